Source: an optimization exercise on an open RTL-to-GDS flow (aim: small area, a short achievable clock period and few clock cycles). Production flows keep margins and buffers that such runs may drop. RTL that was checked went through simulation tests only; none was proved equivalent to the original. Order is by start time. A run may have started before the one above it ended, and the first run may already hold edits. The series may have gaps, and a smaller design here may also do less where the tests do not look. Only the layout flow was run in run 3; the RTL was not checked for function there.

[run.sh]
#!/bin/bash
# synth_recipe.tcl (not shown) runs the flow's synth.tcl, then flattens the netlist and writes it again
# the make line also repeats each setting of config.mk as NAME=value (left out here)
make -C /OpenROAD-flow-scripts/flow DESIGN_CONFIG=/design/flow/config.mk WORK_HOME=/design/flow/orfs CLKGATE_MAP_FILE= SYNTH_SCRIPT=/design/flow/synth_recipe.tcl finish
[config.mk]
export PLATFORM = sky130hd
export DESIGN_NAME = math24_async
export DESIGN_NICKNAME = math24_async
export VERILOG_FILES = /design/flow/design.v
export SDC_FILE = /design/flow/constraint.sdc
export NUM_CORES = 4
export LEC_CHECK = 0
export CAP_MARGIN = 40
export CORE_MARGIN = 2
export CORE_UTILIZATION = 45
export SLEW_MARGIN = 40
[constraint.sdc]
create_clock -name core_clock -period 75.0 [get_ports {iw_clk}]
set_input_delay 15.0000 -clock core_clock [delete_from_list [all_inputs] [get_ports {iw_clk}]]
set_output_delay 15.0000 -clock core_clock [all_outputs]
set_load 0.01 [all_outputs]
[design.v]
module math24_async(
    input  wire                iw_clk,
    input  wire                iw_rst,
    input  wire [23:0] iw_math_ctrl,
    input  wire [23:0] iw_math_opa,
    input  wire [23:0] iw_math_opb,
    input  wire [23:0] iw_math_opc,
    output reg                 ow_csr_wen,
    output reg  [11:0] ow_csr_waddr,
    output reg  [23:0] ow_csr_wdata
);
    wire start = iw_math_ctrl[0];
    wire [4:0] op = iw_math_ctrl[5:1];
    reg  busy;
    reg  ready;
    reg  div0;
    reg  [2:0] wstep;  
    reg  [47:0] prod;
    reg  [23:0] quot;
    reg  [23:0] rem;
    reg  [23:0] root;
    reg  [4:0]  latched_op;
    reg  [23:0] opa_l;
    reg  [23:0] opb_l;
    function automatic [23:0] isqrt24;
        input [23:0] x;
        reg [11:0] r;
        reg [11:0] t;
        integer k;
        begin
            r = 12'd0;
            for (k = 11; k >= 0; k = k - 1) begin
                t = r | (12'd1 << k);
                if ((t * t) <= x)
                    r = t;
            end
            isqrt24 = {12'd0, r};
        end
    endfunction
    function automatic [23:0] add12_diad;
        input [23:0] a;
        input [23:0] b;
        reg [11:0] al, ah, bl, bh;
        reg [11:0] sl, sh;
        begin
            al = a[11:0];  ah = a[23:12];
            bl = b[11:0];  bh = b[23:12];
            sl = (al + bl) & 12'hFFF;
            sh = (ah + bh) & 12'hFFF;
            add12_diad = {sh, sl};
        end
    endfunction
    function automatic [23:0] sub12_diad;
        input [23:0] a;
        input [23:0] b;
        reg [11:0] al, ah, bl, bh;
        reg [11:0] rl, rh;
        begin
            al = a[11:0];  ah = a[23:12];
            bl = b[11:0];  bh = b[23:12];
            rl = (al - bl) & 12'hFFF;
            rh = (ah - bh) & 12'hFFF;
            sub12_diad = {rh, rl};
        end
    endfunction
    function automatic [23:0] neg12_diad;
        input [23:0] a;
        reg [11:0] al, ah;
        reg [11:0] nl, nh;
        begin
            al = a[11:0];  ah = a[23:12];
            nl = (~al + 12'd1) & 12'hFFF;
            nh = (~ah + 12'd1) & 12'hFFF;
            neg12_diad = {nh, nl};
        end
    endfunction
    function automatic [23:0] mul12_diad;
        input [23:0] a;
        input [23:0] b;
        reg [11:0] al, ah, bl, bh;
        reg [11:0] pl, ph;
        begin
            al = a[11:0];  ah = a[23:12];
            bl = b[11:0];  bh = b[23:12];
            pl = (al * bl) & 12'hFFF;
            ph = (ah * bh) & 12'hFFF;
            mul12_diad = {ph, pl};
        end
    endfunction
    function automatic [11:0] isqrt12;
        input [11:0] x;
        reg [5:0] r;
        reg [5:0] t;
        integer k;
        begin
            r = 6'd0;
            for (k = 5; k >= 0; k = k - 1) begin
                t = r | (6'd1 << k);
                if ((t * t) <= x)
                    r = t;
            end
            isqrt12 = {6'd0, r};
        end
    endfunction
    always @* begin
        ow_csr_wen   = 1'b0;
        ow_csr_waddr = {(11+1){1'b0}};
        ow_csr_wdata = {(23+1){1'b0}};
        if (wstep != 3'd0) begin
            ow_csr_wen = 1'b1;
            case (wstep)
                3'd1: begin
                    ow_csr_waddr = 12'h010;
                    ow_csr_wdata = {iw_math_ctrl[23:1], 1'b0};
                end
                3'd2: begin
                    ow_csr_waddr = 12'h011;
                    ow_csr_wdata = div0 ? {21'd0, 1'b1, 1'b0, 1'b1}
                                         : {21'd0, 1'b0, 1'b1, 1'b0};
                end
                3'd3: begin
                    ow_csr_waddr = 12'h014;
                    case (latched_op)
                        5'h00: ow_csr_wdata = prod[23:0];         
                        5'h01: ow_csr_wdata = quot;                
                        5'h02: ow_csr_wdata = rem;                 
                        5'h03: ow_csr_wdata = root;                
                        5'h04: ow_csr_wdata = prod[23:0];         
                        5'h05: ow_csr_wdata = quot;                
                        5'h06: ow_csr_wdata = rem;                 
                        5'h07: ow_csr_wdata = root;                
                        5'h08: ow_csr_wdata = quot;                
                        5'h09: ow_csr_wdata = quot;                
                        5'h0A: ow_csr_wdata = quot;                
                        5'h0B: ow_csr_wdata = quot;                
                        5'h0C: ow_csr_wdata = rem;                 
                        5'h0D: ow_csr_wdata = rem;                 
                        5'h0E: ow_csr_wdata = quot;                
                        5'h0F: ow_csr_wdata = quot;                
                        5'h10: ow_csr_wdata = quot;                
                        5'h11: ow_csr_wdata = quot;                
                        5'h12: ow_csr_wdata = quot;                
                        5'h13: ow_csr_wdata = quot;                
                        5'h14: ow_csr_wdata = quot;                
                        5'h15: ow_csr_wdata = quot;                
                        5'h16: ow_csr_wdata = rem;                 
                        5'h17: ow_csr_wdata = root;                
                        5'h18: ow_csr_wdata = root;                
                        5'h19: ow_csr_wdata = quot;                
                        5'h1A: ow_csr_wdata = quot;                
                        5'h1B: ow_csr_wdata = quot;                
                        5'h1C: ow_csr_wdata = quot;                
                        5'h1D: ow_csr_wdata = rem;                 
                        5'h1E: ow_csr_wdata = rem;                 
                        default: ow_csr_wdata = {(23+1){1'b0}};
                    endcase
                end
                3'd4: begin
                    ow_csr_waddr = 12'h015;
                    case (latched_op)
                        5'h00: ow_csr_wdata = prod[47:24];        
                        5'h01: ow_csr_wdata = rem;                
                        5'h04: ow_csr_wdata = prod[47:24];        
                        5'h05: ow_csr_wdata = rem;                
                        5'h15: ow_csr_wdata = rem;                
                        default: ow_csr_wdata = {(23+1){1'b0}};
                    endcase
                end
                3'd5: begin
                    ow_csr_waddr = 12'h011;
                    ow_csr_wdata = {21'd0, div0, 1'b0, 1'b1};
                end
                default: begin
                    ow_csr_wen   = 1'b0;
                end
            endcase
        end
    end
    always @(posedge iw_clk or posedge iw_rst) begin
        if (iw_rst) begin
            busy       <= 1'b0;
            ready      <= 1'b0;
            div0       <= 1'b0;
            wstep      <= 3'd0;
            prod       <= 48'd0;
            quot       <= 24'd0;
            rem        <= 24'd0;
            root       <= 24'd0;
            latched_op <= 5'd0;
            opa_l      <= 24'd0;
            opb_l      <= 24'd0;
        end else begin
            if (wstep != 3'd0) begin
                if (wstep == 3'd5) begin
                    wstep <= 3'd0;  
                    busy  <= 1'b0;
                    ready <= 1'b1;
                end else begin
                    wstep <= wstep + 3'd1;
                end
            end else if (start && !busy) begin
                busy       <= 1'b1;
                ready      <= 1'b0;
                div0       <= 1'b0;
            latched_op <= op;
            opa_l      <= iw_math_opa;
            opb_l      <= iw_math_opb;
                case (op)
                    5'h00: begin  
                        prod <= iw_math_opa * iw_math_opb;
                        quot <= 24'd0; rem  <= 24'd0; root <= 24'd0;
                    end
                    5'h01: begin  
                        if (iw_math_opb == 24'd0) begin
                            div0 <= 1'b1; quot <= 24'd0; rem  <= 24'd0;
                        end else begin
                            quot <= iw_math_opa / iw_math_opb;
                            rem  <= iw_math_opa % iw_math_opb;
                        end
                        prod <= 48'd0; root <= 24'd0;
                    end
                    5'h02: begin  
                        if (iw_math_opb == 24'd0) begin
                            div0 <= 1'b1; rem  <= 24'd0;
                        end else begin
                            rem  <= iw_math_opa % iw_math_opb;
                        end
                        prod <= 48'd0; quot <= 24'd0; root <= 24'd0;
                    end
                    5'h03: begin  
                        root <= isqrt24(iw_math_opa);
                        prod <= 48'd0; quot <= 24'd0; rem  <= 24'd0;
                    end
                    5'h04: begin  
                        prod <= $signed(iw_math_opa) * $signed(iw_math_opb);
                        quot <= 24'd0; rem  <= 24'd0; root <= 24'd0;
                    end
                    5'h05: begin  
                        if (iw_math_opb == 24'd0) begin
                            div0 <= 1'b1; quot <= 24'd0; rem <= 24'd0;
                        end else begin
                            quot <= $signed(iw_math_opa) / $signed(iw_math_opb);
                            rem  <= $signed(iw_math_opa) % $signed(iw_math_opb);
                        end
                        prod <= 48'd0; root <= 24'd0;
                    end
                    5'h06: begin  
                        if (iw_math_opb == 24'd0) begin
                            div0 <= 1'b1; rem <= 24'd0;
                        end else begin
                            rem  <= $signed(iw_math_opa) % $signed(iw_math_opb);
                        end
                        prod <= 48'd0; quot <= 24'd0; root <= 24'd0;
                    end
                    5'h07: begin  
                        root <= ($signed(iw_math_opa) < 0) ? -$signed(iw_math_opa) : iw_math_opa;
                        prod <= 48'd0; quot <= 24'd0; rem  <= 24'd0;
                    end
                    5'h08: begin  
                        quot <= (iw_math_opa < iw_math_opb) ? iw_math_opa : iw_math_opb;
                        prod <= 48'd0; rem  <= 24'd0; root <= 24'd0;
                    end
                    5'h09: begin  
                        quot <= (iw_math_opa > iw_math_opb) ? iw_math_opa : iw_math_opb;
                        prod <= 48'd0; rem  <= 24'd0; root <= 24'd0;
                    end
                    5'h0A: begin  
                        quot <= ($signed(iw_math_opa) < $signed(iw_math_opb)) ? iw_math_opa : iw_math_opb;
                        prod <= 48'd0; rem  <= 24'd0; root <= 24'd0;
                    end
                    5'h0B: begin  
                        quot <= ($signed(iw_math_opa) > $signed(iw_math_opb)) ? iw_math_opa : iw_math_opb;
                        prod <= 48'd0; rem  <= 24'd0; root <= 24'd0;
                    end
                    5'h0C: begin  
                        if (iw_math_opa < iw_math_opc)      rem <= iw_math_opc;
                        else if (iw_math_opa > iw_math_opb) rem <= iw_math_opb;
                        else                                rem <= iw_math_opa;
                        prod <= 48'd0; quot <= 24'd0; root <= 24'd0;
                    end
                    5'h0D: begin  
                        if ($signed(iw_math_opa) < $signed(iw_math_opc))      rem <= iw_math_opc;
                        else if ($signed(iw_math_opa) > $signed(iw_math_opb)) rem <= iw_math_opb;
                        else                                                  rem <= iw_math_opa;
                        prod <= 48'd0; quot <= 24'd0; root <= 24'd0;
                    end
                    5'h0E: begin  
                        quot <= (iw_math_opa + iw_math_opb) & 24'hFFFFFF;
                        prod <= 48'd0; rem <= 24'd0; root <= 24'd0; div0 <= 1'b0;
                    end
                    5'h0F: begin  
                        quot <= (iw_math_opa - iw_math_opb) & 24'hFFFFFF;
                        prod <= 48'd0; rem <= 24'd0; root <= 24'd0; div0 <= 1'b0;
                    end
                    5'h10: begin  
                        quot <= ((~iw_math_opa) + 24'd1) & 24'hFFFFFF;
                        prod <= 48'd0; rem <= 24'd0; root <= 24'd0; div0 <= 1'b0;
                    end
                    5'h11: begin  
                        quot <= add12_diad(iw_math_opa, iw_math_opb);
                        prod <= 48'd0; rem <= 24'd0; root <= 24'd0; div0 <= 1'b0;
                    end
                    5'h12: begin  
                        quot <= sub12_diad(iw_math_opa, iw_math_opb);
                        prod <= 48'd0; rem <= 24'd0; root <= 24'd0; div0 <= 1'b0;
                    end
                    5'h13: begin  
                        quot <= neg12_diad(iw_math_opa);
                        prod <= 48'd0; rem <= 24'd0; root <= 24'd0; div0 <= 1'b0;
                    end
                    5'h14: begin  
                        quot <= mul12_diad(iw_math_opa, iw_math_opb);
                        prod <= 48'd0; rem <= 24'd0; root <= 24'd0; div0 <= 1'b0;
                    end
                    5'h15: begin  
                        reg [11:0] al, ah, bl, bh;
                        reg [11:0] ql, qh, rl, rh;
                        reg any_div0;
                        al = iw_math_opa[11:0];  ah = iw_math_opa[23:12];
                        bl = iw_math_opb[11:0];  bh = iw_math_opb[23:12];
                        any_div0 = 1'b0;
                        if (bl == 12'd0) begin ql = 12'd0; rl = 12'd0; any_div0 = 1'b1; end
                        else begin ql = (al / bl) & 12'hFFF; rl = (al % bl) & 12'hFFF; end
                        if (bh == 12'd0) begin qh = 12'd0; rh = 12'd0; any_div0 = 1'b1; end
                        else begin qh = (ah / bh) & 12'hFFF; rh = (ah % bh) & 12'hFFF; end
                        quot <= {qh, ql};
                        rem  <= {rh, rl};
                        div0 <= any_div0;
                        prod <= 48'd0; root <= 24'd0;
                    end
                    5'h16: begin  
                        reg [11:0] al, ah, bl, bh;
                        reg [11:0] rl, rh;
                        reg any_div0;
                        al = iw_math_opa[11:0];  ah = iw_math_opa[23:12];
                        bl = iw_math_opb[11:0];  bh = iw_math_opb[23:12];
                        any_div0 = 1'b0;
                        if (bl == 12'd0) begin rl = 12'd0; any_div0 = 1'b1; end
                        else begin rl = (al % bl) & 12'hFFF; end
                        if (bh == 12'd0) begin rh = 12'd0; any_div0 = 1'b1; end
                        else begin rh = (ah % bh) & 12'hFFF; end
                        quot <= 24'd0; rem <= {rh, rl}; prod <= 48'd0; root <= 24'd0; div0 <= any_div0;
                    end
                    5'h17: begin  
                        reg [11:0] al, ah;
                        al = iw_math_opa[11:0];  ah = iw_math_opa[23:12];
                        root <= {isqrt12(ah), isqrt12(al)};
                        prod <= 48'd0; quot <= 24'd0; rem  <= 24'd0; div0 <= 1'b0;
                    end
                    5'h18: begin  
                        reg [11:0] al, ah;
                        reg [11:0] nl, nh;
                        al = iw_math_opa[11:0];  ah = iw_math_opa[23:12];
                        nl = al[11] ? ((~al + 12'd1) & 12'hFFF) : al;
                        nh = ah[11] ? ((~ah + 12'd1) & 12'hFFF) : ah;
                        root <= {nh, nl};
                        prod <= 48'd0; quot <= 24'd0; rem  <= 24'd0; div0 <= 1'b0;
                    end
                    5'h19: begin  
                        reg [11:0] al, ah, bl, bh;
                        reg [11:0] rl, rh;
                        al = iw_math_opa[11:0];  ah = iw_math_opa[23:12];
                        bl = iw_math_opb[11:0];  bh = iw_math_opb[23:12];
                        rl = (al < bl) ? al : bl;
                        rh = (ah < bh) ? ah : bh;
                        quot <= {rh, rl};
                        prod <= 48'd0; rem  <= 24'd0; root <= 24'd0; div0 <= 1'b0;
                    end
                    5'h1A: begin  
                        reg [11:0] al, ah, bl, bh;
                        reg [11:0] rl, rh;
                        al = iw_math_opa[11:0];  ah = iw_math_opa[23:12];
                        bl = iw_math_opb[11:0];  bh = iw_math_opb[23:12];
                        rl = (al > bl) ? al : bl;
                        rh = (ah > bh) ? ah : bh;
                        quot <= {rh, rl};
                        prod <= 48'd0; rem  <= 24'd0; root <= 24'd0; div0 <= 1'b0;
                    end
                    5'h1B: begin  
                        reg  signed [11:0] al, ah, bl, bh;
                        reg  signed [11:0] rl, rh;
                        al = iw_math_opa[11:0];  ah = iw_math_opa[23:12];
                        bl = iw_math_opb[11:0];  bh = iw_math_opb[23:12];
                        rl = (al < bl) ? al : bl;
                        rh = (ah < bh) ? ah : bh;
                        quot <= {rh, rl};
                        prod <= 48'd0; rem  <= 24'd0; root <= 24'd0; div0 <= 1'b0;
                    end
                    5'h1C: begin  
                        reg  signed [11:0] al, ah, bl, bh;
                        reg  signed [11:0] rl, rh;
                        al = iw_math_opa[11:0];  ah = iw_math_opa[23:12];
                        bl = iw_math_opb[11:0];  bh = iw_math_opb[23:12];
                        rl = (al > bl) ? al : bl;
                        rh = (ah > bh) ? ah : bh;
                        quot <= {rh, rl};
                        prod <= 48'd0; rem  <= 24'd0; root <= 24'd0; div0 <= 1'b0;
                    end
                    5'h1D: begin  
                        reg [11:0] al, ah, bl, bh, cl, ch;
                        reg [11:0] rl, rh;
                        al = iw_math_opa[11:0];  ah = iw_math_opa[23:12];
                        bl = iw_math_opb[11:0];  bh = iw_math_opb[23:12];  
                        cl = iw_math_opc[11:0];  ch = iw_math_opc[23:12];  
                        rl = (al < cl) ? cl : ((al > bl) ? bl : al);
                        rh = (ah < ch) ? ch : ((ah > bh) ? bh : ah);
                        rem <= {rh, rl};
                        prod <= 48'd0; quot <= 24'd0; root <= 24'd0; div0 <= 1'b0;
                    end
                    5'h1E: begin  
                        reg  signed [11:0] al, ah, bl, bh, cl, ch;
                        reg  signed [11:0] rl, rh;
                        al = iw_math_opa[11:0];  ah = iw_math_opa[23:12];
                        bl = iw_math_opb[11:0];  bh = iw_math_opb[23:12];  
                        cl = iw_math_opc[11:0];  ch = iw_math_opc[23:12];  
                        rl = (al < cl) ? cl : ((al > bl) ? bl : al);
                        rh = (ah < ch) ? ch : ((ah > bh) ? bh : ah);
                        rem <= {rh, rl};
                        prod <= 48'd0; quot <= 24'd0; root <= 24'd0; div0 <= 1'b0;
                    end
                    default: begin
                        prod <= 48'd0; quot <= 24'd0; rem  <= 24'd0; root <= 24'd0;
                    end
                endcase
                wstep <= 3'd1;
            end else begin
                ready <= ready;  
            end
        end
    end
endmodule
==> results.tsv, run 1 <==
stage	metric	value	unit
setup_path	R2R cell count	9	
global_route	largest net degree at the start of global routing	93	
synthesis	synth unique cells	105	
routing	average routed wire per standard cell	29.8	µm
synthesis	Synth top area share	20.4	%
setup_path	slowest stage delay, CP	0.71	ns
synthesis	synth warn	1	
cells_and_area	most common cell after layout, fill and taps aside	ha_1	
global_route	Total GRT Usage	41.2	%
cts	Hold-fix buffers, CTS	0	
cts	latest clock arrival within the worst-skew pair	0.52	ns
global_route	vias in the first global route	104000	
placed_design	IO buf count	125	
global_route	initial antenna violation count	53	
die	chip height	491	µm
sta	Final setup viols	0	
cells_and_area	most frequent cells in the layout	ha_1 (1673), inv_1 (1542), nor2_1 (1354)	
cells_and_area	share of cells above drive strength 1	8.11	%
sta	max-slew violations	0	
sta	hold_ws	0.492	ns
die	Initial Util	45.3	%
sta	Final Hold Viols	0	
routing	vias post-DR	110000	
placed_design	DP Wirelength	411000	µm
setup_path	critical path class	input pin to flop	
cts	clk slew on worst S/H paths	0.08	ns
cells_and_area	filler cell count	23800	
routing	DRT Pass-1 Iters	17	
sta	min cycle time layout	72.42	ns
synthesis	leading area contributor after synthesis	fa_1	
cells_and_area	Final Instance Area	0.115	mm²
synthesis	Post-synth EDFFs	0	
cts	worst-case clock buffer depth	2	
setup_path	worst-path maximum fanout	37	
global_route	total grt overflow	0	
outcome	status	complete, no violations	
setup_path	crit start category	input pin	
worst_hold_path	Hold Crit Class	flop to flop	
sta	Worst slew margin	26.3	%
routing	vias per inst	6.39	
cts	clock root buffer	clkbuf_16	
synthesis	most area-consuming cells after synthesis	fa_1 (20%), ha_1 (20%), inv_1 (5.5%)	
routing	total wire length	512000	µm
cells_and_area	Layout Cells excl Fill	17200	
synthesis	sequential area share after synthesis	3.04	%
synthesis	Post-Syn Area	0.107	mm²
placed_design	Inst Count DP	17100	
setup_path	Critical Path Slowest Stage Cell	or4b_2	
cells_and_area	Area growth, synth to finish	7.82	%
die	Die Wd	491	µm
setup_path	Setup crit end kind	flop	
synthesis	Synth Area per Inst	7.70	µm²
cts	H-tree Lvls	4	
cells_and_area	Nets	16800	
synthesis	Syn Inst Count	13900	
worst_hold_path	hold depth	2	
die	IO Pins	135	
die	num rows	178	
routing	DR iter-0 viols	13300	
synthesis	Async SR Flop Fraction	100	%
die	die footprint	0.242	mm²
routing	DR DRC count	0	
placed_design	Routability Congestion	1.10	
sta	Final Cycle Share	96.6	%
synthesis	Top FF cell, synth	dfrtp_1	
sta	fmax	13.8	MHz
placed_design	Placed Area	0.114	mm²
sta	Clock Skew	0.0253	ns
setup_path	R2R Setup Slk	71.29	ns
synthesis	register bit total from synthesis	130	
die	Core ar.	0.236	mm²
job	MaxCap Viol Count	0	
setup_path	critical path's most frequent cell	ha_1	
cts	TritonCTS clock tree	built	
sta	Worst-Margin Slew	1.09	ns
setup_path	Critical Path AT	72.83	ns
cts	Sink Count	130	
global_route	global-route wire length before repair	732000	µm
routing	Routed Antenna Nets	0	
setup_path	Required @ worst endpoint	75.41	ns
cells_and_area	final core utilization	48.9	%
cts	CTS buffer count	17	
[stage by stage]
stage | setup slack [ns] | TNS, ns
2_1_floorplan | 2.35 | 0
3_3_place_gp | 0.473 | 0
3_5_place_dp | 0.274 | 0
4_1_cts | 0.560 | 0
5_1_grt | -0.145 | -0.560
6_report | 2.58 | 0
[final timing paths]
kind                                 startpoint                   end
max                              iw_math_opb[2]   rem[16]$_DFFE_PP0P_
min                        root[20]$_DFFE_PP0P_  root[20]$_DFFE_PP0P_
max reg2reg                wstep[0]$_DFFE_PP0P_   rem[23]$_DFFE_PP0P_
min reg2reg                root[20]$_DFFE_PP0P_  root[20]$_DFFE_PP0P_
max in group asynchronous                iw_rst  root[23]$_DFFE_PP0P_
min in group asynchronous                iw_rst  quot[23]$_DFFE_PP0P_
[flip-flops by register name (all words and copies together) (netlist names)]
name        cells
prod           48
quot           24
rem            24
root           24
latched_op      5
wstep           3
busy            1
div0            1
[kinds of logic after synthesis]
group	share of synthesized area, %
adder cells (fa/ha/maj)	39.9
flip-flops	3.04
XOR/XNOR	6.32
multiplexers	2.06
AND/OR/NAND/NOR	18.1
buffers and inverters	7.70
other	0.00351
AO/OA/AOI/OAI	22.9
[Yosys cell counts, types with 223 or more instances]
cell type and n:
ha_1 1675, xnor2_1 549, o21a_1 305, fa_1 1087, o211ai_1 236, nand2_1 1289
nor2_1 1368, a21o_1 291, o21ai_0 662, inv_1 1566, clkbuf_1 452, a21oi_1 861
xor2_1 223, nor3_1 394
[per-layer routing]
layer | vias up | global-route usage, % | wire, µm
li1 | 49000 | - | -
met1 | 52900 | 52.2 | 199000
met2 | 6237 | 60.2 | 209000
met3 | 1591 | 13.3 | 62900
met4 | 36 | 25.9 | 40400
met5 | - | 0.0397 | 311
[repair_timing]
| action | in CTS | in global routing |
|---|---|---|
| gates resized for setup | 0 | 105 |
| buffers inserted | 0 | 11 |
| endpoints found under the setup margin | 0 | 48 |
[worst max-delay path: cells and delay by family]
| family | cells | cell delay (ns) |
|---|---|---|
| AO/OA/AOI/OAI | 105 | 26.20 |
| AND/OR/NAND/NOR | 77 | 18.38 |
| adder cells (fa/ha/maj) | 23 | 7.19 |
| buffers and inverters | 18 | 3.96 |
| multiplexers | 4 | 1.48 |
| XOR/XNOR | 1 | 0.46 |
[layout make-up]
type,count,area [µm²],area share [%]
multi-input cells,11600,96500,83.7
well taps,3150,3940,3.42
clock buffers,18,439,0.381
clock inverters,13,126,0.110
flip-flops and latches,130,3250,2.82
repair buffers,635,4950,4.29
diodes,34,85.1,0.0738
inverters,1594,6010,5.21
Testbench counts, summed over its fixed seeds: cycles 144,000.
Power of run 1 is left out: the tool's default activity adds up to more than one toggle a clock period on the data nets, which glitch-free logic cannot reach.
==> run 2, diff against run 1 <==
==> design.v (replaced) <==
module math24_async(
    input  wire                iw_clk,
    input  wire                iw_rst,
    input  wire [23:0] iw_math_ctrl,
    input  wire [23:0] iw_math_opa,
    input  wire [23:0] iw_math_opb,
    input  wire [23:0] iw_math_opc,
    output wire                ow_csr_wen,
    output wire [11:0] ow_csr_waddr,
    output wire [23:0] ow_csr_wdata
);
    localparam integer K = 2;            
    localparam integer M_DIV    = 0;
    localparam integer M_DIV12  = 1;
    localparam integer M_MUL    = 2;
    localparam integer M_MUL12  = 3;
    localparam integer M_SQRT   = 4;
    localparam integer M_SQRT12 = 5;
    localparam integer M_NEGQ   = 6;
    localparam integer M_NEGR   = 7;
    localparam integer M_ADD    = 8;
    localparam integer M_CMP    = 9;
    localparam integer M_CLAMP  = 10;
    localparam [2:0] P_IDLE = 3'd0;
    localparam [2:0] P_CTRL = 3'd1;
    localparam [2:0] P_ST1  = 3'd2;
    localparam [2:0] P_WAIT = 3'd3;
    localparam [2:0] P_RES0 = 3'd4;
    localparam [2:0] P_RES1 = 3'd5;
    localparam [2:0] P_ST2  = 3'd6;
    reg  [2:0]  ph;
    reg         wen_r;
    reg         a0_r, a2_r;
    reg  [23:0] W;
    reg  [23:0] R, Q, D;
    reg  [4:0]  op;
    reg         sa;
    reg  [5:0]  cnt;
    assign ow_csr_wen   = wen_r;
    assign ow_csr_waddr = {7'd0, 1'b1, 1'b0, a2_r, 1'b0, a0_r};
    assign ow_csr_wdata = W;
    wire lane = (op >= 5'h11) && (op != 5'h1F);
    wire sgn  = (op == 5'h04) || (op == 5'h05) || (op == 5'h06) || (op == 5'h0A) ||
                (op == 5'h0B) || (op == 5'h0D) || (op == 5'h1B) || (op == 5'h1C) ||
                (op == 5'h1E);
    wire sub  = (op == 5'h0F) || (op == 5'h12);
    wire mx   = (op == 5'h09) || (op == 5'h0B) || (op == 5'h1A) || (op == 5'h1C);
    reg [5:0] nsteps;
    always @* begin
        case (op)
            5'h00, 5'h01, 5'h02, 5'h04: nsteps = 6'd24;
            5'h05:                      nsteps = 6'd27;
            5'h06:                      nsteps = 6'd26;
            5'h03, 5'h14, 5'h15, 5'h16: nsteps = 6'd12;
            5'h17:                      nsteps = 6'd6;
            5'h0C, 5'h0D, 5'h1D, 5'h1E: nsteps = 6'd2;
            5'h1F:                      nsteps = 6'd0;
            default:                    nsteps = 6'd1;
        endcase
    end
    function automatic [13:0] modef(input [4:0] o, input [5:0] idx);
        reg [10:0] m;
        reg        mneg;
        reg [1:0]  nsel;   
        begin
            m = 11'd0; mneg = 1'b0; nsel = 2'd0;
            case (o)
                5'h00: m[M_MUL] = 1'b1;
                5'h04: begin m[M_MUL] = 1'b1; mneg = (idx == 6'd23); end
                5'h01, 5'h02: m[M_DIV] = 1'b1;
                5'h03: m[M_SQRT] = 1'b1;
                5'h05: begin
                    if (idx == 6'd0)       begin m[M_NEGQ] = 1'b1; nsel = 2'd1; end
                    else if (idx <= 6'd24) m[M_DIV] = 1'b1;
                    else if (idx == 6'd25) begin m[M_NEGQ] = 1'b1; nsel = 2'd2; end
                    else                   m[M_NEGR] = 1'b1;
                end
                5'h06: begin
                    if (idx == 6'd0)       begin m[M_NEGQ] = 1'b1; nsel = 2'd1; end
                    else if (idx <= 6'd24) m[M_DIV] = 1'b1;
                    else                   m[M_NEGR] = 1'b1;
                end
                5'h07, 5'h18: begin m[M_NEGQ] = 1'b1; nsel = 2'd1; end
                5'h10, 5'h13: m[M_NEGQ] = 1'b1;
                5'h08, 5'h09, 5'h0A, 5'h0B,
                5'h19, 5'h1A, 5'h1B, 5'h1C: m[M_CMP] = 1'b1;
                5'h0C, 5'h0D, 5'h1D, 5'h1E: begin
                    if (idx == 6'd0) m[M_CMP] = 1'b1;
                    else             m[M_CLAMP] = 1'b1;
                end
                5'h0E, 5'h0F, 5'h11, 5'h12: m[M_ADD] = 1'b1;
                5'h14: m[M_MUL12] = 1'b1;
                5'h15, 5'h16: m[M_DIV12] = 1'b1;
                5'h17: m[M_SQRT12] = 1'b1;
                default: ;
            endcase
            modef = {mneg, nsel, m};
        end
    endfunction
    function automatic [25:0] p24x(input [24:0] v);
        p24x = {v[24:12], 1'b1, v[11:0]};
    endfunction
    function automatic [25:0] p24y(input [24:0] v);
        p24y = {v[24:12], 1'b0, v[11:0]};
    endfunction
    function automatic [71:0] step(input [23:0] r, input [23:0] q, input [23:0] d,
                                   input [10:0] m, input ln, input sg, input sbt, input mxx,
                                   input mng, input [1:0] nsl, input sa_);
        reg [25:0] X, Y;
        reg        cin, cinh, ch;
        reg [13:0] sl, sh;
        reg [24:0] yv;
        reg        sb, lt24, ltl, lth, cl, chh, fl, fh, sel_l, sel_h;
        reg [23:0] rn, qn, dn;
        begin
            X = 26'd0; Y = 26'd0; cin = 1'b0; cinh = 1'b0;
            sb = sg & d[23];
            yv = {sg & d[23], d};
            if (m[M_DIV]) begin
                X = p24x({r, q[23]});
                Y = p24y({1'b1, d ^ {24{~sb}}});
                cin = ~sb;
            end
            if (m[M_DIV12]) begin
                X = {r[23:12], q[23], r[11:0], q[11]};
                Y = {1'b1, ~d[23:12], 1'b1, ~d[11:0]};
                cin = 1'b1; cinh = 1'b1;
            end
            if (m[M_MUL]) begin
                X = p24x({sg & r[23], r});
                Y = p24y(q[0] ? (mng ? ~yv : yv) : 25'd0);
                cin = q[0] & mng;
            end
            if (m[M_MUL12]) begin
                X = {1'b0, r[23:12], 1'b0, r[11:0]};
                Y = {1'b0, q[12] ? d[23:12] : 12'd0, 1'b0, q[0] ? d[11:0] : 12'd0};
            end
            if (m[M_SQRT]) begin
                X = p24x({r[22:0], q[23:22]});
                Y = p24y({11'h7FF, ~d[11:0], 2'b10});
                cin = 1'b1;
            end
            if (m[M_SQRT12]) begin
                X = {r[22:12], q[23:22], r[10:0], q[11:10]};
                Y = {5'h1F, ~d[17:12], 2'b10, 5'h1F, ~d[5:0], 2'b10};
                cin = 1'b1; cinh = 1'b1;
            end
            if (m[M_NEGQ]) begin
                X = ln ? {1'b0, ~q[23:12], 1'b0, ~q[11:0]} : p24x({1'b0, ~q});
                cin = 1'b1; cinh = 1'b1;
            end
            if (m[M_NEGR]) begin
                X = p24x({1'b0, ~r});
                cin = 1'b1;
            end
            if (m[M_ADD]) begin
                X = ln ? {1'b0, q[23:12], 1'b0, q[11:0]} : p24x({1'b0, q});
                Y = ln ? {sbt, d[23:12] ^ {12{sbt}}, sbt, d[11:0] ^ {12{sbt}}}
                       : p24y({sbt, d ^ {24{sbt}}});
                cin = sbt; cinh = sbt;
            end
            if (m[M_CMP]) begin
                X = ln ? {sg & q[23], q[23:12], sg & q[11], q[11:0]} : p24x({sg & q[23], q});
                Y = ln ? ~{sg & d[23], d[23:12], sg & d[11], d[11:0]} : p24y(~{sg & d[23], d});
                cin = 1'b1; cinh = 1'b1;
            end
            if (m[M_CLAMP]) begin
                X = ln ? {sg & r[23], r[23:12], sg & r[11], r[11:0]} : p24x({sg & r[23], r});
                Y = ln ? ~{sg & q[23], q[23:12], sg & q[11], q[11:0]} : p24y(~{sg & q[23], q});
            end
            sl = {1'b0, X[12:0]} + {1'b0, Y[12:0]} + {13'd0, cin};
            ch = ln ? cinh : sl[13];
            sh = {1'b0, X[25:13]} + {1'b0, Y[25:13]} + {13'd0, ch};
            rn = r; qn = q; dn = d;
            if (m[M_DIV]) begin
                rn = sh[13] ? {sh[11:0], sl[11:0]} : {r[22:0], q[23]};
                qn = {q[22:0], sh[13]};
            end
            if (m[M_DIV12]) begin
                rn = {sh[13] ? sh[11:0] : {r[22:12], q[23]}, sl[13] ? sl[11:0] : {r[10:0], q[11]}};
                qn = {q[22:12], sh[13], q[10:0], sl[13]};
            end
            if (m[M_MUL]) begin
                rn = {sh[12:0], sl[11:1]};
                qn = {sl[0], q[23:1]};
            end
            if (m[M_MUL12]) begin
                rn = {sh[12:1], sl[12:1]};
                qn = {sh[0], q[23:13], sl[0], q[11:1]};
            end
            if (m[M_SQRT]) begin
                rn = sh[13] ? {sh[11:0], sl[11:0]} : {r[21:0], q[23:22]};
                dn = {d[22:0], sh[13]};
                qn = {q[21:0], 2'b00};
            end
            if (m[M_SQRT12]) begin
                rn = {sh[13] ? sh[11:0] : {r[21:12], q[23:22]}, sl[13] ? sl[11:0] : {r[9:0], q[11:10]}};
                dn = {d[22:12], sh[13], d[10:0], sl[13]};
                qn = {q[21:12], 2'b00, q[9:0], 2'b00};
            end
            if (m[M_NEGQ]) begin
                cl  = (nsl == 2'd0) ? 1'b1 : (nsl == 2'd1) ? (ln ? q[11] : q[23]) : (sa_ ^ d[23]);
                chh = (nsl == 2'd0) ? 1'b1 : (nsl == 2'd1) ? q[23] : (sa_ ^ d[23]);
                qn = {chh ? sh[11:0] : q[23:12], cl ? sl[11:0] : q[11:0]};
            end
            if (m[M_NEGR]) begin
                rn = sa_ ? {sh[11:0], sl[11:0]} : r;
            end
            if (m[M_ADD]) begin
                qn = {sh[11:0], sl[11:0]};
            end
            if (m[M_CMP]) begin
                lth = sh[12];
                ltl = ln ? sl[12] : sh[12];
                dn = {(lth ^ mxx) ? q[23:12] : d[23:12], (ltl ^ mxx) ? q[11:0] : d[11:0]};
            end
            if (m[M_CLAMP]) begin
                fh = ~sh[12];
                fl = ln ? ~sl[12] : ~sh[12];
                dn = {fh ? r[23:12] : d[23:12], fl ? r[11:0] : d[11:0]};
            end
            step = {rn, qn, dn};
        end
    endfunction
    reg  [23:0] cr [0:K];
    reg  [23:0] cq [0:K];
    reg  [23:0] cd [0:K];
    reg  [13:0] md;
    reg  [71:0] so;
    integer j;
    always @* begin
        cr[0] = R; cq[0] = Q; cd[0] = D;
        for (j = 0; j < K; j = j + 1) begin
            md = ((cnt + j) < nsteps) ? modef(op, cnt + j) : 14'd0;
            so = step(cr[j], cq[j], cd[j], md[10:0], lane, sgn, sub, mx, md[13], md[12:11], sa);
            cr[j+1] = so[71:48]; cq[j+1] = so[47:24]; cd[j+1] = so[23:0];
        end
    end
    wire [23:0] Rn = cr[K];
    wire [23:0] Qn = cq[K];
    wire [23:0] Dn = cd[K];
    wire dzl  = (D[11:0] == 12'd0);
    wire dzh  = (D[23:12] == 12'd0);
    wire div24 = (op == 5'h01) || (op == 5'h02) || (op == 5'h05) || (op == 5'h06);
    wire div12 = (op == 5'h15) || (op == 5'h16);
    wire div0  = (div24 & dzl & dzh) | (div12 & (dzl | dzh));
    wire mzl   = (div24 & dzl & dzh) | (div12 & dzl);
    wire mzh   = (div24 & dzl & dzh) | (div12 & dzh);
    wire src0_q = (op == 5'h00) || (op == 5'h01) || (op == 5'h04) || (op == 5'h05) ||
                  (op == 5'h07) || (op == 5'h0E) || (op == 5'h0F) || (op == 5'h10) ||
                  (op == 5'h11) || (op == 5'h12) || (op == 5'h13) || (op == 5'h14) ||
                  (op == 5'h15) || (op == 5'h18);
    wire src0_r = (op == 5'h02) || (op == 5'h06) || (op == 5'h16);
    wire src0_d = (op == 5'h03) || ((op >= 5'h08) && (op <= 5'h0D)) || (op == 5'h17) ||
                  ((op >= 5'h19) && (op <= 5'h1E));
    wire src1_r = (op == 5'h00) || (op == 5'h04) || (op == 5'h01) || (op == 5'h05) ||
                  (op == 5'h15);
    wire [23:0] res0_raw = ({24{src0_q}} & Qn) | ({24{src0_r}} & Rn) | ({24{src0_d}} & Dn);
    wire [23:0] res0 = {mzh ? 12'd0 : res0_raw[23:12], mzl ? 12'd0 : res0_raw[11:0]};
    wire [23:0] res1_raw = {24{src1_r}} & R;
    wire [23:0] res1 = {mzh ? 12'd0 : res1_raw[23:12], mzl ? 12'd0 : res1_raw[11:0]};
    wire running = (ph == P_CTRL) || (ph == P_ST1) || (ph == P_WAIT);
    wire done    = (cnt + K) >= nsteps;
    wire start   = (ph == P_IDLE) && iw_math_ctrl[0];
    always @(posedge iw_clk or posedge iw_rst) begin
        if (iw_rst) begin
            ph    <= P_IDLE;
            wen_r <= 1'b0;
        end else begin
            case (ph)
                P_IDLE: if (iw_math_ctrl[0]) begin ph <= P_CTRL; wen_r <= 1'b1; end
                P_CTRL: ph <= P_ST1;
                P_ST1, P_WAIT: begin
                    if (done) begin ph <= P_RES0; wen_r <= 1'b1; end
                    else      begin ph <= P_WAIT; wen_r <= 1'b0; end
                end
                P_RES0: ph <= P_RES1;
                P_RES1: ph <= P_ST2;
                default: begin ph <= P_IDLE; wen_r <= 1'b0; end
            endcase
        end
    end
    always @(posedge iw_clk) begin
        if (start) begin
            Q   <= iw_math_opa;
            D   <= (iw_math_ctrl[5:1] == 5'h03 || iw_math_ctrl[5:1] == 5'h17) ? 24'd0 : iw_math_opb;
            R   <= (iw_math_ctrl[5:1] == 5'h0C || iw_math_ctrl[5:1] == 5'h0D ||
                    iw_math_ctrl[5:1] == 5'h1D || iw_math_ctrl[5:1] == 5'h1E) ? iw_math_opc : 24'd0;
            op  <= iw_math_ctrl[5:1];
            sa  <= iw_math_opa[23];
            cnt <= 6'd0;
            W   <= {iw_math_ctrl[23:1], 1'b0};
            a0_r <= 1'b0; a2_r <= 1'b0;
        end else begin
            if (running) begin
                R <= Rn; Q <= Qn; D <= Dn;
                if (!done) cnt <= cnt + K;
                else       cnt <= nsteps;
            end
            case (ph)
                P_CTRL: begin W <= div0 ? 24'h5 : 24'h2; a0_r <= 1'b1; a2_r <= 1'b0; end
                P_ST1, P_WAIT: if (done) begin W <= res0; a0_r <= 1'b0; a2_r <= 1'b1; end
                P_RES0: begin W <= res1; a0_r <= 1'b1; a2_r <= 1'b1; end
                P_RES1: begin W <= div0 ? 24'h5 : 24'h1; a0_r <= 1'b1; a2_r <= 1'b0; end
                default: ;
            endcase
        end
    end
endmodule
==> run 2 against run 1 <==
Net effect:
- utilization is 2.3 points higher
- register-to-register slack got worse by 17 ns
- critical path depth down 164
- worst hold slack got worse by 0.0086 ns
- maximum frequency rose to 3.6 times the previous value
- global-route usage rose by 12 points
- flip-flop and latch count is 11 lower
- area after synthesis shrank 78%
- die area decreased by 78%
- via count down 70%
- cell count is 76% lower
==> results.tsv, run 2 <==
stage	metric	value	unit	change
cells_and_area	most frequent cells in the layout	nand2_1 (402), o21ai_0 (332), a21oi_1 (313)		
cells_and_area	filler cell count	5159		-78%
cts	worst-case clock buffer depth	2		unchanged
sta	min cycle time layout	20.40	ns	-52.02 ns
synthesis	Post-synth EDFFs	101		+101
setup_path	R2R cell count	64		+55
placed_design	IO buf count	124		-0.80%
worst_hold_path	Hold Crit Class	flop to flop		
die	Initial Util	45.7	%	+0.38 points
die	IO Pins	135		unchanged
cts	Hold-fix buffers, CTS	0		unchanged
setup_path	critical path class	flop to flop		
sta	fmax	49.0	MHz	+260%
setup_path	Critical Path AT	20.61	ns	-52.22 ns
die	Core ar.	0.0515	mm²	-78%
global_route	largest net degree at the start of global routing	62		-33%
cells_and_area	Nets	3574		-79%
sta	setup slack after layout	54.60	ns	+52.02 ns
setup_path	Required @ worst endpoint	75.21	ns	-0.20 ns
cts	clk slew on worst S/H paths	0.07	ns	about the same
synthesis	Syn Inst Count	3423		-75%
placed_design	pre-CTS setup slack	55.63	ns	+55.36 ns
routing	DR iter-0 viols	6999		-48%
sta	Final Cycle Share	27.2	%	-69 points
synthesis	synth warn	4		+3
setup_path	Critical Path Slowest Stage Cell	nor2_1		
global_route	initial antenna violation count	7		-87%
synthesis	register bit total from synthesis	119		-8.5%
synthesis	Synth Area per Inst	6.88	µm²	-11%
sta	max-slew violations	0		unchanged
synthesis	Synth top area share	12.9	%	-7.5 points
sta	Worst-Margin Slew	0.998	ns	-0.0960 ns
sta	TNS Setup	0	ns	unchanged
cts	H-tree Lvls	4		unchanged
outcome	status	complete, no violations		
die	num rows	83		-53%
cts	clock root buffer	clkbuf_16		
cts	Sink Count	119		-8.5%
die	chip height	233	µm	-53%
setup_path	Setup crit end kind	flop		
setup_path	critical path's most frequent cell	o21ai_0		
synthesis	top post-synthesis cells by count	nand2_1 (405), o21ai_0 (337), nor2_1 (321)		
die	die footprint	0.0542	mm²	-78%
global_route	Total GRT Usage	53.3	%	+12 points
sta	RSZ-0062 raised after global routing	no		
global_route	global-route wire length before repair	210000	µm	-71%
cts	latest clock arrival within the worst-skew pair	0.50	ns	-0.02 ns
job	MaxCap Viol Count	0		unchanged
cts	post-CTS resize count	0		unchanged
cts	TritonCTS clock tree	built		
synthesis	sequential area share after synthesis	14.5	%	+11 points
placed_design	Routability Congestion	1.14		+3.0%
synthesis	most area-consuming cells after synthesis	edfxtp_1 (13%), o21ai_0 (7.2%), a21oi_1 (6.8%)		
synthesis	Top FF cell, synth	edfxtp_1		
setup_path	crit start category	flop		
synthesis	leading area contributor after synthesis	edfxtp_1		
routing	total wire length	149000	µm	-71%
routing	vias per inst	8.00		+25%
cells_and_area	most common cell after layout, fill and taps aside	nand2_1		
routing	average routed wire per standard cell	36.5	µm	+23%
routing	Routed Antenna Nets	0		unchanged
routing	DR DRC count	0		unchanged
cells_and_area	FF+latch area	0.00341	mm²	+4.9%
sta	Final setup viols	0		unchanged
global_route	total grt overflow	0		unchanged
routing	vias post-DR	32700		-70%
routing	DRT Pass-1 Iters	10		-7
setup_path	slowest stage delay, CP	0.72	ns	about the same
cells_and_area	Area growth, synth to finish	12.0	%	
synthesis	most frequent cell after synthesis	nand2_1		
placed_design	DP Wirelength	108000	µm	-74%
sta	Worst slew margin	33.2	%	+6.9 points
worst_hold_path	hold depth	1		-1
cells_and_area	share of cells above drive strength 1	10.6	%	+2.5 points
cts	post-CTS setup buffer count	0		unchanged
die	Die Wd	233	µm	-53%
synthesis	synth unique cells	122		+16%
global_route	vias in the first global route	29100		-72%
cells_and_area	multi-input logic area	0.0189	mm²	-80%
setup_path	worst-path maximum fanout	24		-35%
synthesis	Async SR Flop Fraction	3.36	%	-97 points
sta	Clock Skew	0.0205	ns	-0.00479 ns
sta	Final Hold Viols	0		unchanged
synthesis	Post-Syn Area	0.0235	mm²	-78%
cts	CTS buffer count	17		unchanged
run 2: changes by cell type in the layout (fill, tap and decap cells not counted), sizes merged, moves of 201 or more:
cell,delta
xor2,-201
a21oi,-536
nor2,-1044
o21ai,-314
nor3,-319
buf,-399
ha,-1604
fa,-1079
a21o,-239
xnor2,-516
nand2,-885
inv,-1514
o21a,-277
run 2: cell families after synthesis:
| logic type | synth area share [%] |
|---|---|
| AOI/OAI and AO/OA | 45.8 |
| and+or+nand+nor | 21.5 |
| buffers and inverters | 6.94 |
| DFF | 14.5 |
| muxes | 4.67 |
| adders and majority gates | 4.50 |
| xor gates and xnor gates | 2.08 |
| other | 0.0319 |
run 2: per-stage QoR:
step / std cells / util, % / cell area (µm²) / hold WS (ns)
2_1_floorplan: 3442 / - / 23600 / 0.441
3_3_place_gp: 4050 / 49.5 / 25500 / 0.457
3_5_place_dp: 4051 / 49.7 / 25600 / 0.471
4_1_cts: 4083 / 50.9 / 26200 / 0.488
5_1_grt: 4090 / 51.2 / 26400 / 0.532
6_report: 4091 / 51.2 / 26400 / 0.484
run 2: metal layers:
layer / vias to the layer above / track usage (%) / share of wire, %
met2: 3351 / 71.9 / 38
met5: - / 1.47 / 0.14
met3: 888 / 26.3 / 18
li1: 13200 / - / -
met4: 14 / 32.5 / 8.5
met1: 15300 / 67.0 / 36
run 2: worst paths after layout:
check,startpoint,to,slack [ns]
setup / recovery,cnt[4]$_SDFFE_PP0P_,W[7]$_DFFE_PP_,54.60
hold / removal,wen_r$_DFFE_PP0P_,wen_r$_DFFE_PP0P_,0.48
max in group asynchronous,iw_rst,ph[2]$_DFFE_PP0P_,60.19
setup reg to reg,cnt[4]$_SDFFE_PP0P_,W[7]$_DFFE_PP_,54.60
min in group asynchronous,iw_rst,wen_r$_DFFE_PP0P_,14.67
hold reg to reg,wen_r$_DFFE_PP0P_,wen_r$_DFFE_PP0P_,0.48
run 2: worst max-delay path, delay by kind of cell (launching register included):
kind,cells,cell delay [ns]
multiplexers,2,0.47
adder cells (fa/ha/maj),7,2.68
AO/OA/AOI/OAI,35,10.83
AND/OR/NAND/NOR,14,3.73
buffers and inverters,6,1.62
flip-flops,1,0.71
run 2: area by class of cell:
cell class | instances | share of cell area (%)
Multi-Input combinational cell | 2927 | 71.7
Sequential cell | 119 | 12.9
Timing Repair Buffer | 273 | 9.02
Tap cell | 680 | 3.23
Clock buffer | 17 | 1.61
Inverter | 59 | 0.839
Clock inverter | 15 | 0.650
Antenna cell | 1 | 0.00949
Testbench counts for the RTL of run 2, summed over its fixed seeds: cycles 207,435.
Power of run 2 is left out for the same reason.
==> run 3, diff against run 2 <==
==> design.v (replaced) <==
module math24_async(
    input  wire                iw_clk,
    input  wire                iw_rst,
    input  wire [23:0] iw_math_ctrl,
    input  wire [23:0] iw_math_opa,
    input  wire [23:0] iw_math_opb,
    input  wire [23:0] iw_math_opc,
    output wire                ow_csr_wen,
    output wire [11:0] ow_csr_waddr,
    output wire [23:0] ow_csr_wdata
);
    localparam integer K = 1;            
    localparam integer M_DIV   = 0;      
    localparam integer M_SQRT  = 1;      
    localparam integer M_MUL   = 2;      
    localparam integer M_NEGQ  = 3;      
    localparam integer M_NEGR  = 4;      
    localparam integer M_ADD   = 5;      
    localparam integer M_CMP   = 6;      
    localparam integer M_CLAMP = 7;      
    localparam integer NM      = 8;
    localparam [2:0] P_IDLE = 3'b100;
    localparam [2:0] P_CTRL = 3'b000;
    localparam [2:0] P_ST1  = 3'b001;
    localparam [2:0] P_WAIT = 3'b110;
    localparam [2:0] P_RES0 = 3'b010;
    localparam [2:0] P_RES1 = 3'b011;
    localparam [2:0] P_ST2  = 3'b101;
    reg  [2:0]  ph;
    reg         wen_r;
    reg  [23:0] W;
    reg  [23:0] R, Q, D;
    reg  [4:0]  op;
    reg         sa;
    reg  [5:0]  cnt;
    assign ow_csr_wen   = wen_r;
    assign ow_csr_waddr = {7'd0, 1'b1, 1'b0, ph[1], 1'b0, ph[0]};
    assign ow_csr_wdata = W;
    wire idle = (ph == P_IDLE);
    wire lane = (op >= 5'h11) && (op != 5'h1F);
    wire sgn  = (op == 5'h04) || (op == 5'h05) || (op == 5'h06) || (op == 5'h0A) ||
                (op == 5'h0B) || (op == 5'h0D) || (op == 5'h1B) || (op == 5'h1C) ||
                (op == 5'h1E);
    wire sub  = (op == 5'h0F) || (op == 5'h12);
    wire mx   = (op == 5'h09) || (op == 5'h0B) || (op == 5'h1A) || (op == 5'h1C);
    wire clampop = (op == 5'h0C) || (op == 5'h0D) || (op == 5'h1D) || (op == 5'h1E);
    wire sqrtop  = (op == 5'h03) || (op == 5'h17);
    reg [5:0] nsteps;
    always @* begin
        case (op)
            5'h00, 5'h01, 5'h02, 5'h04: nsteps = 6'd24;
            5'h05:                      nsteps = 6'd27;
            5'h06:                      nsteps = 6'd26;
            5'h03, 5'h14, 5'h15, 5'h16: nsteps = 6'd12;
            5'h17:                      nsteps = 6'd6;
            5'h0C, 5'h0D, 5'h1D, 5'h1E: nsteps = 6'd2;
            5'h1F:                      nsteps = 6'd0;
            default:                    nsteps = 6'd1;
        endcase
    end
    function automatic [NM+2:0] modef(input [4:0] o, input [5:0] idx);
        reg [NM-1:0] m;
        reg        mneg;
        reg [1:0]  nsel;   
        begin
            m = {NM{1'b0}}; mneg = 1'b0; nsel = 2'd0;
            case (o)
                5'h00, 5'h14: m[M_MUL] = 1'b1;
                5'h04: begin m[M_MUL] = 1'b1; mneg = (idx == 6'd23); end
                5'h01, 5'h02, 5'h15, 5'h16: m[M_DIV] = 1'b1;
                5'h03, 5'h17: m[M_SQRT] = 1'b1;
                5'h05: begin
                    if (idx == 6'd0)       begin m[M_NEGQ] = 1'b1; nsel = 2'd1; end
                    else if (idx <= 6'd24) m[M_DIV] = 1'b1;
                    else if (idx == 6'd25) begin m[M_NEGQ] = 1'b1; nsel = 2'd2; end
                    else                   m[M_NEGR] = 1'b1;
                end
                5'h06: begin
                    if (idx == 6'd0)       begin m[M_NEGQ] = 1'b1; nsel = 2'd1; end
                    else if (idx <= 6'd24) m[M_DIV] = 1'b1;
                    else                   m[M_NEGR] = 1'b1;
                end
                5'h07, 5'h18: begin m[M_NEGQ] = 1'b1; nsel = 2'd1; end
                5'h10, 5'h13: m[M_NEGQ] = 1'b1;
                5'h08, 5'h09, 5'h0A, 5'h0B,
                5'h19, 5'h1A, 5'h1B, 5'h1C: m[M_CMP] = 1'b1;
                5'h0C, 5'h0D, 5'h1D, 5'h1E: begin
                    if (idx == 6'd0) m[M_CMP] = 1'b1;
                    else             m[M_CLAMP] = 1'b1;
                end
                5'h0E, 5'h0F, 5'h11, 5'h12: m[M_ADD] = 1'b1;
                default: ;
            endcase
            modef = {mneg, nsel, m};
        end
    endfunction
    function automatic [25:0] rep26(input b);
        rep26 = {26{b}};
    endfunction
    function automatic [23:0] rep24(input b);
        rep24 = {24{b}};
    endfunction
    function automatic [13:0] radd13(input [12:0] a, input [12:0] b, input c0);
        reg [13:0] c;
        reg [12:0] s;
        integer i;
        begin
            c[0] = c0;
            for (i = 0; i < 13; i = i + 1) begin
                s[i]   = a[i] ^ b[i] ^ c[i];
                c[i+1] = (a[i] & b[i]) | (c[i] & (a[i] ^ b[i]));
            end
            radd13 = {c[13], s};
        end
    endfunction
    function automatic [71:0] step(input [23:0] r, input [23:0] q, input [23:0] d,
                                   input [NM-1:0] m, input ln, input sg, input sbt,
                                   input mxx, input mng, input [1:0] nsl, input sa_);
        reg [25:0] X, Y, XA, XB, XC, XD, YA, YB, YC;
        reg        cin, cinh, ch, dum;
        reg [13:0] sl, sh;
        reg [23:0] S, XV;
        reg        yinv, ga, gh, yel, yeh, ql, qh, ltl, lth, cl, chh, nq, xcinv;
        reg        k_hold_r, k_hold_q, k_hold_d;
        reg [23:0] rn, qn, dn;
        begin
            dum = ~ln & (m[M_DIV] | m[M_SQRT] | m[M_MUL] | m[M_NEGQ] | m[M_NEGR] |
                         m[M_ADD] | m[M_CMP] | m[M_CLAMP]);
            XA = {r[23:12], ln ? q[23] : r[11], ln ? r[11] : 1'b0, r[10:0], ln ? q[11] : q[23]};
            XB = {r[22:12], ln ? q[23:22] : r[11:10], ln ? r[10] : 1'b0,
                  r[9:0], ln ? q[11:10] : q[23:22]};
            xcinv = m[M_NEGR];
            XC = {sg & r[23], r[23:12], ln & sg & r[11], r[11:0]} ^ {{13{xcinv}}, 1'b0, {12{xcinv}}};
            XD = {sg & q[23], q[23:12], ln & sg & q[11], q[11:0]};
            X = (rep26(m[M_DIV]) & XA) | (rep26(m[M_SQRT]) & XB) |
                (rep26(m[M_MUL] | m[M_NEGR] | m[M_CLAMP]) & XC) |
                (rep26(m[M_ADD] | m[M_CMP]) & XD) | {13'd0, dum, 12'd0};
            yinv = (m[M_DIV] & ~(sg & d[23])) | (m[M_MUL] & mng) | (m[M_ADD] & sbt) | m[M_CMP];
            yeh  = m[M_DIV] | (m[M_MUL] & ((sg & d[23]) ^ mng)) | (m[M_ADD] & sbt) |
                   (m[M_CMP] & ~(sg & d[23]));
            yel  = ln & (m[M_DIV] | (m[M_ADD] & sbt) | (m[M_CMP] & ~(sg & d[11])));
            ga   = m[M_DIV] | m[M_ADD] | m[M_CMP] | (m[M_MUL] & q[0]);
            gh   = m[M_DIV] | m[M_ADD] | m[M_CMP] | (m[M_MUL] & (ln ? q[12] : q[0]));
            YA = {gh & yeh, {12{gh}} & (d[23:12] ^ {12{yinv}}),
                  ga & yel, {12{ga}} & (d[11:0] ^ {12{yinv}})};
            YB = ln ? {5'h1F, ~d[17:12], 2'b10, 5'h1F, ~d[5:0], 2'b10}
                    : {11'h7FF, ~d[11:10], 1'b0, ~d[9:0], 2'b10};
            YC = {~(sg & q[23]), ~q[23:12], ln & ~(sg & q[11]), ~q[11:0]};
            Y = (rep26(m[M_DIV] | m[M_MUL] | m[M_ADD] | m[M_CMP]) & YA) |
                (rep26(m[M_SQRT]) & YB) | (rep26(m[M_NEGQ] | m[M_CLAMP]) & YC);
            cin  = (m[M_DIV] & ~(sg & d[23])) | (m[M_MUL] & q[0] & mng) | m[M_SQRT] |
                   m[M_NEGQ] | m[M_NEGR] | (m[M_ADD] & sbt) | m[M_CMP];
            cinh = m[M_DIV] | m[M_SQRT] | m[M_NEGQ] | (m[M_ADD] & sbt) | m[M_CMP];
            sl = radd13(X[12:0], Y[12:0], cin);
            ch = ln ? cinh : sl[13];
            sh = radd13(X[25:13], Y[25:13], ch);
            S  = {sh[11:0], sl[11:0]};
            qh = sh[13];
            ql = ln ? sl[13] : sh[13];
            XV = {X[24:13], X[11:0]};
            k_hold_r = ~(m[M_DIV] | m[M_SQRT] | m[M_MUL] | m[M_NEGR]);
            rn = ({24{m[M_DIV] | m[M_SQRT]}} &
                     {qh ? S[23:12] : XV[23:12], ql ? S[11:0] : XV[11:0]}) |
                 ({24{m[M_MUL]}} & {sh[12:1], ln ? sl[12] : sh[0], sl[11:1]}) |
                 ({24{m[M_NEGR]}} & (sa_ ? S : r)) |
                 ({24{k_hold_r}} & r);
            nq  = m[M_NEGQ];
            cl  = (nsl == 2'd0) | ((nsl == 2'd1) & (ln ? q[11] : q[23])) | ((nsl == 2'd2) & (sa_ ^ d[23]));
            chh = (nsl == 2'd0) | ((nsl == 2'd1) & q[23]) | ((nsl == 2'd2) & (sa_ ^ d[23]));
            k_hold_q = ~(m[M_DIV] | m[M_SQRT] | m[M_MUL] | m[M_NEGQ] | m[M_ADD]);
            qn = ({24{m[M_DIV]}} & {q[22:12], ln ? qh : q[11], q[10:0], ql}) |
                 ({24{m[M_SQRT]}} & {q[21:12], ln ? 2'b00 : q[11:10], q[9:0], 2'b00}) |
                 ({24{m[M_MUL]}} & {ln ? sh[0] : sl[0], q[23:13], ln ? sl[0] : q[12], q[11:1]}) |
                 ({24{nq}} & {chh ? S[23:12] : q[23:12], cl ? S[11:0] : q[11:0]}) |
                 ({24{m[M_ADD]}} & S) |
                 ({24{k_hold_q}} & q);
            ltl = ln ? sl[12] : sh[12];
            lth = sh[12];
            k_hold_d = ~(m[M_SQRT] | m[M_CMP] | m[M_CLAMP]);
            dn = ({24{m[M_SQRT]}} & {d[22:12], ln ? qh : d[11], d[10:0], ql}) |
                 ({24{m[M_CMP]}} & {((lth ^ mxx) ? q[23:12] : d[23:12]),
                                    ((ltl ^ mxx) ? q[11:0] : d[11:0])}) |
                 ({24{m[M_CLAMP]}} & {(~lth ? r[23:12] : d[23:12]), (~ltl ? r[11:0] : d[11:0])}) |
                 ({24{k_hold_d}} & d);
            step = {rn, qn, dn};
        end
    endfunction
    wire first = (cnt == 6'd0);
    wire [23:0] R0 = R & {24{~(first & ~clampop)}};
    wire [23:0] D0 = D & {24{~(first & sqrtop)}};
    reg  [23:0] cr [0:K];
    reg  [23:0] cq [0:K];
    reg  [23:0] cd [0:K];
    reg  [NM+2:0] md;
    reg  [71:0] so;
    integer j;
    always @* begin
        cr[0] = R0; cq[0] = Q; cd[0] = D0;
        for (j = 0; j < K; j = j + 1) begin
            md = ((cnt + j) < nsteps) ? modef(op, cnt + j) : {(NM+3){1'b0}};
            so = step(cr[j], cq[j], cd[j], md[NM-1:0], lane, sgn, sub, mx, md[NM+2],
                      md[NM+1:NM], sa);
            cr[j+1] = so[71:48]; cq[j+1] = so[47:24]; cd[j+1] = so[23:0];
        end
    end
    wire [23:0] Rn = cr[K];
    wire [23:0] Qn = cq[K];
    wire [23:0] Dn = cd[K];
    wire dzl  = (D[11:0] == 12'd0);
    wire dzh  = (D[23:12] == 12'd0);
    wire div24 = (op == 5'h01) || (op == 5'h02) || (op == 5'h05) || (op == 5'h06);
    wire div12 = (op == 5'h15) || (op == 5'h16);
    wire div0  = (div24 & dzl & dzh) | (div12 & (dzl | dzh));
    wire mzl   = (div24 & dzl & dzh) | (div12 & dzl);
    wire mzh   = (div24 & dzl & dzh) | (div12 & dzh);
    wire src0_q = (op == 5'h00) || (op == 5'h01) || (op == 5'h04) || (op == 5'h05) ||
                  (op == 5'h07) || (op == 5'h0E) || (op == 5'h0F) || (op == 5'h10) ||
                  (op == 5'h11) || (op == 5'h12) || (op == 5'h13) || (op == 5'h14) ||
                  (op == 5'h15) || (op == 5'h18);
    wire src0_r = (op == 5'h02) || (op == 5'h06) || (op == 5'h16);
    wire src0_d = (op == 5'h03) || ((op >= 5'h08) && (op <= 5'h0D)) || (op == 5'h17) ||
                  ((op >= 5'h19) && (op <= 5'h1E));
    wire src1_r = (op == 5'h00) || (op == 5'h04) || (op == 5'h01) || (op == 5'h05) ||
                  (op == 5'h15);
    wire s0ql = src0_q & ~mzl, s0qh = src0_q & ~mzh;
    wire s0rl = src0_r & ~mzl, s0rh = src0_r & ~mzh;
    wire s1l  = src1_r & ~mzl, s1h  = src1_r & ~mzh;
    wire [23:0] res0 = ({{12{s0qh}}, {12{s0ql}}} & Qn) | ({{12{s0rh}}, {12{s0rl}}} & Rn) |
                       ({24{src0_d}} & Dn);
    wire [23:0] res1 = {{12{s1h}}, {12{s1l}}} & R;
    wire done = (cnt + K) >= nsteps;
    always @(posedge iw_clk or posedge iw_rst) begin
        if (iw_rst) begin
            ph    <= P_IDLE;
            wen_r <= 1'b0;
        end else begin
            case (ph)
                P_IDLE: if (iw_math_ctrl[0]) begin ph <= P_CTRL; wen_r <= 1'b1; end
                P_CTRL: ph <= P_ST1;
                P_ST1, P_WAIT: begin
                    if (done) begin ph <= P_RES0; wen_r <= 1'b1; end
                    else      begin ph <= P_WAIT; wen_r <= 1'b0; end
                end
                P_RES0: ph <= P_RES1;
                P_RES1: ph <= P_ST2;
                default: begin ph <= P_IDLE; wen_r <= 1'b0; end
            endcase
        end
    end
    always @(posedge iw_clk) begin
        if (idle) begin
            Q   <= iw_math_opa;
            D   <= iw_math_opb;
            R   <= iw_math_opc;
            op  <= iw_math_ctrl[5:1];
            sa  <= iw_math_opa[23];
            cnt <= 6'd0;
            W   <= {iw_math_ctrl[23:1], 1'b0};
        end else begin
            R <= Rn; Q <= Qn; D <= Dn;
            cnt <= cnt + K;
            case (ph)
                P_CTRL:        W <= div0 ? 24'h5 : 24'h2;
                P_ST1, P_WAIT: W <= res0;
                P_RES0:        W <= res1;
                default:       W <= div0 ? 24'h5 : 24'h1;
            endcase
        end
    end
endmodule
==> run 3 against run 2 <==
Net effect:
- still clean on timing, DRC and antenna
- cell area decreased by 52%
- area after synthesis decreased by 54%
- global-route usage decreased by 15 points
- worst setup slack improved by 3.1 ns
- critical path depth decreased by 19
- clock-buffer cell count increased by 3
- register-to-register slack improved by 3.1 ns
- flip-flop and latch count decreased by 2
- critical path type unchanged
- largest cell class unchanged
==> results.tsv, run 3 <==
stage	metric	value	unit	change
setup_path	critical path class	flop to flop		
sta	Worst-Margin Slew	0.902	ns	-0.0964 ns
setup_path	Required @ worst endpoint	75.32	ns	+0.11 ns
synthesis	leading area contributor after synthesis	dfxtp_1		
cts	post-CTS setup buffer count	0		unchanged
setup_path	worst-path maximum fanout	25		+4.2%
synthesis	Synth Area per Inst	7.79	µm²	+13%
routing	vias post-DR	12300		-62%
synthesis	sequential area share after synthesis	22.6	%	+8.1 points
outcome	status	complete, no violations		
cts	clk slew on worst S/H paths	0.06	ns	about the same
synthesis	synth warn	4		unchanged
cts	latest clock arrival within the worst-skew pair	0.44	ns	-0.06 ns
cts	Hold-fix buffers, CTS	0		unchanged
placed_design	DP Wirelength	33800	µm	-69%
synthesis	most area-consuming cells after synthesis	dfxtp_1 (20%), nor2_1 (4.9%), a21oi_1 (4.9%)		
cells_and_area	number of diodes	0		-1
sta	Final Hold Viols	0		unchanged
routing	average routed wire per standard cell	27.2	µm	-25%
cts	clock root buffer	clkbuf_16		
sta	TNS Setup	0	ns	unchanged
cts	post-CTS resize count	0		unchanged
cells_and_area	share of cells above drive strength 1	9.42	%	-1.2 points
setup_path	slowest stage delay, CP	0.52	ns	-0.20 ns
sta	Clock Skew	0.0154	ns	-0.00513 ns
die	chip height	158	µm	-32%
synthesis	top post-synthesis cells by count	nor2_1 (140), dfxtp_1 (107), nand2_1 (105)		
cts	TritonCTS clock tree	built		
cells_and_area	most frequent cells in the layout	nor2_1 (137), clkdlybuf4s50_1 (124), dfxtp_1 (107)		
synthesis	Synth Area in Simple Gates	19.8	%	-1.7 points
synthesis	Post-Synth XOR/XNOR Area	3.01	%	+0.93 points
placed_design	IO buf count	124		unchanged
global_route	global-route wire length before repair	71100	µm	-66%
sta	min cycle time layout	17.33	ns	-3.07 ns
synthesis	largest family of logic cells by synthesized area	compound AO/OA/AOI/OAI gates		
cells_and_area	filler cell count	2282		-56%
setup_path	Setup crit end kind	flop		
synthesis	Post-synth EDFFs	6		-94%
synthesis	most frequent cell after synthesis	nor2_1		
die	Die Wd	158	µm	-32%
global_route	largest net degree at the start of global routing	88		+42%
cts	worst-case clock buffer depth	2		unchanged
sta	max-slew violations	0		unchanged
sta	Worst slew margin	39.2	%	+6.0 points
routing	DR iter-0 viols	1897		-73%
routing	DRT Pass-1 Iters	13		+3
global_route	total grt overflow	0		unchanged
cts	Sink Count	117		-1.7%
synthesis	post-synthesis mux area share	3.92	%	-0.74 points
die	Initial Util	45.8	%	+0.083 points
cells_and_area	Area growth, synth to finish	18.4	%	
global_route	vias in the first global route	11500		-61%
job	MaxCap Viol Count	0		unchanged
synthesis	register bit total from synthesis	117		-1.7%
synthesis	synthesized-area fraction occupied by adder cells	6.72	%	+2.2 points
routing	Routed Antenna Nets	0		unchanged
cts	CTS buffer count	17		unchanged
setup_path	crit start category	flop		
die	IO Pins	135		unchanged
sta	Final Cycle Share	23.1	%	-4.1 points
global_route	initial antenna violation count	0		-7
cts	H-tree Lvls	4		unchanged
die	num rows	56		-33%
routing	total wire length	48000	µm	-68%
synthesis	Async SR Flop Fraction	3.42	%	+0.057 points
synthesis	Post-Syn Area	0.0107	mm²	-54%
synthesis	synth unique cells	102		-16%
routing	DR DRC count	0		unchanged
synthesis	Synth top area share	20.0	%	+7.1 points
sta	Final setup viols	0		unchanged
die	Core ar.	0.0234	mm²	-55%
synthesis	Syn Inst Count	1376		-60%
cells_and_area	Nets	1570		-56%
sta	fmax	57.7	MHz	+18%
worst_hold_path	Hold Crit Class	flop to flop		
sta	RSZ-0062 raised after global routing	no		
setup_path	Critical Path AT	17.65	ns	-2.96 ns
synthesis	Top FF cell, synth	dfxtp_1		
die	die footprint	0.0251	mm²	-54%
synthesis	compound-cell area share of the yosys netlist	36.4	%	-9.4 points
cells_and_area	most common cell after layout, fill and taps aside	nor2_1		
setup_path	Critical Path Slowest Stage Cell	dfxtp_1		
setup_path	critical path's most frequent cell	fa_1		
placed_design	Routability Congestion	0.995		-12%
routing	vias per inst	6.98		-13%
global_route	Total GRT Usage	38.0	%	-15 points
[run 3: cells by family (layout without fill, tap and decap cells)]
| family | Yosys count | after routing |
|---|---|---|
| other | 2 | 10 |
| buffers and inverters | 172 | 231 |
| DFF | 117 | 117 |
| xor gates and xnor gates | 36 | 36 |
| and+or+nand+nor | 438 | 438 |
| muxes | 40 | 40 |
| AOI/OAI and AO/OA | 529 | 529 |
| adders and majority gates | 42 | 42 |
[run 3: final cells by class]
type	count	area [µm²]	share of cell area [%]
clock buffer	20	468	3.69
inverter	39	146	1.15
tap	319	399	3.14
timing repair buffer	160	1530	12.0
multi-input combinational	1095	7590	59.8
clock inverter	12	141	1.11
sequential	117	2420	19.1
[run 3: metrics by stage]
stage          hold slack (ns)  setup slack, ns  std cells  utilization, %  cell area [µm²]
6_report                 0.498            57.67       1762            54.2            12700
5_1_grt                  0.536            56.97       1762            54.2            12700
4_1_cts                  0.503            57.79       1759            54.0            12600
3_5_place_dp             0.489            57.82       1727            51.4            12000
3_3_place_gp             0.482            57.86       1725            51.2            12000
2_1_floorplan            0.460            59.20       1384               -            10700
[run 3: worst max-delay path, delay by kind of cell, from the launching register on]
family | cells | cell delay, ns
AO/OA/AOI/OAI | 9 | 2.01
buffers and inverters | 4 | 0.84
flip-flops | 1 | 0.52
adder cells (fa/ha/maj) | 27 | 12.10
multiplexers | 1 | 0.41
AND/OR/NAND/NOR | 4 | 1.29
[run 3: metal layers]
| metal | wire length [µm] | track usage (%) | up-vias |
|---|---|---|---|
| li1 | - | - | 5352 |
| met2 | 19600 | 54.3 | 979 |
| met4 | 2620 | 19.6 | 0 |
| met3 | 6180 | 11.5 | 177 |
| met5 | 0 | 0 | - |
| met1 | 19500 | 51.5 | 5792 |
[run 3: path summary, 6_finish.rpt]
check,start,to,slack (ns),depth (start not counted)
min,wen_r$_DFFE_PP0P_,wen_r$_DFFE_PP0P_,0.50,2
max,cnt[3]$_SDFF_PP0_,W[2]$_DFF_P_,57.67,45
min in group asynchronous,iw_rst,ph[1]$_DFFE_PP0P_,14.75,2
min reg2reg,wen_r$_DFFE_PP0P_,wen_r$_DFFE_PP0P_,0.50,2
max reg2reg,cnt[3]$_SDFF_PP0_,W[2]$_DFF_P_,57.67,45
max in group asynchronous,iw_rst,ph[2]$_DFFE_PP1P_,60.03,2
Power of run 3 is left out for the same reason.
==> run 4, diff against run 3 <==
--- a/design.v
+++ b/design.v
@@ -11,3 +11,2 @@
 );
-    localparam integer K = 1;            
     localparam integer M_DIV   = 0;      
@@ -29,2 +28,3 @@
     reg  [2:0]  ph;
+    reg  [1:0]  wa;
     reg         wen_r;
@@ -36,3 +36,3 @@
     assign ow_csr_wen   = wen_r;
-    assign ow_csr_waddr = {7'd0, 1'b1, 1'b0, ph[1], 1'b0, ph[0]};
+    assign ow_csr_waddr = {7'd0, 1'b1, 1'b0, wa[1], 1'b0, wa[0]};
     assign ow_csr_wdata = W;
@@ -117,3 +117,4 @@
                                    input [NM-1:0] m, input ln, input sg, input sbt,
-                                   input mxx, input mng, input [1:0] nsl, input sa_);
+                                   input mxx, input mng, input [1:0] nsl, input sa_,
+                                   input [23:0] dx);
         reg [25:0] X, Y, XA, XB, XC, XD, YA, YB, YC;
@@ -143,4 +144,3 @@
             gh   = m[M_DIV] | m[M_ADD] | m[M_CMP] | (m[M_MUL] & (ln ? q[12] : q[0]));
-            YA = {gh & yeh, {12{gh}} & (d[23:12] ^ {12{yinv}}),
-                  ga & yel, {12{ga}} & (d[11:0] ^ {12{yinv}})};
+            YA = {gh & yeh, {12{gh}} & dx[23:12], ga & yel, {12{ga}} & dx[11:0]};
             YB = ln ? {5'h1F, ~d[17:12], 2'b10, 5'h1F, ~d[5:0], 2'b10}
@@ -187,23 +187,40 @@
     endfunction
-    wire first = (cnt == 6'd0);
+    reg  [NM+2:0] md_r;                  
+    wire first = (ph == P_CTRL);
     wire [23:0] R0 = R & {24{~(first & ~clampop)}};
     wire [23:0] D0 = D & {24{~(first & sqrtop)}};
-    reg  [23:0] cr [0:K];
-    reg  [23:0] cq [0:K];
-    reg  [23:0] cd [0:K];
-    reg  [NM+2:0] md;
-    reg  [71:0] so;
-    integer j;
+    wire        yinv = (md_r[M_DIV] & ~(sgn & D0[23])) | (md_r[M_MUL] & md_r[NM+2]) |
+                       (md_r[M_ADD] & sub) | md_r[M_CMP];
+    wire [23:0] dx = D0 ^ {24{yinv}};
+    wire [71:0] so = step(R0, Q, D0, md_r[NM-1:0], lane, sgn, sub, mx, md_r[NM+2],
+                          md_r[NM+1:NM], sa, dx);
+    function automatic rcarry24(input [23:0] a, input [23:0] b, input c0);
+        reg c;
+        integer i;
+        begin
+            c = c0;
+            for (i = 0; i < 24; i = i + 1)
+                c = (a[i] & b[i]) | (c & (a[i] ^ b[i]));
+            rcarry24 = c;
+        end
+    endfunction
+    wire [23:0] t8  = {R0[15:0], Q[23:16]};
+    wire        ge8 = rcarry24(t8, dx, yinv);
+    wire        skok = (cnt <= (sgn ? 6'd17 : 6'd16));
+    wire        skip = md_r[M_DIV] & ~lane & skok & (R0[23:16] == 8'd0) & ~ge8;
+    wire [23:0] Rn = skip ? t8 : so[71:48];
+    wire [23:0] Qn = skip ? {Q[15:0], 8'd0} : so[47:24];
+    wire [23:0] Dn = so[23:0];
+    wire [5:0]  cnt_1 = cnt + 6'd1;
+    wire [NM+2:0] md_1 = (cnt_1 < nsteps) ? modef(op, cnt_1) : {(NM+3){1'b0}};
+    wire        skend = sgn ? (cnt == 6'd17) : (cnt == 6'd16);
+    reg  [NM+2:0] md_s;
     always @* begin
-        cr[0] = R0; cq[0] = Q; cd[0] = D0;
-        for (j = 0; j < K; j = j + 1) begin
-            md = ((cnt + j) < nsteps) ? modef(op, cnt + j) : {(NM+3){1'b0}};
-            so = step(cr[j], cq[j], cd[j], md[NM-1:0], lane, sgn, sub, mx, md[NM+2],
-                      md[NM+1:NM], sa);
-            cr[j+1] = so[71:48]; cq[j+1] = so[47:24]; cd[j+1] = so[23:0];
-        end
-    end
-    wire [23:0] Rn = cr[K];
-    wire [23:0] Qn = cq[K];
-    wire [23:0] Dn = cd[K];
+        md_s = {(NM+3){1'b0}};
+        if (!skend)              md_s[M_DIV] = 1'b1;
+        else if (op == 5'h05)    begin md_s[M_NEGQ] = 1'b1; md_s[NM+1:NM] = 2'd2; end
+        else if (op == 5'h06)    md_s[M_NEGR] = 1'b1;
+    end
+    wire [5:0]  cnt_n = skip ? cnt + 6'd8 : cnt_1;
+    wire [NM+2:0] md_n = skip ? md_s : md_1;
     wire dzl  = (D[11:0] == 12'd0);
@@ -230,3 +247,19 @@
     wire [23:0] res1 = {{12{s1h}}, {12{s1l}}} & R;
-    wire done = (cnt + K) >= nsteps;
+    wire done = skip ? (skend & ~sgn) : (cnt_1 >= nsteps);
+    reg  [2:0] ph_n;
+    reg        wen_n;
+    always @* begin
+        ph_n = ph; wen_n = wen_r;
+        case (ph)
+            P_IDLE: if (iw_math_ctrl[0]) begin ph_n = P_CTRL; wen_n = 1'b1; end
+            P_CTRL: ph_n = P_ST1;
+            P_ST1, P_WAIT: begin
+                if (done) begin ph_n = P_RES0; wen_n = 1'b1; end
+                else      begin ph_n = P_WAIT; wen_n = 1'b0; end
+            end
+            P_RES0: ph_n = P_RES1;
+            P_RES1: ph_n = P_ST2;
+            default: begin ph_n = P_IDLE; wen_n = 1'b0; end
+        endcase
+    end
     always @(posedge iw_clk or posedge iw_rst) begin
@@ -236,15 +269,7 @@
         end else begin
-            case (ph)
-                P_IDLE: if (iw_math_ctrl[0]) begin ph <= P_CTRL; wen_r <= 1'b1; end
-                P_CTRL: ph <= P_ST1;
-                P_ST1, P_WAIT: begin
-                    if (done) begin ph <= P_RES0; wen_r <= 1'b1; end
-                    else      begin ph <= P_WAIT; wen_r <= 1'b0; end
-                end
-                P_RES0: ph <= P_RES1;
-                P_RES1: ph <= P_ST2;
-                default: begin ph <= P_IDLE; wen_r <= 1'b0; end
-            endcase
-        end
-    end
+            ph    <= ph_n;
+            wen_r <= wen_n;
+        end
+    end
+    always @(posedge iw_clk) wa <= ph_n[1:0];
     always @(posedge iw_clk) begin
@@ -257,2 +282,3 @@
             cnt <= 6'd0;
+            md_r <= modef(iw_math_ctrl[5:1], 6'd0);
             W   <= {iw_math_ctrl[23:1], 1'b0};
@@ -260,3 +286,4 @@
             R <= Rn; Q <= Qn; D <= Dn;
-            cnt <= cnt + K;
+            cnt <= cnt_n;
+            md_r <= md_n;
             case (ph)
==> run 4 against run 3 <==
Net effect:
- still clean on timing, DRC and antenna
- clock skew is 0.0034 ns lower
- maximum frequency is 2.0% higher
- synthesized cell count grew 22%
- utilization shrank 1.2 points
- flip-flop and latch count increased by 13
- wire length increased by 28%
- worst setup slack better by 0.33 ns
- worst hold slack better by 0.055 ns
- critical path depth decreased by 2
==> results.tsv, run 4 <==
stage	metric	value	unit	change
routing	vias per inst	7.19		+2.9%
synthesis	synth warn	1		-3
die	num rows	60		+7.1%
cts	Sink Count	130		+11%
setup_path	critical path's most frequent cell	fa_1		
cts	clock root buffer	clkbuf_16		
synthesis	top post-synthesis cells by count	nand2_1 (214), o21ai_0 (150), clkbuf_1 (144)		
cts	post-CTS setup buffer count	0		unchanged
synthesis	Async SR Flop Fraction	3.08	%	-0.34 points
routing	Routed Antenna Nets	0		unchanged
cells_and_area	filler cell count	2678		+17%
setup_path	Crit path depth	43		-4.4%
routing	DR iter-0 viols	2724		+44%
sta	Worst slew margin	34.0	%	-5.2 points
die	chip height	170	µm	+7.1%
routing	total wire length	61300	µm	+28%
cts	worst-case clock buffer depth	2		unchanged
cells_and_area	most frequent cells in the layout	nand2_1 (212), o21ai_0 (149), nor2_1 (135)		
setup_path	crit start category	flop		
sta	max-slew violations	0		unchanged
routing	vias post-DR	14700		+20%
cts	TritonCTS clock tree	built		
die	Initial Util	45.8	%	about the same
setup_path	R2R cell count	43		-4.4%
cts	post-CTS resize count	0		unchanged
global_route	largest net degree at the start of global routing	80		-9.1%
setup_path	Critical Path Slowest Stage Cell	or4b_2		
cts	CTS buffer count	17		unchanged
setup_path	Worst Path Buf+Inv	4		unchanged
sta	TNS Setup	0	ns	unchanged
synthesis	Post-Syn Area	0.0123	mm²	+15%
sta	Final setup viols	0		unchanged
setup_path	Setup crit end kind	flop		
cells_and_area	most common cell after layout, fill and taps aside	nand2_1		
setup_path	worst-path maximum fanout	26		+4.0%
sta	Worst-Margin Slew	0.981	ns	+0.0788 ns
sta	fmax	58.8	MHz	+2.0%
cts	clk slew on worst S/H paths	0.07	ns	about the same
die	Die Wd	170	µm	+7.1%
die	IO Pins	135		unchanged
global_route	total grt overflow	0		unchanged
cells_and_area	share of cells above drive strength 1	7.72	%	-1.7 points
job	MaxCap Viol Count	0		unchanged
synthesis	synth unique cells	76		-25%
sta	RSZ-0062 raised after global routing	no		
routing	DRT Pass-1 Iters	9		-4
placed_design	IO buf count	124		unchanged
routing	DR DRC count	0		unchanged
placed_design	DP Wirelength	44200	µm	+31%
sta	Final Hold Viols	0		unchanged
setup_path	Critical Path AT	17.36	ns	-0.29 ns
cells_and_area	multi-input logic area	0.00874	mm²	+15%
setup_path	critical path class	flop to flop		
synthesis	Top FF cell, synth	dfxtp_1		
die	die footprint	0.0288	mm²	+15%
synthesis	sequential area share after synthesis	21.8	%	-0.86 points
synthesis	most area-consuming cells after synthesis	dfxtp_1 (19%), nand2_1 (6.5%), o21ai_0 (6.1%)		
synthesis	Post-synth EDFFs	6		unchanged
synthesis	Syn Inst Count	1681		+22%
setup_path	delay-heaviest family, CP	adder cells		
setup_path	Required @ worst endpoint	75.36	ns	+0.04 ns
global_route	Total GRT Usage	41.9	%	+3.9 points
die	Core ar.	0.0270	mm²	+15%
sta	Final Cycle Share	22.7	%	-0.44 points
cts	Hold-fix buffers, CTS	0		unchanged
synthesis	Synth Area per Inst	7.34	µm²	-5.8%
cells_and_area	Area growth, synth to finish	15.8	%	
synthesis	Synth top area share	19.5	%	-0.52 points
cells_and_area	FF+latch area	0.00269	mm²	+11%
global_route	global-route wire length before repair	89100	µm	+25%
global_route	initial antenna violation count	3		+3
cells_and_area	Nets	1857		+18%
outcome	status	complete, no violations		
synthesis	register bit total from synthesis	130		+11%
global_route	vias in the first global route	13700		+20%
worst_hold_path	Hold Crit Class	flop to flop		
cts	latest clock arrival within the worst-skew pair	0.45	ns	about the same
routing	average routed wire per standard cell	29.9	µm	+9.7%
sta	Clock Skew	0.0120	ns	-0.00337 ns
cts	H-tree Lvls	4		unchanged
placed_design	Routability Congestion	1.04		+4.2%
setup_path	slowest stage delay, CP	0.74	ns	+0.22 ns
worst_hold_path	hold depth	2		unchanged
sta	min cycle time layout	17.00	ns	-0.334 ns
synthesis	most frequent cell after synthesis	nand2_1		
synthesis	leading area contributor after synthesis	dfxtp_1		
run 4: metal layers:
metal	GRT usage (%)	share of wire [%]	wire, µm
met1	54.5	38	23200
met2	60.8	42	25400
met3	16.0	16	9560
met4	20.2	5.1	3100
met5	0	0.015	9
run 4: final timing paths:
| kind | start | endpoint | slack, ns |
|---|---|---|---|
| max in group asynchronous | iw_rst | ph[2]$_DFFE_PP1P_ | 60.05 |
| hold reg to reg | cnt[1]$_SDFFE_PP0N_ | cnt[1]$_SDFFE_PP0N_ | 0.55 |
| hold / removal | cnt[1]$_SDFFE_PP0N_ | cnt[1]$_SDFFE_PP0N_ | 0.55 |
| setup / recovery | op[3]$_DFFE_PP_ | W[1]$_DFF_P_ | 58.00 |
| min in group asynchronous | iw_rst | wen_r$_DFFE_PP0P_ | 14.73 |
| setup reg to reg | op[3]$_DFFE_PP_ | W[1]$_DFF_P_ | 58.00 |
run 4: cell families (layout without fill, tap and decap cells):
logic type / after synthesis / after routing / synth area share [%]
AO/OA/AOI/OAI: 602 / 602 / 34.4
XOR/XNOR: 42 / 42 / 2.98
adder cells (fa/ha/maj): 63 / 63 / 7.95
buffers and inverters: 247 / 268 / 7.99
flip-flops: 130 / 130 / 21.8
multiplexers: 62 / 62 / 5.26
other: 2 / 11 / 0.0609
AND/OR/NAND/NOR: 533 / 533 / 19.6
run 4: layout make-up:
type	instances	share of cell area, %
Antenna cell	1	0.0175
Inverter	62	1.65
Multi-Input combinational cell	1312	61.1
Sequential cell	130	18.8
Tap cell	341	2.99
Timing Repair Buffer	174	11.3
Clock inverter	13	0.972
Clock buffer	19	3.18
run 4: tightest hold or removal path, cell delays in order, from the launching register on:
cell     delay, ns
dfxtp_1       0.37
nand2_1       0.08
a21oi_1       0.05
run 4: through the flow:
stage	setup WS (ns)	hold slack (ns)	utilization, %	instances	instance area [µm²]
after CTS	58.17	0.551	53.0	2048	14300
after global routing	57.47	0.592	53.0	2051	14300
after global placement	58.20	0.537	50.7	2015	13700
final	58.00	0.553	53.0	2052	14300
after floorplan	58.88	0.482	-	1689	12400
after detailed placement	58.16	0.542	50.8	2016	13700
Testbench counts for the RTL of run 4, summed over its fixed seeds: cycles 237,492.
Power of run 4 is not shown: the default activity estimate is doubtful for this run.
==> run 5, diff against run 4 <==
==> flow/run.sh (new file) <==
#!/bin/bash
# Standard layout, with plain buf_1 cells as the port buffers instead of the
# delay buffers buffer_ports picks by default.
set -e
export BUFFER_PORTS_ARGS="-buffer_cell sky130_fd_sc_hd__buf_1"
cp standard.sh standard.sh.txt 2>/dev/null || true
bash standard.sh > standard.log 2>&1
==> standard.sh (new file) <==
#!/bin/bash
# synth_recipe.tcl (not shown) runs the flow's synth.tcl, then flattens the netlist and writes it again
# the make line also repeats each setting of config.mk as NAME=value (left out here)
make -C /OpenROAD-flow-scripts/flow DESIGN_CONFIG=/design/flow/config.mk WORK_HOME=/design/flow/orfs CLKGATE_MAP_FILE= SYNTH_SCRIPT=/design/flow/synth_recipe.tcl "${@:-finish}"
removed: run.sh
==> run 5 against run 4 <==
Net effect:
- cell area decreased by 5.7%
- global-route usage increased by 0.067 points
- die area unchanged
- synthesized cell count unchanged
- critical path type unchanged
- highest routed layer unchanged
==> results.tsv, run 5 <==
stage	metric	value	unit	change
outcome	status	complete, no violations		
setup_path	Critical Path Slowest Stage Cell	or4b_2		
sta	min cycle time layout	17.05	ns	+0.0529 ns
worst_hold_path	Min-Delay Endpoint	cnt[1]$_SDFFE_PP0N_		
die	Core ar.	0.0270	mm²	unchanged
routing	vias per inst	7.17		-0.15%
die	num rows	60		unchanged
placed_design	Routability Congestion	1.07		+2.7%
setup_path	critical path's most frequent cell	fa_1		
setup_path	worst-path maximum fanout	26		unchanged
sta	Final setup viols	0		unchanged
cts	CTS buffer count	17		unchanged
synthesis	most frequent cell after synthesis	nand2_1		
cts	H-tree Lvls	4		unchanged
synthesis	most area-consuming cells after synthesis	dfxtp_1 (19%), nand2_1 (6.5%), o21ai_0 (6.1%)		
routing	vias post-DR	14700		-0.39%
cells_and_area	Nets	1853		-0.22%
die	Die Wd	170	µm	unchanged
synthesis	synth warn	1		unchanged
synthesis	Post-synth EDFFs	6		unchanged
setup_path	Setup crit end kind	flop		
cts	clk slew on worst S/H paths	0.06	ns	about the same
synthesis	register bit total from synthesis	130		unchanged
synthesis	Synth Area per Inst	7.34	µm²	unchanged
cells_and_area	number of diodes	0		-1
setup_path	Required @ worst endpoint	75.37	ns	about the same
routing	DRT Pass-1 Iters	9		unchanged
cts	latest clock arrival within the worst-skew pair	0.46	ns	about the same
global_route	initial antenna violation count	1		-2
global_route	global-route wire length before repair	88900	µm	-0.16%
cells_and_area	share of cells above drive strength 1	7.56	%	-0.16 points
cells_and_area	final core utilization	50.0	%	-3.0 points
synthesis	Top FF cell, synth	dfxtp_1		
synthesis	sequential area share after synthesis	21.8	%	unchanged
setup_path	R2R cell count	43		unchanged
cts	worst-case clock buffer depth	2		unchanged
sta	TNS Setup	0	ns	unchanged
job	MaxCap Viol Count	0		unchanged
sta	fmax	58.7	MHz	-0.31%
cts	Sink Count	130		unchanged
global_route	Total GRT Usage	42.0	%	+0.067 points
setup_path	R2R Setup Slk	57.95	ns	-0.05 ns
cells_and_area	most common cell after layout, fill and taps aside	nand2_1		
setup_path	crit start category	flop		
sta	max-slew violations	0		unchanged
cells_and_area	most frequent cells in the layout	nand2_1 (212), o21ai_0 (149), nor2_1 (134)		
setup_path	critical path class	flop to flop		
global_route	largest net degree at the start of global routing	70		-13%
cts	TritonCTS clock tree	built		
sta	RSZ-0062 raised after global routing	no		
placed_design	DP Wirelength	44700	µm	+1.2%
routing	total wire length	61800	µm	+0.84%
die	IO Pins	135		unchanged
placed_design	IO buf count	124		unchanged
setup_path	RR Endpoint	W[2]$_DFF_P_		
sta	Worst slew margin	41.6	%	+7.6 points
sta	Worst-Margin Slew	0.876	ns	-0.105 ns
routing	DR DRC count	0		unchanged
cts	post-CTS setup buffer count	0		unchanged
routing	average routed wire per standard cell	30.2	µm	+1.1%
worst_hold_path	Hold Crit Class	flop to flop		
synthesis	Async SR Flop Fraction	3.08	%	unchanged
cells_and_area	Area growth, synth to finish	9.25	%	
die	chip height	170	µm	unchanged
cts	Hold-fix buffers, CTS	0		unchanged
synthesis	top post-synthesis cells by count	nand2_1 (214), o21ai_0 (150), clkbuf_1 (144)		
sta	Final Hold Viols	0		unchanged
synthesis	leading area contributor after synthesis	dfxtp_1		
routing	DR iter-0 viols	2545		-6.6%
cts	post-CTS resize count	0		unchanged
worst_hold_path	hold depth	2		unchanged
global_route	total grt overflow	0		unchanged
sta	Final Cycle Share	22.7	%	+0.071 points
cts	clock root buffer	clkbuf_16		
setup_path	slowest stage delay, CP	0.73	ns	about the same
die	Initial Util	45.8	%	unchanged
setup_path	reg2reg start	op[3]$_DFFE_PP_		
synthesis	Synth top area share	19.5	%	unchanged
sta	Clock Skew	0.0177	ns	+0.00566 ns
routing	Routed Antenna Nets	0		unchanged
global_route	vias in the first global route	13400		-1.8%
synthesis	Syn Inst Count	1681		unchanged
synthesis	synth unique cells	76		unchanged
worst_hold_path	hold_sp	cnt[1]$_SDFFE_PP0N_		
die	die footprint	0.0288	mm²	unchanged
setup_path	Critical Path AT	17.42	ns	+0.06 ns
synthesis	Post-Syn Area	0.0123	mm²	unchanged
==> run 5: cell counts after synthesis <==
Identical to the previous run, type by type.
==> run 5: worst max-delay path by stage <==
stage | startpoint | endpoint | slack (ns) | cells past startpoint
2_1_floorplan | iw_math_ctrl[2] | nsteps[2]$_DFF_P_ | 58.88 | 7
3_3_place_gp | op[3]$_DFFE_PP_ | W[3]$_DFF_P_ | 58.45 | 44
3_5_place_dp | op[3]$_DFFE_PP_ | W[2]$_DFF_P_ | 58.28 | 43
4_1_cts | op[3]$_DFFE_PP_ | W[2]$_DFF_P_ | 58.20 | 43
5_1_grt | op[3]$_DFFE_PP_ | R[2]$_DFF_P_ | 57.34 | 43
6_report | op[3]$_DFFE_PP_ | W[2]$_DFF_P_ | 57.95 | 43
==> run 5: metrics by stage <==
stage | cell area (µm²) | hold slack, ns | std cells | worst slack [ns]
finish | 13500 | 0.568 | 2047 | 57.95
floorplan | 12400 | 0.482 | 1689 | 58.88
CTS | 13500 | 0.562 | 2044 | 58.20
global route | 13500 | 0.619 | 2047 | 57.34
detailed placement | 12900 | 0.553 | 2012 | 58.28
global placement | 12900 | 0.545 | 2012 | 58.45
==> run 5: kinds of logic (layout without fill, tap and decap cells) <==
family          Yosys count  in the layout  synth area share, %
xor+xnor                 42             42                 2.98
fa+ha+maj                63             63                 7.95
flops                   130            130                 21.8
other cells               2             10               0.0609
mux                      62             62                 5.26
buf+inv                 247            264                 7.99
simple gates            533            533                 19.6
compound gates          602            602                 34.4
==> run 5: layer usage <==
metal  routed length, µm  part of all wire [%]  global-route usage (%)  vias to the layer above
met5                  27                 0.044                       0                        -
met4                2900                   4.7                    17.6                        4
met3                8430                    14                    13.5                      221
met2               25900                    42                    62.3                     1146
met1               24500                    40                    56.1                     7028
li1                    -                     -                       -                     6288
==> run 5: cell type report <==
class / count / area, µm²
fillers: 2739 / 13500
multi-input cells: 1312 / 8750
well taps: 341 / 427
inverters: 62 / 235
flip-flops and latches: 130 / 2690
clock inverters: 12 / 119
repair buffers: 170 / 803
clock buffers: 20 / 458
==> run 5: worst max-delay path, delay by kind of cell (launching register included) <==
family / cells / cell delay, ns
and+or+nand+nor: 2 / 0.92
buffers and inverters: 4 / 0.63
AOI/OAI and AO/OA: 10 / 2.54
xor gates and xnor gates: 1 / 0.20
adders and majority gates: 26 / 11.96
DFF: 1 / 0.70
Power of run 5 is not shown: the default activity estimate is doubtful for this run.
==> run 6, diff against run 5 <==
--- a/design.v
+++ b/design.v
@@ -39,10 +39,19 @@
     wire idle = (ph == P_IDLE);
-    wire lane = (op >= 5'h11) && (op != 5'h1F);
-    wire sgn  = (op == 5'h04) || (op == 5'h05) || (op == 5'h06) || (op == 5'h0A) ||
-                (op == 5'h0B) || (op == 5'h0D) || (op == 5'h1B) || (op == 5'h1C) ||
-                (op == 5'h1E);
-    wire sub  = (op == 5'h0F) || (op == 5'h12);
-    wire mx   = (op == 5'h09) || (op == 5'h0B) || (op == 5'h1A) || (op == 5'h1C);
-    wire clampop = (op == 5'h0C) || (op == 5'h0D) || (op == 5'h1D) || (op == 5'h1E);
-    wire sqrtop  = (op == 5'h03) || (op == 5'h17);
+    function automatic [5:0] opflags(input [4:0] o);
+        opflags = {(o >= 5'h11) && (o != 5'h1F),
+                   (o == 5'h04) || (o == 5'h05) || (o == 5'h06) || (o == 5'h0A) ||
+                   (o == 5'h0B) || (o == 5'h0D) || (o == 5'h1B) || (o == 5'h1C) ||
+                   (o == 5'h1E),
+                   (o == 5'h0F) || (o == 5'h12),
+                   (o == 5'h09) || (o == 5'h0B) || (o == 5'h1A) || (o == 5'h1C),
+                   (o == 5'h0C) || (o == 5'h0D) || (o == 5'h1D) || (o == 5'h1E),
+                   (o == 5'h03) || (o == 5'h17)};
+    endfunction
+    reg  [5:0] fl;
+    wire lane    = fl[5];
+    wire sgn     = fl[4];
+    wire sub     = fl[3];
+    wire mx      = fl[2];
+    wire clampop = fl[1];
+    wire sqrtop  = fl[0];
     reg [5:0] nsteps;
@@ -280,2 +289,3 @@
             op  <= iw_math_ctrl[5:1];
+            fl  <= opflags(iw_math_ctrl[5:1]);
             sa  <= iw_math_opa[23];
--- a/flow/run.sh
+++ b/flow/run.sh
@@ -5,3 +5,2 @@
 export BUFFER_PORTS_ARGS="-buffer_cell sky130_fd_sc_hd__buf_1"
-cp standard.sh standard.sh.txt 2>/dev/null || true
 bash standard.sh > standard.log 2>&1
--- a/config.mk
+++ b/config.mk
@@ -9,3 +9,3 @@
 export CORE_MARGIN = 2
-export CORE_UTILIZATION = 45
+export CORE_UTILIZATION = 65
 export SLEW_MARGIN = 40
==> run 6 against run 5 <==
Net effect:
- still clean on timing, DRC and antenna
- global-route usage grew 8.4 points
- non-clock buffer count is 10 lower
- utilization rose by 21 points
- register-to-register slack better by 0.64 ns
- maximum frequency rose by 3.9%
- flip-flop and latch count increased by 6
- clock skew hardly changed
- wire length shrank 14%
- cell area is 1.9% higher
- worst setup slack improved by 0.64 ns
- synthesized cell count grew 2.2%
- cell count down 1.9%
==> results.tsv, run 6 <==
stage	metric	value	unit	change
outcome	status	complete, no violations		
cts	TritonCTS clock tree	built		
synthesis	Syn Inst Count	1718		+2.2%
synthesis	most area-consuming cells after synthesis	dfxtp_1 (19%), nand2_1 (7.5%), o21ai_0 (6.2%)		
synthesis	synth unique cells	90		+18%
cts	Sink Count	136		+4.6%
cells_and_area	filler cell count	1642		-40%
cts	latest clock arrival within the worst-skew pair	0.46	ns	about the same
synthesis	leading area contributor after synthesis	dfxtp_1		
die	Die Wd	144	µm	-15%
setup_path	critical path class	flop to flop		
worst_hold_path	Hold Crit Class	flop to flop		
sta	Final Hold Viols	0		unchanged
cts	H-tree Lvls	4		unchanged
cells_and_area	Nets	1890		+2.0%
synthesis	most frequent cell after synthesis	nand2_1		
cts	post-CTS setup buffer count	0		unchanged
cts	clock root buffer	clkbuf_16		
sta	Clock Skew	0.0179	ns	+0.000276 ns
setup_path	Critical Path Slowest Stage Cell	fa_2		
setup_path	critical path's most frequent cell	fa_1		
sta	RSZ-0062 raised after global routing	no		
cells_and_area	most frequent cells in the layout	nand2_1 (253), o21ai_0 (158), nor2_1 (150)		
sta	Worst slew margin	42.1	%	+0.51 points
setup_path	reg2reg start	ph[1]$_DFF_PP0_		
routing	DR DRC count	0		unchanged
synthesis	Post-synth EDFFs	12		+6
sta	fmax	60.9	MHz	+3.9%
synthesis	Post-Syn Area	0.0127	mm²	+2.9%
routing	Routed Antenna Nets	0		unchanged
global_route	global-route wire length before repair	78400	µm	-12%
synthesis	top post-synthesis cells by count	nand2_1 (254), o21ai_0 (158), nor2_1 (151)		
cells_and_area	Area growth, synth to finish	8.18	%	
global_route	initial antenna violation count	2		+1
sta	Worst-Margin Slew	0.868	ns	-0.00767 ns
cells_and_area	number of diodes	0		unchanged
die	IO Pins	135		unchanged
synthesis	sequential area share after synthesis	22.6	%	+0.81 points
cells_and_area	most common cell after layout, fill and taps aside	nand2_1		
die	die footprint	0.0207	mm²	-28%
synthesis	Async SR Flop Fraction	2.94	%	-0.14 points
sta	max-slew violations	0		unchanged
synthesis	Synth Area per Inst	7.39	µm²	+0.65%
synthesis	register bit total from synthesis	136		+4.6%
sta	TNS Setup	0	ns	unchanged
sta	Final Cycle Share	21.9	%	-0.85 points
setup_path	Setup crit end kind	flop		
setup_path	worst-path maximum fanout	27		+3.8%
sta	min cycle time layout	16.41	ns	-0.637 ns
setup_path	slowest stage delay, CP	0.65	ns	-0.08 ns
global_route	vias in the first global route	13400		-0.72%
placed_design	IO buf count	124		unchanged
cells_and_area	share of cells above drive strength 1	7.11	%	-0.45 points
die	chip height	144	µm	-15%
global_route	largest net degree at the start of global routing	83		+19%
synthesis	synth warn	1		unchanged
placed_design	Routability Congestion	1.04		-2.0%
sta	Final setup viols	0		unchanged
setup_path	Setup crit start	ph[1]$_DFF_PP0_		
cts	CTS buffer count	17		unchanged
job	MaxCap Viol Count	0		unchanged
global_route	Total GRT Usage	50.4	%	+8.4 points
routing	DR iter-0 viols	3178		+25%
setup_path	R2R Setup Slk	58.59	ns	+0.64 ns
routing	total wire length	53100	µm	-14%
synthesis	Synth top area share	18.9	%	-0.54 points
setup_path	Required @ worst endpoint	75.31	ns	-0.06 ns
setup_path	RR Endpoint	W[10]$_DFF_P_		
setup_path	crit start category	flop		
synthesis	Top FF cell, synth	dfxtp_1		
setup_path	R2R cell count	45		+4.7%
routing	average routed wire per standard cell	26.4	µm	-12%
routing	vias per inst	7.36		+2.6%
routing	DRT Pass-1 Iters	17		+8
die	num rows	51		-15%
die	Core ar.	0.0193	mm²	-28%
placed_design	DP Wirelength	37200	µm	-17%
cts	post-CTS resize count	0		unchanged
cts	Hold-fix buffers, CTS	0		unchanged
global_route	total grt overflow	0		unchanged
setup_path	Critical Path AT	16.72	ns	-0.70 ns
setup_path	CP endpoint	W[10]$_DFF_P_		
cts	worst-case clock buffer depth	2		unchanged
die	Initial Util	65.6	%	+20 points
cts	clk slew on worst S/H paths	0.07	ns	about the same
routing	vias post-DR	14800		+0.64%
==> run 6: kinds of logic (layout without fill, tap and decap cells) <==
family / Yosys count / after routing / share of synthesized area (%)
AO/OA/AOI/OAI: 570 / 570 / 31.6
buffers and inverters: 234 / 251 / 7.80
flip-flops: 136 / 136 / 22.6
AND/OR/NAND/NOR: 593 / 593 / 21.1
adder cells (fa/ha/maj): 64 / 64 / 7.81
other: 2 / 10 / 0.0592
XOR/XNOR: 61 / 61 / 4.21
multiplexers: 58 / 58 / 4.80
==> run 6: worst min path at each step <==
stage	startpoint	to	slack, ns	depth (start not counted)
4_1_cts	R[14]$_DFF_P_	W[14]$_DFF_P_	0.52	2
2_1_floorplan	R[14]$_DFF_P_	W[14]$_DFF_P_	0.45	2
3_5_place_dp	R[14]$_DFF_P_	W[14]$_DFF_P_	0.50	2
3_3_place_gp	R[14]$_DFF_P_	W[14]$_DFF_P_	0.49	2
5_1_grt	R[14]$_DFF_P_	W[14]$_DFF_P_	0.56	2
6_report	R[14]$_DFF_P_	W[14]$_DFF_P_	0.52	2
==> run 6: routing by layer <==
layer	vias to the layer above	GRT usage [%]	part of all wire (%)	wire [µm]
li1	6349	-	-	-
met1	6718	65.0	36	19200
met2	1404	69.2	39	20800
met3	310	22.0	18	9320
met4	0	29.7	7.0	3710
met5	-	0.752	0	0
==> run 6: final cells by class <==
class	instances	area, µm²	area share (%)
sequential	136	2870	20.9
tap	265	332	2.41
clock inverter	15	194	1.41
multi-input combinational	1356	8940	65.1
inverter	59	224	1.63
timing repair buffer	160	744	5.42
clock buffer	17	425	3.10
==> run 6: critical path: cells and delay by family, from the launching register on <==
kind / cells / cell delay, ns
buffers and inverters: 4 / 0.66
muxes: 1 / 0.62
AOI/OAI and AO/OA: 7 / 1.45
and+or+nand+nor: 5 / 1.20
adders and majority gates: 26 / 11.39
DFF: 1 / 0.57
xor gates and xnor gates: 2 / 0.37
==> run 6: metrics by stage <==
step	instances	cell area (µm²)	hold WS [ns]	setup WS (ns)	util, %
2_1_floorplan	1726	12700	0.454	58.86	-
3_3_place_gp	1970	13000	0.490	58.59	67.3
3_5_place_dp	1973	13100	0.499	58.57	67.7
4_1_cts	2005	13700	0.525	58.82	70.9
5_1_grt	2008	13700	0.557	58.08	71.0
6_report	2008	13700	0.520	58.59	71.0
Testbench counts for the RTL of run 6, summed over its fixed seeds: cycles 237,492.
Power of run 6 is left out: the tool's default activity adds up to more than one toggle a clock period on the data nets, which glitch-free logic cannot reach.
==> run 7, diff against run 6 <==
--- a/design.v
+++ b/design.v
@@ -69,3 +69,3 @@
     end
-    function automatic [NM+2:0] modef(input [4:0] o, input [5:0] idx);
+    function automatic [NM+2:0] modef(input [4:0] o, input f0, input e23, input e25, input g24);
         reg [NM-1:0] m;
@@ -77,3 +77,3 @@
                 5'h00, 5'h14: m[M_MUL] = 1'b1;
-                5'h04: begin m[M_MUL] = 1'b1; mneg = (idx == 6'd23); end
+                5'h04: begin m[M_MUL] = 1'b1; mneg = e23; end
                 5'h01, 5'h02, 5'h15, 5'h16: m[M_DIV] = 1'b1;
@@ -81,11 +81,11 @@
                 5'h05: begin
-                    if (idx == 6'd0)       begin m[M_NEGQ] = 1'b1; nsel = 2'd1; end
-                    else if (idx <= 6'd24) m[M_DIV] = 1'b1;
-                    else if (idx == 6'd25) begin m[M_NEGQ] = 1'b1; nsel = 2'd2; end
-                    else                   m[M_NEGR] = 1'b1;
+                    if (f0)       begin m[M_NEGQ] = 1'b1; nsel = 2'd1; end
+                    else if (!g24) m[M_DIV] = 1'b1;
+                    else if (e25) begin m[M_NEGQ] = 1'b1; nsel = 2'd2; end
+                    else          m[M_NEGR] = 1'b1;
                 end
                 5'h06: begin
-                    if (idx == 6'd0)       begin m[M_NEGQ] = 1'b1; nsel = 2'd1; end
-                    else if (idx <= 6'd24) m[M_DIV] = 1'b1;
-                    else                   m[M_NEGR] = 1'b1;
+                    if (f0)       begin m[M_NEGQ] = 1'b1; nsel = 2'd1; end
+                    else if (!g24) m[M_DIV] = 1'b1;
+                    else          m[M_NEGR] = 1'b1;
                 end
@@ -96,4 +96,4 @@
                 5'h0C, 5'h0D, 5'h1D, 5'h1E: begin
-                    if (idx == 6'd0) m[M_CMP] = 1'b1;
-                    else             m[M_CLAMP] = 1'b1;
+                    if (f0) m[M_CMP] = 1'b1;
+                    else    m[M_CLAMP] = 1'b1;
                 end
@@ -196,3 +196,5 @@
     endfunction
-    reg  [NM+2:0] md_r;                  
+    reg         act;                     
+    reg         e23, e25, g24;           
+    wire [NM+2:0] md_r = act ? modef(op, ph == P_CTRL, e23, e25, g24) : {(NM+3){1'b0}};
     wire first = (ph == P_CTRL);
@@ -223,13 +225,4 @@
     wire [5:0]  cnt_1 = cnt + 6'd1;
-    wire [NM+2:0] md_1 = (cnt_1 < nsteps) ? modef(op, cnt_1) : {(NM+3){1'b0}};
     wire        skend = sgn ? (cnt == 6'd17) : (cnt == 6'd16);
-    reg  [NM+2:0] md_s;
-    always @* begin
-        md_s = {(NM+3){1'b0}};
-        if (!skend)              md_s[M_DIV] = 1'b1;
-        else if (op == 5'h05)    begin md_s[M_NEGQ] = 1'b1; md_s[NM+1:NM] = 2'd2; end
-        else if (op == 5'h06)    md_s[M_NEGR] = 1'b1;
-    end
     wire [5:0]  cnt_n = skip ? cnt + 6'd8 : cnt_1;
-    wire [NM+2:0] md_n = skip ? md_s : md_1;
     wire dzl  = (D[11:0] == 12'd0);
@@ -292,3 +285,4 @@
             cnt <= 6'd0;
-            md_r <= modef(iw_math_ctrl[5:1], 6'd0);
+            act <= (iw_math_ctrl[5:1] != 5'h1F);
+            e23 <= 1'b0; e25 <= 1'b0; g24 <= 1'b0;
             W   <= {iw_math_ctrl[23:1], 1'b0};
@@ -297,3 +291,4 @@
             cnt <= cnt_n;
-            md_r <= md_n;
+            act <= (cnt_n < nsteps);
+            e23 <= (cnt_n == 6'd23); e25 <= (cnt_n == 6'd25); g24 <= (cnt_n > 6'd24);
             case (ph)
==> run 7 against run 6 <==
Net effect:
- largest cell class unchanged
- sequential share of layout area up 0.32 points
- wire length up 1.8%
- via count down 2.1%
- first-iteration DRC count down 7.5%
- worst hold slack worse by 0.0045 ns
- still clean on timing, DRC and antenna
- clock-buffer cell count unchanged
==> results.tsv, run 7 <==
stage	metric	value	unit	change
setup_path	crit start category	flop		
cts	post-CTS resize count	0		unchanged
sta	Final Hold Viols	0		unchanged
sta	Final Cycle Share	23.0	%	+1.1 points
global_route	initial antenna violation count	1		-1
cells_and_area	most common cell after layout, fill and taps aside	nand2_1		
routing	vias per inst	7.86		+6.8%
outcome	status	complete, no violations		
cts	post-CTS setup buffer count	0		unchanged
synthesis	Syn Inst Count	1563		-9.0%
setup_path	Required @ worst endpoint	75.30	ns	about the same
global_route	Total GRT Usage	54.9	%	+4.5 points
sta	Final setup viols	0		unchanged
cts	worst-case clock buffer depth	2		unchanged
placed_design	DP Wirelength	36500	µm	-1.8%
die	chip height	139	µm	-3.4%
cells_and_area	filler cell count	1543		-6.0%
cells_and_area	number of diodes	0		unchanged
setup_path	Critical Path AT	17.54	ns	+0.82 ns
cts	CTS buffer count	17		unchanged
sta	fmax	58.0	MHz	-4.8%
sta	Worst slew margin	30.1	%	-12 points
cts	latest clock arrival within the worst-skew pair	0.46	ns	about the same
setup_path	RR Endpoint	W[6]$_DFF_P_		
routing	DR DRC count	0		unchanged
synthesis	sequential area share after synthesis	23.0	%	+0.46 points
setup_path	worst-path maximum fanout	15		-44%
synthesis	synth warn	1		unchanged
cts	Sink Count	129		-5.1%
global_route	total grt overflow	0		unchanged
setup_path	critical path class	flop to flop		
die	Die Wd	139	µm	-3.4%
sta	min cycle time layout	17.25	ns	+0.834 ns
die	die footprint	0.0193	mm²	-6.6%
cells_and_area	Nets	1761		-6.8%
synthesis	Post-synth EDFFs	12		unchanged
synthesis	top post-synthesis cells by count	nand2_1 (199), nor2_1 (167), o21ai_0 (119)		
setup_path	R2R Setup Slk	57.75	ns	-0.83 ns
cts	clk slew on worst S/H paths	0.07	ns	about the same
cts	H-tree Lvls	4		unchanged
synthesis	most area-consuming cells after synthesis	dfxtp_1 (19%), nand2_1 (6.3%), nor2_1 (5.3%)		
sta	RSZ-0062 raised after global routing	no		
setup_path	reg2reg start	op[4]$_DFFE_PP_		
synthesis	Synth Area per Inst	7.57	µm²	+2.4%
worst_hold_path	hold depth	2		unchanged
die	Core ar.	0.0179	mm²	-7.4%
global_route	vias in the first global route	13500		+0.87%
cells_and_area	most frequent cells in the layout	nand2_1 (198), nor2_1 (164), buf_1 (124)		
die	IO Pins	135		unchanged
placed_design	Routability Congestion	1.04		-0.17%
synthesis	most frequent cell after synthesis	nand2_1		
sta	TNS Setup	0	ns	unchanged
worst_hold_path	Min-Delay Endpoint	W[7]$_DFF_P_		
sta	Worst-Margin Slew	1.04	ns	+0.175 ns
setup_path	critical path's most frequent cell	fa_1		
worst_hold_path	hold_sp	R[7]$_DFF_P_		
global_route	global-route wire length before repair	80900	µm	+3.2%
setup_path	slowest stage delay, CP	0.69	ns	+0.04 ns
setup_path	R2R cell count	46		+2.2%
job	MaxCap Viol Count	0		unchanged
setup_path	Critical Path Slowest Stage Cell	nand3_1		
synthesis	Synth top area share	19.1	%	+0.20 points
routing	average routed wire per standard cell	29.4	µm	+11%
sta	Clock Skew	0.0194	ns	+0.00142 ns
die	Initial Util	66.1	%	+0.43 points
synthesis	leading area contributor after synthesis	dfxtp_1		
routing	DR iter-0 viols	2940		-7.5%
placed_design	IO buf count	124		unchanged
routing	Routed Antenna Nets	0		unchanged
synthesis	register bit total from synthesis	129		-5.1%
cells_and_area	final core utilization	71.8	%	+0.77 points
die	num rows	49		-3.9%
synthesis	Async SR Flop Fraction	3.10	%	+0.16 points
cts	TritonCTS clock tree	built		
synthesis	Top FF cell, synth	dfxtp_1		
routing	total wire length	54100	µm	+1.8%
setup_path	Setup crit end kind	flop		
cells_and_area	Area growth, synth to finish	8.64	%	
synthesis	synth unique cells	92		+2.2%
synthesis	Post-Syn Area	0.0118	mm²	-6.8%
routing	vias post-DR	14500		-2.1%
cells_and_area	share of cells above drive strength 1	7.63	%	+0.52 points
cts	Hold-fix buffers, CTS	0		unchanged
cts	clock root buffer	clkbuf_16		
worst_hold_path	Hold Crit Class	flop to flop		
routing	DRT Pass-1 Iters	14		-3
global_route	largest net degree at the start of global routing	90		+8.4%
sta	max-slew violations	0		unchanged
-- run 7: per-stage QoR --
stage                     worst slack, ns  hold slack, ns  cells  instance area, µm²
after CTS                           58.21           0.506   1837               12800
after global placement              58.48           0.483   1805               12200
after detailed placement            58.33           0.485   1805               12200
after floorplan                     58.91           0.458   1571               11900
after global routing                57.24           0.534   1841               12900
final                               57.75           0.516   1841               12900
-- run 7: logic make-up (layout without fill, tap and decap cells) --
logic type | Yosys count | after routing | synth area share [%]
AOI/OAI and AO/OA | 554 | 554 | 33.9
and+or+nand+nor | 511 | 511 | 19.3
buffers and inverters | 203 | 244 | 7.31
DFF | 129 | 129 | 23.0
adders and majority gates | 64 | 64 | 8.42
xor gates and xnor gates | 60 | 60 | 4.44
muxes | 40 | 40 | 3.53
other | 2 | 10 | 0.0635
-- run 7: worst max path at each step --
stage / from / endpoint / slack, ns / cells past startpoint
2_1_floorplan: iw_math_ctrl[1] / nsteps[2]$_DFF_P_ / 58.91 / 7
3_3_place_gp: ph[2]$_DFFE_PP1P_ / W[3]$_DFF_P_ / 58.48 / 47
3_5_place_dp: op[4]$_DFFE_PP_ / W[3]$_DFF_P_ / 58.33 / 46
4_1_cts: op[4]$_DFFE_PP_ / W[3]$_DFF_P_ / 58.21 / 46
5_1_grt: op[4]$_DFFE_PP_ / D[6]$_DFF_P_ / 57.24 / 46
6_report: op[4]$_DFFE_PP_ / W[6]$_DFF_P_ / 57.75 / 46
-- run 7: worst max-delay path, delay by kind of cell (launching register included) --
kind | cells | cell delay (ns)
adders and majority gates | 26 | 11.06
buffers and inverters | 6 | 0.83
DFF | 1 | 0.62
and+or+nand+nor | 5 | 2.24
xor gates and xnor gates | 2 | 0.40
AOI/OAI and AO/OA | 6 | 1.64
muxes | 1 | 0.29
-- run 7: cell type report --
cell class / instances / area (µm²) / share of cell area [%]
multi-input cells: 1239 / 8340 / 64.9
clock buffers: 17 / 425 / 3.31
repair buffers: 160 / 736 / 5.72
inverters: 52 / 198 / 1.54
flip-flops and latches: 129 / 2720 / 21.2
clock inverters: 15 / 143 / 1.11
well taps: 229 / 287 / 2.23
-- run 7: layer usage --
metal,up-vias,wire length [µm],global-route usage [%]
met4,2,6010,45.4
met5,-,24,3.51
met2,1443,21600,77.2
met3,516,8890,25.5
li1,5970,-,-
met1,6540,17600,63.1
Testbench counts for the RTL of run 7, summed over its fixed seeds: cycles 237,492.
Power of run 7 is not shown: the default activity estimate is doubtful for this run.
==> run 8, diff against run 7 <==
--- a/design.v
+++ b/design.v
@@ -124,2 +124,34 @@
     endfunction
+    function automatic [13:0] radd13s(input [12:0] a, input [12:0] b, input cin);
+        reg [13:0] c, pa;
+        reg [12:0] s, p;
+        integer i;
+        begin
+            p = a ^ b;
+            c[0] = cin;
+            for (i = 0; i < 9; i = i + 1)
+                c[i+1] = (a[i] & b[i]) | (c[i] & p[i]);
+            for (i = 0; i < 9; i = i + 1)
+                s[i] = p[i] ^ c[i];
+            pa[9] = 1'b1;
+            c[9]  = 1'b0;
+            for (i = 9; i < 13; i = i + 1) begin
+                c[i+1]  = (a[i] & b[i]) | (c[i] & p[i]);
+                pa[i+1] = pa[i] & p[i];
+            end
+            for (i = 9; i < 13; i = i + 1)
+                s[i] = p[i] ^ (c[i] | (radd9c(a, b, cin) & pa[i]));
+            radd13s = {c[13] | (radd9c(a, b, cin) & pa[13]), s};
+        end
+    endfunction
+    function automatic radd9c(input [12:0] a, input [12:0] b, input cin);
+        reg c;
+        integer i;
+        begin
+            c = cin;
+            for (i = 0; i < 9; i = i + 1)
+                c = (a[i] & b[i]) | (c & (a[i] ^ b[i]));
+            radd9c = c;
+        end
+    endfunction
     function automatic [71:0] step(input [23:0] r, input [23:0] q, input [23:0] d,
@@ -164,3 +196,3 @@
             ch = ln ? cinh : sl[13];
-            sh = radd13(X[25:13], Y[25:13], ch);
+            sh = radd13s(X[25:13], Y[25:13], ch);
             S  = {sh[11:0], sl[11:0]};
@@ -198,3 +230,34 @@
     reg         e23, e25, g24;           
-    wire [NM+2:0] md_r = act ? modef(op, ph == P_CTRL, e23, e25, g24) : {(NM+3){1'b0}};
+    function automatic [9:0] opclass(input [4:0] o);
+        opclass = {(o == 5'h00) || (o == 5'h04) || (o == 5'h14),
+                   (o == 5'h04),
+                   (o == 5'h01) || (o == 5'h02) || (o == 5'h15) || (o == 5'h16),
+                   (o == 5'h03) || (o == 5'h17),
+                   (o == 5'h05) || (o == 5'h06),
+                   (o == 5'h05),
+                   (o == 5'h07) || (o == 5'h18),
+                   (o == 5'h10) || (o == 5'h13),
+                   ((o >= 5'h08) && (o <= 5'h0B)) || ((o >= 5'h19) && (o <= 5'h1C)),
+                   (o == 5'h0E) || (o == 5'h0F) || (o == 5'h11) || (o == 5'h12)};
+    endfunction
+    reg  [9:0] cf;
+    wire c_mul = cf[9], c_muls = cf[8], c_div = cf[7], c_sqrt = cf[6], c_sdiv = cf[5],
+         c_divs = cf[4], c_negs = cf[3], c_neg = cf[2], c_cmp = cf[1], c_add = cf[0];
+    wire f0 = (ph == P_CTRL);
+    wire negq2 = c_divs & e25;
+    reg  [NM+2:0] md_r;
+    always @* begin
+        md_r = {(NM+3){1'b0}};
+        md_r[M_MUL]   = act & c_mul;
+        md_r[NM+2]    = act & c_muls & e23;
+        md_r[M_DIV]   = act & (c_div | (c_sdiv & ~f0 & ~g24));
+        md_r[M_SQRT]  = act & c_sqrt;
+        md_r[M_NEGQ]  = act & (c_negs | c_neg | (c_sdiv & f0) | negq2);
+        md_r[NM]      = c_negs | (c_sdiv & f0);
+        md_r[NM+1]    = negq2;
+        md_r[M_NEGR]  = act & c_sdiv & g24 & ~negq2;
+        md_r[M_ADD]   = act & c_add;
+        md_r[M_CMP]   = act & (c_cmp | (clampop & f0));
+        md_r[M_CLAMP] = act & clampop & ~f0;
+    end
     wire first = (ph == P_CTRL);
@@ -283,2 +346,3 @@
             fl  <= opflags(iw_math_ctrl[5:1]);
+            cf  <= opclass(iw_math_ctrl[5:1]);
             sa  <= iw_math_opa[23];
==> run 8 against run 7 <==
Net effect:
- clock skew down 0.0058 ns
- global-route usage fell by 3.4 points
- highest routed layer is now met4
- non-clock buffer count fell by 2
- synthesized cell count rose by 2.8%
- critical endpoint is now act$_DFF_P_
- clock-buffer cell count stayed put
- cell count up 2.5%
- maximum frequency grew 7.4%
- largest cell class unchanged
- wire length fell by 3.9%
- flip-flop and latch count rose by 9
- first-iteration DRC count decreased by 2.3%
==> results.tsv, run 8 <==
stage	metric	value	unit	change
cts	post-CTS resize count	0		unchanged
cells_and_area	most frequent cells in the layout	nand2_1 (191), nor2_1 (161), a21oi_1 (125), buf_1 (125), dfxtp_1 (113)		
synthesis	Post-Syn Area	0.0122	mm²	+2.8%
routing	total wire length	51900	µm	-3.9%
die	Core ar.	0.0185	mm²	+3.4%
sta	max-slew violations	0		unchanged
placed_design	Routability Congestion	1.08		+3.9%
setup_path	worst-path maximum fanout	16		+1
die	Die Wd	141	µm	+1.3%
outcome	status	complete, no violations		
cts	clk slew on worst S/H paths	0.07	ns	about the same
sta	RSZ-0062 raised after global routing	no		
sta	Final setup viols	0		unchanged
cells_and_area	Area growth, synth to finish	8.64	%	about the same
global_route	global-route wire length before repair	77700	µm	-3.9%
placed_design	IO buf count	124		unchanged
cts	worst-case clock buffer depth	2		unchanged
die	num rows	50		+2.0%
synthesis	largest family of logic cells by synthesized area	compound AO/OA/AOI/OAI gates		
sta	Final Hold Viols	0		unchanged
sta	Clock Skew	0.0136	ns	-0.00580 ns
placed_design	DP Wirelength	35600	µm	-2.5%
routing	DR DRC count	0		unchanged
routing	DRT Pass-1 Iters	9		-5
sta	Worst slew margin	41.3	%	+11 points
synthesis	Syn Inst Count	1607		+2.8%
synthesis	top post-synthesis cells by count	nand2_1 (192), nor2_1 (165), a21oi_1 (126)		
routing	Routed Antenna Nets	0		unchanged
cells_and_area	Final Instance Area	0.0132	mm²	+2.8%
setup_path	Required @ worst endpoint	75.34	ns	+0.04 ns
setup_path	Critical Path AT	16.40	ns	-1.14 ns
synthesis	Async SR Flop Fraction	2.90	%	-0.20 points
synthesis	Synth Area in Simple Gates	19.1	%	-0.20 points
synthesis	register bit total from synthesis	138		+7.0%
global_route	vias in the first global route	13200		-1.9%
sta	fmax	62.3	MHz	+7.4%
synthesis	sequential area share after synthesis	24.6	%	+1.6 points
cells_and_area	share of cells above drive strength 1	7.63	%	about the same
global_route	met2 GRT Util	74.5	%	-2.8 points
cts	latest clock arrival within the worst-skew pair	0.46	ns	about the same
cts	Hold-fix buffers, CTS	0		unchanged
synthesis	synthesized-area fraction occupied by adder cells	8.11	%	-0.31 points
setup_path	delay-heaviest family, CP	simple AND/OR/NAND/NOR gates		
sta	Final Cycle Share	21.4	%	-1.6 points
setup_path	critical path class	input pin to flop		
setup_path	slowest stage delay, CP	0.48	ns	-0.21 ns
global_route	initial antenna violation count	3		+2
synthesis	Post-Synth XOR/XNOR Area	2.92	%	-1.5 points
die	Initial Util	65.7	%	-0.42 points
cts	H-tree Lvls	4		unchanged
die	die footprint	0.0198	mm²	+2.7%
synthesis	synth unique cells	91		-1.1%
cts	clock root buffer	clkbuf_16		
cells_and_area	Layout Cells excl Fill	1887		+2.5%
sta	Worst-Margin Slew	0.878	ns	-0.165 ns
synthesis	synth warn	1		unchanged
placed_design	Placed Area	0.0126	mm²	+3.1%
synthesis	leading area contributor after synthesis	dfxtp_1		
setup_path	CP cell instances	buf_1 > nand2_1 > nor2_1 > nand2_1 > nand2_1 > o31ai_1 > a21boi_0		
cts	Sink Count	138		+7.0%
routing	DR iter-0 viols	2873		-2.3%
global_route	total grt overflow	0		unchanged
setup_path	Worst Path Buf+Inv	1		-5
synthesis	most area-consuming cells after synthesis	dfxtp_1 (19%), nand2_1 (5.9%), a21oi_1 (5.2%)		
synthesis	post-synthesis mux area share	4.86	%	+1.3 points
die	chip height	141	µm	+1.3%
global_route	Total GRT Usage	51.5	%	-3.4 points
placed_design	Inst Count DP	1853		+2.7%
cts	TritonCTS clock tree	built		
global_route	largest net degree at the start of global routing	103		+14%
cts	post-CTS setup buffer count	0		unchanged
setup_path	critical path's most frequent cell	nand2_1		
sta	min cycle time layout	16.06	ns	-1.19 ns
synthesis	most frequent cell after synthesis	nand2_1		
cells_and_area	most common cell after layout, fill and taps aside	nand2_1		
synthesis	Post-synth EDFFs	21		+9
sta	TNS Setup	0	ns	unchanged
routing	average routed wire per standard cell	27.5	µm	-6.2%
worst_hold_path	Hold Crit Class	flop to flop		
die	IO Pins	135		unchanged
global_route	Top Usage Layer GRT	met2		
cells_and_area	filler cell count	1543		unchanged
job	MaxCap Viol Count	0		unchanged
routing	vias per inst	7.57		-3.8%
cells_and_area	multi-input logic area	0.00836	mm²	+0.30%
setup_path	Setup crit end kind	flop		
synthesis	Top FF cell, synth	dfxtp_1		
synthesis	Synth Area per Inst	7.57	µm²	about the same
cts	CTS buffer count	17		unchanged
routing	vias post-DR	14300		-1.3%
global_route	routing usage on met3	18.5	%	-7.0 points
cells_and_area	FF+latch area	0.00299	mm²	+9.9%
setup_path	Critical Path Slowest Stage Cell	buf_1		
setup_path	crit start category	input pin		
cells_and_area	Nets	1801		+2.3%
global_route	met1 usage	65.1	%	+2.0 points
synthesis	Synth top area share	18.6	%	-0.52 points
synthesis	compound-cell area share of the yosys netlist	32.9	%	-0.99 points
-- run 8: cell count changes after synthesis, sizes merged, moves of 19 or more --
cell,change
o21ai,-19
a222oi,-20
o211ai,-36
xnor2,-23
a21oi,+38
a22oi,+37
-- run 8: through the flow --
step                      hold WS, ns  utilization [%]  worst slack (ns)
after floorplan                 0.484                -             59.01
after global placement          0.507             67.8             58.60
after detailed placement        0.513             68.1             58.54
after CTS                       0.542             71.2             58.97
after global routing            0.563             71.3             58.50
final                           0.535             71.3             58.94
-- run 8: area by class of cell --
cell class	instances	area share, %
antenna	2	0.0379
clock buffer	17	3.22
clock inverter	15	1.14
inverter	67	1.91
multi-input combinational	1256	63.3
sequential	138	22.7
tap	234	2.22
timing repair buffer	158	5.48
-- run 8: path summary, 6_finish.rpt --
kind | end | slack (ns) | startpoint | cells after the start
hold reg to reg | wen_r$_DFFE_PP0P_ | 0.54 | wen_r$_DFFE_PP0P_ | 2
setup / recovery | act$_DFF_P_ | 58.94 | iw_math_ctrl[4] | 7
hold / removal | wen_r$_DFFE_PP0P_ | 0.54 | wen_r$_DFFE_PP0P_ | 2
min in group asynchronous | wen_r$_DFFE_PP0P_ | 14.38 | iw_rst | 2
setup reg to reg | W[2]$_DFF_P_ | 59.06 | ph[1]$_DFF_PP0_ | 44
max in group asynchronous | ph[2]$_DFFE_PP1P_ | 60.39 | iw_rst | 2
-- run 8: layer usage --
layer | vias up | part of all wire, %
met5 | - | 0
met4 | 0 | 8.7
met3 | 393 | 17
met1 | 6401 | 35
met2 | 1461 | 40
li1 | 6021 | -
-- run 8: worst reg2reg max path, delay by kind of cell, from the launching register on --
| family | cells | cell delay (ns) |
|---|---|---|
| AO/OA/AOI/OAI | 10 | 3.16 |
| XOR/XNOR | 1 | 0.20 |
| adder cells (fa/ha/maj) | 22 | 9.45 |
| buffers and inverters | 6 | 1.07 |
| flip-flops | 1 | 0.62 |
| AND/OR/NAND/NOR | 5 | 1.33 |
-- run 8: kinds of logic (layout without fill, tap and decap cells) --
kind of cell,Yosys count,after routing
flops,138,138
xor+xnor,39,39
mux,55,55
simple gates,517,517
buf+inv,221,257
compound gates,570,570
fa+ha+maj,65,65
other cells,2,12
Testbench counts for the RTL of run 8, summed over its fixed seeds: cycles 237,492.
Power of run 8 is left out: the tool's default activity adds up to more than one toggle a clock period on the data nets, which glitch-free logic cannot reach.
==> run 9, diff against run 8 <==
==> flow/run.sh (replaced) <==
#!/bin/bash
# Standard layout with two changes to how cells are chosen:
#  - plain buf_1 cells as the port buffers instead of delay buffers
#  - a clock tree of clkbuf_8 buffers without dummy loads
set -e
export BUFFER_PORTS_ARGS="-buffer_cell sky130_fd_sc_hd__buf_1"
export CTS_ARGS="-sink_clustering_enable -repair_clock_nets -buf_list sky130_fd_sc_hd__clkbuf_8 -dont_use_dummy_load"
bash standard.sh > standard.log 2>&1
--- a/config.mk
+++ b/config.mk
@@ -9,3 +9,3 @@
 export CORE_MARGIN = 2
-export CORE_UTILIZATION = 65
+export CORE_UTILIZATION = 55
 export SLEW_MARGIN = 40
==> run 9 against run 8 <==
Net effect:
- still clean on timing, DRC and antenna
- first-iteration DRC count shrank 19%
- global-route usage shrank 8.0 points
- die area grew 18%
- critical path depth shrank 6
- clock skew grew 0.028 ns
- cell area shrank 2.3%
- flip-flop and latch count is the same
- register-to-register slack gained 0.14 ns
- via count shrank 4.3%
- worst hold slack lost 0.0037 ns
- cell count grew 1.5%
- critical endpoint is now ow_csr_wen
- highest routed layer unchanged
==> results.tsv, run 9 <==
stage	metric	value	unit	change
outcome	status	complete, no violations		
synthesis	most frequent cell after synthesis	nand2_1		
setup_path	Critical Path Slowest Stage Cell	dfrtp_1		
synthesis	synth warn	1		unchanged
routing	Routed Antenna Nets	0		unchanged
routing	vias per inst	7.13		-5.7%
sta	Clock Skew	0.0417	ns	+0.0282 ns
synthesis	largest family of logic cells by synthesized area	compound AO/OA/AOI/OAI gates		
synthesis	Post-Syn Area	0.0122	mm²	unchanged
setup_path	CP cell instances	buf_1		
placed_design	IO buf count	124		unchanged
die	Die Wd	153	µm	+8.5%
setup_path	delay-heaviest family, CP	flip-flops		
cts	CTS buffer count	17		unchanged
worst_hold_path	hold depth	2		unchanged
synthesis	top post-synthesis cells by count	nand2_1 (192), nor2_1 (165), a21oi_1 (126)		
die	IO Pins	135		unchanged
global_route	total grt overflow	0		unchanged
sta	min cycle time layout	16.00	ns	-0.0593 ns
die	Initial Util	55.9	%	-9.8 points
setup_path	Worst Path Buf+Inv	1		unchanged
die	die footprint	0.0233	mm²	+18%
placed_design	DP Wirelength	37300	µm	+4.8%
setup_path	critical path class	flop to primary output		
synthesis	Async SR Flop Fraction	2.90	%	unchanged
worst_hold_path	Min-Delay Endpoint	wen_r$_DFFE_PP0P_		
sta	TNS Setup	0	ns	unchanged
setup_path	worst-path maximum fanout	2		-14
synthesis	synthesized-area fraction occupied by adder cells	8.11	%	unchanged
synthesis	post-synthesis mux area share	4.86	%	unchanged
synthesis	Post-Synth XOR/XNOR Area	2.92	%	unchanged
die	Core ar.	0.0218	mm²	+17%
cts	Sink Count	138		unchanged
global_route	global-route wire length before repair	78400	µm	+0.90%
global_route	largest net degree at the start of global routing	60		-42%
cells_and_area	number of diodes	0		-2
synthesis	synth unique cells	91		unchanged
cts	worst-case clock buffer depth	2		unchanged
worst_hold_path	hold_sp	wen_r$_DFFE_PP0P_		
cts	clk slew on worst S/H paths	0.10	ns	+0.03 ns
cts	H-tree Lvls	4		unchanged
synthesis	most area-consuming cells after synthesis	dfxtp_1 (19%), nand2_1 (5.9%), a21oi_1 (5.2%)		
cts	clock root buffer	clkbuf_8		
synthesis	compound-cell area share of the yosys netlist	32.9	%	unchanged
setup_path	RR Endpoint	W[13]$_DFF_P_		
synthesis	Synth Area in Simple Gates	19.1	%	unchanged
synthesis	Synth Area per Inst	7.57	µm²	unchanged
routing	total wire length	52100	µm	+0.37%
setup_path	Required @ worst endpoint	60.00	ns	-15.34 ns
cells_and_area	Area growth, synth to finish	6.09	%	
routing	DRT Pass-1 Iters	14		+5
setup_path	Crit path depth	1		-6
sta	hold_ws	0.532	ns	-0.00370 ns
cells_and_area	filler cell count	2133		+38%
synthesis	Top FF cell, synth	dfxtp_1		
setup_path	R2R cell count	42		-4.5%
cts	post-CTS setup buffer count	0		unchanged
cts	Hold-fix buffers, CTS	0		unchanged
sta	Final Hold Viols	0		unchanged
setup_path	Critical Path AT	1.00	ns	-15.40 ns
cells_and_area	final core utilization	59.3	%	-12 points
placed_design	Inst Count DP	1898		+2.4%
cells_and_area	most frequent cells in the layout	nand2_1 (190), nor2_1 (162), a21oi_1 (125)		
die	num rows	54		+8.0%
cells_and_area	most common cell after layout, fill and taps aside	nand2_1		
cts	post-CTS resize count	0		unchanged
global_route	Total GRT Usage	43.5	%	-8.0 points
sta	Worst-Margin Slew	0.884	ns	+0.00642 ns
sta	max-slew violations	0		unchanged
setup_path	crit start category	flop		
setup_path	Setup crit end kind	primary output		
synthesis	Syn Inst Count	1607		unchanged
cts	latest clock arrival within the worst-skew pair	0.49	ns	+0.03 ns
routing	DR iter-0 viols	2341		-19%
cells_and_area	share of cells above drive strength 1	6.79	%	-0.84 points
worst_hold_path	Hold Crit Class	flop to flop		
routing	average routed wire per standard cell	27.2	µm	-1.1%
synthesis	leading area contributor after synthesis	dfxtp_1		
synthesis	Post-synth EDFFs	21		unchanged
synthesis	Synth top area share	18.6	%	unchanged
synthesis	sequential area share after synthesis	24.6	%	unchanged
routing	DR DRC count	0		unchanged
cells_and_area	Nets	1800		-0.056%
job	MaxCap Viol Count	0		unchanged
setup_path	slowest stage delay, CP	0.39	ns	-0.09 ns
global_route	initial antenna violation count	1		-2
cells_and_area	Layout Cells excl Fill	1915		+1.5%
synthesis	register bit total from synthesis	138		unchanged
placed_design	Routability Congestion	1.08		+0.11%
sta	Final Cycle Share	21.3	%	-0.079 points
cts	TritonCTS clock tree	built		
sta	fmax	62.5	MHz	+0.37%
sta	RSZ-0062 raised after global routing	no		
die	chip height	153	µm	+8.5%
sta	Worst slew margin	40.7	%	-0.61 points
setup_path	reg2reg start	ph[1]$_DFF_PP0_		
setup_path	R2R Setup Slk	59.20	ns	+0.14 ns
routing	vias post-DR	13700		-4.3%
sta	Final setup viols	0		unchanged
global_route	vias in the first global route	12800		-3.3%
==> run 9: cell counts after synthesis <==
No cell type changed its count.
==> run 9: through the flow <==
stage	setup slack [ns]	instance area (µm²)
after detailed placement	58.54	12600
after global placement	58.59	12600
after global routing	58.81	12900
after CTS	59.00	12900
final	59.00	12900
after floorplan	59.01	12200
==> run 9: final cells by class <==
class | instances | area (µm²) | share of cell area [%]
flip-flops and latches | 138 | 2990 | 23.2
multi-input cells | 1256 | 8360 | 64.8
well taps | 280 | 350 | 2.72
inverters | 67 | 253 | 1.96
clock buffers | 17 | 234 | 1.81
repair buffers | 157 | 711 | 5.51
==> run 9: logic make-up (layout without fill, tap and decap cells) <==
logic type | count (synthesis) | in the layout
adder cells (fa/ha/maj) | 65 | 65
multiplexers | 55 | 55
buffers and inverters | 221 | 241
XOR/XNOR | 39 | 39
AND/OR/NAND/NOR | 517 | 517
AO/OA/AOI/OAI | 570 | 570
flip-flops | 138 | 138
other | 2 | 10
==> run 9: worst min-delay path: stages, from the launching register on <==
cell	delay [ns]
dfrtp_1	0.35
o21ai_0	0.08
o221ai_1	0.07
==> run 9: worst max-delay path by stage <==
stage,from,endpoint,slack [ns]
floorplan,iw_math_ctrl[1],nsteps[1]$_DFF_P_,59.01
global placement,iw_math_ctrl[2],nsteps[3]$_DFF_P_,58.59
detailed placement,iw_math_ctrl[2],nsteps[3]$_DFF_P_,58.54
CTS,wen_r$_DFFE_PP0P_,ow_csr_wen,59.00
global route,iw_math_ctrl[2],nsteps[3]$_DFF_P_,58.81
finish,wen_r$_DFFE_PP0P_,ow_csr_wen,59.00
==> run 9: layer usage <==
layer  vias to the layer above  GRT usage (%)  share of wire (%)
li1                       6007              -                  -
met1                      6228           57.4                 38
met2                      1156           64.0                 41
met3                       266           12.4                 14
met4                         0           24.4                7.0
met5                         -              0                  0
Power of run 9 is left out for the same reason.
==> run 10, diff against run 9 <==
--- a/config.mk
+++ b/config.mk
@@ -7,5 +7,5 @@
 export LEC_CHECK = 0
-export CAP_MARGIN = 40
+export CAP_MARGIN = 15
 export CORE_MARGIN = 2
-export CORE_UTILIZATION = 55
-export SLEW_MARGIN = 40
+export CORE_UTILIZATION = 60
+export SLEW_MARGIN = 15
==> run 10 against run 9 <==
Net effect:
- still clean
- register-to-register slack worse by 0.10 ns
- synthesized cell count unchanged
- flip-flop and latch count did not move
- first-iteration DRC count rose by 0.56%
- via count up 2.0%
- area after synthesis unchanged
- worst hold slack better by 0.016 ns
- non-clock buffer count stayed put
- worst setup slack got worse by 0.023 ns
- maximum frequency fell by 0.14%
- clock skew grew 0.0027 ns
- global-route usage up 3.1 points
- critical endpoint unchanged
- largest cell class unchanged
==> results.tsv, run 10 <==
stage	metric	value	unit	change
outcome	status	complete, no violations		
setup_path	Required @ worst endpoint	60.00	ns	about the same
cts	CTS buffer count	17		unchanged
cts	Hold-fix buffers, CTS	0		unchanged
synthesis	Post-synth EDFFs	21		unchanged
sta	Final Hold Viols	0		unchanged
setup_path	Setup crit end kind	primary output		
routing	DR DRC count	0		unchanged
die	Initial Util	60.7	%	+4.8 points
cells_and_area	Nets	1800		unchanged
routing	DR iter-0 viols	2354		+0.56%
cts	clock root buffer	clkbuf_8		
placed_design	IO buf count	124		unchanged
routing	vias post-DR	13900		+2.0%
setup_path	Worst Path Buf+Inv	1		unchanged
setup_path	CP cell instances	buf_1		
sta	Worst-Margin Slew	1.39	ns	+0.507 ns
cells_and_area	Area growth, synth to finish	5.67	%	
routing	average routed wire per standard cell	26.7	µm	-1.9%
die	Die Wd	146	µm	-4.1%
sta	Final setup viols	0		unchanged
setup_path	Critical Path AT	1.02	ns	+0.02 ns
sta	Worst slew margin	6.40	%	-34 points
sta	min cycle time layout	16.02	ns	+0.0227 ns
cells_and_area	final core utilization	64.1	%	+4.8 points
die	die footprint	0.0214	mm²	-8.1%
synthesis	Async SR Flop Fraction	2.90	%	unchanged
sta	max-slew violations	0		unchanged
cells_and_area	share of cells above drive strength 1	6.24	%	-0.55 points
cts	latest clock arrival within the worst-skew pair	0.50	ns	about the same
die	num rows	52		-3.7%
cells_and_area	multi-input logic area	0.00832	mm²	-0.49%
cells_and_area	filler cell count	1890		-11%
global_route	global-route wire length before repair	76800	µm	-2.0%
die	IO Pins	135		unchanged
cts	TritonCTS clock tree	built		
setup_path	slowest stage delay, CP	0.40	ns	about the same
die	chip height	146	µm	-4.1%
synthesis	most frequent cell after synthesis	nand2_1		
setup_path	delay-heaviest family, CP	flip-flops		
job	MaxCap Viol Count	0		unchanged
cts	post-CTS setup buffer count	0		unchanged
cts	Sink Count	138		unchanged
synthesis	synth warn	1		unchanged
cts	post-CTS resize count	0		unchanged
routing	DRT Pass-1 Iters	8		-6
setup_path	critical path class	flop to primary output		
sta	RSZ-0062 raised after global routing	no		
placed_design	Routability Congestion	1.09		+0.24%
global_route	Total GRT Usage	46.6	%	+3.1 points
global_route	vias in the first global route	12800		-0.13%
synthesis	sequential area share after synthesis	24.6	%	unchanged
setup_path	worst-path maximum fanout	2		unchanged
sta	Clock Skew	0.0445	ns	+0.00272 ns
synthesis	synth unique cells	91		unchanged
cts	worst-case clock buffer depth	2		unchanged
global_route	largest net degree at the start of global routing	83		+38%
synthesis	Syn Inst Count	1607		unchanged
synthesis	Post-Syn Area	0.0122	mm²	unchanged
global_route	initial antenna violation count	0		-1
synthesis	Synth top area share	18.6	%	unchanged
routing	Routed Antenna Nets	0		unchanged
synthesis	top post-synthesis cells by count	nand2_1 (192), nor2_1 (165), a21oi_1 (126)		
worst_hold_path	Hold Crit Class	flop to flop		
setup_path	Critical Path Slowest Stage Cell	dfrtp_1		
global_route	total grt overflow	0		unchanged
synthesis	leading area contributor after synthesis	dfxtp_1		
sta	fmax	62.4	MHz	-0.14%
routing	vias per inst	7.31		+2.5%
cts	clk slew on worst S/H paths	0.11	ns	about the same
cells_and_area	most frequent cells in the layout	nand2_1 (191), nor2_1 (164), a21oi_1 (126)		
setup_path	crit start category	flop		
routing	total wire length	50900	µm	-2.4%
synthesis	register bit total from synthesis	138		unchanged
synthesis	most area-consuming cells after synthesis	dfxtp_1 (19%), nand2_1 (5.9%), a21oi_1 (5.2%)		
synthesis	Top FF cell, synth	dfxtp_1		
sta	TNS Setup	0	ns	unchanged
placed_design	DP Wirelength	36200	µm	-2.8%
sta	Final Cycle Share	21.4	%	+0.030 points
synthesis	Synth Area per Inst	7.57	µm²	unchanged
die	Core ar.	0.0200	mm²	-7.9%
cts	H-tree Lvls	4		unchanged
cells_and_area	FF+latch area	0.00299	mm²	unchanged
cells_and_area	number of diodes	0		unchanged
cells_and_area	most common cell after layout, fill and taps aside	nand2_1		
-- run 10: cell counts after synthesis --
No cell type changed its count.
-- run 10: logic make-up after synthesis --
logic type,Yosys count,synth area share (%)
AOI/OAI and AO/OA,570,32.9
buffers and inverters,221,7.41
DFF,138,24.6
adders and majority gates,65,8.11
xor gates and xnor gates,39,2.92
other,2,0.0618
and+or+nand+nor,517,19.1
muxes,55,4.86
-- run 10: final cells by class --
type / instances / area share (%)
well taps: 270 / 2.63
flip-flops and latches: 138 / 23.3
multi-input cells: 1256 / 64.7
inverters: 67 / 1.97
clock buffers: 17 / 1.82
repair buffers: 157 / 5.55
-- run 10: metrics by stage --
stage                     instance area [µm²]  worst slack [ns]  hold slack (ns)  instances
after detailed placement                12600             58.53            0.508       1888
after global routing                    12800             58.75            0.574       1905
after global placement                  12600             58.58            0.507       1888
final                                   12800             58.98            0.548       1905
after floorplan                         12200             59.01            0.484       1615
after CTS                               12800             58.97            0.548       1905
-- run 10: worst min-delay path: stages (launching register included) --
cell,delay [ns]
dfrtp_1,0.36
o21ai_0,0.08
o221ai_1,0.07
-- run 10: worst paths after layout --
path	slack (ns)	startpoint	cells after the start	endpoint
hold reg to reg	0.55	wen_r$_DFFE_PP0P_	2	wen_r$_DFFE_PP0P_
max in group asynchronous	60.44	iw_rst	2	ph[2]$_DFFE_PP1P_
hold / removal	0.55	wen_r$_DFFE_PP0P_	2	wen_r$_DFFE_PP0P_
min in group asynchronous	14.33	iw_rst	2	ph[1]$_DFF_PP0_
setup / recovery	58.98	wen_r$_DFFE_PP0P_	1	ow_csr_wen
setup reg to reg	59.10	ph[1]$_DFF_PP0_	40	W[1]$_DFF_P_
-- run 10: metal layers --
metal | part of all wire [%] | global-route usage (%)
met1 | 38 | 62.0
met5 | 0 | 0
met4 | 7.5 | 27.9
met3 | 14 | 11.2
met2 | 41 | 68.9
Power of run 10 is left out for the same reason.
==> run 11, diff against run 10 <==
--- a/design.v
+++ b/design.v
@@ -60,4 +60,4 @@
             5'h00, 5'h01, 5'h02, 5'h04: nsteps = 6'd24;
-            5'h05:                      nsteps = 6'd27;
-            5'h06:                      nsteps = 6'd26;
+            5'h05:                      nsteps = sa ? 6'd27 : (D[23] ? 6'd26 : 6'd25);
+            5'h06:                      nsteps = sa ? 6'd26 : 6'd25;
             5'h03, 5'h14, 5'h15, 5'h16: nsteps = 6'd12;
@@ -252,5 +252,5 @@
         md_r[NM+2]    = act & c_muls & e23;
-        md_r[M_DIV]   = act & (c_div | (c_sdiv & ~f0 & ~g24));
+        md_r[M_DIV]   = act & (c_div | (c_sdiv & ~g24 & ~(f0 & Q[23])));
         md_r[M_SQRT]  = act & c_sqrt;
-        md_r[M_NEGQ]  = act & (c_negs | c_neg | (c_sdiv & f0) | negq2);
+        md_r[M_NEGQ]  = act & (c_negs | c_neg | (c_sdiv & f0 & Q[23]) | negq2);
         md_r[NM]      = c_negs | (c_sdiv & f0);
@@ -289,3 +289,4 @@
     wire        skend = sgn ? (cnt == 6'd17) : (cnt == 6'd16);
-    wire [5:0]  cnt_n = skip ? cnt + 6'd8 : cnt_1;
+    wire        adj   = c_sdiv & f0 & ~Q[23];
+    wire [5:0]  cnt_n = (skip ? cnt + 6'd8 : cnt_1) + {5'd0, adj};
     wire dzl  = (D[11:0] == 12'd0);
--- a/config.mk
+++ b/config.mk
@@ -7,5 +7,5 @@
 export LEC_CHECK = 0
-export CAP_MARGIN = 15
+export CAP_MARGIN = 40
 export CORE_MARGIN = 2
-export CORE_UTILIZATION = 60
-export SLEW_MARGIN = 15
+export CORE_UTILIZATION = 55
+export SLEW_MARGIN = 40
==> run 11 against run 10 <==
Net effect:
- synthesized cell count increased by 1.7%
- register-to-register slack about the same
- clock skew decreased by 0.0086 ns
- critical path type unchanged
==> results.tsv, run 11 <==
stage	metric	value	unit	change
outcome	status	complete, no violations		
cells_and_area	number of diodes	0		unchanged
cts	worst-case clock buffer depth	2		unchanged
setup_path	R2R Setup Slk	59.10	ns	about the same
sta	Final setup viols	0		unchanged
global_route	global-route wire length before repair	85700	µm	+12%
cts	H-tree Lvls	4		unchanged
cells_and_area	share of cells above drive strength 1	5.99	%	-0.25 points
cts	post-CTS resize count	0		unchanged
placed_design	Inst Count DP	1932		+2.3%
synthesis	Syn Inst Count	1635		+1.7%
cts	Sink Count	133		-3.6%
global_route	largest net degree at the start of global routing	69		-17%
job	MaxCap Viol Count	0		unchanged
cells_and_area	final core utilization	59.5	%	-4.6 points
sta	Worst-Margin Slew	0.968	ns	-0.423 ns
synthesis	most area-consuming cells after synthesis	dfxtp_1 (18%), nand2_1 (7.0%), o21ai_0 (5.5%)		
setup_path	Setup crit end kind	primary output		
setup_path	Required @ worst endpoint	60.00	ns	about the same
synthesis	top post-synthesis cells by count	nand2_1 (227), nor2_1 (141), o21ai_0 (134)		
cells_and_area	Layout Cells excl Fill	1949		+2.3%
sta	RSZ-0062 raised after global routing	no		
cts	Hold-fix buffers, CTS	0		unchanged
synthesis	synth warn	1		unchanged
die	Core ar.	0.0218	mm²	+8.9%
synthesis	synth unique cells	87		-4.4%
cts	post-CTS setup buffer count	0		unchanged
worst_hold_path	Hold Crit Class	flop to flop		
global_route	total grt overflow	0		unchanged
synthesis	leading area contributor after synthesis	dfxtp_1		
placed_design	DP Wirelength	43300	µm	+19%
setup_path	delay-heaviest family, CP	flip-flops		
synthesis	Synth top area share	17.7	%	-0.89 points
cells_and_area	Nets	1833		+1.8%
sta	Final Cycle Share	21.4	%	about the same
die	Initial Util	55.9	%	-4.8 points
sta	TNS Setup	0	ns	unchanged
cells_and_area	filler cell count	2044		+8.1%
placed_design	Routability Congestion	1.07		-1.3%
routing	average routed wire per standard cell	30.4	µm	+14%
cells_and_area	Area growth, synth to finish	6.50	%	
cts	clk slew on worst S/H paths	0.10	ns	about the same
sta	fmax	62.4	MHz	about the same
global_route	initial antenna violation count	0		unchanged
routing	DR DRC count	0		unchanged
synthesis	Async SR Flop Fraction	3.01	%	+0.11 points
synthesis	most frequent cell after synthesis	nand2_1		
sta	min cycle time layout	16.03	ns	+0.00390 ns
cts	clock root buffer	clkbuf_8		
synthesis	Synth Area per Inst	7.46	µm²	-1.4%
routing	DR iter-0 viols	3366		+43%
die	chip height	153	µm	+4.5%
setup_path	CP cell instances	buf_1		
routing	vias per inst	7.50		+2.6%
placed_design	IO buf count	124		unchanged
synthesis	Top FF cell, synth	dfxtp_1		
die	IO Pins	135		unchanged
sta	Final Hold Viols	0		unchanged
routing	total wire length	59200	µm	+16%
setup_path	worst-path maximum fanout	2		unchanged
sta	Clock Skew	0.0359	ns	-0.00856 ns
setup_path	Critical Path AT	1.03	ns	about the same
synthesis	sequential area share after synthesis	23.7	%	-0.91 points
routing	DRT Pass-1 Iters	17		+9
die	Die Wd	153	µm	+4.5%
cts	TritonCTS clock tree	built		
die	die footprint	0.0234	mm²	+9.2%
setup_path	crit start category	flop		
routing	vias post-DR	14600		+5.0%
die	num rows	54		+3.8%
synthesis	Post-Syn Area	0.0122	mm²	+0.36%
setup_path	critical path class	flop to primary output		
setup_path	Worst Path Buf+Inv	1		unchanged
sta	hold_ws	0.580	ns	+0.0328 ns
synthesis	Post-synth EDFFs	21		unchanged
global_route	Total GRT Usage	48.6	%	+1.9 points
cts	latest clock arrival within the worst-skew pair	0.49	ns	about the same
cells_and_area	most frequent cells in the layout	nand2_1 (226), nor2_1 (141), o21ai_0 (133)		
cells_and_area	most common cell after layout, fill and taps aside	nand2_1		
setup_path	slowest stage delay, CP	0.41	ns	about the same
sta	max-slew violations	0		unchanged
synthesis	register bit total from synthesis	133		-3.6%
cts	CTS buffer count	17		unchanged
sta	Worst slew margin	34.9	%	+28 points
routing	Routed Antenna Nets	0		unchanged
setup_path	Critical Path Slowest Stage Cell	dfrtp_1		
global_route	vias in the first global route	13300		+3.8%
run 11: cell types whose count changed after synthesis, moves of 17 or more:
cell | previous run | this run
a21oi_1 | 126 | 93
a22oi_1 | 47 | 22
o21ai_0 | 106 | 134
nand2_1 | 192 | 227
a221oi_1 | 23 | 40
o221ai_1 | 29 | 46
mux2_2 | 29 | 11
a211oi_1 | 16 | 38
nor2_1 | 165 | 141
run 11: logic make-up (layout without fill, tap and decap cells):
| group | Yosys count | count (layout) | share of synthesized area, % |
|---|---|---|---|
| AO/OA/AOI/OAI | 576 | 576 | 33.4 |
| AND/OR/NAND/NOR | 548 | 548 | 20.5 |
| buffers and inverters | 224 | 250 | 7.33 |
| flip-flops | 133 | 133 | 23.7 |
| adder cells (fa/ha/maj) | 64 | 64 | 7.98 |
| multiplexers | 45 | 45 | 3.80 |
| XOR/XNOR | 43 | 43 | 3.26 |
| other | 2 | 10 | 0.0615 |
run 11: per-layer routing:
layer / vias to the layer above / track usage, % / wire, µm
li1: 6147 / - / -
met1: 6670 / 66.9 / 22400
met2: 1484 / 62.4 / 21400
met3: 316 / 24.1 / 11400
met4: 2 / 22.7 / 3940
met5: - / 0 / 34
run 11: path summary, 6_finish.rpt:
path                                endpoint              start  cells after the start
setup / recovery                  ow_csr_wen  wen_r$_DFFE_PP0P_                      1
hold / removal                  W[6]$_DFF_P_       R[6]$_DFF_P_                      2
setup reg to reg             W[0]$_SDFF_PP0_    ph[0]$_DFF_PP0_                     44
hold reg to reg                 W[6]$_DFF_P_       R[6]$_DFF_P_                      2
max in group asynchronous  ph[2]$_DFFE_PP1P_             iw_rst                      2
min in group asynchronous  wen_r$_DFFE_PP0P_             iw_rst                      2
run 11: area by class of cell:
cell class	count	area [µm²]	share of cell area, %
Sequential cell	133	2890	22.3
Clock buffer	17	234	1.80
Timing Repair Buffer	162	758	5.83
Inverter	71	269	2.07
Tap cell	280	350	2.70
Multi-Input combinational cell	1286	8490	65.3
run 11: metrics by stage:
step                instance area (µm²)  setup WS [ns]
floorplan                         12200          58.86
global placement                  12700          58.63
detailed placement                12800          58.63
CTS                               13000          58.99
global route                      13000          58.61
finish                            13000          58.97
run 11: worst min-delay path: cells and delay by family (launching register included):
kind / cells / cell delay, ns
flip-flops: 1 / 0.38
AO/OA/AOI/OAI: 2 / 0.16
Testbench counts for the RTL of run 11, summed over its fixed seeds: cycles 235,225.
Power of run 11 is left out for the same reason.

==> separate check: timing with driven ports <==
In the flow no input, the clock included, has a driving cell. The finished layouts below were timed again as built, in two steps. Step 1 sets driving cells, clkbuf_16 on the clock port and buf_2 on the other inputs (assumed; they add their load-dependent delay and slew). Step 2 also shifts input and output timing later by t, the mid clock arrival at the registers, as if the neighbouring blocks saw the same clock. Slacks: ideal / step 1 / step 2; pairs: ideal / step 1.
run	shift t [ns]	setup slack, ns	worst slew at a driven data input, ns	pins driven straight from the clock port
run 1	0.593	2.584 / 2.628 / 2.035	0.19	1
run 2	0.563	54.601 / 54.601 / 54.601	0.06	1
run 3	0.487	57.671 / 57.671 / 57.671	0.08	1
run 4	0.500	58.004 / 58.004 / 58.004	0.07	1
run 5	0.503	57.951 / 57.951 / 57.951	0.05	1
run 6	0.498	58.588 / 58.588 / 58.514	0.04	1
run 7	0.504	57.754 / 57.754 / 57.754	0.05	1
run 8	0.500	58.942 / 58.966 / 58.466	0.04	1
run 9	0.513	59.001 / 58.954 / 58.524	0.04	1
run 10	0.522	58.978 / 58.929 / 58.482	0.04	1
run 11	0.514	58.974 / 58.928 / 58.625	0.05	1
After both steps setup and hold are still met in every run listed. The setup slack of run 1, which loses most, moves by +0.044 ns with the drivers and by -0.549 ns with both steps.
